Source: an optimization exercise on an open RTL-to-GDS flow (aim: small area). Production flows keep margins and buffers that such runs may drop. In this exercise RTL edits were held to simulation tests only and were not proved equivalent to the original. Order is by start time. A run may have started before the one above it ended, and the first run may already hold edits. Not every run is shown, and edits may drop behaviour that the tests do not exercise. No activity file was given, so power comes from the tool's default toggle rates.

[flow/design.v]
module RGBtoYCbCr(red_ch, green_ch, blue_ch,
		  luma_ch, cb_ch, cr_ch,
		  clk, rst);
   input rst;
   input clk;
   input [7:0] red_ch;
   input [7:0] green_ch;
   input [7:0] blue_ch;
   output [7:0] luma_ch;
   output [7:0] cb_ch;
   output [7:0] cr_ch;
   reg [7:0] luma_ch;
   reg [7:0] cb_ch;
   reg [7:0] cr_ch;
   parameter NC_red = 77;
   parameter NC_blue = 29;
   parameter NC_green = 150;
   wire [15:0] luma_sum = (NC_red*red_ch) + (NC_green*green_ch) + (NC_blue*blue_ch);
   wire [15:0] cb_sum = 16'd32768 + (16'd128*blue_ch) - (16'd43*red_ch) - (16'd85*green_ch);
   wire [15:0] cr_sum = 16'd32768 + (16'd128*red_ch) - (16'd107*green_ch) - (16'd21*blue_ch);
   always @(posedge clk)
   begin: RGB_to_YCbCr
     if (rst) begin  
      luma_ch <= 0;  
      cb_ch <= 0;
      cr_ch <= 0;
     end
     else begin
      luma_ch <= luma_sum[15:8];
      cb_ch <= cb_sum[15:8];
      cr_ch <= cr_sum[15:8];
     end
   end  
endmodule  
   module SkinDecider(luma_ch, cb_ch, cr_ch,
		   object_image,
		   rst, clk);
   input [7:0] luma_ch, cb_ch, cr_ch;
   output      object_image;
   input 	rst, clk;
   reg  	object_image;
   always @(posedge clk) begin
      if (rst)
	object_image <= 0;
      else begin
	 if ((luma_ch > 80) &&
		  (cb_ch > 125) && (cb_ch < 180) && 
		  (cr_ch > 190) && (cr_ch < 225)) begin
	    object_image <= 1;
	 end
	 else begin
	    object_image <= 0;
	 end
      end
   end  
endmodule  
module PalmIdentification(object_image,
			  palm_height_test,
			  start_of_palm_r,
			  start_of_palm_c,
			  end_of_palm_r,
			  end_of_palm_c,
			  palm_width,
			  palm_height,
			  TESTING_SWITCH,			  
			  rst,clk);
   input object_image;
   input [7:0] palm_height_test;
   output [7:0] start_of_palm_r, start_of_palm_c, end_of_palm_r, end_of_palm_c, palm_height, palm_width;
   input 	TESTING_SWITCH;
   input 	rst, clk;
   reg [7:0] 	start_of_palm_r, start_of_palm_c, end_of_palm_r, end_of_palm_c, palm_height, palm_width;
   reg 		FOUND_PALM_START, FOUND_PALM_END;
   localparam [7:0] IMAGE_WIDTH=120, IMAGE_HEIGHT=160;
   reg [7:0] 	row_count, col_count;
   reg 		INNERBREAK;
   wire [9:0] 	palm_width_x1p5 = ({2'b00, palm_width} * 10'd3 + 10'd1) >> 1;
   always @(posedge clk) begin
      if (rst) begin
	 start_of_palm_r <= 8'b0;
	 start_of_palm_c <= 8'b0;
	 end_of_palm_r <= 8'b0;
	 end_of_palm_c <= 8'b0;
	 palm_width <= 8'b0;
	 palm_height <= 8'b0;
	 FOUND_PALM_START <= 1'b0;
	 FOUND_PALM_END <= 1'b0;
	 INNERBREAK <= 1'b0;
	 row_count <= 8'b0;
	 col_count <= 8'b0;
      end
      else begin
	 if(col_count >= IMAGE_WIDTH-1) begin
	    col_count <= 0;
	    row_count <= row_count + 1;
	 end
	 else begin
   	    col_count <= col_count + 1;
	 end
	 if(INNERBREAK == 1) begin
	 end
	 else begin
	    if(object_image) begin
	       if(FOUND_PALM_START == 0) begin
		  FOUND_PALM_START <= 1;
		  start_of_palm_r <= row_count;
		  start_of_palm_c <= col_count;
	       end  
	       else begin
		  end_of_palm_r <= row_count;
		  end_of_palm_c <= col_count;
		  FOUND_PALM_END <= 1;
	       end  
	    end  
	    else begin
	       if(FOUND_PALM_END == 1) begin
		  palm_width <= end_of_palm_c - start_of_palm_c;
		  if (palm_width > 17) begin
		     INNERBREAK <= 1;
		     if(!TESTING_SWITCH) begin
			palm_height <= palm_width_x1p5[7:0];
		     end  
		     else begin
			palm_height <= palm_height_test;
		     end  
		  end  
		  else begin
		     FOUND_PALM_START  <= 0;
		     FOUND_PALM_END <= 0;
		  end  
	       end  
	    end  
	 end  
      end  
   end  
endmodule  
module FingerIdentification(object_image,
                            palm_width,
                            palm_height,
                            start_of_palm_r,
                            start_of_palm_c,
                            end_of_palm_r,
                            end_of_palm_c,
                            thumb_status,
                            index_status,
                            middle_status,
                            ring_status,
                            pinky_status,
                            rst,clk);
   input object_image;
   input [7:0] palm_width, palm_height;
   input [7:0] start_of_palm_r, start_of_palm_c;
   input [7:0] end_of_palm_r, end_of_palm_c;
   output      thumb_status, index_status, middle_status, ring_status, pinky_status;
   input       rst, clk;
   reg         thumb_status;
   reg 	       index_status;
   reg 	       middle_status;
   reg 	       ring_status;
   reg 	       pinky_status;
   localparam [7:0] IMAGE_WIDTH=120, IMAGE_HEIGHT=160;
   reg [7:0] 	row_count, col_count;
   reg [7:0]   pinky_true;
   reg [7:0]   ring_true;
   reg [7:0]   middle_true;
   reg [7:0]   index_true;
   reg [7:0]   thumb_true;
   reg [7:0]   pinky_left;
   reg [7:0]   pinky_right;
   reg [7:0]   pinky_top;
   reg [7:0]   pinky_bottom;
   reg [7:0]   ring_left;
   reg [7:0]   ring_right;
   reg [7:0]   ring_top;
   reg [7:0]   ring_bottom;
   reg [7:0]   middle_left;
   reg [7:0]   middle_right;
   reg [7:0]   middle_top;
   reg [7:0]   middle_bottom;
   reg [7:0]   thumb_left;
   reg [7:0]   thumb_right;
   reg [7:0]   thumb_top;
   reg [7:0]   thumb_bottom;
   reg [7:0]   index_left;
   reg [7:0]   index_right;
   reg [7:0]   index_top;
   reg [7:0]   index_bottom;
   always @(posedge clk) begin
      if(rst) begin
         thumb_status <= 0;
         index_status <= 0;
         middle_status <= 0;
         ring_status <= 0;
         pinky_status <= 0;
         row_count <= 0;
         col_count <= 0;
         pinky_true <= 0;
         pinky_left <= 0;
         pinky_right <= 0;
         pinky_top <= 0;
         pinky_bottom <= 0;
         ring_true <= 0;
         ring_left <= 0;
         ring_right <= 0;
         ring_top <= 0;
         ring_bottom <= 0;
         middle_true <= 0;
         middle_left <= 0;
         middle_right <= 0;
         middle_top <= 0;
         middle_bottom <= 0;
         index_true <= 0;
         index_left <= 0;
         index_right <= 0;
         index_top <= 0;
         index_bottom <= 0;
         thumb_true <= 0;
         thumb_left <= 0;
         thumb_right <= 0;
         thumb_top <= 0;
         thumb_bottom <= 0;
      end
      else begin
         if(col_count >= IMAGE_WIDTH-1) begin
            col_count <= 0;
            row_count <= row_count + 1;
         end
         else begin
               col_count <= col_count + 1;
         end
         if (palm_width != 0) begin
            pinky_left <= end_of_palm_c - (palm_width >> 2 ) + palm_width;
            pinky_right <= end_of_palm_c - (palm_width >> 2 );
            pinky_bottom <= end_of_palm_r + palm_height;
            pinky_top <= end_of_palm_r + palm_height + palm_height;	    
            if(row_count > pinky_bottom && row_count < pinky_top && col_count > pinky_right && col_count < pinky_left) begin
               if(object_image == 1) begin
                  pinky_true <= pinky_true + 1;
               end
               if(pinky_true > 200) begin
                  pinky_status <= 1;
               end
            end
            ring_left <= end_of_palm_c - (palm_width >> 2 ) - 3;
            ring_right <= start_of_palm_c + (palm_width >> 1) - 5;
            ring_bottom <= end_of_palm_r + palm_height;
            ring_top <= end_of_palm_r + palm_height + palm_height;	    
            if(row_count > ring_bottom && row_count < ring_top && col_count > ring_right && col_count < ring_left) begin            
               if(object_image == 1) begin
                  ring_true <= ring_true + 1;
               end
               if(ring_true > 250) begin
                  ring_status <= 1;
               end
            end
            middle_left <= start_of_palm_c + (palm_width >> 1) - 5 - 7;
            middle_right <=  start_of_palm_c + (palm_width >> 1) - 5 - 7 - (palm_width >> 1);
            middle_bottom <= end_of_palm_r + palm_height;
            middle_top <= end_of_palm_r + palm_height + palm_height;	    
            if(row_count > middle_bottom && row_count < middle_top && col_count > middle_right && col_count < middle_left) begin                    
               if(object_image == 1) begin
                  middle_true <= middle_true + 1;
               end
               if(middle_true > 250) begin
                  middle_status <= 1;
               end
            end
            index_left <= start_of_palm_c + (palm_width >> 1) - 5 - 7 - (palm_width >> 1);
            index_right <= start_of_palm_c + (palm_width >> 1) - 5 - 7 - (palm_width >> 1) - palm_width;
            index_bottom <= end_of_palm_r + palm_height;	    
            index_top <= end_of_palm_r + palm_height + palm_height;
            if(row_count > index_bottom && row_count < index_top && col_count > index_right && col_count < index_left) begin
               if(object_image == 1) begin
                  index_true <= index_true + 1;
               end
               if(index_true > 250) begin
                  index_status <= 1;
               end
            end
            thumb_left <= start_of_palm_c - 10;
            thumb_right <= start_of_palm_c - 10 - palm_height;
            thumb_bottom <= start_of_palm_r;
            thumb_top <= start_of_palm_r + 30;
            if(row_count > thumb_bottom && row_count < thumb_top && col_count > thumb_right && col_count < thumb_left) begin      
               if(object_image == 1) begin
                  thumb_true <= thumb_true + 1;
               end
               if(thumb_true > 250) begin
                  thumb_status <= 1;
               end
            end
         end  
      end  
   end  
endmodule  
module SignIdentification(thumb_status,
			  index_status,
			  middle_status,
			  ring_status,
			  pinky_status,
			  sign_value,
			  rst,clk);
   input      thumb_status;
   input      index_status;
   input      middle_status;
   input      ring_status;
   input      pinky_status;
   output [3:0] sign_value;
   input 	rst, clk;
   reg [3:0]	sign_value;
   reg [4:0] 	finger_db;
   always @(posedge clk) begin
      if(rst) begin
	 sign_value <= 4'b0000;
	 finger_db <= 5'b00000;
      end
      else begin
	 finger_db <= {pinky_status, ring_status, middle_status, index_status, thumb_status};
	 case(finger_db)
	   5'b00010 : sign_value <= 1;
	   5'b00110 : sign_value <= 2;
  	   5'b00111 : sign_value <= 3;
	   5'b01111 : sign_value <= 4;
	   5'b11111 : sign_value <= 5;
	   5'b01110 : sign_value <= 6;
	   5'b10110 : sign_value <= 7;
	   5'b11010 : sign_value <= 8;
	   5'b11100 : sign_value <= 9;
	   default : sign_value <= 0;
	 endcase  
      end  
   end  
endmodule  
module SignToText(red_ch,
		  green_ch,
		  blue_ch,
		  palm_height_test,
		  TESTING_SWITCH,
		  sign_value,
		  thumb_status, index_status, middle_status, ring_status, pinky_status,
		  start_of_palm_r, start_of_palm_c,
		  end_of_palm_r, end_of_palm_c,
		  palm_width, palm_height,
		  clk,rst);
   input [7:0] red_ch, green_ch, blue_ch;
   input [7:0] palm_height_test;
   input       TESTING_SWITCH;
   output [3:0] sign_value;
   output       thumb_status, index_status, middle_status, ring_status, pinky_status;
   output [7:0] start_of_palm_r, start_of_palm_c, end_of_palm_r, end_of_palm_c;
   output [7:0] palm_width, palm_height;
   input       clk, rst;
   wire        rst, clk;
   wire [7:0]  palm_height_test;
   wire [7:0]  luma_ch, cb_ch, cr_ch;
   RGBtoYCbCr dut_0 (.red_ch(red_ch),
		     .green_ch(green_ch),
		     .blue_ch(blue_ch),
		     .luma_ch(luma_ch),
		     .cb_ch(cb_ch),
		     .cr_ch(cr_ch),
		     .rst(rst),
		     .clk(clk));
   wire        object_image;
   SkinDecider dut_1 (.luma_ch(luma_ch),
		      .cb_ch(cb_ch),	
		      .cr_ch(cr_ch),
		      .object_image(object_image),
		      .rst(rst), .clk(clk));
   wire [7:0]  start_of_palm_c, start_of_palm_r;
   wire [7:0]  end_of_palm_c, end_of_palm_r;
   wire [7:0]  palm_height, palm_width;
   PalmIdentification dut_2 (.object_image(object_image),
			     .palm_height_test(palm_height_test),
			     .start_of_palm_r(start_of_palm_r),
			     .start_of_palm_c(start_of_palm_c),
			     .end_of_palm_r(end_of_palm_r),
			     .end_of_palm_c(end_of_palm_c),
			     .palm_width(palm_width),
			     .palm_height(palm_height),
			     .TESTING_SWITCH(TESTING_SWITCH),
			     .rst(rst),.clk(clk));
   wire        thumb_status, index_status, middle_status, ring_status, pinky_status;
   FingerIdentification dut_3 (.object_image(object_image),
			       .palm_width(palm_width),
			       .palm_height(palm_height),
			       .start_of_palm_r(start_of_palm_r),
			       .start_of_palm_c(start_of_palm_c),
			       .end_of_palm_r(end_of_palm_r),
			       .end_of_palm_c(end_of_palm_c),
			       .thumb_status(thumb_status),
			       .index_status(index_status),
			       .middle_status(middle_status),
			       .ring_status(ring_status),
			       .pinky_status(pinky_status),
			       .rst(rst),.clk(clk));
   wire [3:0]  sign_value;
   SignIdentification dut_4(.thumb_status(thumb_status),
			    .index_status(index_status),
			    .middle_status(middle_status),
			    .ring_status(ring_status),
			    .pinky_status(pinky_status),
			    .sign_value(sign_value),
			    .rst(rst),.clk(clk));
endmodule  
[flow/config.mk]
export PLATFORM = sky130hd
export DESIGN_NAME = SignToText
export DESIGN_NICKNAME = SignToText
export VERILOG_FILES = /design/flow/design.v
export SDC_FILE = /design/flow/constraint.sdc
export NUM_CORES = 4
export LEC_CHECK = 0
export CAP_MARGIN = 20
export CORE_MARGIN = 2
export CORE_UTILIZATION = 40
export SLEW_MARGIN = 20
[flow/constraint.sdc]
create_clock -name core_clock -period 10.0 [get_ports {clk}]
set_input_delay 2.0000 -clock core_clock [delete_from_list [all_inputs] [get_ports {clk}]]
set_output_delay 2.0000 -clock core_clock [all_outputs]
set_load 0.01 [all_outputs]
[flow/run.sh]
#!/bin/bash
# synth_recipe.tcl (not shown) runs the flow's synth.tcl, then flattens the netlist and writes it again
# the make line also repeats each setting of config.mk as NAME=value (left out here)
make -C /OpenROAD-flow-scripts/flow DESIGN_CONFIG=/design/flow/config.mk WORK_HOME=/design/flow/orfs CLKGATE_MAP_FILE= SYNTH_SCRIPT=/design/flow/synth_recipe.tcl finish
==> impl_metrics.py, run 1 <==
metrics = {
    "synthesis": {
        "synth_xor_area_share_pct": 6.60,
        "synthSimpleGateAreaFrac_pct": 14.2,
        "synthArstFlopShare_pct": 0,
        "ys_warn_count": 5,
        "synthesis.instances": 2829,
        "ys.flop_type": "dfxtp_1",
        "synth-seq-cells": 264,
        "synthAdderAreaFrac_pct": 32.6,
        "synth-edff-count": 0,
        "ys_seq_area_share_pct": 22.2,
        "synthDistinctLibCells": 67,
        "yosys.area.top_type": "ha_1",
        "synthMuxAreaShare_pct": 1.10,
        "synthTopCellsByArea": "ha_1 (25%), dfxtp_1 (22%), fa_1 (7.8%), inv_1 (6.6%), a21oi_1 (4.9%)",
        "synth_top_family_by_area": "adder cells",
        "synth_compound_area_share_pct": 15.4,
        "synth_area_mm2": 0.0238,
        "synth_top_area_share_pct": 24.8,
        "synth.avg_cell_area_um2": 8.40,
    },
    "grt": {
        "grt_pass1_vias": 19300,
        "grt_usage_pct": 20.1,
        "antenna_found_initial": 0,
        "grt_max_degree": 96,
        "grt-ovfl-total": 0,
        "grt_pass1_wl_mm": 99.3,
    },
    "setup_path": {
        "path_buf_inv": 6,
        "cp-end-kind": "flip-flop",
        "crit_chain": "clkdlybuf4s50_1 > ha_1 > inv_1 > fa_1 > inv_1 > ha_1 > inv_1 > fa_1 > inv_1 > ha_1 > a21o_1 > a311oi_1 > xnor2_1 > fa_1 > inv_1 > ha_1 > or2_2 > a21oi_1 > a31oi_1 > a21oi_1 > o21bai_2 > a21oi_1 > mux2_2",
        "crit_family": "adder cells",
        "path_max_fanout": 5,
        "required_ns": 10.41,
        "crit_arrival_ns": 7.88,
        "worst_path_largest_cell_delay_ns": 0.58,
        "crit_type": "in2reg",
        "cp_slowest_cell": "fa_1",
        "critPathLaunchType": "input port",
        "crit_top_cell": "inv_1",
    },
    "power": {
        "cellPowerDensity_mw_per_mm2": 191,
        "ir_worst_vdd_mv": 0.332,
        "total_power_mw": 5.07,
        "leakage_nw": 11.8,
    },
    "clocking": {
        "ctsHoldBuffers": 0,
        "clk_latency_ns": 0.54,
        "clk_pin_slew_ns": 0.05,
        "cts_root_buf": "clkbuf_16",
        "numCtsBuffers": 34,
        "cts_buffer_depth": 3,
        "cts_sinks": 264,
        "ctsResizeCount": 0,
        "cts_max_level": 2,
        "cts_setup_buffers": 0,
        "cts_tree": "done",
    },
    "timing": {
        "maxSlewViolCount": 0,
        "min_period_ns": 7.47,
        "fin_setup_tns_ns": 0,
        "finalHoldViolations": 0,
        "rsz0062_at_grt": "false",
        "hold_slack_ns": 0.448,
        "setup_ws_ns": 2.53,
        "finClkSkew_ns": 0.0227,
        "fmax_mhz": 134,
        "setup_viol": 0,
        "worstMarginPinSlew_ns": 1.04,
        "slew_headroom_pct": 30.4,
        "min_period_over_period_pct": 74.7,
    },
    "finish": {
        "register_area_mm2": 0.00529,
        "nNetsFinal": 3489,
        "n_fill_cell": 5742,
        "finalInstanceArea_mm2": 0.0265,
        "drive_above_1_share_pct": 3.50,
        "fin_cells": 3687,
        "syn_to_final_growth_pct": 11.6,
        "multi_input_area_mm2": 0.0166,
        "fin_util_pct": 45.0,
        "n_antenna_cell": 0,
    },
    "placed_design": {
        "dpl.cell_count": 3627,
        "place_congestion": 0.904,
        "hpwlAfterDp_mm": 47.4,
        "port_buffers": 91,
        "pre_cts_slack_ns": 2.00,
        "place_area_mm2": 0.0254,
    },
    "run": {
        "drv_cap": 0,
    },
    "min_path": {
        "min_path_type": "reg2reg",
    },
    "routing": {
        "firstDrtPassIters": 5,
        "wirelength_mm": 60.7,
        "vias": 19400,
        "drtIter0Drc": 880,
        "ant_nets": 0,
        "routedWlPerCell_um": 16.5,
        "drc": 0,
        "drt-vias-per-instance": 5.25,
    },
    "floorplan": {
        "row_count": 89,
        "dieArea_mm2": 0.0614,
        "start_util_pct": 40.3,
        "io_pins": 92,
        "die_y_um": 248,
        "coreArea_mm2": 0.0589,
        "die_x_um": 248,
    },
    "outcome": {
        "status": "timing/DRC/antenna clean",
    },
}
cell families after synthesis:
group	after synthesis
DFF	264
other	1
xor gates and xnor gates	179
AOI/OAI and AO/OA	578
and+or+nand+nor	728
muxes	24
buffers and inverters	491
adders and majority gates	564
routing by layer:
layer	up-vias	GRT usage, %	part of all wire, %
li1	9752	-	-
met1	9267	27.1	47
met2	268	34.4	48
met3	70	1.86	2.8
met4	0	5.30	2.0
met5	-	0	0
layout make-up:
class	instances	area share [%]
Tap cell	773	3.65
Timing Repair Buffer	98	3.65
Multi-Input combinational cell	2075	62.8
Clock inverter	12	0.510
Sequential cell	264	19.9
Clock buffer	48	3.60
Inverter	417	5.90
synth_stat cells (38+ instances only):
| cell | number |
|---|---|
| a211oi_1 | 51 |
| a21o_1 | 70 |
| a21oi_1 | 233 |
| clkbuf_1 | 56 |
| dfxtp_1 | 264 |
| fa_1 | 93 |
| ha_1 | 471 |
| inv_1 | 416 |
| nand2_1 | 272 |
| nand3_1 | 52 |
| nor2_1 | 180 |
| nor2b_1 | 41 |
| nor3_1 | 38 |
| o21ai_0 | 74 |
| xnor2_1 | 110 |
| xor2_1 | 69 |
report_power, final:
group | internal, mW | leakage [nW] | switching [mW]
logic | 1.21 | 9.12 | 1.52
registers | 1.11 | 2.13 | 0.0243
clock network | 0.720 | 0.534 | 0.480
total | 3.04 | 11.8 | 2.02
cells in the final DEF (no fill, tap or decap), types with 9 or more instances in the layout:
cell type / instances
nor4_1: 13
a211oi_1: 51
clkbuf_1: 9
clkdlybuf4s50_1: 90
nand3_1: 52
fa_1: 93
dfxtp_1: 264
o31ai_1: 12
o21ai_0: 74
a31oi_1: 9
mux2_2: 17
nor2_1: 178
or3_1: 17
a21oi_1: 233
inv_1: 416
o21a_1: 23
nand2_1: 272
clkbuf_16: 34
nand4_1: 28
a21o_1: 70
o311ai_0: 12
xnor2_1: 110
nor2b_1: 41
xor2_1: 69
nor3_1: 38
o211ai_1: 12
or2_2: 16
or4_1: 10
nand2b_1: 23
o21bai_1: 17
and3_1: 17
ha_1: 471
o41ai_1: 21
worst paths after layout:
kind	slack, ns	from	depth (start not counted)	end
setup / recovery	2.53	green_ch[1]	23	dut_0.cb_ch[7]$_SDFF_PP0_
hold / removal	0.45	dut_3.thumb_bottom[6]$_SDFFE_PP0P_	2	dut_3.thumb_bottom[6]$_SDFFE_PP0P_
setup reg to reg	5.14	dut_2.palm_width[2]$_SDFFE_PP0P_	19	dut_3.index_right[7]$_SDFFE_PP0P_
hold reg to reg	0.45	dut_3.thumb_bottom[6]$_SDFFE_PP0P_	2	dut_3.thumb_bottom[6]$_SDFFE_PP0P_
worst reg2reg max path: stages, from the launching register on:
cell and delay (ns):
dfxtp_1 0.61, inv_1 0.31, ha_1 0.36, inv_1 0.04, ha_1 0.21, fa_1 0.41
xnor2_1 0.40, nand2_1 0.14, xnor2_1 0.27, ha_1 0.30, inv_1 0.07, a21oi_1 0.05
nor2_1 0.18, ha_1 0.31, nand2_1 0.08, o21ai_0 0.12, o41ai_1 0.35, xnor2_1 0.21
xnor2_1 0.17, a21oi_1 0.09
==> inputs of run 2 (changes only) <==
==> flow/design.v (replaced) <==
module RGBtoYCbCr(red_ch, green_ch, blue_ch, skin_q, clk, rst);
   input        clk, rst;
   input  [7:0] red_ch, green_ch, blue_ch;
   output reg   skin_q;
   wire [6:0] r = red_ch[6:0];
   wire [6:0] g = green_ch[6:0];
   wire [7:0] b = blue_ch;
   wire [8:0] u = r + {g, 1'b0};
   wire [9:0] t = b + {b, 1'b0};
   wire s_1 = 1'b1 ^ ~u[0];
   wire s_2 = 1'b1 & ~u[0];
   wire s_3 = s_2 ^ 1'b1 ^ ~u[1];
   wire s_4 = (s_2 & 1'b1) | (s_2 & ~u[1]) | (1'b1 & ~u[1]);
   wire s_5 = s_4 ^ ~u[2];
   wire s_6 = s_4 & ~u[2];
   wire s_7 = s_6 ^ 1'b1 ^ ~u[3];
   wire s_8 = (s_6 & 1'b1) | (s_6 & ~u[3]) | (1'b1 & ~u[3]);
   wire s_9 = s_8 ^ ~u[4];
   wire s_10 = s_8 & ~u[4];
   wire s_11 = s_10 ^ ~u[5];
   wire s_12 = s_10 & ~u[5];
   wire s_13 = s_12 ^ ~u[6];
   wire s_14 = s_12 & ~u[6];
   wire s_15 = s_14 ^ 1'b1 ^ ~u[7];
   wire s_16 = (s_14 & 1'b1) | (s_14 & ~u[7]) | (1'b1 & ~u[7]);
   wire s_17 = s_16 ^ 1'b1 ^ ~u[8];
   wire s_18 = (s_16 & 1'b1) | (s_16 & ~u[8]) | (1'b1 & ~u[8]);
   wire s_19 = s_1 ^ t[0];
   wire s_20 = s_1 & t[0];
   wire s_21 = s_3 ^ t[1] ^ s_20;
   wire s_22 = (s_3 & t[1]) | (s_3 & s_20) | (t[1] & s_20);
   wire s_23 = s_5 ^ t[2] ^ s_22;
   wire s_24 = (s_5 & t[2]) | (s_5 & s_22) | (t[2] & s_22);
   wire s_25 = s_7 ^ t[3] ^ s_24;
   wire s_26 = (s_7 & t[3]) | (s_7 & s_24) | (t[3] & s_24);
   wire s_27 = s_9 ^ t[4] ^ s_26;
   wire s_28 = (s_9 & t[4]) | (s_9 & s_26) | (t[4] & s_26);
   wire s_29 = s_11 ^ t[5] ^ s_28;
   wire s_30 = (s_11 & t[5]) | (s_11 & s_28) | (t[5] & s_28);
   wire s_31 = s_13 ^ t[6] ^ s_30;
   wire s_32 = (s_13 & t[6]) | (s_13 & s_30) | (t[6] & s_30);
   wire s_33 = s_15 ^ t[7] ^ s_32;
   wire s_34 = (s_15 & t[7]) | (s_15 & s_32) | (t[7] & s_32);
   wire s_35 = s_17 ^ t[8] ^ s_34;
   wire s_36 = (s_17 & t[8]) | (s_17 & s_34) | (t[8] & s_34);
   wire s_37 = t[9] ^ s_18 ^ s_36;
   wire s_38 = (t[9] & s_18) | (t[9] & s_36) | (s_18 & s_36);
   wire s_39 = 1'b1 ^ s_38;
   wire s_40 = ~s_19 | 1'b1;
   wire s_41 = ~s_21 | s_40;
   wire s_42 = ~s_23 & s_41;
   wire s_43 = ~s_25 & s_42;
   wire s_44 = ~s_27 & s_43;
   wire s_45 = ~s_29 & s_44;
   wire s_46 = ~s_31 | s_45;
   wire s_47 = ~s_33 & s_46;
   wire s_48 = ~s_35 | s_47;
   wire s_49 = ~s_37 & s_48;
   wire s_50 = ~s_39 & s_49;
   wire s_51 = b[0] ^ ~b[3];
   wire s_52 = b[0] & ~b[3];
   wire s_53 = s_52 ^ b[1] ^ ~b[4];
   wire s_54 = (s_52 & b[1]) | (s_52 & ~b[4]) | (b[1] & ~b[4]);
   wire s_55 = b[6] ^ r[5];
   wire s_56 = b[6] & r[5];
   wire s_57 = s_56 ^ s_54 ^ 1'b1;
   wire s_58 = (s_56 & s_54) | (s_56 & 1'b1) | (s_54 & 1'b1);
   wire s_59 = b[2] ^ ~b[5] ^ b[7];
   wire s_60 = (b[2] & ~b[5]) | (b[2] & b[7]) | (~b[5] & b[7]);
   wire s_61 = r[6] ^ u[1];
   wire s_62 = r[6] & u[1];
   wire s_63 = s_62 ^ s_60 ^ s_58;
   wire s_64 = (s_62 & s_60) | (s_62 & s_58) | (s_60 & s_58);
   wire s_65 = 1'b1 ^ b[3] ^ ~b[6];
   wire s_66 = (1'b1 & b[3]) | (1'b1 & ~b[6]) | (b[3] & ~b[6]);
   wire s_67 = s_66 ^ s_64 ^ 1'b1;
   wire s_68 = (s_66 & s_64) | (s_66 & 1'b1) | (s_64 & 1'b1);
   wire s_69 = ~b[0] ^ b[2];
   wire s_70 = ~b[0] & b[2];
   wire s_71 = s_70 ^ 1'b1 ^ ~b[1];
   wire s_72 = (s_70 & 1'b1) | (s_70 & ~b[1]) | (1'b1 & ~b[1]);
   wire s_73 = b[3] ^ r[2];
   wire s_74 = b[3] & r[2];
   wire s_75 = s_74 ^ s_72 ^ ~b[2];
   wire s_76 = (s_74 & s_72) | (s_74 & ~b[2]) | (s_72 & ~b[2]);
   wire s_77 = b[4] ^ r[3] ^ u[0];
   wire s_78 = (b[4] & r[3]) | (b[4] & u[0]) | (r[3] & u[0]);
   wire s_79 = s_78 ^ s_76 ^ b[5];
   wire s_80 = (s_78 & s_76) | (s_78 & b[5]) | (s_76 & b[5]);
   wire s_81 = r[4] ^ u[1] ^ ~u[3];
   wire s_82 = (r[4] & u[1]) | (r[4] & ~u[3]) | (u[1] & ~u[3]);
   wire s_83 = s_82 ^ s_80 ^ u[0];
   wire s_84 = (s_82 & s_80) | (s_82 & u[0]) | (s_80 & u[0]);
   wire s_85 = u[2] ^ ~u[4] ^ ~u[6];
   wire s_86 = (u[2] & ~u[4]) | (u[2] & ~u[6]) | (~u[4] & ~u[6]);
   wire s_87 = s_86 ^ s_84 ^ u[3];
   wire s_88 = (s_86 & s_84) | (s_86 & u[3]) | (s_84 & u[3]);
   wire s_89 = ~u[5] ^ ~u[7] ^ s_57;
   wire s_90 = (~u[5] & ~u[7]) | (~u[5] & s_57) | (~u[7] & s_57);
   wire s_91 = s_90 ^ s_88 ^ u[2];
   wire s_92 = (s_90 & s_88) | (s_90 & u[2]) | (s_88 & u[2]);
   wire s_93 = u[4] ^ ~u[6] ^ ~u[8];
   wire s_94 = (u[4] & ~u[6]) | (u[4] & ~u[8]) | (~u[6] & ~u[8]);
   wire s_95 = s_94 ^ s_92 ^ b[4];
   wire s_96 = (s_94 & s_92) | (s_94 & b[4]) | (s_92 & b[4]);
   wire s_97 = ~b[7] ^ u[3] ^ u[5];
   wire s_98 = (~b[7] & u[3]) | (~b[7] & u[5]) | (u[3] & u[5]);
   wire s_99 = s_98 ^ s_96 ^ s_68;
   wire s_100 = (s_98 & s_96) | (s_98 & s_68) | (s_96 & s_68);
   wire s_101 = 1'b1 ^ b[5] ^ u[4];
   wire s_102 = (1'b1 & b[5]) | (1'b1 & u[4]) | (b[5] & u[4]);
   wire s_103 = s_102 ^ s_100;
   wire s_104 = s_102 & s_100;
   wire s_105 = r[1] ^ ~u[0];
   wire s_106 = r[1] & ~u[0];
   wire s_107 = s_106 ^ ~u[1] ^ ~u[3];
   wire s_108 = (s_106 & ~u[1]) | (s_106 & ~u[3]) | (~u[1] & ~u[3]);
   wire s_109 = s_108 ^ ~u[2] ^ ~u[4];
   wire s_110 = (s_108 & ~u[2]) | (s_108 & ~u[4]) | (~u[2] & ~u[4]);
   wire s_111 = s_110 ^ ~u[5] ^ s_51;
   wire s_112 = (s_110 & ~u[5]) | (s_110 & s_51) | (~u[5] & s_51);
   wire s_113 = s_112 ^ s_53 ^ s_55;
   wire s_114 = (s_112 & s_53) | (s_112 & s_55) | (s_53 & s_55);
   wire s_115 = s_114 ^ s_59 ^ s_61;
   wire s_116 = (s_114 & s_59) | (s_114 & s_61) | (s_59 & s_61);
   wire s_117 = s_116 ^ s_63 ^ s_65;
   wire s_118 = (s_116 & s_63) | (s_116 & s_65) | (s_63 & s_65);
   wire s_119 = s_118 ^ ~u[7] ^ s_67;
   wire s_120 = (s_118 & ~u[7]) | (s_118 & s_67) | (~u[7] & s_67);
   wire s_121 = s_120 ^ u[6] ^ ~u[8];
   wire s_122 = (s_120 & u[6]) | (s_120 & ~u[8]) | (u[6] & ~u[8]);
   wire s_123 = s_122 ^ b[6] ^ u[5];
   wire s_124 = (s_122 & b[6]) | (s_122 & u[5]) | (b[6] & u[5]);
   wire s_125 = s_124 ^ s_104 ^ b[7];
   wire s_126 = (s_124 & s_104) | (s_124 & b[7]) | (s_104 & b[7]);
   wire s_127 = 1'b1 ^ b[0];
   wire s_128 = 1'b1 & b[0];
   wire s_129 = s_128 ^ b[1] ^ r[0];
   wire s_130 = (s_128 & b[1]) | (s_128 & r[0]) | (b[1] & r[0]);
   wire s_131 = s_130 ^ ~u[2] ^ s_69;
   wire s_132 = (s_130 & ~u[2]) | (s_130 & s_69) | (~u[2] & s_69);
   wire s_133 = s_132 ^ s_71 ^ s_73;
   wire s_134 = (s_132 & s_71) | (s_132 & s_73) | (s_71 & s_73);
   wire s_135 = s_134 ^ s_75 ^ s_77;
   wire s_136 = (s_134 & s_75) | (s_134 & s_77) | (s_75 & s_77);
   wire s_137 = s_136 ^ s_79 ^ s_81;
   wire s_138 = (s_136 & s_79) | (s_136 & s_81) | (s_79 & s_81);
   wire s_139 = s_138 ^ s_83 ^ s_85;
   wire s_140 = (s_138 & s_83) | (s_138 & s_85) | (s_83 & s_85);
   wire s_141 = s_140 ^ s_87 ^ s_89;
   wire s_142 = (s_140 & s_87) | (s_140 & s_89) | (s_87 & s_89);
   wire s_143 = s_142 ^ s_91 ^ s_93;
   wire s_144 = (s_142 & s_91) | (s_142 & s_93) | (s_91 & s_93);
   wire s_145 = s_144 ^ s_95 ^ s_97;
   wire s_146 = (s_144 & s_95) | (s_144 & s_97) | (s_95 & s_97);
   wire s_147 = s_146 ^ s_99 ^ s_101;
   wire s_148 = (s_146 & s_99) | (s_146 & s_101) | (s_99 & s_101);
   wire s_149 = s_148 ^ u[7] ^ s_103;
   wire s_150 = (s_148 & u[7]) | (s_148 & s_103) | (u[7] & s_103);
   wire s_151 = s_150 ^ u[6] ^ u[8];
   wire s_152 = (s_150 & u[6]) | (s_150 & u[8]) | (u[6] & u[8]);
   wire s_153 = s_152 ^ s_126;
   wire s_154 = s_152 & s_126;
   wire s_155 = s_154 ^ 1'b1;
   wire s_156 = s_154 & 1'b1;
   wire s_157 = s_127 & ~u[0];
   wire s_158 = (s_129 & ~u[1]) | (s_129 & s_157) | (~u[1] & s_157);
   wire s_159 = (s_131 & s_105) | (s_131 & s_158) | (s_105 & s_158);
   wire s_160 = (s_133 & s_107) | (s_133 & s_159) | (s_107 & s_159);
   wire s_161 = (s_135 & s_109) | (s_135 & s_160) | (s_109 & s_160);
   wire s_162 = (s_137 & s_111) | (s_137 & s_161) | (s_111 & s_161);
   wire s_163 = (s_139 & s_113) | (s_139 & s_162) | (s_113 & s_162);
   wire s_164 = (s_141 & s_115) | (s_141 & s_163) | (s_115 & s_163);
   wire s_165 = (s_143 & s_117) | (s_143 & s_164) | (s_117 & s_164);
   wire s_166 = (s_145 & s_119) | (s_145 & s_165) | (s_119 & s_165);
   wire s_167 = (s_147 & s_121) | (s_147 & s_166) | (s_121 & s_166);
   wire s_168 = (s_149 & s_123) | (s_149 & s_167) | (s_123 & s_167);
   wire s_169 = (s_151 & s_125) | (s_151 & s_168) | (s_125 & s_168);
   wire s_170 = (s_153 & u[7]) | (s_153 & s_169) | (u[7] & s_169);
   wire s_171 = (s_155 & u[8]) | (s_155 & s_170) | (u[8] & s_170);
   wire s_172 = 1'b1 ^ s_156 ^ s_171;
   wire s_173 = ~s_172;
   wire s_174 = 1'b1 ^ ~t[4];
   wire s_175 = 1'b1 & ~t[4];
   wire s_176 = s_175 ^ 1'b1 ^ ~t[5];
   wire s_177 = (s_175 & 1'b1) | (s_175 & ~t[5]) | (1'b1 & ~t[5]);
   wire s_178 = 1'b1 ^ ~t[0];
   wire s_179 = 1'b1 & ~t[0];
   wire s_180 = s_179 ^ ~t[1] ^ t[4];
   wire s_181 = (s_179 & ~t[1]) | (s_179 & t[4]) | (~t[1] & t[4]);
   wire s_182 = s_181 ^ ~t[2] ^ t[5];
   wire s_183 = (s_181 & ~t[2]) | (s_181 & t[5]) | (~t[2] & t[5]);
   wire s_184 = s_183 ^ ~t[3] ^ t[6];
   wire s_185 = (s_183 & ~t[3]) | (s_183 & t[6]) | (~t[3] & t[6]);
   wire s_186 = s_185 ^ t[7] ^ ~g[0];
   wire s_187 = (s_185 & t[7]) | (s_185 & ~g[0]) | (t[7] & ~g[0]);
   wire s_188 = g[3] ^ g[5];
   wire s_189 = g[3] & g[5];
   wire s_190 = s_189 ^ s_187 ^ t[8];
   wire s_191 = (s_189 & s_187) | (s_189 & t[8]) | (s_187 & t[8]);
   wire s_192 = ~g[1] ^ g[4] ^ g[6];
   wire s_193 = (~g[1] & g[4]) | (~g[1] & g[6]) | (g[4] & g[6]);
   wire s_194 = s_193 ^ s_191 ^ s_177;
   wire s_195 = (s_193 & s_191) | (s_193 & s_177) | (s_191 & s_177);
   wire s_196 = ~t[6] ^ t[9] ^ ~g[2];
   wire s_197 = (~t[6] & t[9]) | (~t[6] & ~g[2]) | (t[9] & ~g[2]);
   wire s_198 = s_197 ^ s_195 ^ ~t[7];
   wire s_199 = (s_197 & s_195) | (s_197 & ~t[7]) | (s_195 & ~t[7]);
   wire s_200 = t[3] ^ g[1];
   wire s_201 = t[3] & g[1];
   wire s_202 = s_201 ^ g[0] ^ g[2];
   wire s_203 = (s_201 & g[0]) | (s_201 & g[2]) | (g[0] & g[2]);
   wire s_204 = s_203 ^ g[1] ^ g[3];
   wire s_205 = (s_203 & g[1]) | (s_203 & g[3]) | (g[1] & g[3]);
   wire s_206 = s_205 ^ g[2] ^ g[4];
   wire s_207 = (s_205 & g[2]) | (s_205 & g[4]) | (g[2] & g[4]);
   wire s_208 = s_207 ^ r[0] ^ s_174;
   wire s_209 = (s_207 & r[0]) | (s_207 & s_174) | (r[0] & s_174);
   wire s_210 = s_209 ^ r[1] ^ s_176;
   wire s_211 = (s_209 & r[1]) | (s_209 & s_176) | (r[1] & s_176);
   wire s_212 = s_211 ^ g[5] ^ r[2];
   wire s_213 = (s_211 & g[5]) | (s_211 & r[2]) | (g[5] & r[2]);
   wire s_214 = s_213 ^ ~g[3] ^ g[6];
   wire s_215 = (s_213 & ~g[3]) | (s_213 & g[6]) | (~g[3] & g[6]);
   wire s_216 = s_215 ^ s_199 ^ ~t[8];
   wire s_217 = (s_215 & s_199) | (s_215 & ~t[8]) | (s_199 & ~t[8]);
   wire s_218 = s_217 ^ ~t[9];
   wire s_219 = s_217 & ~t[9];
   wire s_220 = s_219 ^ 1'b1;
   wire s_221 = s_219 & 1'b1;
   wire s_222 = t[2] ^ g[0];
   wire s_223 = t[2] & g[0];
   wire s_224 = s_223 ^ g[3] ^ s_178;
   wire s_225 = (s_223 & g[3]) | (s_223 & s_178) | (g[3] & s_178);
   wire s_226 = s_225 ^ g[4] ^ s_180;
   wire s_227 = (s_225 & g[4]) | (s_225 & s_180) | (g[4] & s_180);
   wire s_228 = s_227 ^ g[5] ^ s_182;
   wire s_229 = (s_227 & g[5]) | (s_227 & s_182) | (g[5] & s_182);
   wire s_230 = s_229 ^ g[6] ^ s_184;
   wire s_231 = (s_229 & g[6]) | (s_229 & s_184) | (g[6] & s_184);
   wire s_232 = s_231 ^ s_186 ^ s_188;
   wire s_233 = (s_231 & s_186) | (s_231 & s_188) | (s_186 & s_188);
   wire s_234 = s_233 ^ s_190 ^ s_192;
   wire s_235 = (s_233 & s_190) | (s_233 & s_192) | (s_190 & s_192);
   wire s_236 = s_235 ^ s_194 ^ s_196;
   wire s_237 = (s_235 & s_194) | (s_235 & s_196) | (s_194 & s_196);
   wire s_238 = s_237 ^ r[3] ^ s_198;
   wire s_239 = (s_237 & r[3]) | (s_237 & s_198) | (r[3] & s_198);
   wire s_240 = s_239 ^ ~g[4] ^ r[4];
   wire s_241 = (s_239 & ~g[4]) | (s_239 & r[4]) | (~g[4] & r[4]);
   wire s_242 = s_241 ^ ~g[5] ^ r[5];
   wire s_243 = (s_241 & ~g[5]) | (s_241 & r[5]) | (~g[5] & r[5]);
   wire s_244 = s_243 ^ ~g[6] ^ r[6];
   wire s_245 = (s_243 & ~g[6]) | (s_243 & r[6]) | (~g[6] & r[6]);
   wire s_246 = g[0] ^ t[0];
   wire s_247 = g[0] & t[0];
   wire s_248 = g[1] ^ t[1] ^ s_247;
   wire s_249 = (g[1] & t[1]) | (g[1] & s_247) | (t[1] & s_247);
   wire s_250 = s_222 ^ g[2] ^ s_249;
   wire s_251 = (s_222 & g[2]) | (s_222 & s_249) | (g[2] & s_249);
   wire s_252 = s_224 ^ s_200 ^ s_251;
   wire s_253 = (s_224 & s_200) | (s_224 & s_251) | (s_200 & s_251);
   wire s_254 = s_226 ^ s_202 ^ s_253;
   wire s_255 = (s_226 & s_202) | (s_226 & s_253) | (s_202 & s_253);
   wire s_256 = s_228 ^ s_204 ^ s_255;
   wire s_257 = (s_228 & s_204) | (s_228 & s_255) | (s_204 & s_255);
   wire s_258 = s_230 ^ s_206 ^ s_257;
   wire s_259 = (s_230 & s_206) | (s_230 & s_257) | (s_206 & s_257);
   wire s_260 = s_232 ^ s_208 ^ s_259;
   wire s_261 = (s_232 & s_208) | (s_232 & s_259) | (s_208 & s_259);
   wire s_262 = s_234 ^ s_210 ^ s_261;
   wire s_263 = (s_234 & s_210) | (s_234 & s_261) | (s_210 & s_261);
   wire s_264 = s_236 ^ s_212 ^ s_263;
   wire s_265 = (s_236 & s_212) | (s_236 & s_263) | (s_212 & s_263);
   wire s_266 = s_238 ^ s_214 ^ s_265;
   wire s_267 = (s_238 & s_214) | (s_238 & s_265) | (s_214 & s_265);
   wire s_268 = s_240 ^ s_216 ^ s_267;
   wire s_269 = (s_240 & s_216) | (s_240 & s_267) | (s_216 & s_267);
   wire s_270 = s_242 ^ s_218 ^ s_269;
   wire s_271 = (s_242 & s_218) | (s_242 & s_269) | (s_218 & s_269);
   wire s_272 = s_244 ^ s_220 ^ s_271;
   wire s_273 = (s_244 & s_220) | (s_244 & s_271) | (s_220 & s_271);
   wire s_274 = s_221 ^ s_245 ^ s_273;
   wire s_275 = (s_221 & s_245) | (s_221 & s_273) | (s_245 & s_273);
   wire s_276 = 1'b1 ^ s_275;
   wire s_277 = ~s_246 | 1'b1;
   wire s_278 = ~s_248 | s_277;
   wire s_279 = ~s_250 | s_278;
   wire s_280 = ~s_252 | s_279;
   wire s_281 = ~s_254 | s_280;
   wire s_282 = ~s_256 | s_281;
   wire s_283 = ~s_258 | s_282;
   wire s_284 = ~s_260 | s_283;
   wire s_285 = ~s_262 | s_284;
   wire s_286 = ~s_264 & s_285;
   wire s_287 = ~s_266 & s_286;
   wire s_288 = ~s_268 & s_287;
   wire s_289 = ~s_270 & s_288;
   wire s_290 = ~s_272 | s_289;
   wire s_291 = ~s_274 & s_290;
   wire s_292 = ~s_276 & s_291;
   wire skin = red_ch[7] & ~green_ch[7] & s_50 & s_173 & s_292;
   always @(posedge clk)
     if (rst) skin_q <= 1'b0;
     else     skin_q <= skin;
endmodule
module SkinDecider(skin_q, object_image, rst, clk);
   input      skin_q, rst, clk;
   output reg object_image;
   always @(posedge clk)
     if (rst) object_image <= 1'b0;
     else     object_image <= skin_q;
endmodule
module PalmIdentification(object_image,
			  palm_height_test,
			  start_of_palm_r,
			  start_of_palm_c,
			  end_of_palm_r,
			  end_of_palm_c,
			  palm_width,
			  palm_height,
			  TESTING_SWITCH,
			  row_count, col_count, palm_locked,
			  rst,clk);
   input        object_image;
   input  [7:0] palm_height_test;
   input        TESTING_SWITCH;
   input        rst, clk;
   output [7:0] start_of_palm_r, start_of_palm_c, end_of_palm_r, end_of_palm_c, palm_height, palm_width;
   output reg [7:0] row_count;
   output     [6:0] col_count;
   output reg   palm_locked;
   reg [7:0] start_r, end_r, width, height;
   reg [6:0] start_c, end_c, col;
   reg       found_start, found_end, innerbreak;
   assign start_of_palm_r = start_r;
   assign start_of_palm_c = {1'b0, start_c};
   assign end_of_palm_r   = end_r;
   assign end_of_palm_c   = {1'b0, end_c};
   assign palm_width      = width;
   assign palm_height     = height;
   assign col_count       = col;
   wire last_col = &{col[6:4], col[2:0]};
   wire [7:0] width_x1p5 = width + {1'b0, width[7:1]} + {7'd0, width[0]};
   always @(posedge clk) begin
      if (rst) begin
	 start_r <= 8'd0; start_c <= 7'd0;
	 end_r <= 8'd0;   end_c <= 7'd0;
	 width <= 8'd0;   height <= 8'd0;
	 found_start <= 1'b0; found_end <= 1'b0; innerbreak <= 1'b0;
	 palm_locked <= 1'b0;
	 row_count <= 8'd0; col <= 7'd0;
      end
      else begin
	 palm_locked <= innerbreak;
	 if (last_col) begin
	    col <= 7'd0;
	    row_count <= row_count + 8'd1;
	 end
	 else
	   col <= col + 7'd1;
	 if (!innerbreak) begin
	    if (object_image) begin
	       if (!found_start) begin
		  found_start <= 1'b1;
		  start_r <= row_count;
		  start_c <= col;
	       end
	       else begin
		  end_r <= row_count;
		  end_c <= col;
		  found_end <= 1'b1;
	       end
	    end
	    else if (found_end) begin
	       width <= {1'b0, end_c} - {1'b0, start_c};
	       if (width > 8'd17) begin
		  innerbreak <= 1'b1;
		  height <= TESTING_SWITCH ? palm_height_test : width_x1p5;
	       end
	       else begin
		  found_start <= 1'b0;
		  found_end <= 1'b0;
	       end
	    end
	 end
      end
   end
endmodule
module FingerIdentification(object_image,
                            palm_width,
                            palm_height,
                            start_of_palm_r,
                            start_of_palm_c,
                            end_of_palm_r,
                            end_of_palm_c,
                            row_count, col_count, palm_locked,
                            thumb_status,
                            index_status,
                            middle_status,
                            ring_status,
                            pinky_status,
                            rst,clk);
   input       object_image;
   input [7:0] palm_width, palm_height;
   input [7:0] start_of_palm_r, start_of_palm_c;
   input [7:0] end_of_palm_r, end_of_palm_c;
   input [7:0] row_count;
   input [6:0] col_count;
   input       palm_locked;
   input       rst, clk;
   output reg  thumb_status, index_status, middle_status, ring_status, pinky_status;
   reg [7:0] pinky_true, ring_true, middle_true, index_true, thumb_true;
   wire [7:0] w = palm_width, h = palm_height;
   wire [7:0] row = row_count;
   wire [7:0] col = {1'b0, col_count};
   wire [7:0] box_bottom   = end_of_palm_r + h;
   wire [7:0] box_top      = box_bottom + h;
   wire [7:0] pinky_right  = end_of_palm_c - (w >> 2);
   wire [7:0] pinky_left   = pinky_right + w;
   wire [7:0] ring_left    = pinky_right - 8'd3;
   wire [7:0] ring_right   = start_of_palm_c + (w >> 1) - 8'd5;
   wire [7:0] middle_left  = ring_right - 8'd7;
   wire [7:0] middle_right = start_of_palm_c - 8'd12;
   wire [7:0] index_left   = middle_right;
   wire [7:0] index_right  = middle_right - w;
   wire [7:0] thumb_left   = start_of_palm_c - 8'd10;
   wire [7:0] thumb_right  = thumb_left - h;
   wire [7:0] thumb_bottom = start_of_palm_r;
   wire [7:0] thumb_top    = start_of_palm_r + 8'd30;
   wire active  = palm_locked && (w != 8'd0);
   wire rows4   = active && row > box_bottom && row < box_top;
   wire pinky_in  = rows4 && col > pinky_right  && col < pinky_left;
   wire ring_in   = rows4 && col > ring_right   && col < ring_left;
   wire middle_in = rows4 && col > middle_right && col < middle_left;
   wire index_in  = rows4 && col > index_right  && col < index_left;
   wire thumb_in  = active && row > thumb_bottom && row < thumb_top &&
                    col > thumb_right && col < thumb_left;
   always @(posedge clk) begin
      if (rst) begin
         thumb_status <= 1'b0; index_status <= 1'b0; middle_status <= 1'b0;
         ring_status <= 1'b0;  pinky_status <= 1'b0;
         pinky_true <= 8'd0; ring_true <= 8'd0; middle_true <= 8'd0;
         index_true <= 8'd0; thumb_true <= 8'd0;
      end
      else begin
         if (pinky_in) begin
            if (object_image) pinky_true <= pinky_true + 8'd1;
            if (pinky_true > 8'd200) pinky_status <= 1'b1;
         end
         if (ring_in) begin
            if (object_image) ring_true <= ring_true + 8'd1;
            if (ring_true > 8'd250) ring_status <= 1'b1;
         end
         if (middle_in) begin
            if (object_image) middle_true <= middle_true + 8'd1;
            if (middle_true > 8'd250) middle_status <= 1'b1;
         end
         if (index_in) begin
            if (object_image) index_true <= index_true + 8'd1;
            if (index_true > 8'd250) index_status <= 1'b1;
         end
         if (thumb_in) begin
            if (object_image) thumb_true <= thumb_true + 8'd1;
            if (thumb_true > 8'd250) thumb_status <= 1'b1;
         end
      end
   end
endmodule
module SignIdentification(thumb_status,
			  index_status,
			  middle_status,
			  ring_status,
			  pinky_status,
			  sign_value,
			  rst,clk);
   input      thumb_status;
   input      index_status;
   input      middle_status;
   input      ring_status;
   input      pinky_status;
   output [3:0] sign_value;
   input 	rst, clk;
   reg [3:0]	sign_value;
   reg [4:0] 	finger_db;
   always @(posedge clk) begin
      if(rst) begin
	 sign_value <= 4'b0000;
	 finger_db <= 5'b00000;
      end
      else begin
	 finger_db <= {pinky_status, ring_status, middle_status, index_status, thumb_status};
	 case(finger_db)
	   5'b00010 : sign_value <= 1;
	   5'b00110 : sign_value <= 2;
  	   5'b00111 : sign_value <= 3;
	   5'b01111 : sign_value <= 4;
	   5'b11111 : sign_value <= 5;
	   5'b01110 : sign_value <= 6;
	   5'b10110 : sign_value <= 7;
	   5'b11010 : sign_value <= 8;
	   5'b11100 : sign_value <= 9;
	   default : sign_value <= 0;
	 endcase  
      end  
   end  
endmodule  
module SignToText(red_ch,
		  green_ch,
		  blue_ch,
		  palm_height_test,
		  TESTING_SWITCH,
		  sign_value,
		  thumb_status, index_status, middle_status, ring_status, pinky_status,
		  start_of_palm_r, start_of_palm_c,
		  end_of_palm_r, end_of_palm_c,
		  palm_width, palm_height,
		  clk,rst);
   input [7:0] red_ch, green_ch, blue_ch;
   input [7:0] palm_height_test;
   input       TESTING_SWITCH;
   output [3:0] sign_value;
   output       thumb_status, index_status, middle_status, ring_status, pinky_status;
   output [7:0] start_of_palm_r, start_of_palm_c, end_of_palm_r, end_of_palm_c;
   output [7:0] palm_width, palm_height;
   input        clk, rst;
   wire skin_q, object_image;
   wire [7:0] row_count;
   wire [6:0] col_count;
   wire palm_locked;
   RGBtoYCbCr dut_0 (.red_ch(red_ch), .green_ch(green_ch), .blue_ch(blue_ch),
		     .skin_q(skin_q), .rst(rst), .clk(clk));
   SkinDecider dut_1 (.skin_q(skin_q), .object_image(object_image),
		      .rst(rst), .clk(clk));
   PalmIdentification dut_2 (.object_image(object_image),
			     .palm_height_test(palm_height_test),
			     .start_of_palm_r(start_of_palm_r),
			     .start_of_palm_c(start_of_palm_c),
			     .end_of_palm_r(end_of_palm_r),
			     .end_of_palm_c(end_of_palm_c),
			     .palm_width(palm_width),
			     .palm_height(palm_height),
			     .TESTING_SWITCH(TESTING_SWITCH),
			     .row_count(row_count), .col_count(col_count),
			     .palm_locked(palm_locked),
			     .rst(rst),.clk(clk));
   FingerIdentification dut_3 (.object_image(object_image),
			       .palm_width(palm_width),
			       .palm_height(palm_height),
			       .start_of_palm_r(start_of_palm_r),
			       .start_of_palm_c(start_of_palm_c),
			       .end_of_palm_r(end_of_palm_r),
			       .end_of_palm_c(end_of_palm_c),
			       .row_count(row_count), .col_count(col_count),
			       .palm_locked(palm_locked),
			       .thumb_status(thumb_status),
			       .index_status(index_status),
			       .middle_status(middle_status),
			       .ring_status(ring_status),
			       .pinky_status(pinky_status),
			       .rst(rst),.clk(clk));
   SignIdentification dut_4(.thumb_status(thumb_status),
			    .index_status(index_status),
			    .middle_status(middle_status),
			    .ring_status(ring_status),
			    .pinky_status(pinky_status),
			    .sign_value(sign_value),
			    .rst(rst),.clk(clk));
endmodule
==> run 2 against run 1 <==
Still clean on timing, DRC and antenna. Core utilization rose by 1.2 points. First-iteration DRC count fell by 34%. Register-to-register slack got worse by 0.41 ns. Clock-buffer cell count fell by 31. Clock power fell by 49%. Design area fell by 40%. Final cell count fell by 40%. Total power fell by 62%. Die area fell by 41%. Synthesized cell count fell by 42%. Sequential share of layout area fell by 4.6 points. Critical path type unchanged. Critical endpoint is now dut_0.skin_q$_SDFF_PP0_. Largest power group unchanged.
==> impl_metrics.py, run 2 <==
metrics = {
    "outcome": {
        "status": "timing/DRC/antenna clean",
    },
    "synthesis": {
        "synth-edff-count": 0,
        "yosys.cell_count.top_type": "ha_1",
        "synth-seq-cells": 121,
        "synthDistinctLibCells": 79,
        "yosys.area.top_type": "ha_1",
        "synthArstFlopShare_pct": 0,
        "ys.flop_type": "dfxtp_1",
        "synthTopCellsByArea": "ha_1 (21%), dfxtp_1 (18%), fa_1 (13%), inv_1 (6.0%), a21oi_1 (4.6%)",
        "ys_warn_count": 5,
        "synth.avg_cell_area_um2": 8.41,
        "synthTopCellsByCount": "ha_1 (229), inv_1 (220), a21oi_1 (127)",
        "synthesis.instances": 1644,
        "ys_seq_area_share_pct": 17.5,
        "synth_area_mm2": 0.0138,
        "synth_top_area_share_pct": 20.7,
    },
    "finish": {
        "final_cell_mix": "ha_1 (229), inv_1 (220), a21oi_1 (126)",
        "n_antenna_cell": 0,
        "drive_above_1_share_pct": 4.82,
        "syn_to_final_growth_pct": 14.5,
        "nNetsFinal": 2085,
        "mostFrequentLayoutCell": "ha_1",
    },
    "clocking": {
        "ctsResizeCount": 0,
        "cts_sinks": 121,
        "cts_setup_buffers": 0,
        "clk_latency_ns": 0.43,
        "cts_root_buf": "clkbuf_16",
        "ctsHoldBuffers": 0,
        "cts_tree": "done",
        "cts_max_level": 4,
        "numCtsBuffers": 17,
        "cts_buffer_depth": 2,
        "clk_pin_slew_ns": 0.06,
    },
    "setup_path": {
        "crit_type": "in2reg",
        "critPathLaunchType": "input port",
        "worst_path_largest_cell_delay_ns": 0.55,
        "path_max_fanout": 4,
        "crit_top_cell": "fa_1",
        "cp_slowest_cell": "clkdlybuf4s50_1",
        "required_ns": 10.34,
        "cp-end-kind": "flip-flop",
        "crit_arrival_ns": 10.03,
    },
    "power": {
        "combinationalPowerShare_pct": 43.3,
        "leakage_nw": 6.78,
        "switching_power_uw": 714,
        "p_sw_share_pct": 36.9,
        "pwr-share-clk_pct": 31.4,
        "ir_worst_vdd_mv": 0.115,
        "cellPowerDensity_mw_per_mm2": 122,
        "pwr-share-seq_pct": 25.3,
        "p_int_mw": 1.22,
    },
    "routing": {
        "vias": 11800,
        "firstDrtPassIters": 5,
        "drc": 0,
        "drtIter0Drc": 579,
        "wirelength_mm": 37.0,
        "drt-vias-per-instance": 5.36,
        "routedWlPerCell_um": 16.8,
        "ant_nets": 0,
    },
    "timing": {
        "finClkSkew_ns": 0.00794,
        "maxSlewViolCount": 0,
        "setup_ws_ns": 0.312,
        "finalHoldViolations": 0,
        "hold_slack_ns": 0.456,
        "rsz0062_at_grt": "false",
        "worstMarginPinSlew_ns": 0.901,
        "slew_headroom_pct": 39.8,
        "min_period_ns": 9.69,
        "fmax_mhz": 103,
        "setup_viol": 0,
        "min_period_over_period_pct": 96.9,
    },
    "grt": {
        "use_met2_pct": 36.3,
        "global_route.usage.met3_pct": 2.75,
        "grt_usage_pct": 21.0,
        "grt_pass1_wl_mm": 60.4,
        "top_usage_layer": "met2",
        "met1_usage_pct": 27.1,
        "grt_pass1_vias": 11700,
        "grt-ovfl-total": 0,
        "grt_max_degree": 86,
        "antenna_found_initial": 0,
    },
    "min_path": {
        "min_path_type": "reg2reg",
    },
    "placed_design": {
        "hpwlAfterDp_mm": 29.2,
        "port_buffers": 89,
        "place_congestion": 0.891,
        "pre_cts_slack_ns": -0.0877,
    },
    "floorplan": {
        "row_count": 68,
        "die_y_um": 190,
        "start_util_pct": 40.3,
        "die_x_um": 190,
        "dieArea_mm2": 0.0361,
        "io_pins": 92,
        "coreArea_mm2": 0.0343,
    },
    "run": {
        "drv_cap": 0,
    },
}
-- run 2: cell count changes after synthesis, sizes merged, moves of 55 or more --
| cell | change |
|---|---|
| inv | -196 |
| xnor2 | -55 |
| ha | -242 |
| dfxtp | -143 |
| nand2 | -152 |
| a21oi | -106 |
| nor2 | -62 |
-- run 2: final cells by class --
cell class / count / area (µm²)
fill: 3353 / 18500
multi-input combinational: 1266 / 10400
inverter: 221 / 830
sequential: 121 / 2420
tap: 455 / 569
timing repair buffer: 104 / 1000
clock buffer: 17 / 425
clock inverter: 15 / 151
-- run 2: path summary, 6_finish.rpt --
path	endpoint	depth (start not counted)	start	slack, ns
max	dut_0.skin_q$_SDFF_PP0_	29	blue_ch[1]	0.31
min	dut_4.finger_db[2]$_SDFF_PP0_	2	dut_3.middle_status$_SDFFE_PP0P_	0.46
max reg2reg	dut_3.pinky_true[7]$_SDFFE_PP0P_	19	dut_2.height[0]$_SDFFE_PP0P_	4.73
min reg2reg	dut_4.finger_db[2]$_SDFF_PP0_	2	dut_3.middle_status$_SDFFE_PP0P_	0.46
-- run 2: kinds of logic after synthesis --
logic type	synth area share, %
and+or+nand+nor	17.6
xor gates and xnor gates	5.44
other	0.0271
adders and majority gates	34.0
DFF	17.5
buffers and inverters	7.13
muxes	1.37
AOI/OAI and AO/OA	16.9
-- run 2: metrics by stage --
step	util [%]	instances	power (mW)	TNS (ns)	instance area (µm²)
global route	46.2	2199	2.10	0	15800
finish	46.2	2199	1.93	0	15800
floorplan	-	1645	1.11	0	13800
CTS	46.1	2199	1.95	0	15800
detailed placement	44.5	2167	1.34	-0.0877	15200
global placement	44.4	2166	1.31	0	15200
-- run 2: critical path, delay by kind of cell --
family | cells | cell delay (ns)
adders and majority gates | 14 | 5.45
AOI/OAI and AO/OA | 6 | 1.04
buffers and inverters | 6 | 0.88
and+or+nand+nor | 2 | 0.50
xor gates and xnor gates | 1 | 0.14
-- run 2: power by group through the flow --
stage          clock network, mW  registers, mW  logic (mW)
6_report                   0.608          0.489       0.837
5_1_grt                    0.643          0.489       0.964
4_1_cts                    0.622          0.489       0.842
3_5_place_dp                   0          0.500       0.838
3_3_place_gp                   0          0.500       0.812
2_1_floorplan                  0          0.497       0.617
-- run 2: per-layer routing --
layer / vias up / share of wire, %
met3: 39 / 3.8
met5: - / 0
li1: 5900 / -
met1: 5582 / 46
met4: 0 / 2.2
met2: 263 / 47
==> inputs of run 3 (changes only) <==
--- a/flow/design.v
+++ b/flow/design.v
@@ -430,10 +430,21 @@
    wire [7:0] thumb_top    = start_of_palm_r + 8'd30;
+   function gt;
+      input [7:0] a, b;
+      integer i;
+      reg c;
+      begin
+         c = 1'b0;
+         for (i = 0; i < 8; i = i + 1)
+           c = (a[i] & ~b[i]) | (c & (a[i] | ~b[i]));
+         gt = c;
+      end
+   endfunction
    wire active  = palm_locked && (w != 8'd0);
-   wire rows4   = active && row > box_bottom && row < box_top;
-   wire pinky_in  = rows4 && col > pinky_right  && col < pinky_left;
-   wire ring_in   = rows4 && col > ring_right   && col < ring_left;
-   wire middle_in = rows4 && col > middle_right && col < middle_left;
-   wire index_in  = rows4 && col > index_right  && col < index_left;
-   wire thumb_in  = active && row > thumb_bottom && row < thumb_top &&
-                    col > thumb_right && col < thumb_left;
+   wire rows4   = active && gt(row, box_bottom) && gt(box_top, row);
+   wire pinky_in  = rows4 && gt(col, pinky_right)  && gt(pinky_left, col);
+   wire ring_in   = rows4 && gt(col, ring_right)   && gt(ring_left, col);
+   wire middle_in = rows4 && gt(col, middle_right) && gt(middle_left, col);
+   wire index_in  = rows4 && gt(col, index_right)  && gt(index_left, col);
+   wire thumb_in  = active && gt(row, thumb_bottom) && gt(thumb_top, row) &&
+                    gt(col, thumb_right) && gt(thumb_left, col);
    always @(posedge clk) begin
==> flow/flow/run.sh (new file) <==
#!/bin/bash
# Layout flow: the standard synthesis, then an area-oriented re-mapping of the
# combinational logic with ABC (registers untouched: same cells, same names), then
# the standard layout with every port buffered by a buf_1.
set -euo pipefail
WORK=$(pwd)
FLOW=$WORK/flow
R=$WORK/orfs/results/$FLOW_PLATFORM/SignToText/base
LIB=$FLOW_HOME/platforms/$FLOW_PLATFORM/lib/sky130_fd_sc_hd__tt_025C_1v80.lib
YOSYS=yosys
[ -x "$FLOW_HOME/../tools/install/yosys/bin/yosys" ] && YOSYS=$FLOW_HOME/../tools/install/yosys/bin/yosys

# 1. standard synthesis
bash standard.sh synth > $WORK/1_standard_synth.log 2>&1

# 2. re-map the combinational logic
cp $R/1_2_yosys.v $WORK/1_2_yosys_standard.v
python3 $FLOW/libmodels.py $LIB > $WORK/comb_models.v
cat > $WORK/remap.abc <<EOA
&get -n; &st; &deepsyn -T 60; &dch; &nf -R 1000 -p; &put
EOA
cat > $WORK/remap.ys <<EOY
read_liberty -lib $LIB
read_verilog -overwrite $WORK/comb_models.v
read_verilog $WORK/1_2_yosys_standard.v
hierarchy -check -top $FLOW_TOP
flatten
techmap
opt -purge
abc -liberty $LIB -dont_use sky130_fd_sc_hd__probe_p_8 -dont_use sky130_fd_sc_hd__probec_p_8 -dont_use *lpflow* -script $WORK/remap.abc
read_liberty -lib -overwrite $LIB
opt_clean -purge
hilomap -singleton -hicell sky130_fd_sc_hd__conb_1 HI -locell sky130_fd_sc_hd__conb_1 LO
splitnets
opt_clean -purge
tee -o $WORK/remap_stat.txt stat -liberty $LIB
check -assert -mapped
write_verilog -noattr -nohex -nodec $WORK/1_2_yosys_remapped.v
EOY
$YOSYS -c /dev/null > /dev/null 2>&1 || true
$YOSYS -s $WORK/remap.ys > $WORK/2_remap_yosys.log 2>&1
cp $WORK/1_2_yosys_remapped.v $R/1_2_yosys.v
rm -f $R/1_synth.odb $R/1_synth.sdc

# 3. standard layout from the re-mapped netlist
bash standard.sh BUFFER_PORTS_ARGS="-buffer_cell sky130_fd_sc_hd__buf_1" finish > $WORK/3_standard_layout.log 2>&1
==> flow/flow/libmodels.py (new file) <==
# Write Verilog models for the combinational cells of a liberty file (one output pin with a function).
import re, sys
lib = open(sys.argv[1]).read()
out = []
for m in re.finditer(r'\n\s*cell\s*\(\s*"?(\w+)"?\s*\)\s*\{', lib):
    name = m.group(1)
    # find the cell body by brace matching
    i = m.end(); depth = 1
    while depth:
        c = lib[i]
        if c == '{': depth += 1
        elif c == '}': depth -= 1
        i += 1
    body = lib[m.end():i]
    if re.search(r'\b(ff|latch|statetable)\s*\(', body): continue
    pins = re.findall(r'pin\s*\(\s*"?(\w+)"?\s*\)\s*\{(.*?)\n\s{8}\}', body, re.S)
    ins, outs = [], []
    for pn, pb in pins:
        d = re.search(r'direction\s*:\s*"?(\w+)"?', pb)
        if not d: continue
        if d.group(1) == 'input': ins.append(pn)
        elif d.group(1) == 'output':
            f = re.search(r'function\s*:\s*"([^"]*)"', pb)
            if f: outs.append((pn, f.group(1)))
    if not outs or not ins: continue
    ports = ins + [o for o, _ in outs]
    lines = [f"(* keep_hierarchy = 0 *) module {name}(" + ", ".join(ports) + ");"]
    lines += [f"  input {p};" for p in ins]
    for o, f in outs:
        e = f.replace('!', '~').replace('+', '|').replace('*', '&')
        e = re.sub(r'\)\s*\(', ') & (', e)
        e = re.sub(r'(\w)\s+(\w)', r'\1 & \2', e)
        e = re.sub(r'(\w)\s+(\w)', r'\1 & \2', e)
        e = re.sub(r'\)\s+(\w|~|\()', r') & \1', e)
        e = re.sub(r'(\w)\s+(\(|~)', r'\1 & \2', e)
        lines.append(f"  output {o};\n  assign {o} = {e};")
    lines.append("endmodule")
    out.append("\n".join(lines))
print("\n".join(out))
==> flow/standard.sh (new file) <==
#!/bin/bash
# synth_recipe.tcl (not shown) runs the flow's synth.tcl, then flattens the netlist and writes it again
# the make line also repeats each setting of config.mk as NAME=value (left out here)
make -C /OpenROAD-flow-scripts/flow DESIGN_CONFIG=/design/flow/config.mk WORK_HOME=/design/flow/orfs CLKGATE_MAP_FILE= SYNTH_SCRIPT=/design/flow/synth_recipe.tcl "${@:-finish}"
removed: flow/run.sh
==> run 3 against run 2 <==
Hold slack worse by 0.013 ns. Clock skew barely moved. Setup slack gained 1.9 ns. Via count down 18%. Register-to-register slack got worse by 0.75 ns. First-iteration DRC count down 10%. Sequential power rose by 1%. Critical endpoint unchanged.
==> impl_metrics.py, run 3 <==
metrics = {
    "synthesis": {
        "synthesis.instances": 1340,
        "synth_area_mm2": 0.0102,
        "ys_warn_count": 5,
        "synth.avg_cell_area_um2": 7.61,
    },
    "grt": {
        "grt_max_degree": 82,
        "antenna_found_initial": 0,
        "grt_pass1_vias": 8814,
        "grt_usage_pct": 20.4,
        "grt_pass1_wl_mm": 44.1,
        "grt-ovfl-total": 0,
    },
    "clocking": {
        "ctsResizeCount": 0,
        "ctsHoldBuffers": 0,
        "clk_pin_slew_ns": 0.06,
        "cts_max_level": 4,
        "cts_buffer_depth": 2,
        "numCtsBuffers": 17,
        "cts_root_buf": "clkbuf_16",
        "clk_latency_ns": 0.42,
        "cts_tree": "done",
        "cts_setup_buffers": 0,
        "cts_sinks": 121,
    },
    "placed_design": {
        "place_congestion": 0.871,
        "hpwlAfterDp_mm": 20.1,
        "dpl.cell_count": 1767,
        "port_buffers": 89,
        "place_area_mm2": 0.0110,
        "pre_cts_slack_ns": 1.84,
    },
    "floorplan": {
        "row_count": 58,
        "start_util_pct": 40.6,
        "dieArea_mm2": 0.0268,
        "coreArea_mm2": 0.0251,
        "io_pins": 92,
        "die_x_um": 164,
        "die_y_um": 164,
    },
    "setup_path": {
        "cp_slowest_cell": "buf_1",
        "critPathLaunchType": "input port",
        "required_ns": 10.34,
        "r2r_slack_ns": 3.98,
        "crit_family": "adder cells",
        "worst_path_largest_cell_delay_ns": 0.47,
        "crit_type": "in2reg",
        "crit_arrival_ns": 8.08,
        "path_max_fanout": 15,
        "cp-end-kind": "flip-flop",
        "crit_top_cell": "maj3_1",
        "path_buf_inv": 1,
    },
    "routing": {
        "wirelength_mm": 26.9,
        "drc": 0,
        "drt-vias-per-instance": 5.34,
        "firstDrtPassIters": 5,
        "vias": 9615,
        "ant_nets": 0,
        "drtIter0Drc": 519,
        "routedWlPerCell_um": 15.0,
    },
    "timing": {
        "worstMarginPinSlew_ns": 1.07,
        "hold_slack_ns": 0.443,
        "setup_viol": 0,
        "maxSlewViolCount": 0,
        "finalHoldViolations": 0,
        "setup_ws_ns": 2.26,
        "min_period_over_period_pct": 77.4,
        "slew_headroom_pct": 28.4,
        "fin_setup_tns_ns": 0,
        "fmax_mhz": 129,
        "min_period_ns": 7.74,
        "rsz0062_at_grt": "false",
        "finClkSkew_ns": 0.00775,
    },
    "finish": {
        "finalInstanceArea_mm2": 0.0116,
        "fin_cells": 1799,
        "fin_util_pct": 46.3,
        "syn_to_final_growth_pct": 14.0,
        "final_cell_mix": "nor2_1 (186), xnor2_1 (169), dfxtp_1 (121)",
        "drive_above_1_share_pct": 2.79,
        "n_antenna_cell": 0,
        "mostFrequentLayoutCell": "nor2_1",
        "nNetsFinal": 1491,
    },
    "power": {
        "leakage_nw": 3.96,
        "cellPowerDensity_mw_per_mm2": 156,
        "total_power_mw": 1.81,
        "ir_worst_vdd_mv": 0.153,
    },
    "min_path": {
        "min_path_type": "reg2reg",
    },
    "outcome": {
        "status": "timing/DRC/antenna clean",
    },
    "run": {
        "drv_cap": 0,
    },
}
-- run 3: worst paths after layout --
| kind | endpoint | start | cells past startpoint |
|---|---|---|---|
| worst min-delay path | dut_1.object_image$_SDFF_PP0_ | dut_0.skin_q$_SDFF_PP0_ | 1 |
| worst max register to register | dut_3.pinky_true[7]$_SDFFE_PP0P_ | dut_2.width[3]$_SDFFE_PP0P_ | 23 |
| worst min register to register | dut_1.object_image$_SDFF_PP0_ | dut_0.skin_q$_SDFF_PP0_ | 1 |
| worst max-delay path | dut_0.skin_q$_SDFF_PP0_ | blue_ch[1] | 26 |
-- run 3: area by class of cell --
class                      count  area [µm²]
fill                        2533       13500
multi-input combinational   1178        7620
sequential                   121        2420
clock buffer                  17         425
tap                          330         413
timing repair buffer          96         390
clock inverter                15         190
inverter                      42         158
-- run 3: metal layers --
layer / share of wire [%] / GRT usage [%] / wire, µm / vias to the layer above
met5: 0 / 0 / 0 / -
met2: 48 / 35.4 / 12800 / 180
met1: 46 / 25.9 / 12300 / 4420
li1: - / - / - / 4981
met3: 4.1 / 2.82 / 1110 / 34
met4: 2.4 / 7.02 / 641 / 0
-- run 3: power breakdown --
group / total (mW) / leakage [nW] / internal (mW) / switching (mW)
Clock: 0.642 / 0.298 / 0.397 / 0.245
Combinational: 0.671 / 2.69 / 0.320 / 0.351
Sequential: 0.494 / 0.975 / 0.485 / 0.00881
==> inputs of run 4 (changes only) <==
--- a/flow/config.mk
+++ b/flow/config.mk
@@ -10,2 +10,4 @@
 export CORE_UTILIZATION = 40
+export CTS_BUF_LIST = sky130_fd_sc_hd__clkbuf_8
+export CTS_CLUSTER_SIZE = 30
 export SLEW_MARGIN = 20
==> run 4 against run 3 <==
Sequential share of layout area increased by 0.35 points. Highest routed layer unchanged. Via count shrank 0.29%. Largest power group unchanged. Critical endpoint unchanged. Design area fell by 1.6%.
==> impl_metrics.py, run 4 <==
metrics = {
    "finish": {
        "drive_above_1_share_pct": 2.79,
        "n_fill_cell": 2557,
        "n_antenna_cell": 0,
        "syn_to_final_growth_pct": 12.1,
        "mostFrequentLayoutCell": "nor2_1",
        "nNetsFinal": 1491,
        "final_cell_mix": "nor2_1 (186), xnor2_1 (169), dfxtp_1 (121)",
    },
    "timing": {
        "worstMarginPinSlew_ns": 1.16,
        "slew_headroom_pct": 22.2,
        "maxSlewViolCount": 0,
        "min_period_over_period_pct": 77.1,
        "rsz0062_at_grt": "false",
        "min_period_ns": 7.71,
        "finClkSkew_ns": 0.0101,
        "finalHoldViolations": 0,
        "setup_viol": 0,
        "hold_slack_ns": 0.447,
        "fin_setup_tns_ns": 0,
        "fmax_mhz": 130,
    },
    "setup_path": {
        "worst_path_largest_cell_delay_ns": 0.47,
        "critPathLaunchType": "input port",
        "required_ns": 10.36,
        "path_max_fanout": 15,
        "cp-end-kind": "flip-flop",
        "crit_type": "in2reg",
        "path_buf_inv": 1,
        "crit_family": "adder cells",
        "crit_arrival_ns": 8.08,
        "cp_slowest_cell": "buf_1",
        "crit_top_cell": "maj3_1",
    },
    "routing": {
        "routedWlPerCell_um": 14.9,
        "vias": 9587,
        "drc": 0,
        "ant_nets": 0,
        "firstDrtPassIters": 5,
        "drt-vias-per-instance": 5.33,
        "routed.top_layer": "met4",
        "drtIter0Drc": 520,
        "met2WireLength_mm": 12.7,
        "drt-met1-wl_mm": 12.5,
        "route.met3.wl_mm": 1.02,
        "wirelength_mm": 26.8,
    },
    "outcome": {
        "status": "timing/DRC/antenna clean",
    },
    "synthesis": {
        "synth_area_mm2": 0.0102,
        "synth.avg_cell_area_um2": 7.61,
        "ys_warn_count": 5,
        "synthesis.instances": 1340,
    },
    "power": {
        "ir_worst_vdd_mv": 0.129,
        "leakage_nw": 3.87,
        "cellPowerDensity_mw_per_mm2": 143,
    },
    "floorplan": {
        "dieArea_mm2": 0.0268,
        "io_pins": 92,
        "start_util_pct": 40.6,
        "die_x_um": 164,
        "die_y_um": 164,
        "coreArea_mm2": 0.0251,
        "row_count": 58,
    },
    "clocking": {
        "cts_tree": "done",
        "numCtsBuffers": 17,
        "clk_pin_slew_ns": 0.08,
        "cts_max_level": 4,
        "clk_latency_ns": 0.45,
        "cts_root_buf": "clkbuf_8",
        "ctsHoldBuffers": 0,
        "cts_setup_buffers": 0,
        "cts_sinks": 121,
        "ctsResizeCount": 0,
        "cts_buffer_depth": 2,
    },
    "grt": {
        "grt_pass1_wl_mm": 43.9,
        "grt-ovfl-total": 0,
        "antenna_found_initial": 0,
        "grt_usage_pct": 20.3,
        "grt_pass1_vias": 8781,
        "grt_max_degree": 82,
    },
    "run": {
        "drv_cap": 0,
    },
    "min_path": {
        "min_path_type": "reg2reg",
    },
    "placed_design": {
        "port_buffers": 89,
        "place_congestion": 0.871,
        "hpwlAfterDp_mm": 20.1,
    },
}
==> run 4: where the power goes <==
part           internal, mW  total [mW]  switching [mW]
clock                 0.252       0.475           0.223
sequential            0.484       0.493         0.00883
combinational         0.320       0.671           0.351
total                  1.06        1.64           0.583
==> run 4: final cells by class <==
type                    count  area [µm²]  area share, %
multi-input cells        1178        7620           66.7
flip-flops and latches    121        2420           21.2
well taps                 330         413           3.61
repair buffers             96         390           3.42
clock buffers              17         234           2.05
clock inverters            15         190           1.66
inverters                  42         158           1.38
==> run 4: path summary, 6_finish.rpt <==
check                                                  from                          endpoint  slack (ns)  cells past startpoint
worst max-delay path                             blue_ch[1]           dut_0.skin_q$_SDFF_PP0_        2.29                     26
worst min-delay path                dut_0.skin_q$_SDFF_PP0_     dut_1.object_image$_SDFF_PP0_        0.45                      1
worst min register to register      dut_0.skin_q$_SDFF_PP0_     dut_1.object_image$_SDFF_PP0_        0.45                      1
worst max register to register  dut_2.width[3]$_SDFFE_PP0P_  dut_3.pinky_true[7]$_SDFFE_PP0P_        3.97                     23
==> run 4: layer usage <==
layer / global-route usage, % / vias to the layer above
li1: - / 4982
met1: 25.8 / 4416
met2: 35.3 / 156
met3: 2.97 / 33
met4: 6.66 / 0
met5: 0 / -
==> run 4: through the flow <==
stage | util (%) | total power [mW] | area [µm²] | worst slack (ns) | cells
2_1_floorplan | - | 1.06 | 10200 | 2.81 | 1341
3_3_place_gp | 43.8 | 1.16 | 11000 | 2.02 | 1767
3_5_place_dp | 43.8 | 1.18 | 11000 | 1.84 | 1767
4_1_cts | 45.5 | 1.65 | 11400 | 2.30 | 1799
5_1_grt | 45.5 | 1.76 | 11400 | 1.58 | 1799
6_report | 45.5 | 1.64 | 11400 | 2.29 | 1799
==> inputs of run 5 (changes only) <==
--- a/flow/flow/run.sh
+++ b/flow/flow/run.sh
@@ -45,2 +45,2 @@
 # 3. standard layout from the re-mapped netlist
-bash standard.sh BUFFER_PORTS_ARGS="-buffer_cell sky130_fd_sc_hd__buf_1" finish > $WORK/3_standard_layout.log 2>&1
+bash standard.sh BUFFER_PORTS_ARGS="-buffer_cell sky130_fd_sc_hd__buf_1" CTS_ARGS="-sink_clustering_enable -repair_clock_nets -buf_list sky130_fd_sc_hd__clkbuf_4 -sink_clustering_size 10 -sink_clustering_max_diameter 60 -dont_use_dummy_load" finish > $WORK/3_standard_layout.log 2>&1
--- a/flow/config.mk
+++ b/flow/config.mk
@@ -10,4 +10,2 @@
 export CORE_UTILIZATION = 40
-export CTS_BUF_LIST = sky130_fd_sc_hd__clkbuf_8
-export CTS_CLUSTER_SIZE = 30
 export SLEW_MARGIN = 20
==> run 5 against run 4 <==
Clock-buffer cell count did not move. Register-to-register slack improved by 0.03 ns. Critical path type unchanged. Wire length fell by 0.64%. First-iteration DRC count rose by 3.8%. Sequential power barely moved. Final cell count fell by 0.78%. Still clean on timing, DRC and antenna. Global-route usage fell by 0.10 points. Setup slack improved by 0.072 ns. Die area did not move. Total power fell by 15%. Core utilization fell by 1.2 points. Synthesized cell count did not move.
==> impl_metrics.py, run 5 <==
metrics = {
    "outcome": {
        "status": "timing/DRC/antenna clean",
    },
    "timing": {
        "worstMarginPinSlew_ns": 1.15,
        "slew_headroom_pct": 23.4,
        "min_period_ns": 7.64,
        "min_period_over_period_pct": 76.4,
        "setup_viol": 0,
        "setup_ws_ns": 2.36,
        "finalHoldViolations": 0,
        "fmax_mhz": 131,
        "maxSlewViolCount": 0,
        "rsz0062_at_grt": "false",
        "finClkSkew_ns": 0.0516,
        "fin_setup_tns_ns": 0,
    },
    "clocking": {
        "cts_root_buf": "clkbuf_4",
        "clk_pin_slew_ns": 0.09,
        "cts_sinks": 121,
        "cts_max_level": 4,
        "cts_tree": "done",
        "cts_setup_buffers": 0,
        "cts_buffer_depth": 2,
        "ctsHoldBuffers": 0,
        "ctsResizeCount": 0,
        "clk_latency_ns": 0.54,
        "numCtsBuffers": 17,
    },
    "min_path": {
        "hold_end": "dut_1.object_image$_SDFF_PP0_",
        "min_path_type": "reg2reg",
        "whs_path_depth": 1,
        "hp-start": "dut_0.skin_q$_SDFF_PP0_",
    },
    "floorplan": {
        "die_x_um": 164,
        "row_count": 58,
        "dieArea_mm2": 0.0268,
        "start_util_pct": 40.6,
        "io_pins": 92,
        "die_y_um": 164,
        "coreArea_mm2": 0.0251,
    },
    "grt": {
        "grt_pass1_vias": 8758,
        "grt_usage_pct": 20.2,
        "grt_max_degree": 82,
        "grt_pass1_wl_mm": 43.8,
        "grt-ovfl-total": 0,
        "antenna_found_initial": 1,
    },
    "routing": {
        "routedWlPerCell_um": 14.9,
        "drc": 0,
        "wirelength_mm": 26.7,
        "ant_nets": 0,
        "vias": 9591,
        "drtIter0Drc": 540,
        "drt-vias-per-instance": 5.37,
        "firstDrtPassIters": 5,
    },
    "run": {
        "drv_cap": 0,
    },
    "setup_path": {
        "r2r_cells": 23,
        "critPathLaunchType": "input port",
        "r2r-start": "dut_2.width[3]$_SDFFE_PP0P_",
        "r2r_slack_ns": 4.00,
        "reg2reg_to": "dut_3.pinky_true[7]$_SDFFE_PP0P_",
        "path_buf_inv": 1,
        "required_ns": 10.44,
        "crit_arrival_ns": 8.08,
        "cp-end-kind": "flip-flop",
        "crit_family": "adder cells",
        "crit_top_cell": "maj3_1",
        "cp_slowest_cell": "buf_1",
        "path_max_fanout": 15,
        "worst_path_largest_cell_delay_ns": 0.47,
        "crit_type": "in2reg",
    },
    "synthesis": {
        "ys_warn_count": 5,
        "synthesis.instances": 1340,
        "synth.avg_cell_area_um2": 7.61,
        "synth_area_mm2": 0.0102,
    },
    "finish": {
        "syn_to_final_growth_pct": 9.24,
        "drive_above_1_share_pct": 1.79,
        "nNetsFinal": 1491,
        "final_cell_mix": "nor2_1 (186), xnor2_1 (169), dfxtp_1 (121)",
        "mostFrequentLayoutCell": "nor2_1",
        "n_fill_cell": 2600,
        "register_area_mm2": 0.00242,
        "multi_input_area_mm2": 0.00762,
    },
    "power": {
        "ir_worst_vdd_mv": 0.0575,
        "leakage_nw": 3.74,
        "cellPowerDensity_mw_per_mm2": 126,
    },
    "placed_design": {
        "place_congestion": 0.871,
        "port_buffers": 89,
        "pre_cts_slack_ns": 1.84,
        "hpwlAfterDp_mm": 20.1,
    },
}
-- run 5: power breakdown --
group	switching, mW	internal, mW
clock	0.155	0.0775
sequential	0.00875	0.485
combinational	0.351	0.320
-- run 5: area by class of cell --
cell class / count / share of cell area (%)
inverter: 42 / 1.42
tap: 330 / 3.71
timing repair buffer: 96 / 3.51
sequential: 121 / 21.8
antenna: 1 / 0.0225
multi-input combinational: 1178 / 68.5
clock buffer: 17 / 1.15
-- run 5: how the worst max path moves through the flow --
stage	startpoint	end	slack, ns	cells past startpoint
2_1_floorplan	blue_ch[1]	dut_0.skin_q$_SDFF_PP0_	2.81	21
3_3_place_gp	blue_ch[1]	dut_0.skin_q$_SDFF_PP0_	2.02	26
3_5_place_dp	blue_ch[1]	dut_0.skin_q$_SDFF_PP0_	1.84	26
4_1_cts	blue_ch[1]	dut_0.skin_q$_SDFF_PP0_	2.40	26
5_1_grt	blue_ch[1]	dut_0.skin_q$_SDFF_PP0_	1.69	23
6_report	blue_ch[1]	dut_0.skin_q$_SDFF_PP0_	2.36	26
-- run 5: metrics by stage --
stage	util [%]	area, µm²	power, mW	hold slack, ns	std cells
6_report	44.4	11100	1.40	0.450	1785
5_1_grt	44.4	11100	1.52	0.461	1785
4_1_cts	44.3	11100	1.42	0.454	1784
3_5_place_dp	43.8	11000	1.18	0.430	1767
3_3_place_gp	43.8	11000	1.16	0.422	1767
2_1_floorplan	-	10200	1.06	0.414	1341
-- run 5: routing by layer --
layer	vias up	global-route usage [%]	wire, µm
li1	4963	-	-
met1	4433	25.8	12300
met5	-	0	0
met2	169	35.3	12800
met4	0	6.10	476
met3	26	2.97	1070
==> inputs of run 6 (changes only) <==
--- a/flow/flow/run.sh
+++ b/flow/flow/run.sh
@@ -45,2 +45,2 @@
 # 3. standard layout from the re-mapped netlist
-bash standard.sh BUFFER_PORTS_ARGS="-buffer_cell sky130_fd_sc_hd__buf_1" CTS_ARGS="-sink_clustering_enable -repair_clock_nets -buf_list sky130_fd_sc_hd__clkbuf_4 -sink_clustering_size 10 -sink_clustering_max_diameter 60 -dont_use_dummy_load" finish > $WORK/3_standard_layout.log 2>&1
+bash standard.sh BUFFER_PORTS_ARGS="-buffer_cell sky130_fd_sc_hd__buf_1" CTS_ARGS="-sink_clustering_enable -repair_clock_nets -buf_list sky130_fd_sc_hd__clkbuf_8 -dont_use_dummy_load" finish > $WORK/3_standard_layout.log 2>&1
==> run 6 against run 5 <==
Largest cell class unchanged. Hold slack got worse by 0.0071 ns. Non-clock buffer count unchanged. Via count unchanged. Setup slack got worse by 0.091 ns. Sequential power about the same. Core utilization increased by 0.41 points. Clock-buffer cell count unchanged. Sequential share of layout area decreased by 0.20 points.
==> impl_metrics.py, run 6 <==
metrics = {
    "outcome": {
        "status": "timing/DRC/antenna clean",
    },
    "finish": {
        "nNetsFinal": 1491,
        "register_area_mm2": 0.00242,
        "n_antenna_cell": 0,
        "n_fill_cell": 2587,
        "drive_above_1_share_pct": 1.79,
        "fin_util_pct": 44.8,
        "finalInstanceArea_mm2": 0.0112,
        "mostFrequentLayoutCell": "nor2_1",
        "syn_to_final_growth_pct": 10.3,
        "final_cell_mix": "nor2_1 (186), xnor2_1 (169), dfxtp_1 (121)",
        "multi_input_area_mm2": 0.00762,
    },
    "grt": {
        "grt_usage_pct": 20.2,
        "grt-ovfl-total": 0,
        "antenna_found_initial": 0,
        "grt_pass1_wl_mm": 43.7,
        "grt_max_degree": 82,
        "grt_pass1_vias": 8727,
    },
    "timing": {
        "min_period_over_period_pct": 77.3,
        "min_period_ns": 7.73,
        "maxSlewViolCount": 0,
        "fmax_mhz": 129,
        "slew_headroom_pct": 24.8,
        "rsz0062_at_grt": "false",
        "fin_setup_tns_ns": 0,
        "finClkSkew_ns": 0.0358,
        "finalHoldViolations": 0,
        "worstMarginPinSlew_ns": 1.13,
        "setup_viol": 0,
    },
    "floorplan": {
        "io_pins": 92,
        "start_util_pct": 40.6,
        "coreArea_mm2": 0.0251,
        "dieArea_mm2": 0.0268,
        "die_y_um": 164,
        "die_x_um": 164,
        "row_count": 58,
    },
    "setup_path": {
        "critPathLaunchType": "input port",
        "path_max_fanout": 15,
        "cp-end-kind": "flip-flop",
        "required_ns": 10.35,
        "r2r-start": "dut_2.width[3]$_SDFFE_PP0P_",
        "crit_arrival_ns": 8.08,
        "r2r_cells": 23,
        "r2r_slack_ns": 3.98,
        "crit_type": "in2reg",
        "reg2reg_to": "dut_3.pinky_true[7]$_SDFFE_PP0P_",
    },
    "routing": {
        "routedWlPerCell_um": 14.9,
        "wirelength_mm": 26.6,
        "drc": 0,
        "drt-vias-per-instance": 5.38,
        "ant_nets": 0,
        "vias": 9591,
        "firstDrtPassIters": 6,
        "drtIter0Drc": 532,
    },
    "synthesis": {
        "synthesis.instances": 1340,
        "synth_area_mm2": 0.0102,
        "synth.avg_cell_area_um2": 7.61,
        "ys_warn_count": 5,
    },
    "power": {
        "pwr-share-clk_pct": 21.4,
        "p_int_uw": 954,
        "combinationalPowerShare_pct": 45.3,
        "total_power_mw": 1.48,
        "pwr-share-seq_pct": 33.3,
        "leakage_nw": 3.78,
        "ir_worst_vdd_mv": 0.0729,
        "switching_power_uw": 528,
        "cellPowerDensity_mw_per_mm2": 132,
        "p_sw_share_pct": 35.6,
    },
    "clocking": {
        "numCtsBuffers": 17,
        "ctsHoldBuffers": 0,
        "clk_pin_slew_ns": 0.06,
        "cts_max_level": 4,
        "cts_setup_buffers": 0,
        "cts_tree": "done",
        "ctsResizeCount": 0,
        "clk_latency_ns": 0.45,
        "cts_root_buf": "clkbuf_8",
        "cts_buffer_depth": 2,
        "cts_sinks": 121,
    },
    "min_path": {
        "hp-start": "dut_0.skin_q$_SDFF_PP0_",
        "min_path_type": "reg2reg",
        "hold_end": "dut_1.object_image$_SDFF_PP0_",
        "whs_path_depth": 1,
    },
    "placed_design": {
        "place_congestion": 0.871,
        "hpwlAfterDp_mm": 20.1,
        "place_area_mm2": 0.0110,
        "port_buffers": 89,
    },
    "run": {
        "drv_cap": 0,
    },
}
run 6: worst max-delay path, stage by stage:
cell and delay [ns]:
buf_1 0.47, and2_0 0.27, nor2_1 0.08, nor2_1 0.17
nor2_1 0.07, xnor2_1 0.17, o21ai_0 0.13, o21a_1 0.13
and2_0 0.20, nor2_1 0.41, xor2_1 0.14, o21ai_0 0.19
nand2_1 0.14, maj3_1 0.41, maj3_1 0.39, maj3_1 0.40
maj3_1 0.38, maj3_1 0.38, xnor2_1 0.21, xor2_1 0.13
o211ai_1 0.11, o21ai_0 0.17, maj3_1 0.42, nor3b_1 0.20
nor3_1 0.06, nor4_1 0.24
run 6: layout make-up:
cell class / instances / area share (%)
multi-input cells: 1178 / 67.8
flip-flops and latches: 121 / 21.5
well taps: 330 / 3.67
repair buffers: 96 / 3.47
clock buffers: 17 / 2.08
inverters: 42 / 1.40
run 6: how the worst max path moves through the flow:
stage | start | end | slack, ns
5_1_grt | blue_ch[1] | dut_0.skin_q$_SDFF_PP0_ | 1.57
3_5_place_dp | blue_ch[1] | dut_0.skin_q$_SDFF_PP0_ | 1.84
3_3_place_gp | blue_ch[1] | dut_0.skin_q$_SDFF_PP0_ | 2.02
6_report | blue_ch[1] | dut_0.skin_q$_SDFF_PP0_ | 2.27
2_1_floorplan | blue_ch[1] | dut_0.skin_q$_SDFF_PP0_ | 2.81
4_1_cts | blue_ch[1] | dut_0.skin_q$_SDFF_PP0_ | 2.29
run 6: power groups by stage:
stage	clock network [mW]	logic (mW)	registers, mW
floorplan	0	0.558	0.502
global placement	0	0.660	0.504
detailed placement	0	0.673	0.505
CTS	0.328	0.676	0.494
global route	0.348	0.756	0.495
finish	0.317	0.671	0.494
run 6: per-stage QoR:
stage,worst slack (ns),cells,hold slack (ns)
finish,2.27,1784,0.443
detailed placement,1.84,1767,0.430
CTS,2.29,1784,0.446
global route,1.57,1784,0.454
global placement,2.02,1767,0.422
floorplan,2.81,1341,0.414
run 6: metal layers:
layer	up-vias	track usage, %	routed length, µm
li1	4961	-	-
met1	4404	25.8	12300
met2	195	35.3	12700
met3	31	2.95	1180
met4	0	6.02	480
met5	-	0	0
==> inputs of run 7 (changes only) <==
--- a/flow/design.v
+++ b/flow/design.v
@@ -416,16 +416,2 @@
    wire [7:0] col = {1'b0, col_count};
-   wire [7:0] box_bottom   = end_of_palm_r + h;
-   wire [7:0] box_top      = box_bottom + h;
-   wire [7:0] pinky_right  = end_of_palm_c - (w >> 2);
-   wire [7:0] pinky_left   = pinky_right + w;
-   wire [7:0] ring_left    = pinky_right - 8'd3;
-   wire [7:0] ring_right   = start_of_palm_c + (w >> 1) - 8'd5;
-   wire [7:0] middle_left  = ring_right - 8'd7;
-   wire [7:0] middle_right = start_of_palm_c - 8'd12;
-   wire [7:0] index_left   = middle_right;
-   wire [7:0] index_right  = middle_right - w;
-   wire [7:0] thumb_left   = start_of_palm_c - 8'd10;
-   wire [7:0] thumb_right  = thumb_left - h;
-   wire [7:0] thumb_bottom = start_of_palm_r;
-   wire [7:0] thumb_top    = start_of_palm_r + 8'd30;
    function gt;
@@ -441,2 +427,21 @@
    endfunction
+   wire [7:0] box_bottom   = end_of_palm_r + h;
+   wire [7:0] box_top      = box_bottom + h;
+   wire [7:0] pinky_right  = end_of_palm_c - (w >> 2);
+   wire [7:0] pinky_left   = pinky_right + w;
+   wire [7:0] ring_left    = pinky_right - 8'd3;
+   wire [7:0] index_right  = start_of_palm_c - 8'd12 - w;
+   wire [7:0] thumb_right  = start_of_palm_c - 8'd10 - h;
+   wire [6:0] sc = start_of_palm_c[6:0];
+   wire signed [8:0] d  = {2'b00, col_count} - {2'b00, sc};         
+   wire signed [9:0] e  = {d[8], d} - {3'b000, w[7:1]};              
+   wire [7:0]        sh = {1'b0, sc} + {1'b0, w[7:1]};               
+   wire signed [9:0] dr = {2'b00, row} - {2'b00, start_of_palm_r};   
+   wire gt_middle_right = (sc >= 7'd12) && (d >= -9'sd11);
+   wire lt_index_left   = (sc <  7'd12) || (d <= -9'sd13);
+   wire lt_thumb_left   = (sc <  7'd10) || (d <= -9'sd11);
+   wire gt_ring_right   = (sh >= 8'd5)   && (e >= -10'sd4);
+   wire lt_middle_left  = (sh <= 8'd11)  || (e <= -10'sd13);
+   wire gt_thumb_bottom = dr > 10'sd0;
+   wire lt_thumb_top    = (start_of_palm_r < 8'd226) ? (dr < 10'sd30) : (dr < -10'sd226);
    wire active  = palm_locked && (w != 8'd0);
@@ -444,7 +449,7 @@
    wire pinky_in  = rows4 && gt(col, pinky_right)  && gt(pinky_left, col);
-   wire ring_in   = rows4 && gt(col, ring_right)   && gt(ring_left, col);
-   wire middle_in = rows4 && gt(col, middle_right) && gt(middle_left, col);
-   wire index_in  = rows4 && gt(col, index_right)  && gt(index_left, col);
-   wire thumb_in  = active && gt(row, thumb_bottom) && gt(thumb_top, row) &&
-                    gt(col, thumb_right) && gt(thumb_left, col);
+   wire ring_in   = rows4 && gt_ring_right         && gt(ring_left, col);
+   wire middle_in = rows4 && gt_middle_right       && lt_middle_left;
+   wire index_in  = rows4 && gt(col, index_right)  && lt_index_left;
+   wire thumb_in  = active && gt_thumb_bottom && lt_thumb_top &&
+                    gt(col, thumb_right) && lt_thumb_left;
    always @(posedge clk) begin
--- a/flow/flow/run.sh
+++ b/flow/flow/run.sh
@@ -19,3 +19,3 @@
 cat > $WORK/remap.abc <<EOA
-&get -n; &st; &deepsyn -T 60; &dch; &nf -R 1000 -p; &put
+&get -n; &st; &deepsyn -T 60; &dch -f; &nf -R 1000 -p -F 10 -A 6; &put
 EOA
@@ -26,2 +26,6 @@
 hierarchy -check -top $FLOW_TOP
+select -set skc c:dut_0.skin_q* %ci*
+select -set keepfa @skc t:sky130_fd_sc_hd__fa_1 t:sky130_fd_sc_hd__ha_1 %u %i
+setattr -set keep_hierarchy 1 @keepfa
+select -clear
 flatten
@@ -39,3 +43,2 @@
 EOY
-$YOSYS -c /dev/null > /dev/null 2>&1 || true
 $YOSYS -s $WORK/remap.ys > $WORK/2_remap_yosys.log 2>&1
==> run 7 against run 6 <==
Fmax fell by 17%. Clock skew fell by 0.0012 ns. Design area fell by 1.7%. Via count fell by 11%. Core utilization rose by 0.42 points.
==> impl_metrics.py, run 7 <==
metrics = {
    "outcome": {
        "status": "timing/DRC/antenna clean",
    },
    "finish": {
        "drive_above_1_share_pct": 2.22,
        "mostFrequentLayoutCell": "clkinv_1",
        "final_cell_mix": "clkinv_1 (145), dfxtp_1 (121), buf_1 (88)",
        "syn_to_final_growth_pct": 10.5,
        "n_antenna_cell": 0,
        "n_fill_cell": 2404,
        "nNetsFinal": 1419,
    },
    "setup_path": {
        "cp-end-kind": "flip-flop",
        "worst_path_largest_cell_delay_ns": 0.51,
        "path_buf_inv": 7,
        "crit_family": "adder cells",
        "path_max_fanout": 6,
        "cp_slowest_cell": "fa_1",
        "critPathLaunchType": "input port",
        "required_ns": 10.35,
        "crit_top_cell": "fa_1",
        "crit_type": "in2reg",
        "crit_arrival_ns": 9.70,
    },
    "floorplan": {
        "die_y_um": 162,
        "start_util_pct": 40.9,
        "row_count": 57,
        "dieArea_mm2": 0.0263,
        "die_x_um": 162,
        "io_pins": 92,
        "coreArea_mm2": 0.0245,
    },
    "power": {
        "ir_worst_vdd_mv": 0.0763,
        "total_power_mw": 1.49,
        "cellPowerDensity_mw_per_mm2": 135,
        "leakage_nw": 4.05,
    },
    "clocking": {
        "cts_buffer_depth": 2,
        "cts_setup_buffers": 0,
        "cts_tree": "done",
        "cts_root_buf": "clkbuf_8",
        "clk_pin_slew_ns": 0.05,
        "numCtsBuffers": 17,
        "ctsHoldBuffers": 0,
        "cts_max_level": 4,
        "ctsResizeCount": 0,
        "clk_latency_ns": 0.44,
        "cts_sinks": 121,
    },
    "timing": {
        "maxSlewViolCount": 0,
        "fin_setup_tns_ns": 0,
        "min_period_ns": 9.36,
        "rsz0062_at_grt": "false",
        "fmax_mhz": 107,
        "slew_headroom_pct": 36.0,
        "setup_viol": 0,
        "finClkSkew_ns": 0.0346,
        "min_period_over_period_pct": 93.6,
        "finalHoldViolations": 0,
        "worstMarginPinSlew_ns": 0.960,
    },
    "routing": {
        "vias": 8560,
        "ant_nets": 0,
        "firstDrtPassIters": 5,
        "routedWlPerCell_um": 15.8,
        "drtIter0Drc": 562,
        "drc": 0,
        "wirelength_mm": 25.1,
        "drt-vias-per-instance": 5.40,
    },
    "synthesis": {
        "ys_warn_count": 5,
        "synth_area_mm2": 0.0100,
        "synthesis.instances": 1145,
        "synth.avg_cell_area_um2": 8.74,
    },
    "grt": {
        "grt_usage_pct": 19.7,
        "grt_pass1_vias": 8083,
        "antenna_found_initial": 0,
        "grt_pass1_wl_mm": 41.2,
        "grt_max_degree": 72,
        "grt-ovfl-total": 0,
    },
    "run": {
        "drv_cap": 0,
    },
    "placed_design": {
        "port_buffers": 89,
        "hpwlAfterDp_mm": 19.5,
        "place_congestion": 0.884,
    },
    "min_path": {
        "min_path_type": "reg2reg",
    },
}
## run 7: stage by stage
stage / utilization, % / worst slack, ns / hold WS [ns] / cells / instance area (µm²)
global route: 45.2 / 0.198 / 0.491 / 1584 / 11100
finish: 45.2 / 0.642 / 0.455 / 1584 / 11100
CTS: 45.2 / 0.610 / 0.460 / 1584 / 11100
global placement: 44.2 / 0.313 / 0.447 / 1567 / 10800
detailed placement: 44.2 / 0.157 / 0.453 / 1567 / 10800
floorplan: - / 0.926 / 0.414 / 1146 / 10000
## run 7: power breakdown
part	internal (mW)	switching, mW	total (mW)
Sequential	0.483	0.00369	0.487
Combinational	0.304	0.373	0.677
Clock	0.149	0.174	0.324
Total	0.937	0.551	1.49
## run 7: final timing paths
check / from / to / slack [ns] / cells past startpoint
setup / recovery: blue_ch[1] / dut_0.skin_q$_SDFF_PP0_ / 0.64 / 28
setup reg to reg: dut_2.width[3]$_SDFFE_PP0P_ / dut_3.pinky_true[7]$_SDFFE_PP0P_ / 3.99 / 20
hold / removal: dut_3.middle_true[7]$_SDFFE_PP0P_ / dut_3.middle_true[7]$_SDFFE_PP0P_ / 0.45 / 1
hold reg to reg: dut_3.middle_true[7]$_SDFFE_PP0P_ / dut_3.middle_true[7]$_SDFFE_PP0P_ / 0.45 / 1
## run 7: worst reg2reg max path, cell delays in order, from the launching register on
cell and delay, ns:
dfxtp_1 0.80, xnor2_1 0.37, and2_0 0.27, a21oi_1 0.09, maj3_1 0.44, maj3_1 0.41, maj3_1 0.41, xnor2_1 0.38
nor2_1 0.14, a21o_1 0.18, o21ai_0 0.19, o21ai_0 0.12, a221oi_1 0.28, nand2_1 0.08, a21oi_1 0.46, nand4_1 0.21
nor2b_1 0.31, and3_1 0.25, and2_0 0.27, and3_1 0.19, nor3_1 0.05
## run 7: final cells by class
| type | instances | area [µm²] | area share (%) |
|---|---|---|---|
| timing repair buffer | 97 | 395 | 3.58 |
| sequential | 121 | 2420 | 21.9 |
| inverter | 145 | 544 | 4.92 |
| multi-input combinational | 880 | 7050 | 63.8 |
| tap | 324 | 405 | 3.67 |
| clock buffer | 17 | 234 | 2.12 |
## run 7: per-layer routing
| layer | part of all wire, % | track usage, % |
|---|---|---|
| met4 | 1.3 | 4.63 |
| met1 | 50 | 28.1 |
| met5 | 0 | 0 |
| met3 | 3.7 | 3.24 |
| met2 | 45 | 31.1 |
==> inputs of run 8 (changes only) <==
--- a/flow/design.v
+++ b/flow/design.v
@@ -59,203 +59,203 @@
    wire s_50 = ~s_39 & s_49;
-   wire s_51 = b[0] ^ ~b[3];
-   wire s_52 = b[0] & ~b[3];
-   wire s_53 = s_52 ^ b[1] ^ ~b[4];
-   wire s_54 = (s_52 & b[1]) | (s_52 & ~b[4]) | (b[1] & ~b[4]);
-   wire s_55 = b[6] ^ r[5];
-   wire s_56 = b[6] & r[5];
+   wire s_51 = ~t[6] ^ b[1];
+   wire s_52 = ~t[6] & b[1];
+   wire s_53 = s_52 ^ 1'b1 ^ ~t[7];
+   wire s_54 = (s_52 & 1'b1) | (s_52 & ~t[7]) | (1'b1 & ~t[7]);
+   wire s_55 = b[2] ^ r[6];
+   wire s_56 = b[2] & r[6];
    wire s_57 = s_56 ^ s_54 ^ 1'b1;
    wire s_58 = (s_56 & s_54) | (s_56 & 1'b1) | (s_54 & 1'b1);
-   wire s_59 = b[2] ^ ~b[5] ^ b[7];
-   wire s_60 = (b[2] & ~b[5]) | (b[2] & b[7]) | (~b[5] & b[7]);
-   wire s_61 = r[6] ^ u[1];
-   wire s_62 = r[6] & u[1];
-   wire s_63 = s_62 ^ s_60 ^ s_58;
-   wire s_64 = (s_62 & s_60) | (s_62 & s_58) | (s_60 & s_58);
-   wire s_65 = 1'b1 ^ b[3] ^ ~b[6];
-   wire s_66 = (1'b1 & b[3]) | (1'b1 & ~b[6]) | (b[3] & ~b[6]);
-   wire s_67 = s_66 ^ s_64 ^ 1'b1;
-   wire s_68 = (s_66 & s_64) | (s_66 & 1'b1) | (s_64 & 1'b1);
-   wire s_69 = ~b[0] ^ b[2];
-   wire s_70 = ~b[0] & b[2];
-   wire s_71 = s_70 ^ 1'b1 ^ ~b[1];
-   wire s_72 = (s_70 & 1'b1) | (s_70 & ~b[1]) | (1'b1 & ~b[1]);
-   wire s_73 = b[3] ^ r[2];
-   wire s_74 = b[3] & r[2];
-   wire s_75 = s_74 ^ s_72 ^ ~b[2];
-   wire s_76 = (s_74 & s_72) | (s_74 & ~b[2]) | (s_72 & ~b[2]);
-   wire s_77 = b[4] ^ r[3] ^ u[0];
-   wire s_78 = (b[4] & r[3]) | (b[4] & u[0]) | (r[3] & u[0]);
-   wire s_79 = s_78 ^ s_76 ^ b[5];
-   wire s_80 = (s_78 & s_76) | (s_78 & b[5]) | (s_76 & b[5]);
-   wire s_81 = r[4] ^ u[1] ^ ~u[3];
-   wire s_82 = (r[4] & u[1]) | (r[4] & ~u[3]) | (u[1] & ~u[3]);
-   wire s_83 = s_82 ^ s_80 ^ u[0];
-   wire s_84 = (s_82 & s_80) | (s_82 & u[0]) | (s_80 & u[0]);
-   wire s_85 = u[2] ^ ~u[4] ^ ~u[6];
-   wire s_86 = (u[2] & ~u[4]) | (u[2] & ~u[6]) | (~u[4] & ~u[6]);
-   wire s_87 = s_86 ^ s_84 ^ u[3];
-   wire s_88 = (s_86 & s_84) | (s_86 & u[3]) | (s_84 & u[3]);
-   wire s_89 = ~u[5] ^ ~u[7] ^ s_57;
-   wire s_90 = (~u[5] & ~u[7]) | (~u[5] & s_57) | (~u[7] & s_57);
-   wire s_91 = s_90 ^ s_88 ^ u[2];
-   wire s_92 = (s_90 & s_88) | (s_90 & u[2]) | (s_88 & u[2]);
-   wire s_93 = u[4] ^ ~u[6] ^ ~u[8];
-   wire s_94 = (u[4] & ~u[6]) | (u[4] & ~u[8]) | (~u[6] & ~u[8]);
-   wire s_95 = s_94 ^ s_92 ^ b[4];
-   wire s_96 = (s_94 & s_92) | (s_94 & b[4]) | (s_92 & b[4]);
-   wire s_97 = ~b[7] ^ u[3] ^ u[5];
-   wire s_98 = (~b[7] & u[3]) | (~b[7] & u[5]) | (u[3] & u[5]);
-   wire s_99 = s_98 ^ s_96 ^ s_68;
-   wire s_100 = (s_98 & s_96) | (s_98 & s_68) | (s_96 & s_68);
-   wire s_101 = 1'b1 ^ b[5] ^ u[4];
-   wire s_102 = (1'b1 & b[5]) | (1'b1 & u[4]) | (b[5] & u[4]);
-   wire s_103 = s_102 ^ s_100;
-   wire s_104 = s_102 & s_100;
-   wire s_105 = r[1] ^ ~u[0];
-   wire s_106 = r[1] & ~u[0];
-   wire s_107 = s_106 ^ ~u[1] ^ ~u[3];
-   wire s_108 = (s_106 & ~u[1]) | (s_106 & ~u[3]) | (~u[1] & ~u[3]);
-   wire s_109 = s_108 ^ ~u[2] ^ ~u[4];
-   wire s_110 = (s_108 & ~u[2]) | (s_108 & ~u[4]) | (~u[2] & ~u[4]);
-   wire s_111 = s_110 ^ ~u[5] ^ s_51;
-   wire s_112 = (s_110 & ~u[5]) | (s_110 & s_51) | (~u[5] & s_51);
-   wire s_113 = s_112 ^ s_53 ^ s_55;
-   wire s_114 = (s_112 & s_53) | (s_112 & s_55) | (s_53 & s_55);
-   wire s_115 = s_114 ^ s_59 ^ s_61;
-   wire s_116 = (s_114 & s_59) | (s_114 & s_61) | (s_59 & s_61);
-   wire s_117 = s_116 ^ s_63 ^ s_65;
-   wire s_118 = (s_116 & s_63) | (s_116 & s_65) | (s_63 & s_65);
-   wire s_119 = s_118 ^ ~u[7] ^ s_67;
-   wire s_120 = (s_118 & ~u[7]) | (s_118 & s_67) | (~u[7] & s_67);
-   wire s_121 = s_120 ^ u[6] ^ ~u[8];
-   wire s_122 = (s_120 & u[6]) | (s_120 & ~u[8]) | (u[6] & ~u[8]);
-   wire s_123 = s_122 ^ b[6] ^ u[5];
-   wire s_124 = (s_122 & b[6]) | (s_122 & u[5]) | (b[6] & u[5]);
-   wire s_125 = s_124 ^ s_104 ^ b[7];
-   wire s_126 = (s_124 & s_104) | (s_124 & b[7]) | (s_104 & b[7]);
-   wire s_127 = 1'b1 ^ b[0];
-   wire s_128 = 1'b1 & b[0];
-   wire s_129 = s_128 ^ b[1] ^ r[0];
-   wire s_130 = (s_128 & b[1]) | (s_128 & r[0]) | (b[1] & r[0]);
-   wire s_131 = s_130 ^ ~u[2] ^ s_69;
-   wire s_132 = (s_130 & ~u[2]) | (s_130 & s_69) | (~u[2] & s_69);
-   wire s_133 = s_132 ^ s_71 ^ s_73;
-   wire s_134 = (s_132 & s_71) | (s_132 & s_73) | (s_71 & s_73);
-   wire s_135 = s_134 ^ s_75 ^ s_77;
-   wire s_136 = (s_134 & s_75) | (s_134 & s_77) | (s_75 & s_77);
-   wire s_137 = s_136 ^ s_79 ^ s_81;
-   wire s_138 = (s_136 & s_79) | (s_136 & s_81) | (s_79 & s_81);
-   wire s_139 = s_138 ^ s_83 ^ s_85;
-   wire s_140 = (s_138 & s_83) | (s_138 & s_85) | (s_83 & s_85);
-   wire s_141 = s_140 ^ s_87 ^ s_89;
-   wire s_142 = (s_140 & s_87) | (s_140 & s_89) | (s_87 & s_89);
-   wire s_143 = s_142 ^ s_91 ^ s_93;
-   wire s_144 = (s_142 & s_91) | (s_142 & s_93) | (s_91 & s_93);
-   wire s_145 = s_144 ^ s_95 ^ s_97;
-   wire s_146 = (s_144 & s_95) | (s_144 & s_97) | (s_95 & s_97);
-   wire s_147 = s_146 ^ s_99 ^ s_101;
-   wire s_148 = (s_146 & s_99) | (s_146 & s_101) | (s_99 & s_101);
-   wire s_149 = s_148 ^ u[7] ^ s_103;
-   wire s_150 = (s_148 & u[7]) | (s_148 & s_103) | (u[7] & s_103);
-   wire s_151 = s_150 ^ u[6] ^ u[8];
-   wire s_152 = (s_150 & u[6]) | (s_150 & u[8]) | (u[6] & u[8]);
-   wire s_153 = s_152 ^ s_126;
-   wire s_154 = s_152 & s_126;
-   wire s_155 = s_154 ^ 1'b1;
-   wire s_156 = s_154 & 1'b1;
-   wire s_157 = s_127 & ~u[0];
-   wire s_158 = (s_129 & ~u[1]) | (s_129 & s_157) | (~u[1] & s_157);
-   wire s_159 = (s_131 & s_105) | (s_131 & s_158) | (s_105 & s_158);
-   wire s_160 = (s_133 & s_107) | (s_133 & s_159) | (s_107 & s_159);
-   wire s_161 = (s_135 & s_109) | (s_135 & s_160) | (s_109 & s_160);
-   wire s_162 = (s_137 & s_111) | (s_137 & s_161) | (s_111 & s_161);
-   wire s_163 = (s_139 & s_113) | (s_139 & s_162) | (s_113 & s_162);
-   wire s_164 = (s_141 & s_115) | (s_141 & s_163) | (s_115 & s_163);
-   wire s_165 = (s_143 & s_117) | (s_143 & s_164) | (s_117 & s_164);
-   wire s_166 = (s_145 & s_119) | (s_145 & s_165) | (s_119 & s_165);
-   wire s_167 = (s_147 & s_121) | (s_147 & s_166) | (s_121 & s_166);
-   wire s_168 = (s_149 & s_123) | (s_149 & s_167) | (s_123 & s_167);
-   wire s_169 = (s_151 & s_125) | (s_151 & s_168) | (s_125 & s_168);
-   wire s_170 = (s_153 & u[7]) | (s_153 & s_169) | (u[7] & s_169);
-   wire s_171 = (s_155 & u[8]) | (s_155 & s_170) | (u[8] & s_170);
-   wire s_172 = 1'b1 ^ s_156 ^ s_171;
-   wire s_173 = ~s_172;
-   wire s_174 = 1'b1 ^ ~t[4];
-   wire s_175 = 1'b1 & ~t[4];
-   wire s_176 = s_175 ^ 1'b1 ^ ~t[5];
-   wire s_177 = (s_175 & 1'b1) | (s_175 & ~t[5]) | (1'b1 & ~t[5]);
-   wire s_178 = 1'b1 ^ ~t[0];
-   wire s_179 = 1'b1 & ~t[0];
-   wire s_180 = s_179 ^ ~t[1] ^ t[4];
-   wire s_181 = (s_179 & ~t[1]) | (s_179 & t[4]) | (~t[1] & t[4]);
-   wire s_182 = s_181 ^ ~t[2] ^ t[5];
-   wire s_183 = (s_181 & ~t[2]) | (s_181 & t[5]) | (~t[2] & t[5]);
-   wire s_184 = s_183 ^ ~t[3] ^ t[6];
-   wire s_185 = (s_183 & ~t[3]) | (s_183 & t[6]) | (~t[3] & t[6]);
-   wire s_186 = s_185 ^ t[7] ^ ~g[0];
-   wire s_187 = (s_185 & t[7]) | (s_185 & ~g[0]) | (t[7] & ~g[0]);
-   wire s_188 = g[3] ^ g[5];
-   wire s_189 = g[3] & g[5];
-   wire s_190 = s_189 ^ s_187 ^ t[8];
-   wire s_191 = (s_189 & s_187) | (s_189 & t[8]) | (s_187 & t[8]);
-   wire s_192 = ~g[1] ^ g[4] ^ g[6];
-   wire s_193 = (~g[1] & g[4]) | (~g[1] & g[6]) | (g[4] & g[6]);
-   wire s_194 = s_193 ^ s_191 ^ s_177;
-   wire s_195 = (s_193 & s_191) | (s_193 & s_177) | (s_191 & s_177);
-   wire s_196 = ~t[6] ^ t[9] ^ ~g[2];
-   wire s_197 = (~t[6] & t[9]) | (~t[6] & ~g[2]) | (t[9] & ~g[2]);
-   wire s_198 = s_197 ^ s_195 ^ ~t[7];
-   wire s_199 = (s_197 & s_195) | (s_197 & ~t[7]) | (s_195 & ~t[7]);
-   wire s_200 = t[3] ^ g[1];
-   wire s_201 = t[3] & g[1];
-   wire s_202 = s_201 ^ g[0] ^ g[2];
-   wire s_203 = (s_201 & g[0]) | (s_201 & g[2]) | (g[0] & g[2]);
-   wire s_204 = s_203 ^ g[1] ^ g[3];
-   wire s_205 = (s_203 & g[1]) | (s_203 & g[3]) | (g[1] & g[3]);
-   wire s_206 = s_205 ^ g[2] ^ g[4];
-   wire s_207 = (s_205 & g[2]) | (s_205 & g[4]) | (g[2] & g[4]);
-   wire s_208 = s_207 ^ r[0] ^ s_174;
-   wire s_209 = (s_207 & r[0]) | (s_207 & s_174) | (r[0] & s_174);
-   wire s_210 = s_209 ^ r[1] ^ s_176;
-   wire s_211 = (s_209 & r[1]) | (s_209 & s_176) | (r[1] & s_176);
-   wire s_212 = s_211 ^ g[5] ^ r[2];
-   wire s_213 = (s_211 & g[5]) | (s_211 & r[2]) | (g[5] & r[2]);
-   wire s_214 = s_213 ^ ~g[3] ^ g[6];
-   wire s_215 = (s_213 & ~g[3]) | (s_213 & g[6]) | (~g[3] & g[6]);
-   wire s_216 = s_215 ^ s_199 ^ ~t[8];
-   wire s_217 = (s_215 & s_199) | (s_215 & ~t[8]) | (s_199 & ~t[8]);
-   wire s_218 = s_217 ^ ~t[9];
-   wire s_219 = s_217 & ~t[9];
-   wire s_220 = s_219 ^ 1'b1;
-   wire s_221 = s_219 & 1'b1;
-   wire s_222 = t[2] ^ g[0];
-   wire s_223 = t[2] & g[0];
-   wire s_224 = s_223 ^ g[3] ^ s_178;
-   wire s_225 = (s_223 & g[3]) | (s_223 & s_178) | (g[3] & s_178);
-   wire s_226 = s_225 ^ g[4] ^ s_180;
-   wire s_227 = (s_225 & g[4]) | (s_225 & s_180) | (g[4] & s_180);
-   wire s_228 = s_227 ^ g[5] ^ s_182;
-   wire s_229 = (s_227 & g[5]) | (s_227 & s_182) | (g[5] & s_182);
-   wire s_230 = s_229 ^ g[6] ^ s_184;
-   wire s_231 = (s_229 & g[6]) | (s_229 & s_184) | (g[6] & s_184);
-   wire s_232 = s_231 ^ s_186 ^ s_188;
-   wire s_233 = (s_231 & s_186) | (s_231 & s_188) | (s_186 & s_188);
-   wire s_234 = s_233 ^ s_190 ^ s_192;
-   wire s_235 = (s_233 & s_190) | (s_233 & s_192) | (s_190 & s_192);
-   wire s_236 = s_235 ^ s_194 ^ s_196;
-   wire s_237 = (s_235 & s_194) | (s_235 & s_196) | (s_194 & s_196);
-   wire s_238 = s_237 ^ r[3] ^ s_198;
-   wire s_239 = (s_237 & r[3]) | (s_237 & s_198) | (r[3] & s_198);
-   wire s_240 = s_239 ^ ~g[4] ^ r[4];
-   wire s_241 = (s_239 & ~g[4]) | (s_239 & r[4]) | (~g[4] & r[4]);
-   wire s_242 = s_241 ^ ~g[5] ^ r[5];
-   wire s_243 = (s_241 & ~g[5]) | (s_241 & r[5]) | (~g[5] & r[5]);
-   wire s_244 = s_243 ^ ~g[6] ^ r[6];
-   wire s_245 = (s_243 & ~g[6]) | (s_243 & r[6]) | (~g[6] & r[6]);
-   wire s_246 = g[0] ^ t[0];
-   wire s_247 = g[0] & t[0];
-   wire s_248 = g[1] ^ t[1] ^ s_247;
-   wire s_249 = (g[1] & t[1]) | (g[1] & s_247) | (t[1] & s_247);
-   wire s_250 = s_222 ^ g[2] ^ s_249;
-   wire s_251 = (s_222 & g[2]) | (s_222 & s_249) | (g[2] & s_249);
+   wire s_59 = ~t[8] ^ b[3];
+   wire s_60 = ~t[8] & b[3];
+   wire s_61 = s_60 ^ s_58 ^ 1'b1;
+   wire s_62 = (s_60 & s_58) | (s_60 & 1'b1) | (s_58 & 1'b1);
+   wire s_63 = 1'b1 ^ ~t[2];
+   wire s_64 = 1'b1 & ~t[2];
+   wire s_65 = s_64 ^ ~t[3];
+   wire s_66 = s_64 & ~t[3];
+   wire s_67 = s_66 ^ ~t[4] ^ r[3];
+   wire s_68 = (s_66 & ~t[4]) | (s_66 & r[3]) | (~t[4] & r[3]);
+   wire s_69 = s_68 ^ ~t[5] ^ b[0];
+   wire s_70 = (s_68 & ~t[5]) | (s_68 & b[0]) | (~t[5] & b[0]);
+   wire s_71 = r[4] ^ u[1];
+   wire s_72 = r[4] & u[1];
+   wire s_73 = s_72 ^ s_70 ^ r[5];
+   wire s_74 = (s_72 & s_70) | (s_72 & r[5]) | (s_70 & r[5]);
+   wire s_75 = u[0] ^ u[2] ^ ~u[4];
+   wire s_76 = (u[0] & u[2]) | (u[0] & ~u[4]) | (u[2] & ~u[4]);
+   wire s_77 = s_76 ^ s_74 ^ u[1];
+   wire s_78 = (s_76 & s_74) | (s_76 & u[1]) | (s_74 & u[1]);
+   wire s_79 = u[3] ^ ~u[5] ^ ~u[7];
+   wire s_80 = (u[3] & ~u[5]) | (u[3] & ~u[7]) | (~u[5] & ~u[7]);
+   wire s_81 = s_80 ^ s_78 ^ u[2];
+   wire s_82 = (s_80 & s_78) | (s_80 & u[2]) | (s_78 & u[2]);
+   wire s_83 = u[4] ^ ~u[6] ^ ~u[8];
+   wire s_84 = (u[4] & ~u[6]) | (u[4] & ~u[8]) | (~u[6] & ~u[8]);
+   wire s_85 = s_84 ^ s_82 ^ ~t[9];
+   wire s_86 = (s_84 & s_82) | (s_84 & ~t[9]) | (s_82 & ~t[9]);
+   wire s_87 = b[4] ^ u[3] ^ u[5];
+   wire s_88 = (b[4] & u[3]) | (b[4] & u[5]) | (u[3] & u[5]);
+   wire s_89 = s_88 ^ s_86 ^ s_62;
+   wire s_90 = (s_88 & s_86) | (s_88 & s_62) | (s_86 & s_62);
+   wire s_91 = 1'b1 ^ b[5] ^ u[4];
+   wire s_92 = (1'b1 & b[5]) | (1'b1 & u[4]) | (b[5] & u[4]);
+   wire s_93 = s_92 ^ s_90;
+   wire s_94 = s_92 & s_90;
+   wire s_95 = 1'b1 ^ ~t[1];
+   wire s_96 = 1'b1 & ~t[1];
+   wire s_97 = s_96 ^ r[1] ^ ~u[0];
+   wire s_98 = (s_96 & r[1]) | (s_96 & ~u[0]) | (r[1] & ~u[0]);
+   wire s_99 = s_98 ^ r[2] ^ ~u[1];
+   wire s_100 = (s_98 & r[2]) | (s_98 & ~u[1]) | (r[2] & ~u[1]);
+   wire s_101 = s_100 ^ u[0] ^ ~u[2];
+   wire s_102 = (s_100 & u[0]) | (s_100 & ~u[2]) | (u[0] & ~u[2]);
+   wire s_103 = s_102 ^ ~u[3] ^ ~u[5];
+   wire s_104 = (s_102 & ~u[3]) | (s_102 & ~u[5]) | (~u[3] & ~u[5]);
+   wire s_105 = s_104 ^ ~u[6] ^ s_51;
+   wire s_106 = (s_104 & ~u[6]) | (s_104 & s_51) | (~u[6] & s_51);
+   wire s_107 = s_106 ^ s_53 ^ s_55;
+   wire s_108 = (s_106 & s_53) | (s_106 & s_55) | (s_53 & s_55);
+   wire s_109 = s_108 ^ s_57 ^ s_59;
+   wire s_110 = (s_108 & s_57) | (s_108 & s_59) | (s_57 & s_59);
+   wire s_111 = s_110 ^ ~u[7] ^ s_61;
+   wire s_112 = (s_110 & ~u[7]) | (s_110 & s_61) | (~u[7] & s_61);
+   wire s_113 = s_112 ^ u[6] ^ ~u[8];
+   wire s_114 = (s_112 & u[6]) | (s_112 & ~u[8]) | (u[6] & ~u[8]);
+   wire s_115 = s_114 ^ b[6] ^ u[5];
+   wire s_116 = (s_114 & b[6]) | (s_114 & u[5]) | (b[6] & u[5]);
+   wire s_117 = s_116 ^ s_94 ^ b[7];
+   wire s_118 = (s_116 & s_94) | (s_116 & b[7]) | (s_94 & b[7]);
+   wire s_119 = r[0] ^ ~u[1];
+   wire s_120 = r[0] & ~u[1];
+   wire s_121 = s_120 ^ ~u[2] ^ s_63;
+   wire s_122 = (s_120 & ~u[2]) | (s_120 & s_63) | (~u[2] & s_63);
+   wire s_123 = s_122 ^ ~u[3] ^ s_65;
+   wire s_124 = (s_122 & ~u[3]) | (s_122 & s_65) | (~u[3] & s_65);
+   wire s_125 = s_124 ^ ~u[4] ^ s_67;
+   wire s_126 = (s_124 & ~u[4]) | (s_124 & s_67) | (~u[4] & s_67);
+   wire s_127 = s_126 ^ s_69 ^ s_71;
+   wire s_128 = (s_126 & s_69) | (s_126 & s_71) | (s_69 & s_71);
+   wire s_129 = s_128 ^ s_73 ^ s_75;
+   wire s_130 = (s_128 & s_73) | (s_128 & s_75) | (s_73 & s_75);
+   wire s_131 = s_130 ^ s_77 ^ s_79;
+   wire s_132 = (s_130 & s_77) | (s_130 & s_79) | (s_77 & s_79);
+   wire s_133 = s_132 ^ s_81 ^ s_83;
+   wire s_134 = (s_132 & s_81) | (s_132 & s_83) | (s_81 & s_83);
+   wire s_135 = s_134 ^ s_85 ^ s_87;
+   wire s_136 = (s_134 & s_85) | (s_134 & s_87) | (s_85 & s_87);
+   wire s_137 = s_136 ^ s_89 ^ s_91;
+   wire s_138 = (s_136 & s_89) | (s_136 & s_91) | (s_89 & s_91);
+   wire s_139 = s_138 ^ u[7] ^ s_93;
+   wire s_140 = (s_138 & u[7]) | (s_138 & s_93) | (u[7] & s_93);
+   wire s_141 = s_140 ^ u[6] ^ u[8];
+   wire s_142 = (s_140 & u[6]) | (s_140 & u[8]) | (u[6] & u[8]);
+   wire s_143 = s_142 ^ s_118;
+   wire s_144 = s_142 & s_118;
+   wire s_145 = s_144 ^ 1'b1;
+   wire s_146 = s_144 & 1'b1;
+   wire s_147 = ~u[0] & ~t[0];
+   wire s_148 = (s_119 & s_95) | (s_119 & s_147) | (s_95 & s_147);
+   wire s_149 = (s_121 & s_97) | (s_121 & s_148) | (s_97 & s_148);
+   wire s_150 = (s_123 & s_99) | (s_123 & s_149) | (s_99 & s_149);
+   wire s_151 = (s_125 & s_101) | (s_125 & s_150) | (s_101 & s_150);
+   wire s_152 = (s_127 & s_103) | (s_127 & s_151) | (s_103 & s_151);
+   wire s_153 = (s_129 & s_105) | (s_129 & s_152) | (s_105 & s_152);
+   wire s_154 = (s_131 & s_107) | (s_131 & s_153) | (s_107 & s_153);
+   wire s_155 = (s_133 & s_109) | (s_133 & s_154) | (s_109 & s_154);
+   wire s_156 = (s_135 & s_111) | (s_135 & s_155) | (s_111 & s_155);
+   wire s_157 = (s_137 & s_113) | (s_137 & s_156) | (s_113 & s_156);
+   wire s_158 = (s_139 & s_115) | (s_139 & s_157) | (s_115 & s_157);
+   wire s_159 = (s_141 & s_117) | (s_141 & s_158) | (s_117 & s_158);
+   wire s_160 = (s_143 & u[7]) | (s_143 & s_159) | (u[7] & s_159);
+   wire s_161 = (s_145 & u[8]) | (s_145 & s_160) | (u[8] & s_160);
+   wire s_162 = 1'b1 ^ s_146 ^ s_161;
+   wire s_163 = ~s_162;
+   wire s_164 = 1'b1 ^ ~t[4];
+   wire s_165 = 1'b1 & ~t[4];
+   wire s_166 = s_165 ^ 1'b1 ^ ~t[5];
+   wire s_167 = (s_165 & 1'b1) | (s_165 & ~t[5]) | (1'b1 & ~t[5]);
+   wire s_168 = 1'b1 ^ ~t[0];
+   wire s_169 = 1'b1 & ~t[0];
+   wire s_170 = s_169 ^ ~t[1] ^ t[4];
+   wire s_171 = (s_169 & ~t[1]) | (s_169 & t[4]) | (~t[1] & t[4]);
+   wire s_172 = s_171 ^ ~t[2] ^ t[5];
+   wire s_173 = (s_171 & ~t[2]) | (s_171 & t[5]) | (~t[2] & t[5]);
+   wire s_174 = s_173 ^ ~t[3] ^ t[6];
+   wire s_175 = (s_173 & ~t[3]) | (s_173 & t[6]) | (~t[3] & t[6]);
+   wire s_176 = s_175 ^ t[7] ^ ~g[0];
+   wire s_177 = (s_175 & t[7]) | (s_175 & ~g[0]) | (t[7] & ~g[0]);
+   wire s_178 = g[3] ^ g[5];
+   wire s_179 = g[3] & g[5];
+   wire s_180 = s_179 ^ s_177 ^ t[8];
+   wire s_181 = (s_179 & s_177) | (s_179 & t[8]) | (s_177 & t[8]);
+   wire s_182 = ~g[1] ^ g[4] ^ g[6];
+   wire s_183 = (~g[1] & g[4]) | (~g[1] & g[6]) | (g[4] & g[6]);
+   wire s_184 = s_183 ^ s_181 ^ s_167;
+   wire s_185 = (s_183 & s_181) | (s_183 & s_167) | (s_181 & s_167);
+   wire s_186 = ~t[6] ^ t[9] ^ ~g[2];
+   wire s_187 = (~t[6] & t[9]) | (~t[6] & ~g[2]) | (t[9] & ~g[2]);
+   wire s_188 = s_187 ^ s_185 ^ ~t[7];
+   wire s_189 = (s_187 & s_185) | (s_187 & ~t[7]) | (s_185 & ~t[7]);
+   wire s_190 = t[3] ^ g[1];
+   wire s_191 = t[3] & g[1];
+   wire s_192 = s_191 ^ g[0] ^ g[2];
+   wire s_193 = (s_191 & g[0]) | (s_191 & g[2]) | (g[0] & g[2]);
+   wire s_194 = s_193 ^ g[1] ^ g[3];
+   wire s_195 = (s_193 & g[1]) | (s_193 & g[3]) | (g[1] & g[3]);
+   wire s_196 = s_195 ^ g[2] ^ g[4];
+   wire s_197 = (s_195 & g[2]) | (s_195 & g[4]) | (g[2] & g[4]);
+   wire s_198 = s_197 ^ r[0] ^ s_164;
+   wire s_199 = (s_197 & r[0]) | (s_197 & s_164) | (r[0] & s_164);
+   wire s_200 = s_199 ^ r[1] ^ s_166;
+   wire s_201 = (s_199 & r[1]) | (s_199 & s_166) | (r[1] & s_166);
+   wire s_202 = s_201 ^ g[5] ^ r[2];
+   wire s_203 = (s_201 & g[5]) | (s_201 & r[2]) | (g[5] & r[2]);
+   wire s_204 = s_203 ^ ~g[3] ^ g[6];
+   wire s_205 = (s_203 & ~g[3]) | (s_203 & g[6]) | (~g[3] & g[6]);
+   wire s_206 = s_205 ^ s_189 ^ ~t[8];
+   wire s_207 = (s_205 & s_189) | (s_205 & ~t[8]) | (s_189 & ~t[8]);
+   wire s_208 = s_207 ^ ~t[9];
+   wire s_209 = s_207 & ~t[9];
+   wire s_210 = s_209 ^ 1'b1;
+   wire s_211 = s_209 & 1'b1;
+   wire s_212 = t[2] ^ g[0];
+   wire s_213 = t[2] & g[0];
+   wire s_214 = s_213 ^ g[3] ^ s_168;
+   wire s_215 = (s_213 & g[3]) | (s_213 & s_168) | (g[3] & s_168);
+   wire s_216 = s_215 ^ g[4] ^ s_170;
+   wire s_217 = (s_215 & g[4]) | (s_215 & s_170) | (g[4] & s_170);
+   wire s_218 = s_217 ^ g[5] ^ s_172;
+   wire s_219 = (s_217 & g[5]) | (s_217 & s_172) | (g[5] & s_172);
+   wire s_220 = s_219 ^ g[6] ^ s_174;
+   wire s_221 = (s_219 & g[6]) | (s_219 & s_174) | (g[6] & s_174);
+   wire s_222 = s_221 ^ s_176 ^ s_178;
+   wire s_223 = (s_221 & s_176) | (s_221 & s_178) | (s_176 & s_178);
+   wire s_224 = s_223 ^ s_180 ^ s_182;
+   wire s_225 = (s_223 & s_180) | (s_223 & s_182) | (s_180 & s_182);
+   wire s_226 = s_225 ^ s_184 ^ s_186;
+   wire s_227 = (s_225 & s_184) | (s_225 & s_186) | (s_184 & s_186);
+   wire s_228 = s_227 ^ r[3] ^ s_188;
+   wire s_229 = (s_227 & r[3]) | (s_227 & s_188) | (r[3] & s_188);
+   wire s_230 = s_229 ^ ~g[4] ^ r[4];
+   wire s_231 = (s_229 & ~g[4]) | (s_229 & r[4]) | (~g[4] & r[4]);
+   wire s_232 = s_231 ^ ~g[5] ^ r[5];
+   wire s_233 = (s_231 & ~g[5]) | (s_231 & r[5]) | (~g[5] & r[5]);
+   wire s_234 = s_233 ^ ~g[6] ^ r[6];
+   wire s_235 = (s_233 & ~g[6]) | (s_233 & r[6]) | (~g[6] & r[6]);
+   wire s_236 = g[0] ^ t[0];
+   wire s_237 = g[0] & t[0];
+   wire s_238 = g[1] ^ t[1] ^ s_237;
+   wire s_239 = (g[1] & t[1]) | (g[1] & s_237) | (t[1] & s_237);
+   wire s_240 = s_212 ^ g[2] ^ s_239;
+   wire s_241 = (s_212 & g[2]) | (s_212 & s_239) | (g[2] & s_239);
+   wire s_242 = s_214 ^ s_190 ^ s_241;
+   wire s_243 = (s_214 & s_190) | (s_214 & s_241) | (s_190 & s_241);
+   wire s_244 = s_216 ^ s_192 ^ s_243;
+   wire s_245 = (s_216 & s_192) | (s_216 & s_243) | (s_192 & s_243);
+   wire s_246 = s_218 ^ s_194 ^ s_245;
+   wire s_247 = (s_218 & s_194) | (s_218 & s_245) | (s_194 & s_245);
+   wire s_248 = s_220 ^ s_196 ^ s_247;
+   wire s_249 = (s_220 & s_196) | (s_220 & s_247) | (s_196 & s_247);
+   wire s_250 = s_222 ^ s_198 ^ s_249;
+   wire s_251 = (s_222 & s_198) | (s_222 & s_249) | (s_198 & s_249);
    wire s_252 = s_224 ^ s_200 ^ s_251;
@@ -272,32 +272,22 @@
    wire s_263 = (s_234 & s_210) | (s_234 & s_261) | (s_210 & s_261);
-   wire s_264 = s_236 ^ s_212 ^ s_263;
-   wire s_265 = (s_236 & s_212) | (s_236 & s_263) | (s_212 & s_263);
-   wire s_266 = s_238 ^ s_214 ^ s_265;
-   wire s_267 = (s_238 & s_214) | (s_238 & s_265) | (s_214 & s_265);
-   wire s_268 = s_240 ^ s_216 ^ s_267;
-   wire s_269 = (s_240 & s_216) | (s_240 & s_267) | (s_216 & s_267);
-   wire s_270 = s_242 ^ s_218 ^ s_269;
-   wire s_271 = (s_242 & s_218) | (s_242 & s_269) | (s_218 & s_269);
-   wire s_272 = s_244 ^ s_220 ^ s_271;
-   wire s_273 = (s_244 & s_220) | (s_244 & s_271) | (s_220 & s_271);
-   wire s_274 = s_221 ^ s_245 ^ s_273;
-   wire s_275 = (s_221 & s_245) | (s_221 & s_273) | (s_245 & s_273);
-   wire s_276 = 1'b1 ^ s_275;
-   wire s_277 = ~s_246 | 1'b1;
-   wire s_278 = ~s_248 | s_277;
-   wire s_279 = ~s_250 | s_278;
-   wire s_280 = ~s_252 | s_279;
-   wire s_281 = ~s_254 | s_280;
-   wire s_282 = ~s_256 | s_281;
-   wire s_283 = ~s_258 | s_282;
-   wire s_284 = ~s_260 | s_283;
-   wire s_285 = ~s_262 | s_284;
-   wire s_286 = ~s_264 & s_285;
-   wire s_287 = ~s_266 & s_286;
-   wire s_288 = ~s_268 & s_287;
-   wire s_289 = ~s_270 & s_288;
-   wire s_290 = ~s_272 | s_289;
-   wire s_291 = ~s_274 & s_290;
-   wire s_292 = ~s_276 & s_291;
-   wire skin = red_ch[7] & ~green_ch[7] & s_50 & s_173 & s_292;
+   wire s_264 = s_211 ^ s_235 ^ s_263;
+   wire s_265 = (s_211 & s_235) | (s_211 & s_263) | (s_235 & s_263);
+   wire s_266 = 1'b1 ^ s_265;
+   wire s_267 = ~s_236 | 1'b1;
+   wire s_268 = ~s_238 | s_267;
+   wire s_269 = ~s_240 | s_268;
+   wire s_270 = ~s_242 | s_269;
+   wire s_271 = ~s_244 | s_270;
+   wire s_272 = ~s_246 | s_271;
+   wire s_273 = ~s_248 | s_272;
+   wire s_274 = ~s_250 | s_273;
+   wire s_275 = ~s_252 | s_274;
+   wire s_276 = ~s_254 & s_275;
+   wire s_277 = ~s_256 & s_276;
+   wire s_278 = ~s_258 & s_277;
+   wire s_279 = ~s_260 & s_278;
+   wire s_280 = ~s_262 | s_279;
+   wire s_281 = ~s_264 & s_280;
+   wire s_282 = ~s_266 & s_281;
+   wire skin = red_ch[7] & ~green_ch[7] & s_50 & s_163 & s_282;
    always @(posedge clk)
--- a/flow/flow/run.sh
+++ b/flow/flow/run.sh
@@ -26,6 +26,2 @@
 hierarchy -check -top $FLOW_TOP
-select -set skc c:dut_0.skin_q* %ci*
-select -set keepfa @skc t:sky130_fd_sc_hd__fa_1 t:sky130_fd_sc_hd__ha_1 %u %i
-setattr -set keep_hierarchy 1 @keepfa
-select -clear
 flatten
==> run 8 against run 7 <==
Still clean on timing, DRC and antenna. Non-clock buffer count is the same. Design area shrank 3.0%. Synthesized cell count grew 12%. Clock skew shrank 0.0044 ns.
==> impl_metrics.py, run 8 <==
metrics = {
    "outcome": {
        "status": "timing/DRC/antenna clean",
    },
    "setup_path": {
        "crit_family": "adder cells",
        "crit_arrival_ns": 7.97,
        "crit_top_cell": "xnor2_1",
        "cp-startpoint": "blue_ch[1]",
        "r2r-start": "dut_2.width[3]$_SDFFE_PP0P_",
        "r2r_cells": 27,
        "worst_path_largest_cell_delay_ns": 0.56,
        "path_max_fanout": 14,
        "critPathLaunchType": "input port",
        "required_ns": 10.34,
        "crit_type": "in2reg",
        "path_buf_inv": 2,
        "r2r_slack_ns": 4.05,
        "reg2reg_to": "dut_3.pinky_true[7]$_SDFFE_PP0P_",
        "cp_slowest_cell": "xor2_1",
        "crit_chain": "buf_1 > and2_0 > nand2b_1 > o21ai_0 > xor2_1 > clkinv_1 > nand2_1 > xnor2_1 > xnor2_1 > maj3_1 > maj3_1 > maj3_1 > a32o_1 > maj3_1 > a21oi_1 > o21ai_0 > xnor2_1 > xnor2_1 > nor2_1 > nor3_1 > a21oi_1 > xnor2_1 > o21ai_0 > a41oi_1",
        "cp-end-kind": "flip-flop",
    },
    "placed_design": {
        "hpwlAfterDp_mm": 19.8,
        "port_buffers": 89,
        "place_congestion": 0.856,
    },
    "floorplan": {
        "coreArea_mm2": 0.0236,
        "die_x_um": 160,
        "row_count": 56,
        "die_y_um": 160,
        "start_util_pct": 41.0,
        "dieArea_mm2": 0.0255,
        "io_pins": 92,
    },
    "timing": {
        "fin_setup_tns_ns": 0,
        "min_period_ns": 7.63,
        "min_period_over_period_pct": 76.3,
        "slew_headroom_pct": 32.9,
        "worstMarginPinSlew_ns": 1.00,
        "setup_viol": 0,
        "finalHoldViolations": 0,
        "finClkSkew_ns": 0.0302,
        "maxSlewViolCount": 0,
        "fmax_mhz": 131,
        "hold_slack_ns": 0.452,
        "rsz0062_at_grt": "false",
    },
    "clocking": {
        "cts_root_buf": "clkbuf_8",
        "cts_max_level": 4,
        "clk_latency_ns": 0.44,
        "ctsResizeCount": 0,
        "ctsHoldBuffers": 0,
        "numCtsBuffers": 17,
        "cts_buffer_depth": 2,
        "cts_setup_buffers": 0,
        "cts_sinks": 121,
        "cts_tree": "done",
        "clk_pin_slew_ns": 0.07,
    },
    "finish": {
        "nNetsFinal": 1431,
        "n_antenna_cell": 0,
        "final_cell_mix": "xnor2_1 (153), nor2_1 (136), dfxtp_1 (121)",
        "syn_to_final_growth_pct": 10.8,
        "n_fill_cell": 2468,
        "drive_above_1_share_pct": 1.94,
        "mostFrequentLayoutCell": "xnor2_1",
    },
    "synthesis": {
        "synth.avg_cell_area_um2": 7.57,
        "synth_area_mm2": 0.00968,
        "ys_warn_count": 5,
        "synthesis.instances": 1279,
    },
    "routing": {
        "drtIter0Drc": 738,
        "routedWlPerCell_um": 15.4,
        "firstDrtPassIters": 5,
        "drt-vias-per-instance": 5.52,
        "ant_nets": 0,
        "vias": 9462,
        "wirelength_mm": 26.3,
        "drc": 0,
    },
    "run": {
        "drv_cap": 0,
    },
    "grt": {
        "antenna_found_initial": 0,
        "grt_pass1_vias": 8622,
        "grt_max_degree": 47,
        "grt_usage_pct": 20.5,
        "grt-ovfl-total": 0,
        "grt_pass1_wl_mm": 43.2,
    },
    "min_path": {
        "min_path_type": "reg2reg",
        "whs_path_depth": 1,
        "hold_end": "dut_3.middle_true[7]$_SDFFE_PP0P_",
        "hp-start": "dut_3.middle_true[7]$_SDFFE_PP0P_",
    },
    "power": {
        "ir_worst_vdd_mv": 0.0729,
        "total_power_mw": 1.36,
        "cellPowerDensity_mw_per_mm2": 127,
        "leakage_nw": 3.80,
    },
}
run 8: cell types whose count changed in the layout (fill, tap and decap cells not counted), sizes merged, moves of 12 or more:
| cell | change |
|---|---|
| a21oi | +29 |
| fa | -81 |
| maj3 | +26 |
| nor2 | +55 |
| nand2 | +55 |
| xor2 | +22 |
| clkinv | -99 |
| o21bai | -12 |
| o21ai | +58 |
| ha | -41 |
| nor2b | +12 |
| xnor2 | +84 |
run 8: cell type report:
cell class              count  area, µm²  share of cell area (%)
multi-input cells        1113       7100                    66.2
flip-flops and latches    121       2420                    22.6
repair buffers             97        395                    3.69
clock buffers              17        234                    2.18
inverters                  46        173                    1.61
well taps                 319        399                    3.72
run 8: worst reg2reg max path, cell delays in order, from the launching register on:
cell,delay [ns]
dfxtp_1,0.75
xnor2_1,0.31
nand2_1,0.16
nor2_1,0.14
a21oi_1,0.08
maj3_1,0.42
xnor2_1,0.35
xnor2_1,0.21
nor2_1,0.06
a21oi_1,0.19
xnor2_1,0.13
nand2_1,0.09
o21ai_0,0.14
maj3_1,0.40
nor2b_1,0.16
nand2_1,0.07
o21ai_0,0.11
a21oi_1,0.16
a21oi_1,0.07
a211oi_1,0.29
o211ai_1,0.22
nor2_1,0.19
and3_1,0.21
and2_0,0.25
and3_1,0.22
and2_0,0.24
and3_1,0.18
nor3_1,0.05
run 8: metal layers:
metal	GRT usage (%)	part of all wire, %	vias to the layer above
met2	33.7	46	180
met4	5.95	1.7	0
met5	0	0	-
met1	28.1	49	4438
li1	-	-	4810
met3	2.74	3.3	34
run 8: power breakdown:
part	internal (mW)	switching (mW)
Clock	0.149	0.172
Combinational	0.242	0.312
Sequential	0.483	0.00450
Total	0.875	0.488
run 8: worst max-delay path by stage:
stage,slack (ns),endpoint,cells after the start
floorplan,2.91,dut_0.skin_q$_SDFF_PP0_,19
global placement,2.12,dut_0.skin_q$_SDFF_PP0_,24
detailed placement,1.94,dut_0.skin_q$_SDFF_PP0_,24
CTS,2.39,dut_0.skin_q$_SDFF_PP0_,24
global route,1.87,dut_0.skin_q$_SDFF_PP0_,24
finish,2.37,dut_0.skin_q$_SDFF_PP0_,24
run 8: metrics by stage:
step / utilization, % / area [µm²] / cells / worst slack, ns
after floorplan: - / 9690 / 1280 / 2.91
after global placement: 44.4 / 10500 / 1696 / 2.12
after detailed placement: 44.4 / 10500 / 1696 / 1.94
after CTS: 45.4 / 10700 / 1713 / 2.39
after global routing: 45.4 / 10700 / 1713 / 1.87
final: 45.4 / 10700 / 1713 / 2.37
==> inputs of run 9 (changes only) <==
--- a/flow/flow/run.sh
+++ b/flow/flow/run.sh
@@ -19,3 +19,3 @@
 cat > $WORK/remap.abc <<EOA
-&get -n; &st; &deepsyn -T 60; &dch -f; &nf -R 1000 -p -F 10 -A 6; &put
+&get -n; &st; &deepsyn -T 120; &dch -f; &nf -R 1000 -p -F 10 -A 6; &put
 EOA
==> run 9 against run 8 <==
Combinational power hardly changed. Register-to-register slack about the same. Non-clock buffer count did not move. Clock power about the same. Global-route usage stayed put. Synthesized cell count stayed put. Critical path depth did not move. Setup slack unchanged. Fmax unchanged. Wire length stayed put. Flip-flop and latch count did not move. Area after synthesis unchanged.
==> impl_metrics.py, run 9 <==
metrics = {
    "floorplan": {
        "start_util_pct": 41.0,
        "row_count": 56,
        "die_y_um": 160,
        "dieArea_mm2": 0.0255,
        "die_x_um": 160,
        "coreArea_mm2": 0.0236,
        "io_pins": 92,
    },
    "finish": {
        "register_area_mm2": 0.00242,
        "drive_above_1_share_pct": 1.94,
        "mostFrequentLayoutCell": "xnor2_1",
        "n_antenna_cell": 0,
        "nNetsFinal": 1431,
        "n_fill_cell": 2468,
        "final_cell_mix": "xnor2_1 (153), nor2_1 (136), dfxtp_1 (121)",
        "finalInstanceArea_mm2": 0.0107,
        "multi_input_area_mm2": 0.00710,
        "syn_to_final_growth_pct": 10.8,
        "fin_util_pct": 45.4,
    },
    "timing": {
        "fin_setup_tns_ns": 0,
        "slew_headroom_pct": 32.9,
        "min_period_over_period_pct": 76.3,
        "finClkSkew_ns": 0.0302,
        "maxSlewViolCount": 0,
        "setup_viol": 0,
        "finalHoldViolations": 0,
        "worstMarginPinSlew_ns": 1.00,
        "fmax_mhz": 131,
        "rsz0062_at_grt": "false",
        "min_period_ns": 7.63,
    },
    "routing": {
        "vias": 9462,
        "drt-vias-per-instance": 5.52,
        "routed.top_layer": "met4",
        "met2WireLength_mm": 12.0,
        "drc": 0,
        "drtIter0Drc": 738,
        "drt-met1-wl_mm": 13.0,
        "wirelength_mm": 26.3,
        "route.met3.wl_um": 878,
        "routedWlPerCell_um": 15.4,
        "ant_nets": 0,
        "firstDrtPassIters": 5,
    },
    "synthesis": {
        "synth_area_mm2": 0.00968,
        "ys_warn_count": 5,
        "synthesis.instances": 1279,
        "synth.avg_cell_area_um2": 7.57,
    },
    "clocking": {
        "clk_latency_ns": 0.44,
        "cts_tree": "done",
        "ctsResizeCount": 0,
        "cts_sinks": 121,
        "ctsHoldBuffers": 0,
        "clk_pin_slew_ns": 0.07,
        "cts_buffer_depth": 2,
        "cts_max_level": 4,
        "cts_setup_buffers": 0,
        "numCtsBuffers": 17,
        "cts_root_buf": "clkbuf_8",
    },
    "power": {
        "pwr-share-seq_pct": 35.8,
        "total_power_mw": 1.36,
        "ir_worst_vdd_mv": 0.0729,
        "combinationalPowerShare_pct": 40.6,
        "switching_power_uw": 488,
        "leakage_nw": 3.80,
        "p_int_uw": 875,
        "pwr-share-clk_pct": 23.6,
        "p_sw_share_pct": 35.8,
        "cellPowerDensity_mw_per_mm2": 127,
    },
    "placed_design": {
        "port_buffers": 89,
        "place_area_mm2": 0.0105,
        "hpwlAfterDp_mm": 19.8,
        "place_congestion": 0.856,
    },
    "setup_path": {
        "crit_top_cell": "xnor2_1",
        "critPathLaunchType": "input port",
        "required_ns": 10.34,
        "r2r_cells": 27,
        "cp_slowest_cell": "xor2_1",
        "r2r-start": "dut_2.width[3]$_SDFFE_PP0P_",
        "crit_type": "in2reg",
        "cp-end-kind": "flip-flop",
        "crit_arrival_ns": 7.97,
        "path_max_fanout": 14,
        "worst_path_largest_cell_delay_ns": 0.56,
        "crit_chain": "buf_1 > and2_0 > nand2b_1 > o21ai_0 > xor2_1 > clkinv_1 > nand2_1 > xnor2_1 > xnor2_1 > maj3_1 > maj3_1 > maj3_1 > a32o_1 > maj3_1 > a21oi_1 > o21ai_0 > xnor2_1 > xnor2_1 > nor2_1 > nor3_1 > a21oi_1 > xnor2_1 > o21ai_0 > a41oi_1",
        "cp-startpoint": "blue_ch[1]",
    },
    "min_path": {
        "hp-start": "dut_3.middle_true[7]$_SDFFE_PP0P_",
        "whs_path_depth": 1,
        "min_path_type": "reg2reg",
    },
    "grt": {
        "grt_usage_pct": 20.5,
        "grt-ovfl-total": 0,
        "grt_pass1_vias": 8622,
        "antenna_found_initial": 0,
        "grt_max_degree": 47,
        "grt_pass1_wl_mm": 43.2,
    },
    "run": {
        "drv_cap": 0,
    },
    "outcome": {
        "status": "timing/DRC/antenna clean",
    },
}
run 9: final timing paths:
check                                            to  slack (ns)
setup / recovery            dut_0.skin_q$_SDFF_PP0_        2.37
hold / removal    dut_3.middle_true[7]$_SDFFE_PP0P_        0.45
setup reg to reg   dut_3.pinky_true[7]$_SDFFE_PP0P_        4.05
hold reg to reg   dut_3.middle_true[7]$_SDFFE_PP0P_        0.45
run 9: power groups by stage:
| stage | Sequential, mW | Clock, mW | Combinational [mW] |
|---|---|---|---|
| floorplan | 0.497 | 0 | 0.444 |
| global placement | 0.498 | 0 | 0.538 |
| detailed placement | 0.498 | 0 | 0.551 |
| CTS | 0.488 | 0.330 | 0.553 |
| global route | 0.488 | 0.353 | 0.619 |
| finish | 0.488 | 0.321 | 0.554 |
run 9: critical path, delay by kind of cell:
family,cells,cell delay (ns)
fa+ha+maj,4,1.61
buf+inv,2,0.81
simple gates,5,0.93
xor+xnor,6,1.35
compound gates,7,1.25
run 9: metal layers:
metal  track usage, %  vias to the layer above
met2             33.7                      180
met1             28.1                     4438
met3             2.74                       34
met4             5.95                        0
met5                0                        -
li1                 -                     4810
run 9: final cells by class:
class	count	share of cell area [%]
clock buffers	17	2.18
flip-flops and latches	121	22.6
repair buffers	97	3.69
well taps	319	3.72
multi-input cells	1113	66.2
inverters	46	1.61
run 9: stage by stage:
| step | setup slack, ns | instances | hold slack (ns) |
|---|---|---|---|
| 5_1_grt | 1.87 | 1713 | 0.477 |
| 3_5_place_dp | 1.94 | 1696 | 0.445 |
| 4_1_cts | 2.39 | 1713 | 0.457 |
| 2_1_floorplan | 2.91 | 1280 | 0.414 |
| 3_3_place_gp | 2.12 | 1696 | 0.435 |
| 6_report | 2.37 | 1713 | 0.452 |
==> inputs of run 10 (changes only) <==
--- a/flow/flow/run.sh
+++ b/flow/flow/run.sh
@@ -44,2 +44,2 @@
 # 3. standard layout from the re-mapped netlist
-bash standard.sh BUFFER_PORTS_ARGS="-buffer_cell sky130_fd_sc_hd__buf_1" CTS_ARGS="-sink_clustering_enable -repair_clock_nets -buf_list sky130_fd_sc_hd__clkbuf_8 -dont_use_dummy_load" finish > $WORK/3_standard_layout.log 2>&1
+bash standard.sh BUFFER_PORTS_ARGS="-buffer_cell sky130_fd_sc_hd__buf_1" CTS_ARGS="-sink_clustering_enable -repair_clock_nets -buf_list sky130_fd_sc_hd__clkbuf_4 -root_buf sky130_fd_sc_hd__clkbuf_8 -dont_use_dummy_load" finish > $WORK/3_standard_layout.log 2>&1
==> run 10 against run 9 <==
Critical path type unchanged. Final cell count is the same. Wire length is 0.40% lower. Sequential power about the same. Design area down 0.93%. Still clean. Clock-buffer cell count did not move. Fmax shrank 0.34%. Combinational power hardly changed.
==> impl_metrics.py, run 10 <==
metrics = {
    "floorplan": {
        "die_y_um": 160,
        "row_count": 56,
        "dieArea_mm2": 0.0255,
        "coreArea_mm2": 0.0236,
        "start_util_pct": 41.0,
        "die_x_um": 160,
        "io_pins": 92,
    },
    "clocking": {
        "ctsResizeCount": 0,
        "cts_setup_buffers": 0,
        "clk_pin_slew_ns": 0.11,
        "cts_buffer_depth": 2,
        "ctsHoldBuffers": 0,
        "numCtsBuffers": 17,
        "cts_sinks": 121,
        "cts_tree": "done",
        "clk_latency_ns": 0.42,
        "cts_max_level": 4,
        "cts_root_buf": "clkbuf_8",
    },
    "routing": {
        "drtIter0Drc": 677,
        "drc": 0,
        "vias": 9464,
        "firstDrtPassIters": 5,
        "wirelength_mm": 26.2,
        "ant_nets": 0,
        "drt-vias-per-instance": 5.52,
        "routedWlPerCell_um": 15.3,
    },
    "grt": {
        "grt_pass1_vias": 8643,
        "grt_usage_pct": 20.5,
        "grt-ovfl-total": 0,
        "grt_pass1_wl_mm": 43.2,
        "antenna_found_initial": 0,
        "grt_max_degree": 47,
    },
    "timing": {
        "rsz0062_at_grt": "false",
        "finClkSkew_ns": 0.0480,
        "fmax_mhz": 131,
        "setup_viol": 0,
        "slew_headroom_pct": 32.2,
        "worstMarginPinSlew_ns": 1.01,
        "maxSlewViolCount": 0,
        "finalHoldViolations": 0,
        "min_period_over_period_pct": 76.5,
        "fin_setup_tns_ns": 0,
        "min_period_ns": 7.65,
    },
    "outcome": {
        "status": "timing/DRC/antenna clean",
    },
    "setup_path": {
        "path_buf_inv": 2,
        "worstSetupEndpoint": "dut_0.skin_q$_SDFF_PP0_",
        "cp-startpoint": "blue_ch[1]",
        "crit_top_cell": "xnor2_1",
        "r2r-start": "dut_2.width[3]$_SDFFE_PP0P_",
        "path_max_fanout": 14,
        "crit_chain": "buf_1 > and2_0 > nand2b_1 > o21ai_0 > xor2_1 > clkinv_1 > nand2_1 > xnor2_1 > xnor2_1 > maj3_1 > maj3_1 > maj3_1 > a32o_1 > maj3_1 > a21oi_1 > o21ai_0 > xnor2_1 > xnor2_1 > nor2_1 > nor3_1 > a21oi_1 > xnor2_1 > o21ai_0 > a41oi_1",
        "cp-end-kind": "flip-flop",
        "r2r_slack_ns": 4.04,
        "critPathLaunchType": "input port",
        "cp_slowest_cell": "xor2_1",
        "reg2reg_to": "dut_3.pinky_true[7]$_SDFFE_PP0P_",
        "required_ns": 10.31,
        "crit_family": "adder cells",
        "crit_arrival_ns": 7.96,
        "cp_num_cells": 24,
        "worst_path_largest_cell_delay_ns": 0.56,
        "crit_type": "in2reg",
        "r2r_cells": 27,
    },
    "placed_design": {
        "place_congestion": 0.856,
        "port_buffers": 89,
        "hpwlAfterDp_mm": 19.8,
        "dpl.cell_count": 1696,
    },
    "min_path": {
        "min_path_type": "reg2reg",
    },
    "run": {
        "drv_cap": 0,
    },
    "finish": {
        "fin_cells": 1713,
        "final_cell_mix": "xnor2_1 (153), nor2_1 (136), dfxtp_1 (121)",
        "drive_above_1_share_pct": 1.94,
        "nNetsFinal": 1431,
        "n_antenna_cell": 0,
        "mostFrequentLayoutCell": "xnor2_1",
        "n_fill_cell": 2466,
        "syn_to_final_growth_pct": 9.74,
    },
    "synthesis": {
        "synth_area_mm2": 0.00968,
        "synthesis.instances": 1279,
        "synth.avg_cell_area_um2": 7.57,
        "ys_warn_count": 5,
    },
    "power": {
        "cellPowerDensity_mw_per_mm2": 121,
        "ir_worst_vdd_mv": 0.0583,
        "leakage_nw": 3.76,
    },
}
[run 10: cell count changes in the layout (fill, tap and decap cells not counted)]
cell / previous run / this run
clkbuf_8: 17 / 1
clkbuf_4: 0 / 16
[run 10: where the power goes]
group	internal (mW)	switching [mW]
sequential	0.483	0.00441
clock	0.0834	0.160
combinational	0.242	0.312
[run 10: stage by stage]
step	utilization [%]	setup WS, ns	power (mW)	hold slack, ns	cell area (µm²)
after global routing	45.0	1.85	1.38	0.483	10600
after detailed placement	44.4	1.94	1.05	0.445	10500
final	45.0	2.35	1.28	0.458	10600
after floorplan	-	2.91	0.941	0.414	9690
after CTS	45.0	2.37	1.29	0.463	10600
after global placement	44.4	2.12	1.04	0.435	10500
[run 10: how the worst min path moves through the flow]
stage | endpoint | start | cells after the start | slack [ns]
2_1_floorplan | dut_1.object_image$_SDFF_PP0_ | dut_0.skin_q$_SDFF_PP0_ | 1 | 0.41
3_3_place_gp | dut_3.middle_true[7]$_SDFFE_PP0P_ | dut_3.middle_true[7]$_SDFFE_PP0P_ | 1 | 0.44
3_5_place_dp | dut_3.middle_true[7]$_SDFFE_PP0P_ | dut_3.middle_true[7]$_SDFFE_PP0P_ | 1 | 0.44
4_1_cts | dut_3.middle_true[7]$_SDFFE_PP0P_ | dut_3.middle_true[7]$_SDFFE_PP0P_ | 1 | 0.46
5_1_grt | dut_4.finger_db[3]$_SDFF_PP0_ | dut_3.ring_status$_SDFFE_PP0P_ | 2 | 0.48
6_report | dut_3.middle_true[7]$_SDFFE_PP0P_ | dut_3.middle_true[7]$_SDFFE_PP0P_ | 1 | 0.46
[run 10: layout make-up]
class | instances | area, µm² | area share [%]
multi-input combinational | 1113 | 7100 | 66.8
sequential | 121 | 2420 | 22.8
tap | 319 | 399 | 3.76
timing repair buffer | 97 | 395 | 3.72
inverter | 46 | 173 | 1.63
clock buffer | 17 | 134 | 1.26
[run 10: worst register-to-register path, stage by stage, from the launching register on]
cell      delay (ns)
dfxtp_1         0.77
xnor2_1         0.31
nand2_1         0.16
nor2_1          0.14
a21oi_1         0.08
maj3_1          0.42
xnor2_1         0.35
xnor2_1         0.21
nor2_1          0.06
a21oi_1         0.19
xnor2_1         0.13
nand2_1         0.09
o21ai_0         0.14
maj3_1          0.40
nor2b_1         0.16
nand2_1         0.06
o21ai_0         0.11
a21oi_1         0.16
a21oi_1         0.07
a211oi_1        0.29
o211ai_1        0.21
nor2_1          0.20
and3_1          0.21
and2_0          0.24
and3_1          0.22
and2_0          0.24
and3_1          0.18
nor3_1          0.05
[run 10: layer usage]
layer	wire length, µm	GRT usage [%]	vias to the layer above
met5	0	0	-
met4	419	5.87	0
met3	832	2.89	29
met2	11900	33.5	184
met1	13000	28.1	4430
li1	-	-	4821
==> inputs of run 11 (changes only) <==
==> flow/design.v (replaced) <==
module RGBtoYCbCr(red_ch, green_ch, blue_ch, skin_q, clk, rst);
  input [7:0] red_ch;
  wire [7:0] red_ch;
  input [7:0] green_ch;
  wire [7:0] green_ch;
  input [7:0] blue_ch;
  wire [7:0] blue_ch;
  output skin_q;
  reg skin_q;
  input clk;
  wire clk;
  input rst;
  wire rst;
  wire _0000_;
  wire _0001_;
  wire _0002_;
  wire _0003_;
  wire _0004_;
  wire _0005_;
  wire _0006_;
  wire _0007_;
  wire _0008_;
  wire _0009_;
  wire _0010_;
  wire _0011_;
  wire _0012_;
  wire _0013_;
  wire _0014_;
  wire _0015_;
  wire _0016_;
  wire _0017_;
  wire _0018_;
  wire _0019_;
  wire _0020_;
  wire _0021_;
  wire _0022_;
  wire _0023_;
  wire _0024_;
  wire _0025_;
  wire _0026_;
  wire _0027_;
  wire _0028_;
  wire _0029_;
  wire _0030_;
  wire _0031_;
  wire _0032_;
  wire _0033_;
  wire _0034_;
  wire _0035_;
  wire _0036_;
  wire _0037_;
  wire _0038_;
  wire _0039_;
  wire _0040_;
  wire _0041_;
  wire _0042_;
  wire _0043_;
  wire _0044_;
  wire _0045_;
  wire _0046_;
  wire _0047_;
  wire _0048_;
  wire _0049_;
  wire _0050_;
  wire _0051_;
  wire _0052_;
  wire _0053_;
  wire _0054_;
  wire _0055_;
  wire _0056_;
  wire _0057_;
  wire _0058_;
  wire _0059_;
  wire _0060_;
  wire _0061_;
  wire _0062_;
  wire _0063_;
  wire _0064_;
  wire _0065_;
  wire _0066_;
  wire _0067_;
  wire _0068_;
  wire _0069_;
  wire _0070_;
  wire _0071_;
  wire _0072_;
  wire _0073_;
  wire _0074_;
  wire _0075_;
  wire _0076_;
  wire _0077_;
  wire _0078_;
  wire _0079_;
  wire _0080_;
  wire _0081_;
  wire _0082_;
  wire _0083_;
  wire _0084_;
  wire _0085_;
  wire _0086_;
  wire _0087_;
  wire _0088_;
  wire _0089_;
  wire _0090_;
  wire _0091_;
  wire _0092_;
  wire _0093_;
  wire _0094_;
  wire _0095_;
  wire _0096_;
  wire _0097_;
  wire _0098_;
  wire _0099_;
  wire _0100_;
  wire _0101_;
  wire _0102_;
  wire _0103_;
  wire _0104_;
  wire _0105_;
  wire _0106_;
  wire _0107_;
  wire _0108_;
  wire _0109_;
  wire _0110_;
  wire _0111_;
  wire _0112_;
  wire _0113_;
  wire _0114_;
  wire _0115_;
  wire _0116_;
  wire _0117_;
  wire _0118_;
  wire _0119_;
  wire _0120_;
  wire _0121_;
  wire _0122_;
  wire _0123_;
  wire _0124_;
  wire _0125_;
  wire _0126_;
  wire _0127_;
  wire _0128_;
  wire _0129_;
  wire _0130_;
  wire _0131_;
  wire _0132_;
  wire _0133_;
  wire _0134_;
  wire _0135_;
  wire _0136_;
  wire _0137_;
  wire _0138_;
  wire _0139_;
  wire _0140_;
  wire _0141_;
  wire _0142_;
  wire _0143_;
  wire _0144_;
  wire _0145_;
  wire _0146_;
  wire _0147_;
  wire _0148_;
  wire _0149_;
  wire _0150_;
  wire _0151_;
  wire _0152_;
  wire _0153_;
  wire _0154_;
  wire _0155_;
  wire _0156_;
  wire _0157_;
  wire _0158_;
  wire _0159_;
  wire _0160_;
  wire _0161_;
  wire _0162_;
  wire _0163_;
  wire _0164_;
  wire _0165_;
  wire _0166_;
  wire _0167_;
  wire _0168_;
  wire _0169_;
  wire _0170_;
  wire _0171_;
  wire _0172_;
  wire _0173_;
  wire _0174_;
  wire _0175_;
  wire _0176_;
  wire _0177_;
  wire _0178_;
  wire _0179_;
  wire _0180_;
  wire _0181_;
  wire _0182_;
  wire _0183_;
  wire _0184_;
  wire _0185_;
  wire _0186_;
  wire _0187_;
  wire _0188_;
  wire _0189_;
  wire _0190_;
  wire _0191_;
  wire _0192_;
  wire _0193_;
  wire _0194_;
  wire _0195_;
  wire _0196_;
  wire _0197_;
  wire _0198_;
  wire _0199_;
  wire _0200_;
  wire _0201_;
  wire _0202_;
  wire _0203_;
  wire _0204_;
  wire _0205_;
  wire _0206_;
  wire _0207_;
  wire _0208_;
  wire _0209_;
  wire _0210_;
  wire _0211_;
  wire _0212_;
  wire _0213_;
  wire _0214_;
  wire _0215_;
  wire _0216_;
  wire _0217_;
  wire _0218_;
  wire _0219_;
  wire _0220_;
  wire _0221_;
  wire _0222_;
  wire _0223_;
  wire _0224_;
  wire _0225_;
  wire _0226_;
  wire _0227_;
  wire _0228_;
  wire _0229_;
  wire _0230_;
  wire _0231_;
  wire _0232_;
  wire _0233_;
  wire _0234_;
  wire _0235_;
  wire _0236_;
  wire _0237_;
  wire _0238_;
  wire _0239_;
  wire _0240_;
  wire _0241_;
  wire _0242_;
  wire _0243_;
  wire _0244_;
  wire _0245_;
  wire _0246_;
  wire _0247_;
  wire _0248_;
  wire _0249_;
  wire _0250_;
  wire _0251_;
  wire _0252_;
  wire _0253_;
  wire _0254_;
  wire _0255_;
  wire _0256_;
  wire _0257_;
  wire _0258_;
  wire _0259_;
  wire _0260_;
  wire _0261_;
  wire _0262_;
  wire _0263_;
  wire _0264_;
  wire _0265_;
  wire _0266_;
  wire _0267_;
  wire _0268_;
  wire _0269_;
  wire _0270_;
  wire _0271_;
  wire _0272_;
  wire _0273_;
  wire _0274_;
  wire _0275_;
  wire _0276_;
  wire _0277_;
  wire _0278_;
  wire _0279_;
  wire _0280_;
  wire _0281_;
  wire _0282_;
  wire _0283_;
  wire _0284_;
  wire _0285_;
  wire _0286_;
  wire _0287_;
  wire _0288_;
  wire _0289_;
  wire _0290_;
  wire _0291_;
  wire _0292_;
  wire _0293_;
  wire _0294_;
  wire _0295_;
  wire _0296_;
  wire _0297_;
  wire _0298_;
  wire _0299_;
  wire _0300_;
  wire _0301_;
  wire _0302_;
  wire _0303_;
  wire _0304_;
  wire _0305_;
  wire _0306_;
  wire _0307_;
  wire _0308_;
  wire _0309_;
  wire _0310_;
  wire _0311_;
  wire _0312_;
  wire _0313_;
  wire _0314_;
  wire _0315_;
  wire _0316_;
  wire _0317_;
  wire _0318_;
  wire _0319_;
  wire _0320_;
  wire _0321_;
  wire _0322_;
  wire _0323_;
  wire _0324_;
  wire _0325_;
  wire _0326_;
  wire _0327_;
  wire _0328_;
  wire _0329_;
  wire _0330_;
  wire _0331_;
  wire _0332_;
  wire _0333_;
  wire _0334_;
  wire _0335_;
  wire _0336_;
  wire _0337_;
  wire _0338_;
  wire _0339_;
  wire _0340_;
  wire _0341_;
  wire _0342_;
  wire _0343_;
  wire _0344_;
  wire _0345_;
  wire _0346_;
  wire _0347_;
  wire _0348_;
  wire _0349_;
  wire _0350_;
  wire _0351_;
  wire _0352_;
  wire _0353_;
  wire _0354_;
  wire _0355_;
  wire _0356_;
  wire _0357_;
  wire _0358_;
  wire _0359_;
  wire _0360_;
  wire _0361_;
  wire _0362_;
  wire _0363_;
  wire _0364_;
  wire _0365_;
  wire _0366_;
  wire _0367_;
  wire _0368_;
  wire _0369_;
  wire _0370_;
  wire _0371_;
  wire _0372_;
  wire _0373_;
  wire _0374_;
  wire _0375_;
  wire _0376_;
  wire _0377_;
  wire _0378_;
  wire _0379_;
  wire _0380_;
  wire _0381_;
  wire _0382_;
  wire _0383_;
  wire _0384_;
  wire _0385_;
  wire _0386_;
  wire _0387_;
  wire _0388_;
  wire _0389_;
  wire _0390_;
  wire _0391_;
  wire _0392_;
  wire _0393_;
  wire _0394_;
  wire _0395_;
  wire _0396_;
  wire _0397_;
  wire _0398_;
  wire _0399_;
  wire _0400_;
  wire _0401_;
  wire _0402_;
  wire _0403_;
  wire _0404_;
  wire _0405_;
  wire _0406_;
  wire _0407_;
  wire _0408_;
  wire _0409_;
  wire _0410_;
  wire _0411_;
  wire _0412_;
  wire _0413_;
  wire _0414_;
  wire _0415_;
  wire _0416_;
  wire _0417_;
  wire _0418_;
  wire _0419_;
  wire _0420_;
  wire _0421_;
  wire _0422_;
  wire _0423_;
  wire _0424_;
  wire _0425_;
  wire _0426_;
  wire _0427_;
  wire _0428_;
  wire _0429_;
  wire _0430_;
  wire _0431_;
  wire _0432_;
  wire _0433_;
  wire _0434_;
  wire _0435_;
  wire _0436_;
  wire _0437_;
  wire _0438_;
  wire _0439_;
  wire _0440_;
  wire _0441_;
  wire _0442_;
  wire _0443_;
  wire _0444_;
  wire _0445_;
  wire _0446_;
  wire _0447_;
  wire _0448_;
  wire _0449_;
  wire _0450_;
  wire _0451_;
  wire _0452_;
  wire _0453_;
  wire _0454_;
  wire _0455_;
  wire _0456_;
  wire _0457_;
  wire _0458_;
  wire _0459_;
  wire _0460_;
  wire _0461_;
  wire _0462_;
  wire _0463_;
  wire _0464_;
  wire _0465_;
  wire _0466_;
  wire _0467_;
  wire _0468_;
  wire _0469_;
  wire _0470_;
  wire _0471_;
  wire _0472_;
  wire _0473_;
  wire _0474_;
  wire _0475_;
  wire _0476_;
  wire _0477_;
  wire _0478_;
  wire _0479_;
  wire _0480_;
  wire _0481_;
  wire _0482_;
  wire _0483_;
  wire _0484_;
  wire _0485_;
  wire _0486_;
  wire _0487_;
  wire _0488_;
  wire _0489_;
  wire _0490_;
  wire _0491_;
  wire _0492_;
  wire _0493_;
  wire _0494_;
  wire _0495_;
  wire _0496_;
  wire _0497_;
  wire _0498_;
  wire _0499_;
  wire _0500_;
  wire _0501_;
  wire _0502_;
  wire _0503_;
  wire _0504_;
  wire _0505_;
  wire _0506_;
  wire _0507_;
  wire _0508_;
  wire _0509_;
  wire _0510_;
  wire _0511_;
  wire _0512_;
  wire _0513_;
  wire _0514_;
  wire _0515_;
  wire _0516_;
  wire _0517_;
  wire _0518_;
  wire _0519_;
  wire _0520_;
  wire _0521_;
  wire _0522_;
  wire _0523_;
  wire _0524_;
  wire _0525_;
  wire _0526_;
  wire _0527_;
  wire _0528_;
  wire _0529_;
  wire _0530_;
  wire _0531_;
  wire _0532_;
  wire _0533_;
  wire _0534_;
  wire _0535_;
  wire _0536_;
  wire _0537_;
  wire _0538_;
  wire _0539_;
  wire _0540_;
  wire _0541_;
  wire _0542_;
  wire _0543_;
  wire _0544_;
  wire _0545_;
  wire _0546_;
  wire _0547_;
  wire _0548_;
  wire _0549_;
  wire _0550_;
  wire _0551_;
  wire _0552_;
  wire _0553_;
  wire _0554_;
  wire _0555_;
  wire _0556_;
  wire _0557_;
  wire _0558_;
  wire _0559_;
  wire _0560_;
  wire _0561_;
  wire _0562_;
  wire _0563_;
  wire _0564_;
  wire _0565_;
  wire _0566_;
  wire _0567_;
  wire _0568_;
  wire _0569_;
  wire _0570_;
  wire _0571_;
  wire _0572_;
  wire _0573_;
  wire _0574_;
  wire _0575_;
  wire _0576_;
  wire _0577_;
  wire _0578_;
  wire _0579_;
  wire _0580_;
  wire _0581_;
  wire _0582_;
  wire _0583_;
  wire _0584_;
  wire _0585_;
  wire [7:0] b;
  wire [6:0] g;
  wire [6:0] r;
  wire s_1;
  wire s_168;
  wire s_267;
  wire s_268;
  wire s_269;
  wire s_270;
  wire s_271;
  wire s_272;
  wire s_273;
  wire s_274;
  wire s_275;
  wire s_40;
  wire s_41;
  wire skin;
  wire [9:0] t;
  wire [8:0] u;
  assign _0160_ = blue_ch[5] ^ blue_ch[6];
  assign _0171_ = ~(blue_ch[1] & blue_ch[2]);
  assign _0182_ = ~blue_ch[3];
  assign _0193_ = ~blue_ch[1];
  assign _0204_ = blue_ch[0] & blue_ch[1];
  assign _0215_ = blue_ch[2] ? _0193_ : _0204_;
  assign _0226_ = _0215_ & ~(_0182_);
  assign _0237_ = _0226_ | ~(_0171_);
  assign _0248_ = blue_ch[4] | ~(blue_ch[3]);
  assign _0259_ = _0237_ & ~(_0248_);
  assign _0270_ = blue_ch[3] | ~(blue_ch[4]);
  assign _0281_ = _0270_ | ~(_0171_);
  assign _0292_ = _0281_ & ~(_0259_);
  assign _0303_ = _0292_ | blue_ch[5];
  assign _0314_ = ~(_0259_ | blue_ch[4]);
  assign _0325_ = _0303_ & ~(_0314_);
  assign _0336_ = _0325_ & _0160_;
  assign _0347_ = blue_ch[6] | ~(blue_ch[7]);
  assign _0358_ = ~(_0347_ | _0336_);
  assign _0369_ = blue_ch[7] & ~(_0358_);
  assign _0380_ = ~_0369_;
  assign _0391_ = blue_ch[5] & blue_ch[6];
  assign _0402_ = _0336_ | _0391_;
  assign _0413_ = blue_ch[7] | ~(blue_ch[6]);
  assign _0424_ = _0413_ & _0347_;
  assign _0435_ = _0424_ ^ _0402_;
  assign _0446_ = ~_0435_;
  assign _0457_ = _0325_ ^ _0160_;
  assign _0468_ = _0457_ & green_ch[2];
  assign _0479_ = _0457_ ^ green_ch[2];
  assign _0490_ = _0479_ & ~(_0369_);
  assign _0501_ = ~(_0490_ | _0468_);
  assign _0512_ = _0501_ & ~(_0446_);
  assign _0523_ = _0501_ ^ _0435_;
  assign _0534_ = _0402_ & ~(_0413_);
  assign _0545_ = ~(_0534_ | _0358_);
  assign _0548_ = ~(_0435_ & green_ch[0]);
  assign _0549_ = _0435_ ^ green_ch[0];
  assign _0550_ = _0215_ ^ blue_ch[3];
  assign _0551_ = _0457_ | ~(_0550_);
  assign _0552_ = _0550_ ^ _0457_;
  assign _0553_ = blue_ch[1] & ~(blue_ch[0]);
  assign _0554_ = ~(_0553_ ^ blue_ch[2]);
  assign _0555_ = _0270_ & _0248_;
  assign _0556_ = _0555_ ^ _0237_;
  assign _0557_ = _0193_ ? blue_ch[0] : _0556_;
  assign _0558_ = _0554_ | ~(_0557_);
  assign _0559_ = _0292_ ^ blue_ch[5];
  assign _0560_ = _0557_ ^ _0554_;
  assign _0561_ = _0559_ & ~(_0560_);
  assign _0562_ = _0558_ & ~(_0561_);
  assign _0563_ = ~(_0562_ | _0552_);
  assign _0564_ = _0551_ & ~(_0563_);
  assign _0565_ = _0549_ & ~(_0564_);
  assign _0566_ = _0548_ & ~(_0565_);
  assign _0567_ = _0545_ & ~(_0566_);
  assign _0568_ = ~(green_ch[3] & green_ch[5]);
  assign _0569_ = ~_0545_;
  assign _0570_ = _0566_ ^ _0569_;
  assign _0571_ = _0570_ & _0568_;
  assign _0572_ = _0571_ | _0567_;
  assign _0573_ = green_ch[6] & ~(green_ch[1]);
  assign _0574_ = green_ch[1] & ~(green_ch[6]);
  assign _0575_ = green_ch[4] & ~(_0574_);
  assign _0576_ = ~(_0575_ | _0573_);
  assign _0577_ = ~(_0576_ & _0572_);
  assign _0578_ = ~(_0555_ ^ _0237_);
  assign _0579_ = _0578_ & ~(_0559_);
  assign _0580_ = _0576_ ^ _0572_;
  assign _0581_ = _0580_ & _0579_;
  assign _0582_ = _0577_ & ~(_0581_);
  assign _0583_ = _0582_ & _0523_;
  assign _0584_ = ~(_0583_ | _0512_);
  assign _0585_ = green_ch[3] & ~(green_ch[6]);
  assign _0000_ = ~(red_ch[2] | green_ch[5]);
  assign _0001_ = red_ch[2] ^ green_ch[5];
  assign _0002_ = _0578_ | red_ch[0];
  assign _0003_ = ~red_ch[0];
  assign _0004_ = _0556_ ^ _0003_;
  assign _0005_ = green_ch[2] | green_ch[4];
  assign _0006_ = ~(green_ch[1] | green_ch[3]);
  assign _0007_ = green_ch[1] ^ green_ch[3];
  assign _0008_ = green_ch[0] & green_ch[2];
  assign _0009_ = _0550_ & green_ch[1];
  assign _0010_ = green_ch[0] ^ green_ch[2];
  assign _0011_ = _0010_ & _0009_;
  assign _0012_ = ~(_0011_ | _0008_);
  assign _0013_ = _0012_ & _0007_;
  assign _0014_ = ~(_0013_ | _0006_);
  assign _0015_ = green_ch[2] ^ green_ch[4];
  assign _0016_ = _0015_ & ~(_0014_);
  assign _0017_ = _0005_ & ~(_0016_);
  assign _0018_ = _0004_ & ~(_0017_);
  assign _0019_ = _0002_ & ~(_0018_);
  assign _0020_ = _0019_ | red_ch[1];
  assign _0021_ = _0559_ ^ _0556_;
  assign _0022_ = _0019_ ^ red_ch[1];
  assign _0023_ = _0022_ & _0021_;
  assign _0024_ = _0020_ & ~(_0023_);
  assign _0025_ = _0001_ & ~(_0024_);
  assign _0026_ = ~(_0025_ | _0000_);
  assign _0027_ = ~(green_ch[6] ^ green_ch[3]);
  assign _0028_ = _0027_ & ~(_0026_);
  assign _0029_ = ~(_0028_ | _0585_);
  assign _0030_ = _0029_ ^ _0569_;
  assign _0031_ = _0584_ & ~(_0030_);
  assign _0032_ = ~(_0029_ & _0380_);
  assign _0033_ = _0031_ ? _0380_ : _0032_;
  assign _0034_ = ~(red_ch[5] ^ green_ch[5]);
  assign _0035_ = green_ch[4] & ~(red_ch[4]);
  assign _0036_ = ~red_ch[3];
  assign _0037_ = ~(_0479_ ^ _0369_);
  assign _0038_ = ~(_0574_ | _0573_);
  assign _0039_ = _0038_ ^ green_ch[4];
  assign _0040_ = _0564_ ^ _0549_;
  assign _0041_ = ~green_ch[6];
  assign _0042_ = _0562_ ^ _0552_;
  assign _0043_ = _0042_ | _0041_;
  assign _0044_ = _0042_ ^ _0041_;
  assign _0045_ = ~green_ch[5];
  assign _0046_ = ~(_0560_ ^ _0559_);
  assign _0047_ = ~(_0046_ & _0045_);
  assign _0048_ = green_ch[3] & blue_ch[0];
  assign _0049_ = green_ch[0] & ~(_0554_);
  assign _0050_ = green_ch[3] ^ blue_ch[0];
  assign _0051_ = _0050_ & _0049_;
  assign _0052_ = ~(_0051_ | _0048_);
  assign _0053_ = _0052_ & ~(green_ch[4]);
  assign _0054_ = ~(_0052_ ^ green_ch[4]);
  assign _0055_ = _0556_ ^ _0193_;
  assign _0056_ = _0054_ & ~(_0055_);
  assign _0057_ = _0056_ | _0053_;
  assign _0058_ = green_ch[5] & ~(_0046_);
  assign _0059_ = _0057_ & ~(_0058_);
  assign _0060_ = _0047_ & ~(_0059_);
  assign _0061_ = _0060_ & _0044_;
  assign _0062_ = _0043_ & ~(_0061_);
  assign _0063_ = _0040_ | ~(_0062_);
  assign _0064_ = ~(_0062_ ^ _0040_);
  assign _0065_ = green_ch[3] ^ green_ch[5];
  assign _0066_ = _0064_ & ~(_0065_);
  assign _0067_ = _0063_ & ~(_0066_);
  assign _0068_ = _0067_ | _0039_;
  assign _0069_ = _0570_ ^ _0568_;
  assign _0070_ = _0067_ ^ _0039_;
  assign _0071_ = _0070_ & _0069_;
  assign _0072_ = _0068_ & ~(_0071_);
  assign _0073_ = _0037_ | ~(_0072_);
  assign _0074_ = ~(_0580_ ^ _0579_);
  assign _0075_ = ~(_0072_ ^ _0037_);
  assign _0076_ = _0075_ & _0074_;
  assign _0077_ = _0073_ & ~(_0076_);
  assign _0078_ = _0077_ | _0036_;
  assign _0079_ = _0582_ ^ _0523_;
  assign _0080_ = _0077_ ^ _0036_;
  assign _0081_ = _0080_ & _0079_;
  assign _0082_ = _0078_ & ~(_0081_);
  assign _0083_ = ~(red_ch[4] ^ green_ch[4]);
  assign _0084_ = _0083_ & _0082_;
  assign _0085_ = ~(_0084_ | _0035_);
  assign _0086_ = _0085_ ^ _0034_;
  assign _0087_ = ~(_0086_ & _0033_);
  assign _0088_ = ~(_0083_ ^ _0082_);
  assign _0089_ = ~(_0030_ ^ _0584_);
  assign _0090_ = _0088_ | ~(_0089_);
  assign _0091_ = _0089_ ^ _0088_;
  assign _0092_ = _0080_ ^ _0079_;
  assign _0093_ = ~(_0027_ ^ _0026_);
  assign _0094_ = _0092_ | ~(_0093_);
  assign _0095_ = _0093_ ^ _0092_;
  assign _0096_ = _0075_ ^ _0074_;
  assign _0097_ = ~(_0024_ ^ _0001_);
  assign _0098_ = _0096_ & ~(_0097_);
  assign _0099_ = ~(_0097_ ^ _0096_);
  assign _0100_ = _0022_ ^ _0021_;
  assign _0101_ = ~(_0070_ ^ _0069_);
  assign _0102_ = _0100_ & ~(_0101_);
  assign _0103_ = ~(_0065_ ^ _0064_);
  assign _0104_ = ~(_0017_ ^ _0004_);
  assign _0105_ = _0104_ & _0103_;
  assign _0106_ = _0104_ | _0103_;
  assign _0107_ = _0060_ ^ _0044_;
  assign _0108_ = ~(_0015_ ^ _0014_);
  assign _0109_ = _0107_ | ~(_0108_);
  assign _0110_ = _0108_ | ~(_0107_);
  assign _0111_ = _0012_ ^ _0007_;
  assign _0112_ = _0559_ ^ _0045_;
  assign _0113_ = _0112_ ^ _0560_;
  assign _0114_ = ~(_0113_ ^ _0057_);
  assign _0115_ = ~(_0114_ & _0111_);
  assign _0116_ = _0114_ | _0111_;
  assign _0117_ = _0010_ ^ _0009_;
  assign _0118_ = _0050_ ^ _0049_;
  assign _0119_ = _0550_ ^ green_ch[1];
  assign _0120_ = _0119_ & _0118_;
  assign _0121_ = _0119_ | _0118_;
  assign _0122_ = green_ch[0] & ~(blue_ch[1]);
  assign _0123_ = ~(_0122_ | green_ch[1]);
  assign _0124_ = ~(blue_ch[0] | blue_ch[1]);
  assign _0125_ = _0204_ & ~(green_ch[0]);
  assign _0126_ = _0125_ | _0124_;
  assign _0127_ = ~(_0126_ | _0123_);
  assign _0128_ = ~(_0127_ & green_ch[2]);
  assign _0129_ = _0127_ | green_ch[2];
  assign _0130_ = _0554_ ^ green_ch[0];
  assign _0131_ = _0129_ & ~(_0130_);
  assign _0132_ = _0128_ & ~(_0131_);
  assign _0133_ = _0121_ & ~(_0132_);
  assign _0134_ = ~(_0133_ | _0120_);
  assign _0135_ = _0117_ & ~(_0134_);
  assign _0136_ = _0055_ ^ _0054_;
  assign _0137_ = _0136_ | _0135_;
  assign _0138_ = _0134_ & ~(_0117_);
  assign _0139_ = _0137_ & ~(_0138_);
  assign _0140_ = _0116_ & ~(_0139_);
  assign _0141_ = _0115_ & ~(_0140_);
  assign _0142_ = _0110_ & ~(_0141_);
  assign _0143_ = _0109_ & ~(_0142_);
  assign _0144_ = _0106_ & ~(_0143_);
  assign _0145_ = _0144_ | _0105_;
  assign _0146_ = _0145_ | _0102_;
  assign _0147_ = _0101_ & ~(_0100_);
  assign _0148_ = _0146_ & ~(_0147_);
  assign _0149_ = _0099_ & ~(_0148_);
  assign _0150_ = _0149_ | _0098_;
  assign _0151_ = ~_0150_;
  assign _0152_ = _0151_ & ~(_0095_);
  assign _0153_ = _0152_ | ~(_0094_);
  assign _0154_ = _0153_ & ~(_0091_);
  assign _0155_ = _0090_ & ~(_0154_);
  assign _0156_ = _0086_ ^ _0033_;
  assign _0157_ = _0156_ & _0155_;
  assign _0158_ = _0157_ | ~(_0087_);
  assign _0159_ = _0032_ | _0031_;
  assign _0161_ = green_ch[5] | ~(red_ch[5]);
  assign _0162_ = _0085_ & _0034_;
  assign _0163_ = _0161_ & ~(_0162_);
  assign _0164_ = ~(green_ch[6] ^ red_ch[6]);
  assign _0165_ = _0164_ ^ _0163_;
  assign _0166_ = _0165_ | _0159_;
  assign _0167_ = _0158_ & ~(_0166_);
  assign _0168_ = red_ch[6] | ~(green_ch[6]);
  assign _0169_ = _0164_ & _0163_;
  assign _0170_ = _0168_ & ~(_0169_);
  assign _0172_ = _0165_ & _0159_;
  assign _0173_ = _0172_ & ~(_0158_);
  assign _0174_ = _0173_ | _0170_;
  assign _0175_ = _0174_ | _0167_;
  assign _0176_ = _0156_ ^ _0155_;
  assign _0177_ = _0091_ & ~(_0153_);
  assign _0178_ = _0095_ & ~(_0151_);
  assign _0179_ = ~(_0148_ ^ _0099_);
  assign _0180_ = _0179_ | _0152_;
  assign _0181_ = _0180_ | _0178_;
  assign _0183_ = _0181_ | _0177_;
  assign _0184_ = _0183_ | _0154_;
  assign _0185_ = _0184_ | _0176_;
  assign _0186_ = _0166_ & ~(_0172_);
  assign _0187_ = _0186_ ^ _0158_;
  assign _0188_ = _0185_ & ~(_0187_);
  assign _0189_ = red_ch[5] ^ green_ch[4];
  assign _0190_ = green_ch[3] | red_ch[4];
  assign _0191_ = ~(red_ch[3] | green_ch[2]);
  assign _0192_ = ~(red_ch[2] & green_ch[1]);
  assign _0194_ = ~(green_ch[0] & red_ch[1]);
  assign _0195_ = red_ch[2] ^ green_ch[1];
  assign _0196_ = _0195_ & ~(_0194_);
  assign _0197_ = _0192_ & ~(_0196_);
  assign _0198_ = red_ch[3] ^ green_ch[2];
  assign _0199_ = _0198_ & _0197_;
  assign _0200_ = _0199_ | _0191_;
  assign _0201_ = green_ch[3] ^ red_ch[4];
  assign _0202_ = _0201_ & _0200_;
  assign _0203_ = _0190_ & ~(_0202_);
  assign _0205_ = ~(_0203_ ^ _0189_);
  assign _0206_ = _0205_ & ~(blue_ch[6]);
  assign _0207_ = ~blue_ch[7];
  assign _0208_ = ~blue_ch[5];
  assign _0209_ = _0201_ ^ _0200_;
  assign _0210_ = ~(_0209_ & _0208_);
  assign _0211_ = blue_ch[1] & ~(_0457_);
  assign _0212_ = ~(_0211_ | _0435_);
  assign _0213_ = red_ch[6] & blue_ch[2];
  assign _0214_ = _0212_ & ~(_0213_);
  assign _0216_ = _0545_ & ~(_0182_);
  assign _0217_ = _0214_ & ~(_0216_);
  assign _0218_ = _0198_ ^ _0197_;
  assign _0219_ = _0218_ | _0205_;
  assign _0220_ = _0218_ ^ _0205_;
  assign _0221_ = _0220_ & blue_ch[4];
  assign _0222_ = _0219_ & ~(_0221_);
  assign _0223_ = _0222_ | _0217_;
  assign _0224_ = _0222_ ^ _0217_;
  assign _0225_ = _0209_ | _0369_;
  assign _0227_ = _0195_ ^ _0194_;
  assign _0228_ = green_ch[0] ^ red_ch[1];
  assign _0229_ = red_ch[0] & ~(_0227_);
  assign _0230_ = _0227_ ^ _0003_;
  assign _0231_ = _0230_ & _0209_;
  assign _0232_ = ~(_0231_ | _0229_);
  assign _0233_ = _0232_ & ~(_0228_);
  assign _0234_ = ~_0228_;
  assign _0235_ = _0232_ ^ _0234_;
  assign _0236_ = ~red_ch[5];
  assign _0238_ = _0554_ & ~(_0550_);
  assign _0239_ = _0238_ | red_ch[3];
  assign _0240_ = _0238_ ^ red_ch[3];
  assign _0241_ = _0240_ & ~(_0556_);
  assign _0242_ = _0239_ & ~(_0241_);
  assign _0243_ = ~(_0242_ & _0559_);
  assign _0244_ = _0242_ ^ _0559_;
  assign _0245_ = _0244_ & blue_ch[0];
  assign _0246_ = _0243_ & ~(_0245_);
  assign _0247_ = _0246_ | _0236_;
  assign _0249_ = _0228_ & red_ch[4];
  assign _0250_ = _0246_ ^ _0236_;
  assign _0251_ = _0250_ & _0249_;
  assign _0252_ = _0247_ & ~(_0251_);
  assign _0253_ = _0252_ & _0235_;
  assign _0254_ = ~(_0253_ | _0233_);
  assign _0255_ = _0254_ & ~(_0227_);
  assign _0256_ = ~_0218_;
  assign _0257_ = _0256_ | _0205_;
  assign _0258_ = ~_0227_;
  assign _0260_ = _0254_ ^ _0258_;
  assign _0261_ = _0260_ & _0257_;
  assign _0262_ = _0261_ | _0255_;
  assign _0263_ = _0209_ ^ _0369_;
  assign _0264_ = _0263_ & _0262_;
  assign _0265_ = _0225_ & ~(_0264_);
  assign _0266_ = _0224_ & ~(_0265_);
  assign _0267_ = _0223_ & ~(_0266_);
  assign _0268_ = _0210_ & ~(_0267_);
  assign _0269_ = _0268_ ^ _0207_;
  assign _0271_ = ~(_0269_ ^ _0206_);
  assign _0272_ = ~(red_ch[5] | green_ch[4]);
  assign _0273_ = _0189_ & ~(_0203_);
  assign _0274_ = _0273_ | _0272_;
  assign _0275_ = red_ch[6] ^ green_ch[5];
  assign _0276_ = _0275_ ^ _0274_;
  assign _0277_ = ~(_0267_ ^ _0210_);
  assign _0278_ = ~(_0265_ ^ _0224_);
  assign _0279_ = _0260_ ^ _0257_;
  assign _0280_ = _0279_ | _0209_;
  assign _0282_ = ~_0220_;
  assign _0283_ = _0230_ ^ _0209_;
  assign _0284_ = _0240_ ^ _0578_;
  assign _0285_ = _0284_ | ~(_0209_);
  assign _0286_ = ~(_0284_ ^ _0209_);
  assign _0287_ = red_ch[0] & ~(_0228_);
  assign _0288_ = _0554_ | ~(_0287_);
  assign _0289_ = _0287_ ^ _0554_;
  assign _0290_ = _0227_ & ~(_0289_);
  assign _0291_ = _0288_ & ~(_0290_);
  assign _0293_ = ~(_0291_ & _0256_);
  assign _0294_ = _0554_ ^ _0550_;
  assign _0295_ = ~_0294_;
  assign _0296_ = _0291_ ^ _0256_;
  assign _0297_ = _0296_ & ~(_0295_);
  assign _0298_ = _0293_ & ~(_0297_);
  assign _0299_ = _0298_ & _0286_;
  assign _0300_ = _0285_ & ~(_0299_);
  assign _0301_ = _0228_ ^ red_ch[4];
  assign _0302_ = _0300_ | ~(_0301_);
  assign _0304_ = _0244_ ^ blue_ch[0];
  assign _0305_ = ~(_0301_ ^ _0300_);
  assign _0306_ = _0305_ & _0304_;
  assign _0307_ = _0302_ & ~(_0306_);
  assign _0308_ = _0283_ & ~(_0307_);
  assign _0309_ = ~(_0307_ ^ _0283_);
  assign _0310_ = _0250_ ^ _0249_;
  assign _0311_ = _0310_ & _0309_;
  assign _0312_ = _0311_ | _0308_;
  assign _0313_ = _0282_ & ~(_0312_);
  assign _0315_ = _0312_ ^ _0220_;
  assign _0316_ = ~(_0252_ ^ _0235_);
  assign _0317_ = _0315_ & ~(_0316_);
  assign _0318_ = _0317_ | _0313_;
  assign _0319_ = _0279_ ^ _0209_;
  assign _0320_ = _0319_ & _0318_;
  assign _0321_ = _0280_ & ~(_0320_);
  assign _0322_ = _0263_ ^ _0262_;
  assign _0323_ = ~(_0322_ | _0321_);
  assign _0324_ = _0322_ ^ _0321_;
  assign _0326_ = _0220_ ^ blue_ch[4];
  assign _0327_ = _0324_ & ~(_0326_);
  assign _0328_ = _0327_ | _0323_;
  assign _0329_ = _0328_ | ~(_0278_);
  assign _0330_ = ~(_0328_ ^ _0278_);
  assign _0331_ = _0209_ ^ _0208_;
  assign _0332_ = _0330_ & ~(_0331_);
  assign _0333_ = _0329_ & ~(_0332_);
  assign _0334_ = _0277_ | ~(_0333_);
  assign _0335_ = red_ch[6] | green_ch[5];
  assign _0337_ = _0275_ & _0274_;
  assign _0338_ = _0335_ & ~(_0337_);
  assign _0339_ = _0338_ ^ _0041_;
  assign _0340_ = _0277_ & ~(_0333_);
  assign _0341_ = _0339_ & ~(_0340_);
  assign _0342_ = _0341_ | ~(_0334_);
  assign _0343_ = _0342_ ^ _0276_;
  assign _0344_ = _0271_ | ~(_0343_);
  assign _0345_ = _0205_ ^ blue_ch[6];
  assign _0346_ = _0457_ ^ _0193_;
  assign _0348_ = ~red_ch[2];
  assign _0349_ = red_ch[0] & ~(red_ch[1]);
  assign _0350_ = ~(red_ch[0] ^ red_ch[1]);
  assign _0351_ = _0124_ | _0204_;
  assign _0352_ = _0350_ & ~(_0351_);
  assign _0353_ = ~(_0352_ | _0349_);
  assign _0354_ = _0353_ & ~(_0348_);
  assign _0355_ = _0353_ ^ _0348_;
  assign _0356_ = _0234_ & ~(_0355_);
  assign _0357_ = ~(_0356_ | _0354_);
  assign _0359_ = ~(_0357_ & _0003_);
  assign _0360_ = _0357_ ^ red_ch[0];
  assign _0361_ = _0258_ & ~(_0360_);
  assign _0362_ = _0359_ & ~(_0361_);
  assign _0363_ = _0220_ & ~(_0362_);
  assign _0364_ = _0363_ | ~(_0219_);
  assign _0365_ = _0346_ & ~(_0364_);
  assign _0366_ = _0365_ & ~(_0435_);
  assign _0367_ = red_ch[6] ^ blue_ch[2];
  assign _0368_ = _0211_ ^ _0435_;
  assign _0370_ = _0365_ ? _0446_ : _0368_;
  assign _0371_ = _0367_ & ~(_0370_);
  assign _0372_ = ~(_0371_ | _0366_);
  assign _0373_ = ~(_0213_ ^ _0212_);
  assign _0374_ = _0373_ & _0372_;
  assign _0375_ = _0373_ ^ _0372_;
  assign _0376_ = _0545_ ^ blue_ch[3];
  assign _0377_ = _0375_ & ~(_0376_);
  assign _0378_ = _0377_ | _0374_;
  assign _0379_ = ~(_0216_ ^ _0214_);
  assign _0381_ = _0379_ & _0378_;
  assign _0382_ = ~(_0326_ ^ _0324_);
  assign _0383_ = ~(_0379_ | _0378_);
  assign _0384_ = _0383_ | _0381_;
  assign _0385_ = _0384_ & ~(_0382_);
  assign _0386_ = _0376_ ^ _0375_;
  assign _0387_ = _0319_ ^ _0318_;
  assign _0388_ = _0386_ | ~(_0387_);
  assign _0389_ = ~(_0316_ ^ _0315_);
  assign _0390_ = ~(_0370_ ^ _0367_);
  assign _0392_ = _0389_ & ~(_0390_);
  assign _0393_ = _0389_ | ~(_0390_);
  assign _0394_ = ~(_0305_ ^ _0304_);
  assign _0395_ = _0362_ ^ _0282_;
  assign _0396_ = ~(_0395_ & _0394_);
  assign _0397_ = _0395_ | _0394_;
  assign _0398_ = _0298_ ^ _0286_;
  assign _0399_ = ~_0398_;
  assign _0400_ = _0355_ ^ _0228_;
  assign _0401_ = _0296_ ^ _0295_;
  assign _0403_ = ~(_0401_ | _0400_);
  assign _0404_ = _0289_ ^ _0227_;
  assign _0405_ = ~(_0287_ | _0204_);
  assign _0406_ = blue_ch[1] & ~(_0405_);
  assign _0407_ = _0228_ ? _0003_ : _0406_;
  assign _0408_ = _0407_ | _0124_;
  assign _0409_ = ~(_0228_ & _0193_);
  assign _0410_ = _0408_ & ~(_0409_);
  assign _0411_ = _0410_ | ~(_0405_);
  assign _0412_ = _0411_ & _0404_;
  assign _0414_ = _0411_ | _0404_;
  assign _0415_ = _0351_ ^ _0350_;
  assign _0416_ = _0414_ & ~(_0415_);
  assign _0417_ = _0416_ | _0412_;
  assign _0418_ = _0417_ | _0403_;
  assign _0419_ = _0401_ & _0400_;
  assign _0420_ = _0419_ | ~(_0418_);
  assign _0421_ = _0420_ & ~(_0399_);
  assign _0422_ = _0360_ ^ _0258_;
  assign _0423_ = _0422_ | _0421_;
  assign _0425_ = _0399_ & ~(_0420_);
  assign _0426_ = _0423_ & ~(_0425_);
  assign _0427_ = _0397_ & ~(_0426_);
  assign _0428_ = _0396_ & ~(_0427_);
  assign _0429_ = ~(_0310_ ^ _0309_);
  assign _0430_ = ~(_0364_ ^ _0346_);
  assign _0431_ = _0430_ & ~(_0429_);
  assign _0432_ = _0431_ | _0428_;
  assign _0433_ = _0429_ & ~(_0430_);
  assign _0434_ = _0432_ & ~(_0433_);
  assign _0436_ = _0393_ & ~(_0434_);
  assign _0437_ = _0436_ | _0392_;
  assign _0438_ = _0388_ & ~(_0437_);
  assign _0439_ = _0386_ & ~(_0387_);
  assign _0440_ = _0439_ | _0438_;
  assign _0441_ = _0440_ | _0385_;
  assign _0442_ = _0441_ | ~(_0381_);
  assign _0443_ = _0331_ ^ _0330_;
  assign _0444_ = _0443_ | ~(_0442_);
  assign _0445_ = _0382_ & ~(_0383_);
  assign _0447_ = _0445_ | _0381_;
  assign _0448_ = _0441_ & ~(_0447_);
  assign _0449_ = _0448_ | ~(_0444_);
  assign _0450_ = _0449_ & _0345_;
  assign _0451_ = _0449_ | _0345_;
  assign _0452_ = _0340_ | ~(_0334_);
  assign _0453_ = _0451_ & ~(_0452_);
  assign _0454_ = _0453_ | _0450_;
  assign _0455_ = _0344_ & ~(_0454_);
  assign _0456_ = _0271_ & ~(_0343_);
  assign _0458_ = ~(_0342_ | _0276_);
  assign _0459_ = _0207_ & ~(_0268_);
  assign _0460_ = _0206_ & ~(_0269_);
  assign _0461_ = ~(_0460_ | _0459_);
  assign _0462_ = _0461_ | ~(_0339_);
  assign _0463_ = ~_0462_;
  assign _0464_ = _0463_ & ~(_0458_);
  assign _0465_ = _0464_ | _0456_;
  assign _0466_ = _0465_ | _0455_;
  assign _0467_ = _0458_ & ~(_0463_);
  assign _0469_ = _0461_ & _0338_;
  assign _0470_ = _0469_ | green_ch[6];
  assign _0471_ = _0470_ | _0467_;
  assign _0472_ = _0466_ & ~(_0471_);
  assign _0473_ = _0228_ & ~(_0003_);
  assign _0474_ = _0227_ & ~(_0473_);
  assign _0475_ = ~(_0474_ | _0218_);
  assign _0476_ = _0209_ & ~(_0475_);
  assign _0477_ = _0476_ & _0205_;
  assign _0478_ = _0477_ & _0276_;
  assign _0480_ = ~(_0478_ | _0339_);
  assign _0481_ = _0041_ & ~(_0480_);
  assign _0482_ = ~(_0481_ & _0569_);
  assign _0483_ = _0481_ ^ _0569_;
  assign _0484_ = ~_0483_;
  assign _0485_ = _0474_ ^ _0218_;
  assign _0486_ = _0485_ & ~(_0550_);
  assign _0487_ = ~(_0473_ ^ _0227_);
  assign _0488_ = _0554_ | ~(_0487_);
  assign _0489_ = _0485_ ^ _0550_;
  assign _0491_ = _0488_ & ~(_0489_);
  assign _0492_ = _0554_ & ~(_0487_);
  assign _0493_ = ~(_0492_ | _0408_);
  assign _0494_ = _0491_ & ~(_0493_);
  assign _0495_ = ~(_0494_ | _0486_);
  assign _0496_ = _0495_ & ~(_0556_);
  assign _0497_ = ~(_0475_ ^ _0209_);
  assign _0498_ = _0495_ ^ _0578_;
  assign _0499_ = _0498_ & _0497_;
  assign _0500_ = ~(_0499_ | _0496_);
  assign _0502_ = _0500_ & _0559_;
  assign _0503_ = ~(_0476_ ^ _0205_);
  assign _0504_ = _0500_ ^ _0559_;
  assign _0505_ = _0504_ & _0503_;
  assign _0506_ = _0505_ | _0502_;
  assign _0507_ = _0457_ & ~(_0506_);
  assign _0508_ = ~(_0506_ ^ _0457_);
  assign _0509_ = _0477_ ^ _0276_;
  assign _0510_ = _0509_ & _0508_;
  assign _0511_ = ~(_0510_ | _0507_);
  assign _0513_ = _0511_ & ~(_0446_);
  assign _0514_ = _0478_ ^ _0339_;
  assign _0515_ = ~_0514_;
  assign _0516_ = _0511_ ^ _0435_;
  assign _0517_ = _0516_ & ~(_0515_);
  assign _0518_ = ~(_0517_ | _0513_);
  assign _0519_ = _0518_ & ~(_0484_);
  assign _0520_ = _0482_ & ~(_0519_);
  assign _0521_ = _0520_ ^ _0369_;
  assign _0522_ = _0515_ & ~(_0516_);
  assign _0524_ = _0509_ | _0508_;
  assign _0525_ = _0504_ | _0503_;
  assign _0526_ = _0498_ ^ _0497_;
  assign _0527_ = _0491_ | ~(_0408_);
  assign _0528_ = _0493_ & _0488_;
  assign _0529_ = _0527_ & ~(_0528_);
  assign _0530_ = _0489_ & ~(_0492_);
  assign _0531_ = _0530_ | _0529_;
  assign _0532_ = _0531_ | _0526_;
  assign _0533_ = _0532_ | _0505_;
  assign _0535_ = _0525_ & ~(_0533_);
  assign _0536_ = _0535_ | _0510_;
  assign _0537_ = _0524_ & ~(_0536_);
  assign _0538_ = _0537_ | _0517_;
  assign _0539_ = _0538_ | _0522_;
  assign _0540_ = _0518_ ^ _0484_;
  assign _0541_ = _0539_ & ~(_0540_);
  assign _0542_ = green_ch[7] | ~(red_ch[7]);
  assign _0543_ = _0542_ | _0541_;
  assign _0544_ = _0543_ | _0521_;
  assign _0546_ = _0544_ | _0472_;
  assign _0547_ = _0546_ | _0188_;
  assign skin = _0175_ & ~(_0547_);
  always @(posedge clk)
    if (rst) skin_q <= 1'h0;
    else skin_q <= skin;
  assign s_275 = 1'h1;
  assign s_274 = 1'h1;
  assign s_273 = 1'h1;
  assign s_272 = 1'h1;
  assign s_271 = 1'h1;
  assign s_270 = 1'h1;
  assign s_269 = 1'h1;
  assign s_268 = 1'h1;
  assign s_267 = 1'h1;
  assign s_168 = blue_ch[0];
  assign s_41 = 1'h1;
  assign s_40 = 1'h1;
  assign s_1 = red_ch[0];
  assign t[0] = blue_ch[0];
  assign u[0] = red_ch[0];
  assign b = blue_ch;
  assign g = green_ch[6:0];
  assign r = red_ch[6:0];
endmodule
module SkinDecider(skin_q, object_image, rst, clk);
   input      skin_q, rst, clk;
   output reg object_image;
   always @(posedge clk)
     if (rst) object_image <= 1'b0;
     else     object_image <= skin_q;
endmodule
module PalmIdentification(object_image,
			  palm_height_test,
			  start_of_palm_r,
			  start_of_palm_c,
			  end_of_palm_r,
			  end_of_palm_c,
			  palm_width,
			  palm_height,
			  TESTING_SWITCH,
			  row_count, col_count, palm_locked,
			  rst,clk);
   input        object_image;
   input  [7:0] palm_height_test;
   input        TESTING_SWITCH;
   input        rst, clk;
   output [7:0] start_of_palm_r, start_of_palm_c, end_of_palm_r, end_of_palm_c, palm_height, palm_width;
   output reg [7:0] row_count;
   output     [6:0] col_count;
   output reg   palm_locked;
   reg [7:0] start_r, end_r, width, height;
   reg [6:0] start_c, end_c, col;
   reg       found_start, found_end, innerbreak;
   assign start_of_palm_r = start_r;
   assign start_of_palm_c = {1'b0, start_c};
   assign end_of_palm_r   = end_r;
   assign end_of_palm_c   = {1'b0, end_c};
   assign palm_width      = width;
   assign palm_height     = height;
   assign col_count       = col;
   wire last_col = &{col[6:4], col[2:0]};
   wire [7:0] width_x1p5 = width + {1'b0, width[7:1]} + {7'd0, width[0]};
   always @(posedge clk) begin
      if (rst) begin
	 start_r <= 8'd0; start_c <= 7'd0;
	 end_r <= 8'd0;   end_c <= 7'd0;
	 width <= 8'd0;   height <= 8'd0;
	 found_start <= 1'b0; found_end <= 1'b0; innerbreak <= 1'b0;
	 palm_locked <= 1'b0;
	 row_count <= 8'd0; col <= 7'd0;
      end
      else begin
	 palm_locked <= innerbreak;
	 if (last_col) begin
	    col <= 7'd0;
	    row_count <= row_count + 8'd1;
	 end
	 else
	   col <= col + 7'd1;
	 if (!innerbreak) begin
	    if (object_image) begin
	       if (!found_start) begin
		  found_start <= 1'b1;
		  start_r <= row_count;
		  start_c <= col;
	       end
	       else begin
		  end_r <= row_count;
		  end_c <= col;
		  found_end <= 1'b1;
	       end
	    end
	    else if (found_end) begin
	       width <= {1'b0, end_c} - {1'b0, start_c};
	       if (width > 8'd17) begin
		  innerbreak <= 1'b1;
		  height <= TESTING_SWITCH ? palm_height_test : width_x1p5;
	       end
	       else begin
		  found_start <= 1'b0;
		  found_end <= 1'b0;
	       end
	    end
	 end
      end
   end
endmodule
module FingerIdentification(object_image,
                            palm_width,
                            palm_height,
                            start_of_palm_r,
                            start_of_palm_c,
                            end_of_palm_r,
                            end_of_palm_c,
                            row_count, col_count, palm_locked,
                            thumb_status,
                            index_status,
                            middle_status,
                            ring_status,
                            pinky_status,
                            rst,clk);
   input       object_image;
   input [7:0] palm_width, palm_height;
   input [7:0] start_of_palm_r, start_of_palm_c;
   input [7:0] end_of_palm_r, end_of_palm_c;
   input [7:0] row_count;
   input [6:0] col_count;
   input       palm_locked;
   input       rst, clk;
   output reg  thumb_status, index_status, middle_status, ring_status, pinky_status;
   reg [7:0] pinky_true, ring_true, middle_true, index_true, thumb_true;
   wire [7:0] w = palm_width, h = palm_height;
   wire [7:0] row = row_count;
   wire [7:0] col = {1'b0, col_count};
   function gt;
      input [7:0] a, b;
      integer i;
      reg c;
      begin
         c = 1'b0;
         for (i = 0; i < 8; i = i + 1)
           c = (a[i] & ~b[i]) | (c & (a[i] | ~b[i]));
         gt = c;
      end
   endfunction
   wire [7:0] box_bottom   = end_of_palm_r + h;
   wire [7:0] box_top      = box_bottom + h;
   wire [7:0] pinky_right  = end_of_palm_c - (w >> 2);
   wire [7:0] pinky_left   = pinky_right + w;
   wire [7:0] ring_left    = pinky_right - 8'd3;
   wire [7:0] index_right  = start_of_palm_c - 8'd12 - w;
   wire [7:0] thumb_right  = start_of_palm_c - 8'd10 - h;
   wire [6:0] sc = start_of_palm_c[6:0];
   wire signed [8:0] d  = {2'b00, col_count} - {2'b00, sc};         
   wire signed [9:0] e  = {d[8], d} - {3'b000, w[7:1]};              
   wire [7:0]        sh = {1'b0, sc} + {1'b0, w[7:1]};               
   wire signed [9:0] dr = {2'b00, row} - {2'b00, start_of_palm_r};   
   wire gt_middle_right = (sc >= 7'd12) && (d >= -9'sd11);
   wire lt_index_left   = (sc <  7'd12) || (d <= -9'sd13);
   wire lt_thumb_left   = (sc <  7'd10) || (d <= -9'sd11);
   wire gt_ring_right   = (sh >= 8'd5)   && (e >= -10'sd4);
   wire lt_middle_left  = (sh <= 8'd11)  || (e <= -10'sd13);
   wire gt_thumb_bottom = dr > 10'sd0;
   wire lt_thumb_top    = (start_of_palm_r < 8'd226) ? (dr < 10'sd30) : (dr < -10'sd226);
   wire active  = palm_locked && (w != 8'd0);
   wire rows4   = active && gt(row, box_bottom) && gt(box_top, row);
   wire pinky_in  = rows4 && gt(col, pinky_right)  && gt(pinky_left, col);
   wire ring_in   = rows4 && gt_ring_right         && gt(ring_left, col);
   wire middle_in = rows4 && gt_middle_right       && lt_middle_left;
   wire index_in  = rows4 && gt(col, index_right)  && lt_index_left;
   wire thumb_in  = active && gt_thumb_bottom && lt_thumb_top &&
                    gt(col, thumb_right) && lt_thumb_left;
   always @(posedge clk) begin
      if (rst) begin
         thumb_status <= 1'b0; index_status <= 1'b0; middle_status <= 1'b0;
         ring_status <= 1'b0;  pinky_status <= 1'b0;
         pinky_true <= 8'd0; ring_true <= 8'd0; middle_true <= 8'd0;
         index_true <= 8'd0; thumb_true <= 8'd0;
      end
      else begin
         if (pinky_in) begin
            if (object_image) pinky_true <= pinky_true + 8'd1;
            if (pinky_true > 8'd200) pinky_status <= 1'b1;
         end
         if (ring_in) begin
            if (object_image) ring_true <= ring_true + 8'd1;
            if (ring_true > 8'd250) ring_status <= 1'b1;
         end
         if (middle_in) begin
            if (object_image) middle_true <= middle_true + 8'd1;
            if (middle_true > 8'd250) middle_status <= 1'b1;
         end
         if (index_in) begin
            if (object_image) index_true <= index_true + 8'd1;
            if (index_true > 8'd250) index_status <= 1'b1;
         end
         if (thumb_in) begin
            if (object_image) thumb_true <= thumb_true + 8'd1;
            if (thumb_true > 8'd250) thumb_status <= 1'b1;
         end
      end
   end
endmodule
module SignIdentification(thumb_status,
			  index_status,
			  middle_status,
			  ring_status,
			  pinky_status,
			  sign_value,
			  rst,clk);
   input      thumb_status;
   input      index_status;
   input      middle_status;
   input      ring_status;
   input      pinky_status;
   output [3:0] sign_value;
   input 	rst, clk;
   reg [3:0]	sign_value;
   reg [4:0] 	finger_db;
   always @(posedge clk) begin
      if(rst) begin
	 sign_value <= 4'b0000;
	 finger_db <= 5'b00000;
      end
      else begin
	 finger_db <= {pinky_status, ring_status, middle_status, index_status, thumb_status};
	 case(finger_db)
	   5'b00010 : sign_value <= 1;
	   5'b00110 : sign_value <= 2;
  	   5'b00111 : sign_value <= 3;
	   5'b01111 : sign_value <= 4;
	   5'b11111 : sign_value <= 5;
	   5'b01110 : sign_value <= 6;
	   5'b10110 : sign_value <= 7;
	   5'b11010 : sign_value <= 8;
	   5'b11100 : sign_value <= 9;
	   default : sign_value <= 0;
	 endcase  
      end  
   end  
endmodule  
module SignToText(red_ch,
		  green_ch,
		  blue_ch,
		  palm_height_test,
		  TESTING_SWITCH,
		  sign_value,
		  thumb_status, index_status, middle_status, ring_status, pinky_status,
		  start_of_palm_r, start_of_palm_c,
		  end_of_palm_r, end_of_palm_c,
		  palm_width, palm_height,
		  clk,rst);
   input [7:0] red_ch, green_ch, blue_ch;
   input [7:0] palm_height_test;
   input       TESTING_SWITCH;
   output [3:0] sign_value;
   output       thumb_status, index_status, middle_status, ring_status, pinky_status;
   output [7:0] start_of_palm_r, start_of_palm_c, end_of_palm_r, end_of_palm_c;
   output [7:0] palm_width, palm_height;
   input        clk, rst;
   wire skin_q, object_image;
   wire [7:0] row_count;
   wire [6:0] col_count;
   wire palm_locked;
   RGBtoYCbCr dut_0 (.red_ch(red_ch), .green_ch(green_ch), .blue_ch(blue_ch),
		     .skin_q(skin_q), .rst(rst), .clk(clk));
   SkinDecider dut_1 (.skin_q(skin_q), .object_image(object_image),
		      .rst(rst), .clk(clk));
   PalmIdentification dut_2 (.object_image(object_image),
			     .palm_height_test(palm_height_test),
			     .start_of_palm_r(start_of_palm_r),
			     .start_of_palm_c(start_of_palm_c),
			     .end_of_palm_r(end_of_palm_r),
			     .end_of_palm_c(end_of_palm_c),
			     .palm_width(palm_width),
			     .palm_height(palm_height),
			     .TESTING_SWITCH(TESTING_SWITCH),
			     .row_count(row_count), .col_count(col_count),
			     .palm_locked(palm_locked),
			     .rst(rst),.clk(clk));
   FingerIdentification dut_3 (.object_image(object_image),
			       .palm_width(palm_width),
			       .palm_height(palm_height),
			       .start_of_palm_r(start_of_palm_r),
			       .start_of_palm_c(start_of_palm_c),
			       .end_of_palm_r(end_of_palm_r),
			       .end_of_palm_c(end_of_palm_c),
			       .row_count(row_count), .col_count(col_count),
			       .palm_locked(palm_locked),
			       .thumb_status(thumb_status),
			       .index_status(index_status),
			       .middle_status(middle_status),
			       .ring_status(ring_status),
			       .pinky_status(pinky_status),
			       .rst(rst),.clk(clk));
   SignIdentification dut_4(.thumb_status(thumb_status),
			    .index_status(index_status),
			    .middle_status(middle_status),
			    .ring_status(ring_status),
			    .pinky_status(pinky_status),
			    .sign_value(sign_value),
			    .rst(rst),.clk(clk));
endmodule
--- a/flow/flow/run.sh
+++ b/flow/flow/run.sh
@@ -44,2 +44,2 @@
 # 3. standard layout from the re-mapped netlist
-bash standard.sh BUFFER_PORTS_ARGS="-buffer_cell sky130_fd_sc_hd__buf_1" CTS_ARGS="-sink_clustering_enable -repair_clock_nets -buf_list sky130_fd_sc_hd__clkbuf_4 -root_buf sky130_fd_sc_hd__clkbuf_8 -dont_use_dummy_load" finish > $WORK/3_standard_layout.log 2>&1
+bash standard.sh BUFFER_PORTS_ARGS="-buffer_cell sky130_fd_sc_hd__buf_1" CTS_ARGS="-sink_clustering_enable -repair_clock_nets -buf_list sky130_fd_sc_hd__clkbuf_8 -dont_use_dummy_load" finish > $WORK/3_standard_layout.log 2>&1
==> run 11 against run 10 <==
Via count is 1.6% higher. Die area up 0.36%. Wire length grew 0.67%. Total power up 5.7%. Flip-flop and latch count unchanged. Register-to-register slack better by 0.03 ns. Sequential share of layout area down 0.37 points. Non-clock buffer count rose by 6. Area after synthesis is 0.36% higher. Critical path depth shrank 6. First-iteration DRC count shrank 0.15%. Fmax down 6.3%. Largest cell class unchanged.
==> impl_metrics.py, run 11 <==
metrics = {
    "outcome": {
        "status": "timing/DRC/antenna clean",
    },
    "power": {
        "ir_worst_vdd_mv": 0.111,
        "leakage_nw": 3.76,
        "p_int_uw": 873,
        "switching_power_uw": 485,
        "p_sw_share_pct": 35.7,
        "cellPowerDensity_mw_per_mm2": 126,
        "pwr-share-seq_pct": 35.9,
        "combinationalPowerShare_pct": 40.5,
        "total_power_mw": 1.36,
        "pwr-share-clk_pct": 23.6,
    },
    "synthesis": {
        "synth.avg_cell_area_um2": 7.53,
        "synth_area_mm2": 0.00972,
        "ys_warn_count": 5,
        "synthesis.instances": 1291,
    },
    "floorplan": {
        "coreArea_mm2": 0.0241,
        "row_count": 57,
        "start_util_pct": 40.3,
        "io_pins": 92,
        "dieArea_mm2": 0.0256,
        "die_y_um": 160,
        "die_x_um": 160,
    },
    "finish": {
        "drive_above_1_share_pct": 2.27,
        "n_antenna_cell": 0,
        "n_fill_cell": 2536,
        "fin_cells": 1736,
        "mostFrequentLayoutCell": "nor2_1",
        "syn_to_final_growth_pct": 11.2,
        "finalInstanceArea_mm2": 0.0108,
        "nNetsFinal": 1449,
        "final_cell_mix": "nor2_1 (162), xnor2_1 (139), dfxtp_1 (121)",
    },
    "min_path": {
        "min_path_type": "reg2reg",
        "hp-start": "dut_3.ring_status$_SDFFE_PP0P_",
    },
    "timing": {
        "maxSlewViolCount": 0,
        "fin_setup_tns_ns": 0,
        "rsz0062_at_grt": "false",
        "slew_headroom_pct": 35.1,
        "min_period_over_period_pct": 81.7,
        "finalHoldViolations": 0,
        "fmax_mhz": 122,
        "worstMarginPinSlew_ns": 0.969,
        "min_period_ns": 8.17,
        "finClkSkew_ns": 0.0349,
        "setup_viol": 0,
    },
    "setup_path": {
        "cp_slowest_cell": "xor2_1",
        "crit_arrival_ns": 8.50,
        "path_max_fanout": 17,
        "r2r-start": "dut_2.width[3]$_SDFFE_PP0P_",
        "crit_type": "in2reg",
        "required_ns": 10.33,
        "crit_top_cell": "maj3_1",
        "worst_path_largest_cell_delay_ns": 0.78,
        "critPathLaunchType": "input port",
        "cp-end-kind": "flip-flop",
        "cp-startpoint": "blue_ch[1]",
        "crit_chain": "buf_1 > o21ai_0 > o21ai_0 > xor2_1 > xnor2_1 > maj3_1 > maj3_1 > maj3_1 > maj3_1 > maj3_1 > maj3_1 > maj3_1 > maj3_1 > maj3_1 > xnor2_1 > mux2i_1 > a21oi_1 > nor4_1",
    },
    "grt": {
        "grt_max_degree": 65,
        "grt-ovfl-total": 0,
        "grt_pass1_vias": 8651,
        "antenna_found_initial": 0,
        "grt_usage_pct": 20.5,
        "grt_pass1_wl_mm": 43.3,
    },
    "placed_design": {
        "port_buffers": 89,
        "hpwlAfterDp_mm": 19.9,
        "place_congestion": 0.942,
        "dpl.cell_count": 1719,
        "place_area_mm2": 0.0106,
    },
    "routing": {
        "drc": 0,
        "drtIter0Drc": 676,
        "firstDrtPassIters": 5,
        "drt-vias-per-instance": 5.54,
        "routedWlPerCell_um": 15.2,
        "ant_nets": 0,
        "wirelength_mm": 26.4,
        "vias": 9615,
    },
    "clocking": {
        "ctsHoldBuffers": 0,
        "ctsResizeCount": 0,
        "cts_setup_buffers": 0,
        "numCtsBuffers": 17,
        "cts_tree": "done",
        "cts_sinks": 121,
        "cts_buffer_depth": 2,
        "clk_pin_slew_ns": 0.07,
        "cts_root_buf": "clkbuf_8",
        "clk_latency_ns": 0.45,
        "cts_max_level": 4,
    },
    "run": {
        "drv_cap": 0,
    },
}
run 11: cell count changes in the layout (fill, tap and decap cells not counted), sizes merged, moves of 11 or more:
| cell | before | now |
|---|---|---|
| nor2 | 136 | 162 |
| nor3 | 44 | 68 |
| xnor2 | 153 | 139 |
| a21oi | 115 | 101 |
| nor2b | 42 | 31 |
| o21ai | 101 | 84 |
run 11: path summary, 6_finish.rpt:
kind,to,slack (ns),cells after the start
worst max-delay path,dut_0.skin_q$_SDFF_PP0_,1.83,18
worst min-delay path,dut_4.finger_db[3]$_SDFF_PP0_,0.43,2
worst max register to register,dut_3.pinky_true[7]$_SDFFE_PP0P_,4.07,20
worst min register to register,dut_4.finger_db[3]$_SDFF_PP0_,0.43,2
run 11: power by group through the flow:
stage	logic [mW]	clock network (mW)	registers [mW]
after floorplan	0.440	0	0.497
after global placement	0.539	0	0.498
after detailed placement	0.547	0	0.498
after CTS	0.550	0.329	0.487
after global routing	0.621	0.353	0.488
final	0.550	0.320	0.488
run 11: stage by stage:
step | util (%) | hold WS [ns] | setup WS (ns)
2_1_floorplan | - | 0.414 | 2.45
3_3_place_gp | 43.8 | 0.428 | 1.53
3_5_place_dp | 43.8 | 0.438 | 1.38
4_1_cts | 44.8 | 0.440 | 1.81
5_1_grt | 44.8 | 0.466 | 1.27
6_report | 44.8 | 0.435 | 1.83
run 11: metal layers:
metal / part of all wire [%] / global-route usage, % / routed length (µm)
met3: 4.8 / 3.38 / 1280
met4: 1.8 / 6.22 / 470
met5: 0 / 0 / 0
met2: 44 / 31.3 / 11600
met1: 49 / 29.5 / 13100
run 11: layout make-up:
cell class / instances / area (µm²) / area share (%)
well taps: 324 / 405 / 3.75
multi-input cells: 1131 / 7150 / 66.2
flip-flops and latches: 121 / 2420 / 22.4
inverters: 40 / 150 / 1.39
repair buffers: 103 / 440 / 4.08
clock buffers: 17 / 234 / 2.17
run 11: critical path, delay by kind of cell:
family | cells | cell delay [ns]
xor gates and xnor gates | 3 | 1.28
muxes | 1 | 0.23
adders and majority gates | 9 | 3.60
and+or+nand+nor | 1 | 0.26
AOI/OAI and AO/OA | 3 | 0.52
buffers and inverters | 1 | 0.61
==> inputs of run 12 (changes only) <==
--- a/flow/flow/run.sh
+++ b/flow/flow/run.sh
@@ -44,2 +44,2 @@
 # 3. standard layout from the re-mapped netlist
-bash standard.sh BUFFER_PORTS_ARGS="-buffer_cell sky130_fd_sc_hd__buf_1" CTS_ARGS="-sink_clustering_enable -repair_clock_nets -buf_list sky130_fd_sc_hd__clkbuf_8 -dont_use_dummy_load" finish > $WORK/3_standard_layout.log 2>&1
+bash standard.sh BUFFER_PORTS_ARGS="-buffer_cell sky130_fd_sc_hd__buf_1" CTS_ARGS="-sink_clustering_enable -repair_clock_nets -buf_list {sky130_fd_sc_hd__clkbuf_4 sky130_fd_sc_hd__clkbuf_8} -root_buf sky130_fd_sc_hd__clkbuf_8 -sink_buffer_max_cap_derate 0.5 -dont_use_dummy_load" finish > $WORK/3_standard_layout.log 2>&1
==> run 12 against run 11 <==
Hold slack did not move. Register-to-register slack barely moved. Wire length did not move. Core utilization did not move. Design area did not move. Via count did not move. Combinational power barely moved. Flip-flop and latch count did not move. Highest routed layer unchanged.
==> impl_metrics.py, run 12 <==
metrics = {
    "floorplan": {
        "die_x_um": 160,
        "die_y_um": 160,
        "start_util_pct": 40.3,
        "coreArea_mm2": 0.0241,
        "dieArea_mm2": 0.0256,
        "io_pins": 92,
        "row_count": 57,
    },
    "finish": {
        "finalInstanceArea_mm2": 0.0108,
        "syn_to_final_growth_pct": 11.2,
        "mostFrequentLayoutCell": "nor2_1",
        "fin_cells": 1736,
        "n_antenna_cell": 0,
        "fin_util_pct": 44.8,
        "register_area_mm2": 0.00242,
        "final_cell_mix": "nor2_1 (162), xnor2_1 (139), dfxtp_1 (121)",
        "drive_above_1_share_pct": 2.27,
        "nNetsFinal": 1449,
        "n_fill_cell": 2536,
        "multi_input_area_mm2": 0.00715,
    },
    "setup_path": {
        "cp-end-kind": "flip-flop",
        "crit_arrival_ns": 8.50,
        "required_ns": 10.33,
        "crit_type": "in2reg",
        "crit_top_cell": "maj3_1",
        "r2r_slack_ns": 4.07,
        "worst_path_largest_cell_delay_ns": 0.78,
        "critPathLaunchType": "input port",
        "crit_chain": "buf_1 > o21ai_0 > o21ai_0 > xor2_1 > xnor2_1 > maj3_1 > maj3_1 > maj3_1 > maj3_1 > maj3_1 > maj3_1 > maj3_1 > maj3_1 > maj3_1 > xnor2_1 > mux2i_1 > a21oi_1 > nor4_1",
        "r2r-start": "dut_2.width[3]$_SDFFE_PP0P_",
        "r2r_cells": 20,
        "cp_slowest_cell": "xor2_1",
        "cp-startpoint": "blue_ch[1]",
        "reg2reg_to": "dut_3.pinky_true[7]$_SDFFE_PP0P_",
        "path_max_fanout": 17,
    },
    "run": {
        "drv_cap": 0,
    },
    "synthesis": {
        "synthesis.instances": 1291,
        "ys_warn_count": 5,
        "synth.avg_cell_area_um2": 7.53,
        "synth_area_mm2": 0.00972,
    },
    "routing": {
        "drtIter0Drc": 676,
        "ant_nets": 0,
        "drt-vias-per-instance": 5.54,
        "vias": 9615,
        "drc": 0,
        "routedWlPerCell_um": 15.2,
        "wirelength_mm": 26.4,
        "firstDrtPassIters": 5,
    },
    "placed_design": {
        "dpl.cell_count": 1719,
        "hpwlAfterDp_mm": 19.9,
        "place_congestion": 0.942,
        "port_buffers": 89,
        "place_area_mm2": 0.0106,
        "pre_cts_slack_ns": 1.38,
    },
    "clocking": {
        "clk_pin_slew_ns": 0.07,
        "cts_tree": "done",
        "cts_setup_buffers": 0,
        "cts_sinks": 121,
        "ctsHoldBuffers": 0,
        "cts_root_buf": "clkbuf_8",
        "cts_buffer_depth": 2,
        "ctsResizeCount": 0,
        "cts_max_level": 4,
        "clk_latency_ns": 0.45,
        "numCtsBuffers": 17,
    },
    "timing": {
        "fin_setup_tns_ns": 0,
        "min_period_ns": 8.17,
        "finalHoldViolations": 0,
        "fmax_mhz": 122,
        "setup_ws_ns": 1.83,
        "setup_viol": 0,
        "worstMarginPinSlew_ns": 0.969,
        "maxSlewViolCount": 0,
        "min_period_over_period_pct": 81.7,
        "hold_slack_ns": 0.435,
        "finClkSkew_ns": 0.0349,
        "slew_headroom_pct": 35.1,
        "rsz0062_at_grt": "false",
    },
    "grt": {
        "grt_pass1_vias": 8651,
        "grt-ovfl-total": 0,
        "antenna_found_initial": 0,
        "grt_usage_pct": 20.5,
        "grt_pass1_wl_mm": 43.3,
        "grt_max_degree": 65,
    },
    "power": {
        "cellPowerDensity_mw_per_mm2": 126,
        "ir_worst_vdd_mv": 0.111,
        "leakage_nw": 3.76,
        "total_power_mw": 1.36,
    },
    "min_path": {
        "hp-start": "dut_3.ring_status$_SDFFE_PP0P_",
        "hold_end": "dut_4.finger_db[3]$_SDFF_PP0_",
        "whs_path_depth": 2,
        "min_path_type": "reg2reg",
    },
    "outcome": {
        "status": "timing/DRC/antenna clean",
    },
}
## run 12: cell counts in the layout (fill, tap and decap cells not counted)
Identical to the previous run, type by type.
## run 12: metal layers
layer	share of wire (%)	vias up	global-route usage [%]	routed length, µm
li1	-	4894	-	-
met1	49	4453	29.5	13100
met2	44	234	31.3	11600
met3	4.8	34	3.38	1280
met4	1.8	0	6.22	470
met5	0	-	0	0
## run 12: worst max-delay path by stage
stage / endpoint / slack (ns) / cells after the start
after floorplan: dut_0.skin_q$_SDFF_PP0_ / 2.45 / 17
final: dut_0.skin_q$_SDFF_PP0_ / 1.83 / 18
after global placement: dut_0.skin_q$_SDFF_PP0_ / 1.53 / 18
after global routing: dut_0.skin_q$_SDFF_PP0_ / 1.27 / 25
after CTS: dut_0.skin_q$_SDFF_PP0_ / 1.81 / 18
after detailed placement: dut_0.skin_q$_SDFF_PP0_ / 1.38 / 18
## run 12: worst max-delay path: cells and delay by family
| kind | cells | cell delay (ns) |
|---|---|---|
| AOI/OAI and AO/OA | 3 | 0.52 |
| xor gates and xnor gates | 3 | 1.28 |
| adders and majority gates | 9 | 3.60 |
| buffers and inverters | 1 | 0.61 |
| muxes | 1 | 0.23 |
| and+or+nand+nor | 1 | 0.26 |
## run 12: final cells by class
class | instances | area share [%]
Inverter | 40 | 1.39
Sequential cell | 121 | 22.4
Clock buffer | 17 | 2.17
Tap cell | 324 | 3.75
Multi-Input combinational cell | 1131 | 66.2
Timing Repair Buffer | 103 | 4.08
## run 12: where the power goes
part           switching, mW  internal, mW  total (mW)
clock                  0.171         0.149       0.320
combinational          0.310         0.240       0.550
sequential           0.00374         0.484       0.488
total                  0.485         0.873        1.36
==> inputs of run 13 (changes only) <==
==> flow/design.v (replaced) <==
module RGBtoYCbCr(red_ch, green_ch, blue_ch, skin_q, clk, rst);
   input        clk, rst;
   input  [7:0] red_ch, green_ch, blue_ch;
   output reg   skin_q;
   wire [6:0] r = red_ch[6:0];
   wire [6:0] g = green_ch[6:0];
   wire [7:0] b = blue_ch;
   wire [8:0] u = r + {g, 1'b0};
   wire [9:0] t = b + {b, 1'b0};
   wire s_1 = 1'b1 ^ ~u[0];
   wire s_2 = 1'b1 & ~u[0];
   wire s_3 = s_2 ^ 1'b1 ^ ~u[1];
   wire s_4 = (s_2 & 1'b1) | (s_2 & ~u[1]) | (1'b1 & ~u[1]);
   wire s_5 = s_4 ^ ~u[2];
   wire s_6 = s_4 & ~u[2];
   wire s_7 = s_6 ^ 1'b1 ^ ~u[3];
   wire s_8 = (s_6 & 1'b1) | (s_6 & ~u[3]) | (1'b1 & ~u[3]);
   wire s_9 = s_8 ^ ~u[4];
   wire s_10 = s_8 & ~u[4];
   wire s_11 = s_10 ^ ~u[5];
   wire s_12 = s_10 & ~u[5];
   wire s_13 = s_12 ^ ~u[6];
   wire s_14 = s_12 & ~u[6];
   wire s_15 = s_14 ^ 1'b1 ^ ~u[7];
   wire s_16 = (s_14 & 1'b1) | (s_14 & ~u[7]) | (1'b1 & ~u[7]);
   wire s_17 = s_16 ^ 1'b1 ^ ~u[8];
   wire s_18 = (s_16 & 1'b1) | (s_16 & ~u[8]) | (1'b1 & ~u[8]);
   wire s_19 = s_1 ^ t[0];
   wire s_20 = s_1 & t[0];
   wire s_21 = s_3 ^ t[1] ^ s_20;
   wire s_22 = (s_3 & t[1]) | (s_3 & s_20) | (t[1] & s_20);
   wire s_23 = s_5 ^ t[2] ^ s_22;
   wire s_24 = (s_5 & t[2]) | (s_5 & s_22) | (t[2] & s_22);
   wire s_25 = s_7 ^ t[3] ^ s_24;
   wire s_26 = (s_7 & t[3]) | (s_7 & s_24) | (t[3] & s_24);
   wire s_27 = s_9 ^ t[4] ^ s_26;
   wire s_28 = (s_9 & t[4]) | (s_9 & s_26) | (t[4] & s_26);
   wire s_29 = s_11 ^ t[5] ^ s_28;
   wire s_30 = (s_11 & t[5]) | (s_11 & s_28) | (t[5] & s_28);
   wire s_31 = s_13 ^ t[6] ^ s_30;
   wire s_32 = (s_13 & t[6]) | (s_13 & s_30) | (t[6] & s_30);
   wire s_33 = s_15 ^ t[7] ^ s_32;
   wire s_34 = (s_15 & t[7]) | (s_15 & s_32) | (t[7] & s_32);
   wire s_35 = s_17 ^ t[8] ^ s_34;
   wire s_36 = (s_17 & t[8]) | (s_17 & s_34) | (t[8] & s_34);
   wire s_37 = t[9] ^ s_18 ^ s_36;
   wire s_38 = (t[9] & s_18) | (t[9] & s_36) | (s_18 & s_36);
   wire s_39 = 1'b1 ^ s_38;
   wire s_40 = ~s_19 | 1'b1;
   wire s_41 = ~s_21 | s_40;
   wire s_42 = ~s_23 & s_41;
   wire s_43 = ~s_25 & s_42;
   wire s_44 = ~s_27 & s_43;
   wire s_45 = ~s_29 & s_44;
   wire s_46 = ~s_31 | s_45;
   wire s_47 = ~s_33 & s_46;
   wire s_48 = ~s_35 | s_47;
   wire s_49 = ~s_37 & s_48;
   wire s_50 = ~s_39 & s_49;
   wire s_51 = ~t[6] ^ b[1];
   wire s_52 = ~t[6] & b[1];
   wire s_53 = s_52 ^ 1'b1 ^ ~t[7];
   wire s_54 = (s_52 & 1'b1) | (s_52 & ~t[7]) | (1'b1 & ~t[7]);
   wire s_55 = b[2] ^ r[6];
   wire s_56 = b[2] & r[6];
   wire s_57 = s_56 ^ s_54 ^ 1'b1;
   wire s_58 = (s_56 & s_54) | (s_56 & 1'b1) | (s_54 & 1'b1);
   wire s_59 = ~t[8] ^ b[3];
   wire s_60 = ~t[8] & b[3];
   wire s_61 = s_60 ^ s_58 ^ 1'b1;
   wire s_62 = (s_60 & s_58) | (s_60 & 1'b1) | (s_58 & 1'b1);
   wire s_63 = 1'b1 ^ ~t[2];
   wire s_64 = 1'b1 & ~t[2];
   wire s_65 = s_64 ^ ~t[3];
   wire s_66 = s_64 & ~t[3];
   wire s_67 = s_66 ^ ~t[4] ^ r[3];
   wire s_68 = (s_66 & ~t[4]) | (s_66 & r[3]) | (~t[4] & r[3]);
   wire s_69 = s_68 ^ ~t[5] ^ b[0];
   wire s_70 = (s_68 & ~t[5]) | (s_68 & b[0]) | (~t[5] & b[0]);
   wire s_71 = r[4] ^ u[1];
   wire s_72 = r[4] & u[1];
   wire s_73 = s_72 ^ s_70 ^ r[5];
   wire s_74 = (s_72 & s_70) | (s_72 & r[5]) | (s_70 & r[5]);
   wire s_75 = u[0] ^ u[2] ^ ~u[4];
   wire s_76 = (u[0] & u[2]) | (u[0] & ~u[4]) | (u[2] & ~u[4]);
   wire s_77 = s_76 ^ s_74 ^ u[1];
   wire s_78 = (s_76 & s_74) | (s_76 & u[1]) | (s_74 & u[1]);
   wire s_79 = u[3] ^ ~u[5] ^ ~u[7];
   wire s_80 = (u[3] & ~u[5]) | (u[3] & ~u[7]) | (~u[5] & ~u[7]);
   wire s_81 = s_80 ^ s_78 ^ u[2];
   wire s_82 = (s_80 & s_78) | (s_80 & u[2]) | (s_78 & u[2]);
   wire s_83 = u[4] ^ ~u[6] ^ ~u[8];
   wire s_84 = (u[4] & ~u[6]) | (u[4] & ~u[8]) | (~u[6] & ~u[8]);
   wire s_85 = s_84 ^ s_82 ^ ~t[9];
   wire s_86 = (s_84 & s_82) | (s_84 & ~t[9]) | (s_82 & ~t[9]);
   wire s_87 = b[4] ^ u[3] ^ u[5];
   wire s_88 = (b[4] & u[3]) | (b[4] & u[5]) | (u[3] & u[5]);
   wire s_89 = s_88 ^ s_86 ^ s_62;
   wire s_90 = (s_88 & s_86) | (s_88 & s_62) | (s_86 & s_62);
   wire s_91 = 1'b1 ^ b[5] ^ u[4];
   wire s_92 = (1'b1 & b[5]) | (1'b1 & u[4]) | (b[5] & u[4]);
   wire s_93 = s_92 ^ s_90;
   wire s_94 = s_92 & s_90;
   wire s_95 = 1'b1 ^ ~t[1];
   wire s_96 = 1'b1 & ~t[1];
   wire s_97 = s_96 ^ r[1] ^ ~u[0];
   wire s_98 = (s_96 & r[1]) | (s_96 & ~u[0]) | (r[1] & ~u[0]);
   wire s_99 = s_98 ^ r[2] ^ ~u[1];
   wire s_100 = (s_98 & r[2]) | (s_98 & ~u[1]) | (r[2] & ~u[1]);
   wire s_101 = s_100 ^ u[0] ^ ~u[2];
   wire s_102 = (s_100 & u[0]) | (s_100 & ~u[2]) | (u[0] & ~u[2]);
   wire s_103 = s_102 ^ ~u[3] ^ ~u[5];
   wire s_104 = (s_102 & ~u[3]) | (s_102 & ~u[5]) | (~u[3] & ~u[5]);
   wire s_105 = s_104 ^ ~u[6] ^ s_51;
   wire s_106 = (s_104 & ~u[6]) | (s_104 & s_51) | (~u[6] & s_51);
   wire s_107 = s_106 ^ s_53 ^ s_55;
   wire s_108 = (s_106 & s_53) | (s_106 & s_55) | (s_53 & s_55);
   wire s_109 = s_108 ^ s_57 ^ s_59;
   wire s_110 = (s_108 & s_57) | (s_108 & s_59) | (s_57 & s_59);
   wire s_111 = s_110 ^ ~u[7] ^ s_61;
   wire s_112 = (s_110 & ~u[7]) | (s_110 & s_61) | (~u[7] & s_61);
   wire s_113 = s_112 ^ u[6] ^ ~u[8];
   wire s_114 = (s_112 & u[6]) | (s_112 & ~u[8]) | (u[6] & ~u[8]);
   wire s_115 = s_114 ^ b[6] ^ u[5];
   wire s_116 = (s_114 & b[6]) | (s_114 & u[5]) | (b[6] & u[5]);
   wire s_117 = s_116 ^ s_94 ^ b[7];
   wire s_118 = (s_116 & s_94) | (s_116 & b[7]) | (s_94 & b[7]);
   wire s_119 = r[0] ^ ~u[1];
   wire s_120 = r[0] & ~u[1];
   wire s_121 = s_120 ^ ~u[2] ^ s_63;
   wire s_122 = (s_120 & ~u[2]) | (s_120 & s_63) | (~u[2] & s_63);
   wire s_123 = s_122 ^ ~u[3] ^ s_65;
   wire s_124 = (s_122 & ~u[3]) | (s_122 & s_65) | (~u[3] & s_65);
   wire s_125 = s_124 ^ ~u[4] ^ s_67;
   wire s_126 = (s_124 & ~u[4]) | (s_124 & s_67) | (~u[4] & s_67);
   wire s_127 = s_126 ^ s_69 ^ s_71;
   wire s_128 = (s_126 & s_69) | (s_126 & s_71) | (s_69 & s_71);
   wire s_129 = s_128 ^ s_73 ^ s_75;
   wire s_130 = (s_128 & s_73) | (s_128 & s_75) | (s_73 & s_75);
   wire s_131 = s_130 ^ s_77 ^ s_79;
   wire s_132 = (s_130 & s_77) | (s_130 & s_79) | (s_77 & s_79);
   wire s_133 = s_132 ^ s_81 ^ s_83;
   wire s_134 = (s_132 & s_81) | (s_132 & s_83) | (s_81 & s_83);
   wire s_135 = s_134 ^ s_85 ^ s_87;
   wire s_136 = (s_134 & s_85) | (s_134 & s_87) | (s_85 & s_87);
   wire s_137 = s_136 ^ s_89 ^ s_91;
   wire s_138 = (s_136 & s_89) | (s_136 & s_91) | (s_89 & s_91);
   wire s_139 = s_138 ^ u[7] ^ s_93;
   wire s_140 = (s_138 & u[7]) | (s_138 & s_93) | (u[7] & s_93);
   wire s_141 = s_140 ^ u[6] ^ u[8];
   wire s_142 = (s_140 & u[6]) | (s_140 & u[8]) | (u[6] & u[8]);
   wire s_143 = s_142 ^ s_118;
   wire s_144 = s_142 & s_118;
   wire s_145 = s_144 ^ 1'b1;
   wire s_146 = s_144 & 1'b1;
   wire s_147 = ~u[0] & ~t[0];
   wire s_148 = (s_119 & s_95) | (s_119 & s_147) | (s_95 & s_147);
   wire s_149 = (s_121 & s_97) | (s_121 & s_148) | (s_97 & s_148);
   wire s_150 = (s_123 & s_99) | (s_123 & s_149) | (s_99 & s_149);
   wire s_151 = (s_125 & s_101) | (s_125 & s_150) | (s_101 & s_150);
   wire s_152 = (s_127 & s_103) | (s_127 & s_151) | (s_103 & s_151);
   wire s_153 = (s_129 & s_105) | (s_129 & s_152) | (s_105 & s_152);
   wire s_154 = (s_131 & s_107) | (s_131 & s_153) | (s_107 & s_153);
   wire s_155 = (s_133 & s_109) | (s_133 & s_154) | (s_109 & s_154);
   wire s_156 = (s_135 & s_111) | (s_135 & s_155) | (s_111 & s_155);
   wire s_157 = (s_137 & s_113) | (s_137 & s_156) | (s_113 & s_156);
   wire s_158 = (s_139 & s_115) | (s_139 & s_157) | (s_115 & s_157);
   wire s_159 = (s_141 & s_117) | (s_141 & s_158) | (s_117 & s_158);
   wire s_160 = (s_143 & u[7]) | (s_143 & s_159) | (u[7] & s_159);
   wire s_161 = (s_145 & u[8]) | (s_145 & s_160) | (u[8] & s_160);
   wire s_162 = 1'b1 ^ s_146 ^ s_161;
   wire s_163 = ~s_162;
   wire s_164 = 1'b1 ^ ~t[4];
   wire s_165 = 1'b1 & ~t[4];
   wire s_166 = s_165 ^ 1'b1 ^ ~t[5];
   wire s_167 = (s_165 & 1'b1) | (s_165 & ~t[5]) | (1'b1 & ~t[5]);
   wire s_168 = 1'b1 ^ ~t[0];
   wire s_169 = 1'b1 & ~t[0];
   wire s_170 = s_169 ^ ~t[1] ^ t[4];
   wire s_171 = (s_169 & ~t[1]) | (s_169 & t[4]) | (~t[1] & t[4]);
   wire s_172 = s_171 ^ ~t[2] ^ t[5];
   wire s_173 = (s_171 & ~t[2]) | (s_171 & t[5]) | (~t[2] & t[5]);
   wire s_174 = s_173 ^ ~t[3] ^ t[6];
   wire s_175 = (s_173 & ~t[3]) | (s_173 & t[6]) | (~t[3] & t[6]);
   wire s_176 = s_175 ^ t[7] ^ ~g[0];
   wire s_177 = (s_175 & t[7]) | (s_175 & ~g[0]) | (t[7] & ~g[0]);
   wire s_178 = g[3] ^ g[5];
   wire s_179 = g[3] & g[5];
   wire s_180 = s_179 ^ s_177 ^ t[8];
   wire s_181 = (s_179 & s_177) | (s_179 & t[8]) | (s_177 & t[8]);
   wire s_182 = ~g[1] ^ g[4] ^ g[6];
   wire s_183 = (~g[1] & g[4]) | (~g[1] & g[6]) | (g[4] & g[6]);
   wire s_184 = s_183 ^ s_181 ^ s_167;
   wire s_185 = (s_183 & s_181) | (s_183 & s_167) | (s_181 & s_167);
   wire s_186 = ~t[6] ^ t[9] ^ ~g[2];
   wire s_187 = (~t[6] & t[9]) | (~t[6] & ~g[2]) | (t[9] & ~g[2]);
   wire s_188 = s_187 ^ s_185 ^ ~t[7];
   wire s_189 = (s_187 & s_185) | (s_187 & ~t[7]) | (s_185 & ~t[7]);
   wire s_190 = t[3] ^ g[1];
   wire s_191 = t[3] & g[1];
   wire s_192 = s_191 ^ g[0] ^ g[2];
   wire s_193 = (s_191 & g[0]) | (s_191 & g[2]) | (g[0] & g[2]);
   wire s_194 = s_193 ^ g[1] ^ g[3];
   wire s_195 = (s_193 & g[1]) | (s_193 & g[3]) | (g[1] & g[3]);
   wire s_196 = s_195 ^ g[2] ^ g[4];
   wire s_197 = (s_195 & g[2]) | (s_195 & g[4]) | (g[2] & g[4]);
   wire s_198 = s_197 ^ r[0] ^ s_164;
   wire s_199 = (s_197 & r[0]) | (s_197 & s_164) | (r[0] & s_164);
   wire s_200 = s_199 ^ r[1] ^ s_166;
   wire s_201 = (s_199 & r[1]) | (s_199 & s_166) | (r[1] & s_166);
   wire s_202 = s_201 ^ g[5] ^ r[2];
   wire s_203 = (s_201 & g[5]) | (s_201 & r[2]) | (g[5] & r[2]);
   wire s_204 = s_203 ^ ~g[3] ^ g[6];
   wire s_205 = (s_203 & ~g[3]) | (s_203 & g[6]) | (~g[3] & g[6]);
   wire s_206 = s_205 ^ s_189 ^ ~t[8];
   wire s_207 = (s_205 & s_189) | (s_205 & ~t[8]) | (s_189 & ~t[8]);
   wire s_208 = s_207 ^ ~t[9];
   wire s_209 = s_207 & ~t[9];
   wire s_210 = s_209 ^ 1'b1;
   wire s_211 = s_209 & 1'b1;
   wire s_212 = t[2] ^ g[0];
   wire s_213 = t[2] & g[0];
   wire s_214 = s_213 ^ g[3] ^ s_168;
   wire s_215 = (s_213 & g[3]) | (s_213 & s_168) | (g[3] & s_168);
   wire s_216 = s_215 ^ g[4] ^ s_170;
   wire s_217 = (s_215 & g[4]) | (s_215 & s_170) | (g[4] & s_170);
   wire s_218 = s_217 ^ g[5] ^ s_172;
   wire s_219 = (s_217 & g[5]) | (s_217 & s_172) | (g[5] & s_172);
   wire s_220 = s_219 ^ g[6] ^ s_174;
   wire s_221 = (s_219 & g[6]) | (s_219 & s_174) | (g[6] & s_174);
   wire s_222 = s_221 ^ s_176 ^ s_178;
   wire s_223 = (s_221 & s_176) | (s_221 & s_178) | (s_176 & s_178);
   wire s_224 = s_223 ^ s_180 ^ s_182;
   wire s_225 = (s_223 & s_180) | (s_223 & s_182) | (s_180 & s_182);
   wire s_226 = s_225 ^ s_184 ^ s_186;
   wire s_227 = (s_225 & s_184) | (s_225 & s_186) | (s_184 & s_186);
   wire s_228 = s_227 ^ r[3] ^ s_188;
   wire s_229 = (s_227 & r[3]) | (s_227 & s_188) | (r[3] & s_188);
   wire s_230 = s_229 ^ ~g[4] ^ r[4];
   wire s_231 = (s_229 & ~g[4]) | (s_229 & r[4]) | (~g[4] & r[4]);
   wire s_232 = s_231 ^ ~g[5] ^ r[5];
   wire s_233 = (s_231 & ~g[5]) | (s_231 & r[5]) | (~g[5] & r[5]);
   wire s_234 = s_233 ^ ~g[6] ^ r[6];
   wire s_235 = (s_233 & ~g[6]) | (s_233 & r[6]) | (~g[6] & r[6]);
   wire s_236 = g[0] ^ t[0];
   wire s_237 = g[0] & t[0];
   wire s_238 = g[1] ^ t[1] ^ s_237;
   wire s_239 = (g[1] & t[1]) | (g[1] & s_237) | (t[1] & s_237);
   wire s_240 = s_212 ^ g[2] ^ s_239;
   wire s_241 = (s_212 & g[2]) | (s_212 & s_239) | (g[2] & s_239);
   wire s_242 = s_214 ^ s_190 ^ s_241;
   wire s_243 = (s_214 & s_190) | (s_214 & s_241) | (s_190 & s_241);
   wire s_244 = s_216 ^ s_192 ^ s_243;
   wire s_245 = (s_216 & s_192) | (s_216 & s_243) | (s_192 & s_243);
   wire s_246 = s_218 ^ s_194 ^ s_245;
   wire s_247 = (s_218 & s_194) | (s_218 & s_245) | (s_194 & s_245);
   wire s_248 = s_220 ^ s_196 ^ s_247;
   wire s_249 = (s_220 & s_196) | (s_220 & s_247) | (s_196 & s_247);
   wire s_250 = s_222 ^ s_198 ^ s_249;
   wire s_251 = (s_222 & s_198) | (s_222 & s_249) | (s_198 & s_249);
   wire s_252 = s_224 ^ s_200 ^ s_251;
   wire s_253 = (s_224 & s_200) | (s_224 & s_251) | (s_200 & s_251);
   wire s_254 = s_226 ^ s_202 ^ s_253;
   wire s_255 = (s_226 & s_202) | (s_226 & s_253) | (s_202 & s_253);
   wire s_256 = s_228 ^ s_204 ^ s_255;
   wire s_257 = (s_228 & s_204) | (s_228 & s_255) | (s_204 & s_255);
   wire s_258 = s_230 ^ s_206 ^ s_257;
   wire s_259 = (s_230 & s_206) | (s_230 & s_257) | (s_206 & s_257);
   wire s_260 = s_232 ^ s_208 ^ s_259;
   wire s_261 = (s_232 & s_208) | (s_232 & s_259) | (s_208 & s_259);
   wire s_262 = s_234 ^ s_210 ^ s_261;
   wire s_263 = (s_234 & s_210) | (s_234 & s_261) | (s_210 & s_261);
   wire s_264 = s_211 ^ s_235 ^ s_263;
   wire s_265 = (s_211 & s_235) | (s_211 & s_263) | (s_235 & s_263);
   wire s_266 = 1'b1 ^ s_265;
   wire s_267 = ~s_236 | 1'b1;
   wire s_268 = ~s_238 | s_267;
   wire s_269 = ~s_240 | s_268;
   wire s_270 = ~s_242 | s_269;
   wire s_271 = ~s_244 | s_270;
   wire s_272 = ~s_246 | s_271;
   wire s_273 = ~s_248 | s_272;
   wire s_274 = ~s_250 | s_273;
   wire s_275 = ~s_252 | s_274;
   wire s_276 = ~s_254 & s_275;
   wire s_277 = ~s_256 & s_276;
   wire s_278 = ~s_258 & s_277;
   wire s_279 = ~s_260 & s_278;
   wire s_280 = ~s_262 | s_279;
   wire s_281 = ~s_264 & s_280;
   wire s_282 = ~s_266 & s_281;
   wire skin = red_ch[7] & ~green_ch[7] & s_50 & s_163 & s_282;
   always @(posedge clk)
     if (rst) skin_q <= 1'b0;
     else     skin_q <= skin;
endmodule
module SkinDecider(skin_q, object_image, rst, clk);
   input      skin_q, rst, clk;
   output reg object_image;
   always @(posedge clk)
     if (rst) object_image <= 1'b0;
     else     object_image <= skin_q;
endmodule
module PalmIdentification(object_image,
			  palm_height_test,
			  start_of_palm_r,
			  start_of_palm_c,
			  end_of_palm_r,
			  end_of_palm_c,
			  palm_width,
			  palm_height,
			  TESTING_SWITCH,
			  row_count, col_count, palm_locked,
			  rst,clk);
   input        object_image;
   input  [7:0] palm_height_test;
   input        TESTING_SWITCH;
   input        rst, clk;
   output [7:0] start_of_palm_r, start_of_palm_c, end_of_palm_r, end_of_palm_c, palm_height, palm_width;
   output reg [7:0] row_count;
   output     [6:0] col_count;
   output reg   palm_locked;
   reg [7:0] start_r, end_r, width, height;
   reg [6:0] start_c, end_c, col;
   reg       found_start, found_end, innerbreak;
   assign start_of_palm_r = start_r;
   assign start_of_palm_c = {1'b0, start_c};
   assign end_of_palm_r   = end_r;
   assign end_of_palm_c   = {1'b0, end_c};
   assign palm_width      = width;
   assign palm_height     = height;
   assign col_count       = col;
   wire last_col = &{col[6:4], col[2:0]};
   wire [7:0] width_x1p5 = width + {1'b0, width[7:1]} + {7'd0, width[0]};
   always @(posedge clk) begin
      if (rst) begin
	 start_r <= 8'd0; start_c <= 7'd0;
	 end_r <= 8'd0;   end_c <= 7'd0;
	 width <= 8'd0;   height <= 8'd0;
	 found_start <= 1'b0; found_end <= 1'b0; innerbreak <= 1'b0;
	 palm_locked <= 1'b0;
	 row_count <= 8'd0; col <= 7'd0;
      end
      else begin
	 palm_locked <= innerbreak;
	 if (last_col) begin
	    col <= 7'd0;
	    row_count <= row_count + 8'd1;
	 end
	 else
	   col <= col + 7'd1;
	 if (!innerbreak) begin
	    if (object_image) begin
	       if (!found_start) begin
		  found_start <= 1'b1;
		  start_r <= row_count;
		  start_c <= col;
	       end
	       else begin
		  end_r <= row_count;
		  end_c <= col;
		  found_end <= 1'b1;
	       end
	    end
	    else if (found_end) begin
	       width <= {1'b0, end_c} - {1'b0, start_c};
	       if (width > 8'd17) begin
		  innerbreak <= 1'b1;
		  height <= TESTING_SWITCH ? palm_height_test : width_x1p5;
	       end
	       else begin
		  found_start <= 1'b0;
		  found_end <= 1'b0;
	       end
	    end
	 end
      end
   end
endmodule
module FingerIdentification(object_image,
                            palm_width,
                            palm_height,
                            start_of_palm_r,
                            start_of_palm_c,
                            end_of_palm_r,
                            end_of_palm_c,
                            row_count, col_count, palm_locked,
                            thumb_status,
                            index_status,
                            middle_status,
                            ring_status,
                            pinky_status,
                            rst,clk);
   input       object_image;
   input [7:0] palm_width, palm_height;
   input [7:0] start_of_palm_r, start_of_palm_c;
   input [7:0] end_of_palm_r, end_of_palm_c;
   input [7:0] row_count;
   input [6:0] col_count;
   input       palm_locked;
   input       rst, clk;
   output reg  thumb_status, index_status, middle_status, ring_status, pinky_status;
   reg [7:0] pinky_true, ring_true, middle_true, index_true, thumb_true;
   wire [7:0] w = palm_width, h = palm_height;
   wire [7:0] row = row_count;
   wire [7:0] col = {1'b0, col_count};
   function gt;
      input [7:0] a, b;
      integer i;
      reg c;
      begin
         c = 1'b0;
         for (i = 0; i < 8; i = i + 1)
           c = (a[i] & ~b[i]) | (c & (a[i] | ~b[i]));
         gt = c;
      end
   endfunction
   wire [7:0] box_bottom   = end_of_palm_r + h;
   wire [7:0] box_top      = box_bottom + h;
   wire [7:0] pinky_right  = end_of_palm_c - (w >> 2);
   wire [7:0] pinky_left   = pinky_right + w;
   wire [7:0] ring_left    = pinky_right - 8'd3;
   wire [7:0] index_right  = start_of_palm_c - 8'd12 - w;
   wire [7:0] thumb_right  = start_of_palm_c - 8'd10 - h;
   wire [6:0] sc = start_of_palm_c[6:0];
   wire signed [8:0] d  = {2'b00, col_count} - {2'b00, sc};         
   wire signed [9:0] e  = {d[8], d} - {3'b000, w[7:1]};              
   wire [7:0]        sh = {1'b0, sc} + {1'b0, w[7:1]};               
   wire signed [9:0] dr = {2'b00, row} - {2'b00, start_of_palm_r};   
   wire gt_middle_right = (sc >= 7'd12) && (d >= -9'sd11);
   wire lt_index_left   = (sc <  7'd12) || (d <= -9'sd13);
   wire lt_thumb_left   = (sc <  7'd10) || (d <= -9'sd11);
   wire gt_ring_right   = (sh >= 8'd5)   && (e >= -10'sd4);
   wire lt_middle_left  = (sh <= 8'd11)  || (e <= -10'sd13);
   wire gt_thumb_bottom = dr > 10'sd0;
   wire lt_thumb_top    = (start_of_palm_r < 8'd226) ? (dr < 10'sd30) : (dr < -10'sd226);
   wire active  = palm_locked && (w != 8'd0);
   wire rows4   = active && gt(row, box_bottom) && gt(box_top, row);
   wire pinky_in  = rows4 && gt(col, pinky_right)  && gt(pinky_left, col);
   wire ring_in   = rows4 && gt_ring_right         && gt(ring_left, col);
   wire middle_in = rows4 && gt_middle_right       && lt_middle_left;
   wire index_in  = rows4 && gt(col, index_right)  && lt_index_left;
   wire thumb_in  = active && gt_thumb_bottom && lt_thumb_top &&
                    gt(col, thumb_right) && lt_thumb_left;
   always @(posedge clk) begin
      if (rst) begin
         thumb_status <= 1'b0; index_status <= 1'b0; middle_status <= 1'b0;
         ring_status <= 1'b0;  pinky_status <= 1'b0;
         pinky_true <= 8'd0; ring_true <= 8'd0; middle_true <= 8'd0;
         index_true <= 8'd0; thumb_true <= 8'd0;
      end
      else begin
         if (pinky_in) begin
            if (object_image) pinky_true <= pinky_true + 8'd1;
            if (pinky_true == 8'd201) pinky_status <= 1'b1;
         end
         if (ring_in) begin
            if (object_image) ring_true <= ring_true + 8'd1;
            if (ring_true == 8'd251) ring_status <= 1'b1;
         end
         if (middle_in) begin
            if (object_image) middle_true <= middle_true + 8'd1;
            if (middle_true == 8'd251) middle_status <= 1'b1;
         end
         if (index_in) begin
            if (object_image) index_true <= index_true + 8'd1;
            if (index_true == 8'd251) index_status <= 1'b1;
         end
         if (thumb_in) begin
            if (object_image) thumb_true <= thumb_true + 8'd1;
            if (thumb_true == 8'd251) thumb_status <= 1'b1;
         end
      end
   end
endmodule
module SignIdentification(thumb_status,
			  index_status,
			  middle_status,
			  ring_status,
			  pinky_status,
			  sign_value,
			  rst,clk);
   input      thumb_status;
   input      index_status;
   input      middle_status;
   input      ring_status;
   input      pinky_status;
   output [3:0] sign_value;
   input 	rst, clk;
   reg [3:0]	sign_value;
   reg [4:0] 	finger_db;
   always @(posedge clk) begin
      if(rst) begin
	 sign_value <= 4'b0000;
	 finger_db <= 5'b00000;
      end
      else begin
	 finger_db <= {pinky_status, ring_status, middle_status, index_status, thumb_status};
	 case(finger_db)
	   5'b00010 : sign_value <= 1;
	   5'b00110 : sign_value <= 2;
  	   5'b00111 : sign_value <= 3;
	   5'b01111 : sign_value <= 4;
	   5'b11111 : sign_value <= 5;
	   5'b01110 : sign_value <= 6;
	   5'b10110 : sign_value <= 7;
	   5'b11010 : sign_value <= 8;
	   5'b11100 : sign_value <= 9;
	   default : sign_value <= 0;
	 endcase  
      end  
   end  
endmodule  
module SignToText(red_ch,
		  green_ch,
		  blue_ch,
		  palm_height_test,
		  TESTING_SWITCH,
		  sign_value,
		  thumb_status, index_status, middle_status, ring_status, pinky_status,
		  start_of_palm_r, start_of_palm_c,
		  end_of_palm_r, end_of_palm_c,
		  palm_width, palm_height,
		  clk,rst);
   input [7:0] red_ch, green_ch, blue_ch;
   input [7:0] palm_height_test;
   input       TESTING_SWITCH;
   output [3:0] sign_value;
   output       thumb_status, index_status, middle_status, ring_status, pinky_status;
   output [7:0] start_of_palm_r, start_of_palm_c, end_of_palm_r, end_of_palm_c;
   output [7:0] palm_width, palm_height;
   input        clk, rst;
   wire skin_q, object_image;
   wire [7:0] row_count;
   wire [6:0] col_count;
   wire palm_locked;
   RGBtoYCbCr dut_0 (.red_ch(red_ch), .green_ch(green_ch), .blue_ch(blue_ch),
		     .skin_q(skin_q), .rst(rst), .clk(clk));
   SkinDecider dut_1 (.skin_q(skin_q), .object_image(object_image),
		      .rst(rst), .clk(clk));
   PalmIdentification dut_2 (.object_image(object_image),
			     .palm_height_test(palm_height_test),
			     .start_of_palm_r(start_of_palm_r),
			     .start_of_palm_c(start_of_palm_c),
			     .end_of_palm_r(end_of_palm_r),
			     .end_of_palm_c(end_of_palm_c),
			     .palm_width(palm_width),
			     .palm_height(palm_height),
			     .TESTING_SWITCH(TESTING_SWITCH),
			     .row_count(row_count), .col_count(col_count),
			     .palm_locked(palm_locked),
			     .rst(rst),.clk(clk));
   FingerIdentification dut_3 (.object_image(object_image),
			       .palm_width(palm_width),
			       .palm_height(palm_height),
			       .start_of_palm_r(start_of_palm_r),
			       .start_of_palm_c(start_of_palm_c),
			       .end_of_palm_r(end_of_palm_r),
			       .end_of_palm_c(end_of_palm_c),
			       .row_count(row_count), .col_count(col_count),
			       .palm_locked(palm_locked),
			       .thumb_status(thumb_status),
			       .index_status(index_status),
			       .middle_status(middle_status),
			       .ring_status(ring_status),
			       .pinky_status(pinky_status),
			       .rst(rst),.clk(clk));
   SignIdentification dut_4(.thumb_status(thumb_status),
			    .index_status(index_status),
			    .middle_status(middle_status),
			    .ring_status(ring_status),
			    .pinky_status(pinky_status),
			    .sign_value(sign_value),
			    .rst(rst),.clk(clk));
endmodule
--- a/flow/flow/run.sh
+++ b/flow/flow/run.sh
@@ -44,2 +44,2 @@
 # 3. standard layout from the re-mapped netlist
-bash standard.sh BUFFER_PORTS_ARGS="-buffer_cell sky130_fd_sc_hd__buf_1" CTS_ARGS="-sink_clustering_enable -repair_clock_nets -buf_list {sky130_fd_sc_hd__clkbuf_4 sky130_fd_sc_hd__clkbuf_8} -root_buf sky130_fd_sc_hd__clkbuf_8 -sink_buffer_max_cap_derate 0.5 -dont_use_dummy_load" finish > $WORK/3_standard_layout.log 2>&1
+bash standard.sh BUFFER_PORTS_ARGS="-buffer_cell sky130_fd_sc_hd__buf_1" CTS_ARGS="-sink_clustering_enable -repair_clock_nets -buf_list sky130_fd_sc_hd__clkbuf_4 -root_buf sky130_fd_sc_hd__clkbuf_8 -dont_use_dummy_load" finish > $WORK/3_standard_layout.log 2>&1
==> run 13 against run 12 <==
Fmax rose by 2.0%. Total power fell by 3.8%. Core utilization rose by 0.24 points. Area after synthesis fell by 0.93%. Critical path depth rose by 9. Final cell count fell by 1.8%. Setup slack improved by 0.16 ns. Critical path type unchanged. Critical endpoint unchanged. Highest routed layer unchanged.
==> impl_metrics.py, run 13 <==
metrics = {
    "clocking": {
        "ctsHoldBuffers": 0,
        "cts_max_level": 4,
        "cts_root_buf": "clkbuf_8",
        "cts_sinks": 121,
        "cts_tree": "done",
        "ctsResizeCount": 0,
        "clk_latency_ns": 0.43,
        "cts_buffer_depth": 2,
        "numCtsBuffers": 17,
        "clk_pin_slew_ns": 0.08,
        "cts_setup_buffers": 0,
    },
    "finish": {
        "mostFrequentLayoutCell": "xnor2_1",
        "fin_cells": 1705,
        "drive_above_1_share_pct": 2.38,
        "fin_util_pct": 45.0,
        "final_cell_mix": "xnor2_1 (138), nor2_1 (130), dfxtp_1 (121)",
        "n_fill_cell": 2478,
        "finalInstanceArea_mm2": 0.0106,
        "nNetsFinal": 1423,
        "n_antenna_cell": 0,
        "syn_to_final_growth_pct": 10.2,
    },
    "grt": {
        "grt_usage_pct": 19.8,
        "top_usage_layer": "met2",
        "antenna_found_initial": 1,
        "grt_max_degree": 47,
        "use_met2_pct": 31.6,
        "grt-ovfl-total": 0,
        "grt_pass1_vias": 8544,
        "global_route.usage.met3_pct": 3.28,
        "grt_pass1_wl_mm": 42.3,
        "met1_usage_pct": 28.1,
    },
    "floorplan": {
        "die_y_um": 159,
        "start_util_pct": 40.9,
        "coreArea_mm2": 0.0235,
        "io_pins": 92,
        "die_x_um": 159,
        "dieArea_mm2": 0.0253,
        "row_count": 56,
    },
    "timing": {
        "setup_viol": 0,
        "slew_headroom_pct": 30.3,
        "finalHoldViolations": 0,
        "finClkSkew_ns": 0.0567,
        "fmax_mhz": 125,
        "min_period_ns": 8.00,
        "min_period_over_period_pct": 80.0,
        "fin_setup_tns_ns": 0,
        "setup_ws_ns": 2.00,
        "maxSlewViolCount": 0,
        "rsz0062_at_grt": "false",
        "worstMarginPinSlew_ns": 1.04,
    },
    "outcome": {
        "status": "timing/DRC/antenna clean",
    },
    "routing": {
        "drc": 0,
        "wirelength_mm": 25.5,
        "vias": 9366,
        "ant_nets": 0,
        "firstDrtPassIters": 5,
        "routedWlPerCell_um": 14.9,
        "drtIter0Drc": 599,
        "drt-vias-per-instance": 5.49,
    },
    "synthesis": {
        "ys_warn_count": 5,
        "synth_area_mm2": 0.00963,
        "synthesis.instances": 1267,
        "synth.avg_cell_area_um2": 7.60,
    },
    "setup_path": {
        "cp-startpoint": "blue_ch[1]",
        "critPathLaunchType": "input port",
        "cp_num_cells": 27,
        "path_buf_inv": 2,
        "cp-end-kind": "flip-flop",
        "path_max_fanout": 17,
        "r2r_cells": 23,
        "r2r_slack_ns": 4.01,
        "required_ns": 10.31,
        "crit_type": "in2reg",
        "crit_arrival_ns": 8.32,
        "crit_family": "simple AND/OR/NAND/NOR gates",
        "cp_slowest_cell": "xnor2_2",
        "r2r-start": "dut_2.width[3]$_SDFFE_PP0P_",
        "worst_path_largest_cell_delay_ns": 0.59,
        "worstSetupEndpoint": "dut_0.skin_q$_SDFF_PP0_",
        "reg2reg_to": "dut_3.pinky_true[7]$_SDFFE_PP0P_",
    },
    "placed_design": {
        "hpwlAfterDp_mm": 19.0,
        "place_area_mm2": 0.0105,
        "port_buffers": 89,
        "place_congestion": 0.870,
        "pre_cts_slack_ns": 1.30,
        "dpl.cell_count": 1688,
    },
    "run": {
        "drv_cap": 0,
    },
    "power": {
        "ir_worst_vdd_mv": 0.120,
        "leakage_nw": 3.77,
        "cellPowerDensity_mw_per_mm2": 123,
    },
    "min_path": {
        "min_path_type": "reg2reg",
    },
}
[run 13: area by class of cell]
type | instances | area (µm²) | area share, %
clock buffers | 17 | 134 | 1.26
inverters | 36 | 135 | 1.27
repair buffers | 101 | 425 | 4.01
well taps | 319 | 399 | 3.76
multi-input cells | 1111 | 7090 | 66.8
flip-flops and latches | 121 | 2420 | 22.8
[run 13: metrics by stage]
| stage | power, mW | hold WS [ns] |
|---|---|---|
| detailed placement | 1.07 | 0.429 |
| global placement | 1.07 | 0.438 |
| floorplan | 0.967 | 0.414 |
| finish | 1.31 | 0.471 |
| CTS | 1.32 | 0.476 |
| global route | 1.41 | 0.483 |
[run 13: metal layers]
metal	up-vias	wire, µm
li1	4795	-
met2	186	11400
met5	-	0
met4	0	291
met3	23	1040
met1	4362	12700
[run 13: worst min path at each step]
stage                                          start                            end  slack, ns  cells after the start
finish                       dut_0.skin_q$_SDFF_PP0_  dut_1.object_image$_SDFF_PP0_       0.47                      1
global route        dut_3.middle_status$_SDFFE_PP0P_  dut_4.finger_db[2]$_SDFF_PP0_       0.48                      1
CTS                 dut_3.middle_status$_SDFFE_PP0P_  dut_4.finger_db[2]$_SDFF_PP0_       0.48                      1
detailed placement           dut_0.skin_q$_SDFF_PP0_  dut_1.object_image$_SDFF_PP0_       0.43                      1
global placement             dut_0.skin_q$_SDFF_PP0_  dut_1.object_image$_SDFF_PP0_       0.44                      1
floorplan                    dut_0.skin_q$_SDFF_PP0_  dut_1.object_image$_SDFF_PP0_       0.41                      1
[run 13: report_power, final]
group / internal [mW] / leakage, nW / switching [mW]
Sequential: 0.483 / 0.975 / 0.00447
Combinational: 0.260 / 2.72 / 0.316
Clock: 0.0832 / 0.0808 / 0.159
Total: 0.826 / 3.77 / 0.479
[run 13: worst register-to-register path: stages, from the launching register on]
cell and delay (ns):
dfxtp_1 0.81, xnor2_1 0.33, nand2_1 0.14, nor2_1 0.22
a21oi_1 0.10, maj3_1 0.43, xnor2_1 0.50, a21oi_1 0.20
xnor2_1 0.26, nor2_1 0.08, o21ai_0 0.22, nand2b_1 0.10
xnor2_1 0.13, maj3_1 0.33, a21oi_1 0.16, nor3_1 0.07
nor4_1 0.38, nor2b_1 0.20, and2_0 0.25, and3_1 0.23
and2_0 0.23, and3_1 0.25, and3_1 0.17, nor3_1 0.04
==> inputs of run 14 (changes only) <==
--- a/flow/flow/run.sh
+++ b/flow/flow/run.sh
@@ -44,2 +44,2 @@
 # 3. standard layout from the re-mapped netlist
-bash standard.sh BUFFER_PORTS_ARGS="-buffer_cell sky130_fd_sc_hd__buf_1" CTS_ARGS="-sink_clustering_enable -repair_clock_nets -buf_list sky130_fd_sc_hd__clkbuf_4 -root_buf sky130_fd_sc_hd__clkbuf_8 -dont_use_dummy_load" finish > $WORK/3_standard_layout.log 2>&1
+bash standard.sh BUFFER_PORTS_ARGS="-buffer_cell sky130_fd_sc_hd__buf_1" CTS_ARGS="-sink_clustering_enable -repair_clock_nets -buf_list sky130_fd_sc_hd__clkbuf_8 -dont_use_dummy_load" finish > $WORK/3_standard_layout.log 2>&1
==> run 14 against run 13 <==
Still clean. Critical path type unchanged. Setup slack improved by 0.031 ns. Flip-flop and latch count unchanged. Largest power group unchanged. Clock skew decreased by 0.020 ns. Die area unchanged. Wire length increased by 0.50%.
==> impl_metrics.py, run 14 <==
metrics = {
    "clocking": {
        "ctsResizeCount": 0,
        "cts_root_buf": "clkbuf_8",
        "numCtsBuffers": 17,
        "cts_tree": "done",
        "cts_max_level": 4,
        "cts_sinks": 121,
        "clk_pin_slew_ns": 0.06,
        "ctsHoldBuffers": 0,
        "cts_setup_buffers": 0,
        "cts_buffer_depth": 2,
        "clk_latency_ns": 0.45,
    },
    "power": {
        "switching_power_uw": 491,
        "leakage_nw": 3.82,
        "combinationalPowerShare_pct": 41.7,
        "cellPowerDensity_mw_per_mm2": 129,
        "p_sw_share_pct": 35.5,
        "p_int_uw": 893,
        "pwr-share-clk_pct": 23.1,
        "ir_worst_vdd_mv": 0.119,
        "pwr-share-seq_pct": 35.3,
        "total_power_mw": 1.38,
    },
    "setup_path": {
        "r2r_slack_ns": 4.03,
        "r2r_cells": 23,
        "cp-startpoint": "blue_ch[1]",
        "critPathLaunchType": "input port",
        "cp_slowest_cell": "xnor2_2",
        "required_ns": 10.34,
        "crit_arrival_ns": 8.31,
        "cp-end-kind": "flip-flop",
        "path_max_fanout": 17,
        "reg2reg_to": "dut_3.pinky_true[7]$_SDFFE_PP0P_",
        "crit_type": "in2reg",
        "worst_path_largest_cell_delay_ns": 0.59,
        "r2r-start": "dut_2.width[3]$_SDFFE_PP0P_",
    },
    "floorplan": {
        "coreArea_mm2": 0.0235,
        "start_util_pct": 40.9,
        "die_y_um": 159,
        "dieArea_mm2": 0.0253,
        "io_pins": 92,
        "die_x_um": 159,
        "row_count": 56,
    },
    "placed_design": {
        "place_congestion": 0.870,
        "port_buffers": 89,
        "hpwlAfterDp_mm": 19.0,
    },
    "grt": {
        "grt_pass1_wl_mm": 42.4,
        "grt-ovfl-total": 0,
        "grt_pass1_vias": 8583,
        "antenna_found_initial": 1,
        "grt_max_degree": 47,
        "grt_usage_pct": 19.9,
    },
    "timing": {
        "fmax_mhz": 125,
        "setup_viol": 0,
        "rsz0062_at_grt": "false",
        "fin_setup_tns_ns": 0,
        "min_period_over_period_pct": 79.7,
        "min_period_ns": 7.97,
        "slew_headroom_pct": 30.4,
        "maxSlewViolCount": 0,
        "finClkSkew_ns": 0.0362,
        "finalHoldViolations": 0,
        "hold_slack_ns": 0.456,
        "worstMarginPinSlew_ns": 1.04,
    },
    "min_path": {
        "min_path_type": "reg2reg",
        "hold_end": "dut_1.object_image$_SDFF_PP0_",
        "hp-start": "dut_0.skin_q$_SDFF_PP0_",
        "whs_path_depth": 1,
    },
    "routing": {
        "vias": 9381,
        "drtIter0Drc": 535,
        "drc": 0,
        "drt-vias-per-instance": 5.50,
        "firstDrtPassIters": 5,
        "routedWlPerCell_um": 15.0,
        "wirelength_mm": 25.6,
        "ant_nets": 0,
    },
    "synthesis": {
        "synthesis.instances": 1267,
        "ys_warn_count": 5,
        "synth.avg_cell_area_um2": 7.60,
        "synth_area_mm2": 0.00963,
    },
    "finish": {
        "syn_to_final_growth_pct": 11.2,
        "drive_above_1_share_pct": 2.38,
        "mostFrequentLayoutCell": "xnor2_1",
        "final_cell_mix": "xnor2_1 (138), nor2_1 (130), dfxtp_1 (121)",
        "n_antenna_cell": 0,
        "nNetsFinal": 1423,
    },
    "outcome": {
        "status": "timing/DRC/antenna clean",
    },
    "run": {
        "drv_cap": 0,
    },
}
-- run 14: routing by layer --
layer	up-vias	global-route usage, %	part of all wire [%]
met3	21	3.28	3.7
met4	0	4.79	0.93
met2	171	31.8	45
met1	4396	28.1	50
li1	4793	-	-
met5	-	0	0
-- run 14: worst max path at each step --
stage                               to  cells after the start  slack, ns
2_1_floorplan  dut_0.skin_q$_SDFF_PP0_                     25       2.78
3_3_place_gp   dut_0.skin_q$_SDFF_PP0_                     26       1.52
3_5_place_dp   dut_0.skin_q$_SDFF_PP0_                     26       1.30
4_1_cts        dut_0.skin_q$_SDFF_PP0_                     26       1.74
5_1_grt        dut_0.skin_q$_SDFF_PP0_                     27       1.41
6_report       dut_0.skin_q$_SDFF_PP0_                     27       2.03
-- run 14: cell type report --
class / count / area (µm²)
Tap cell: 319 / 399
Fill cell: 2457 / 12800
Inverter: 36 / 135
Timing Repair Buffer: 101 / 425
Clock buffer: 17 / 234
Multi-Input combinational cell: 1111 / 7090
Sequential cell: 121 / 2420
-- run 14: worst max-delay path, delay by kind of cell --
family,cells,cell delay (ns)
XOR/XNOR,3,0.94
adder cells (fa/ha/maj),2,0.84
AO/OA/AOI/OAI,8,1.42
AND/OR/NAND/NOR,12,2.43
buffers and inverters,2,0.69
-- run 14: through the flow --
step / cells / utilization [%] / cell area [µm²] / setup WS (ns)
finish: 1705 / 45.5 / 10700 / 2.03
global route: 1705 / 45.5 / 10700 / 1.41
CTS: 1705 / 45.4 / 10700 / 1.74
detailed placement: 1688 / 44.4 / 10500 / 1.30
global placement: 1688 / 44.4 / 10500 / 1.52
floorplan: 1268 / - / 9630 / 2.78
-- run 14: power by group through the flow --
stage	Combinational, mW	Clock (mW)	Sequential, mW
floorplan	0.470	0	0.497
global placement	0.569	0	0.499
detailed placement	0.575	0	0.499
CTS	0.578	0.329	0.488
global route	0.654	0.350	0.488
finish	0.577	0.319	0.488
==> inputs of run 15 (changes only) <==
--- a/flow/design.v
+++ b/flow/design.v
@@ -454,3 +454,3 @@
             if (object_image) pinky_true <= pinky_true + 8'd1;
-            if (pinky_true == 8'd201) pinky_status <= 1'b1;
+            if (pinky_true[7] & pinky_true[6] & pinky_true[3] & pinky_true[0]) pinky_status <= 1'b1;
          end
@@ -458,3 +458,3 @@
             if (object_image) ring_true <= ring_true + 8'd1;
-            if (ring_true == 8'd251) ring_status <= 1'b1;
+            if ((&ring_true[7:3]) & ring_true[1] & ring_true[0]) ring_status <= 1'b1;
          end
@@ -462,3 +462,3 @@
             if (object_image) middle_true <= middle_true + 8'd1;
-            if (middle_true == 8'd251) middle_status <= 1'b1;
+            if ((&middle_true[7:3]) & middle_true[1] & middle_true[0]) middle_status <= 1'b1;
          end
@@ -466,3 +466,3 @@
             if (object_image) index_true <= index_true + 8'd1;
-            if (index_true == 8'd251) index_status <= 1'b1;
+            if ((&index_true[7:3]) & index_true[1] & index_true[0]) index_status <= 1'b1;
          end
@@ -470,3 +470,3 @@
             if (object_image) thumb_true <= thumb_true + 8'd1;
-            if (thumb_true == 8'd251) thumb_status <= 1'b1;
+            if ((&thumb_true[7:3]) & thumb_true[1] & thumb_true[0]) thumb_status <= 1'b1;
          end
==> run 15 against run 14 <==
Total power up 4.0%. Sequential power is essentially flat. Synthesized cell count grew 3.0%. Core utilization down 0.36 points. Setup slack got worse by 0.23 ns. Clock power grew 2%. Global-route usage grew 1.1 points. Non-clock buffer count increased by 5. Critical path depth unchanged. Combinational power increased by 8.7%. Sequential share of layout area decreased by 0.42 points. Clock skew shrank 0.0062 ns. Highest routed layer unchanged.
==> impl_metrics.py, run 15 <==
metrics = {
    "outcome": {
        "status": "timing/DRC/antenna clean",
    },
    "placed_design": {
        "port_buffers": 89,
        "place_congestion": 0.890,
        "dpl.cell_count": 1736,
        "hpwlAfterDp_mm": 20.5,
    },
    "timing": {
        "finalHoldViolations": 0,
        "fmax_mhz": 122,
        "rsz0062_at_grt": "false",
        "finClkSkew_ns": 0.0300,
        "slew_headroom_pct": 29.0,
        "setup_viol": 0,
        "maxSlewViolCount": 0,
        "min_period_over_period_pct": 82.0,
        "worstMarginPinSlew_ns": 1.06,
        "min_period_ns": 8.20,
        "fin_setup_tns_ns": 0,
    },
    "power": {
        "cellPowerDensity_mw_per_mm2": 132,
        "p_sw_share_pct": 36.5,
        "p_int_uw": 914,
        "leakage_nw": 3.73,
        "combinationalPowerShare_pct": 43.6,
        "switching_power_uw": 525,
        "pwr-share-seq_pct": 33.9,
        "ir_worst_vdd_mv": 0.0693,
        "pwr-share-clk_pct": 22.5,
    },
    "setup_path": {
        "critPathLaunchType": "input port",
        "path_max_fanout": 18,
        "crit_arrival_ns": 8.54,
        "r2r_slack_ns": 3.38,
        "crit_type": "in2reg",
        "cp-end-kind": "flip-flop",
        "required_ns": 10.33,
        "worst_path_largest_cell_delay_ns": 0.62,
        "cp_slowest_cell": "xnor2_1",
        "path_buf_inv": 3,
        "crit_family": "adder cells",
        "crit_top_cell": "maj3_1",
    },
    "grt": {
        "top_usage_layer": "met2",
        "antenna_found_initial": 0,
        "grt_pass1_wl_mm": 44.2,
        "use_met2_pct": 34.2,
        "global_route.usage.met3_pct": 3.87,
        "grt_pass1_vias": 8798,
        "grt-ovfl-total": 0,
        "grt_max_degree": 41,
        "grt_usage_pct": 21.1,
        "met1_usage_pct": 28.6,
    },
    "finish": {
        "fin_cells": 1753,
        "drive_above_1_share_pct": 2.52,
        "mostFrequentLayoutCell": "xnor2_1",
        "final_cell_mix": "xnor2_1 (160), nor2_1 (139), dfxtp_1 (121)",
        "nNetsFinal": 1466,
        "n_antenna_cell": 0,
        "n_fill_cell": 2502,
        "syn_to_final_growth_pct": 11.4,
    },
    "clocking": {
        "cts_root_buf": "clkbuf_8",
        "ctsHoldBuffers": 0,
        "clk_pin_slew_ns": 0.08,
        "cts_setup_buffers": 0,
        "cts_max_level": 4,
        "cts_tree": "done",
        "clk_latency_ns": 0.45,
        "ctsResizeCount": 0,
        "cts_buffer_depth": 2,
        "numCtsBuffers": 17,
        "cts_sinks": 121,
    },
    "routing": {
        "wirelength_mm": 27.1,
        "drc": 0,
        "ant_nets": 0,
        "vias": 9681,
        "routedWlPerCell_um": 15.5,
        "drtIter0Drc": 573,
        "firstDrtPassIters": 5,
        "drt-vias-per-instance": 5.52,
    },
    "floorplan": {
        "io_pins": 92,
        "dieArea_mm2": 0.0257,
        "start_util_pct": 40.5,
        "row_count": 57,
        "die_x_um": 160,
        "die_y_um": 160,
        "coreArea_mm2": 0.0242,
    },
    "synthesis": {
        "ys_warn_count": 5,
        "synth_area_mm2": 0.00979,
        "synth.avg_cell_area_um2": 7.50,
        "synthesis.instances": 1305,
    },
    "min_path": {
        "min_path_type": "reg2reg",
    },
    "run": {
        "drv_cap": 0,
    },
}
run 15: tightest hold or removal path, cell delays in order (launching register included):
cell and delay, ns:
dfxtp_1 0.32, clkinv_1 0.06, nor2_1 0.03
run 15: layout make-up:
cell class,instances,area [µm²],area share [%]
well taps,324,405,3.72
clock buffers,17,234,2.15
flip-flops and latches,121,2420,22.2
inverters,52,195,1.79
multi-input cells,1133,7190,65.9
repair buffers,106,463,4.25
run 15: power groups by stage:
stage	clock network (mW)	registers, mW	logic [mW]
2_1_floorplan	0	0.497	0.510
3_3_place_gp	0	0.498	0.613
3_5_place_dp	0	0.498	0.623
4_1_cts	0.335	0.487	0.627
5_1_grt	0.353	0.487	0.706
6_report	0.324	0.487	0.627
run 15: final timing paths:
path | startpoint | endpoint | cells past startpoint
hold / removal | dut_3.pinky_status$_SDFFE_PP0P_ | dut_4.finger_db[4]$_SDFF_PP0_ | 2
setup / recovery | blue_ch[0] | dut_0.skin_q$_SDFF_PP0_ | 27
hold reg to reg | dut_3.pinky_status$_SDFFE_PP0P_ | dut_4.finger_db[4]$_SDFF_PP0_ | 2
setup reg to reg | dut_2.width[3]$_SDFFE_PP0P_ | dut_3.pinky_true[7]$_SDFFE_PP0P_ | 20
run 15: metrics by stage:
| step | worst slack [ns] | util [%] | hold slack [ns] | power, mW | cell area (µm²) |
|---|---|---|---|---|---|
| after floorplan | 2.26 | - | 0.414 | 1.01 | 9790 |
| final | 1.80 | 45.1 | 0.451 | 1.44 | 10900 |
| after CTS | 1.81 | 45.1 | 0.451 | 1.45 | 10900 |
| after detailed placement | 1.39 | 44.1 | 0.435 | 1.12 | 10700 |
| after global routing | 1.21 | 45.1 | 0.465 | 1.55 | 10900 |
| after global placement | 1.55 | 44.1 | 0.428 | 1.11 | 10700 |
run 15: routing by layer:
metal	part of all wire [%]	vias to the layer above
met2	45	239
met5	0	-
met1	48	4516
met4	1.6	0
met3	5.3	33
li1	-	4893

-- re-timing with driven ports --
In the flow no input, the clock included, has a driving cell. The finished layouts below were timed again as built, in two steps. Step 1 assumes that a clkbuf_16 drives the clock port and a buf_2 every other input. Step 2, shift: input delay + t, output delay - t, t = (earliest + latest rising clock arrival at the registers) / 2. This alone moves slack from input paths to output paths. Slacks: no drivers / after step 1 / after step 2; pairs: no drivers / after step 1.
run	shift t [ns]	setup slack, ns	slew at the worst register clock pin (ns)	pins driven straight from the clock port
run 1	0.581	2.530 / 2.559 / 1.978	0.06 / 0.06	1
run 2	0.469	0.312 / 0.336 / -0.133	0.06 / 0.06	1
run 3	0.470	2.256 / 2.282 / 1.812	0.06 / 0.06	1
run 4	0.487	2.285 / 2.306 / 1.819	0.08 / 0.08	1
run 5	0.557	2.358 / 2.374 / 1.817	0.12 / 0.12	1
run 6	0.471	2.267 / 2.283 / 1.812	0.08 / 0.08	1
run 7	0.462	0.642 / 0.646 / 0.184	0.08 / 0.08	1
run 8	0.459	2.373 / 2.388 / 1.930	0.07 / 0.07	1
run 9	0.459	2.373 / 2.388 / 1.930	0.07 / 0.07	1
run 10	0.434	2.347 / 2.366 / 1.932	0.11 / 0.11	1
run 11	0.474	1.831 / 1.848 / 1.374	0.08 / 0.08	1
run 12	0.474	1.831 / 1.848 / 1.374	0.08 / 0.08	1
run 13	0.439	1.995 / 2.006 / 1.568	0.12 / 0.12	1
run 14	0.467	2.026 / 2.040 / 1.573	0.08 / 0.08	1
run 15	0.472	1.796 / 1.815 / 1.343	0.08 / 0.08	1
Met with ideal ports but missed after step 2: setup timing in run 2. For run 1, which loses most, drivers alone change the setup slack by +0.029 ns; drivers and shift together by -0.552 ns.
